What follows belongs to an exercise in optimizing a design on an open flow for small area; a production flow would make more cautious choices. At most, simulation tests tie the RTL to the original design; equivalence was not proved. The runs stand in the order in which they began. Some may have run side by side, so a run need not build on the results above it, and the first need not be the original design. Not every run is shown, and edits may drop behaviour that the tests do not exercise. For run 8, only the layout was checked, not whether the RTL still works. Power figures rest on the tool's default switching activity, not on a simulated workload.

<file path="run.sh">
#!/bin/bash
# synth_recipe.tcl (not shown) runs the flow's synth.tcl, then flattens the netlist and writes it again
# the make line also repeats each setting of config.mk as NAME=value (left out here)
make -C /OpenROAD-flow-scripts/flow DESIGN_CONFIG=/design/flow/config.mk WORK_HOME=/design/flow/orfs CLKGATE_MAP_FILE= SYNTH_SCRIPT=/design/flow/synth_recipe.tcl finish
</file>
<file path="design.v">
module shift(
	input clk,
	input rst,
	input WireIn,
	output ANDShift
	);
	reg Out;
	reg [9:0] ShiftReg;
	always@ (posedge clk) begin
		if (rst) begin
			ShiftReg = 10'b0;
			Out <= 0;
		end
		else begin
			ShiftReg = ShiftReg << 1;  
			ShiftReg[0] = WireIn;  
			if(ShiftReg == 10'b11_1111_1111) Out <= 1;  
			else Out <= 0;
		end
	end
	assign ANDShift = Out;
endmodule
module move_forward(
	input clk,
	input rst,
	input go,
	input [11:0] steps,
	input [3:0] old_state,
	input boundary,
	output [3:0] state,
	output reg done
	);
	reg [3:0] mystate;
	assign state = mystate;
	reg [23:0] counter;
	reg [11:0] mysteps;
	always@(posedge clk) begin
		if (rst) begin
			done <= 0;
			counter <= 0;
			mysteps <= 0;
			mystate <= 4'b1100;
		end
		else if (go && boundary) done <= 1;
		else if (go && !done) begin
			if (mysteps	< steps) begin
				counter <= counter+1;
				if (counter == 24'b0000_0000_0000_0000_0111_1111) begin
					mysteps <= mysteps+1;
					case (mystate)
						4'b1100: mystate <= 4'b0110;
						4'b0110: mystate <= 4'b0011;
						4'b0011: mystate <= 4'b1001;
						4'b1001: mystate <= 4'b1100;
					endcase
					counter <= 0;
				end
			end
			else done <= 1;
		end
		else if (!go) begin
			done <= 0;
			mysteps <= 0;
			mystate <= old_state;
		end
	end
endmodule
module move_backward(
	input clk,
	input rst,
	input go,
	input [11:0] steps,
	input [3:0] old_state,
	input boundary,
	output [3:0] state,
	output reg done
	);
	reg [3:0] mystate;
	assign state = mystate;
	reg [23:0] counter;
	reg [11:0] mysteps;
	always@(posedge clk) begin
		if (rst) begin
			done <= 0;
			counter <= 0;
			mysteps <= 0;
			mystate <= 4'b1100;
		end
		else if (go && boundary) done <= 1;
		else if (go && !done) begin
			if (mysteps	< steps) begin
				counter <= counter+1;
				if (counter == 24'b0000_0000_0000_0000_0111_1111) begin
					mysteps <= mysteps+1;
					case (mystate)
						4'b1100: mystate <= 4'b1001;
						4'b1001: mystate <= 4'b0011;
						4'b0011: mystate <= 4'b0110;
						4'b0110: mystate <= 4'b1100;
					endcase
					counter <= 0;					
				end
			end
			else done <= 1;
		end
		else if (!go) begin
			done <= 0;
			mysteps <= 0;
			mystate <= old_state;
		end
	end
endmodule
module motor_control(
	input clk,
	input rst,
	input go,
	input direction,
	input [11:0] steps,
	input boundary1,
	input boundary2,
	output reg [3:0] state,
	output reg done
	);
	reg [3:0] mystate;
	wire [3:0] state_forward;
	wire [3:0] state_backward;
	reg go_forward;
	reg go_backward;
	wire done_forward;
	wire done_backward;	
	always@(posedge clk) begin
		if (rst) begin
			done <= 0;
			state <= 0;
			mystate <= 4'b1100;
			go_forward <= 0;
			go_backward <= 0;
		end
		else begin
		if (!direction) done <= done_forward;
		else if (direction) done <= done_backward;
		if (go) begin
			state <= mystate;
			if (!direction) begin
				go_forward <= 1;
				mystate <= state_forward;
			end
			else if (direction) begin
				go_backward <= 1;
				mystate <= state_backward;
			end
		end
		else begin
			go_forward <= 0;
			go_backward <= 0;
			state <= 0;
		end
		end
	end
	move_forward mf(
		.clk(clk),
		.rst(rst),
		.go(go_forward),
		.steps(steps),
		.old_state(mystate),
		.boundary(boundary1),
		.state(state_forward),
		.done(done_forward)
		);
	move_backward mb(
		.clk(clk),
		.rst(rst),
		.go(go_backward),
		.steps(steps),
		.old_state(mystate),
		.boundary(boundary2),
		.state(state_backward),
		.done(done_backward)
		);
endmodule
module motor_main(
	input clk,
	input rst,
	input [7:0] direction,
	input scan_offset_move,
	input scan_move,
	input horizontal_offset,
	input boundary_main_1,
	input boundary_main_2,
	input boundary_magnet_1,
	input boundary_magnet_2,
	input reset,
	output [3:0] motor_main_state,
	output [3:0] motor_magnet_state,
	output reg movement_done,
	output reg reset_done,
	output reg offset_done
	);	
	wire wire_N = direction[0];
	wire wire_NE = direction[1];
	wire wire_E = direction[2];
	wire wire_SE = direction[3];
	wire wire_S = direction[4];
	wire wire_SW = direction[5];
	wire wire_W = direction[6];
	wire wire_NW = direction[7];
	wire [3:0] state_main;
	wire [3:0] state_magnet;
	reg go_main;
	reg go_magnet;
	reg [11:0] steps_main;
	reg [11:0] steps_magnet;
	reg dir_main;
	reg dir_magnet;
	reg resetting;
	reg offsetting;
	wire done_main;
	wire done_magnet;
	assign motor_main_state = state_main;
	assign motor_magnet_state = state_magnet;
	always@(posedge clk) begin
		if (rst) begin
			movement_done <= 0;
			reset_done <= 0;
			offset_done <= 0;
			go_main <= 0;
			go_magnet <= 0;
			steps_main <= 0;
			steps_magnet <= 0;
			dir_main <= 0;
			dir_magnet <= 0;
			resetting <= 0;
			offsetting <= 0;
		end
		else begin
		if (resetting) reset_done <= (done_main && done_magnet);
		else if (offsetting) offset_done <= done_magnet;
		else if (go_main && go_magnet) movement_done <= (done_main && done_magnet);
		else if (go_main) movement_done <= done_main;
		else if (go_magnet) movement_done <= done_magnet;
		if (!go_main && !go_magnet) begin
			movement_done <= 0;
			reset_done <= 0;
			offset_done <= 0;
		end
		if (movement_done || reset_done || offset_done) begin
			go_main <= 0;
			go_magnet <= 0;
			resetting <= 0;
			offsetting <= 0;
		end
		else if (reset) begin
			go_main <= 1;
			go_magnet <= 1;
			dir_main <= 0;
			dir_magnet <= 0;
			steps_main <= 12'b1111_1111_1111;
			steps_magnet <= 12'b1111_1111_1111;
			resetting <= 1;
		end
		else if (scan_offset_move) begin
			go_main <= 1;
			dir_main <= 1;
			steps_main <= 12'd220;
		end
		else if (scan_move) begin
			go_main <= 1;
			dir_main <= 1;
			steps_main <= 12'd188;
		end
		else if (horizontal_offset) begin
			go_magnet <= 1;
			dir_magnet <= 1;
			steps_magnet <= 12'd83;
			offsetting <= 1;
		end
		else if (wire_N) begin
			go_main <= 1;
			dir_main <= 0;
			steps_main <= 12'd188;
		end
		else if (wire_S) begin
			go_main <= 1;
			dir_main <= 1;
			steps_main <= 12'd188;
		end
		else if (wire_W) begin
			go_magnet <= 1;
			dir_magnet <= 0;
			steps_magnet <= 12'd188;
		end
		else if (wire_E) begin
			go_magnet <= 1;
			dir_magnet <= 1;
			steps_magnet <= 12'd188;
		end
		else if (wire_NW) begin
			go_main <= 1;
			go_magnet <= 1;
			dir_main <= 0;
			dir_magnet <= 0;
			steps_main <= 12'd188;
			steps_magnet <= 12'd188;
		end
		else if (wire_SW) begin
			go_main <= 1;
			go_magnet <= 1;
			dir_main <= 1;
			dir_magnet <= 0;
			steps_main <= 12'd188;
			steps_magnet <= 12'd188;
		end
		else if (wire_SE) begin
			go_main <= 1;
			go_magnet <= 1;
			dir_main <= 1;
			dir_magnet <= 1;
			steps_main <= 12'd188;
			steps_magnet <= 12'd188;
		end
		else if (wire_NE) begin
			go_main <= 1;
			go_magnet <= 1;
			dir_main <= 0;
			dir_magnet <= 1;
			steps_main <= 12'd188;
			steps_magnet <= 12'd188;
		end
		end
	end
	motor_control mainMotor(
		.clk(clk),
		.rst(rst),
		.go(go_main),
		.direction(dir_main),
		.steps(steps_main),
		.boundary1(boundary_main_1),
		.boundary2(boundary_main_2),
		.state(state_main),
		.done(done_main)
	);
	motor_control magnetMotor(
		.clk(clk),
		.rst(rst),
		.go(go_magnet),
		.direction(dir_magnet),
		.steps(steps_magnet),
		.boundary1(boundary_magnet_1),
		.boundary2(boundary_magnet_2),
		.state(state_magnet),
		.done(done_magnet)
	);
endmodule
module sensor_scan(
	input clk,
	input rst,
	input start_scan,
	input [9:0] scan_data,
	input scan_move_done,
	input TxD_busy,
	output reg sending_scan_left,
	output reg sending_scan_right,
	output reg [4:0] pieces,
	output reg scan_offset_move,
	output reg scan_move
	);
	reg scanning;
	reg done;
	reg [4:0] position;
	reg begun_move;
	reg sending_move;
	reg sent_left;
	reg sent_right;
	reg sent_move;
	always@(posedge clk) begin
		if (rst) begin
			scanning <= 0;
			done <= 0;
			position <= 0;
			begun_move <= 0;
			sending_move <= 0;
			sent_left <= 0;
			sent_right <= 0;
			sent_move <= 0;
			sending_scan_left <= 0;
			sending_scan_right <= 0;
			pieces <= 0;
			scan_offset_move <= 0;
			scan_move <= 0;
		end
		else begin
		if (scan_move) scan_move <= 0;
		if (scan_offset_move) scan_offset_move <= 0;
		if (begun_move) begin
			if (scan_move_done) begin
				begun_move <= 0;
				sending_move <= 1;
			end
		end
		else if (TxD_busy) begin
			if (sending_move) begin
				sending_move <= 0;
				sent_move <= 1;
				position <= position+1;
			end
			else if (sending_scan_left) begin
				sending_scan_left <= 0;
				sent_left <= 1;
			end
			else if (sending_scan_right) begin
				sending_scan_right <= 0;
				sent_right <= 1;
			end
		end
		else if (start_scan) begin
			scanning <= 1;
			position <= 5'd0;
		end
		else if (scanning) begin
			if (position == 0) begin
				scan_offset_move <= 1;
				begun_move <= 1;
			end
			else if (sent_move) begin
				sent_move <= 0;
				sending_scan_left <= 1;
				pieces[0] <= scan_data[0];
				pieces[1] <= scan_data[1];
				pieces[2] <= scan_data[2];
				pieces[3] <= scan_data[3];
				pieces[4] <= scan_data[4];
			end
			else if (sent_left) begin
				sent_left <= 0;
				sending_scan_right <= 1;
				pieces[0] <= scan_data[5];
				pieces[1] <= scan_data[6];
				pieces[2] <= scan_data[7];
				pieces[3] <= scan_data[8];
				pieces[4] <= scan_data[9];
			end
			else if (sent_right) begin
				sent_right <= 0;
				if (position == 5'd10) scanning <= 0;
				else begin
					scan_move <= 1;
					begun_move <= 1;
				end
			end
		end
		end
	end
endmodule
module magnet_control(
	input clk,
	input rst,
	input magnet_on,
	input magnet_off,
	output magnet_state
	);
	reg magnet;
	assign magnet_state = magnet;
	always@(posedge clk) begin
		if (rst) magnet <= 1;
		else if (magnet_on) magnet <= 0;
		else if (magnet_off) magnet <= 1;
	end
endmodule
module display_interface(
	input clk,
	input rst,
	input black_to_play,
	input white_to_play,
	input draw_offer,
	input black_wins,
	input white_wins,
	input draw_game,
	input normal_wait,
	input player_must_jump,
	input more_jumps_available,
	input unrecoverable_error,
	input did_not_move,
	input new_game,
	input user_turn_done,
	output [10:0] display
	);
	reg black_play;
	reg white_play;
	reg draw_offered;
	reg black_win;
	reg white_win;
	reg draw;
	reg normal;
	reg must_jump;
	reg more_jumps;
	reg error;
	reg no_move;
	assign display[0] = black_play;
	assign display[1] = white_play;
	assign display[2] = black_win;
	assign display[3] = white_win;
	assign display[4] = draw;
	assign display[5] = normal;
	assign display[6] = must_jump;
	assign display[7] = more_jumps;
	assign display[8] = error;
	assign display[9] = draw_offered;
	assign display[10] = no_move;
	always@(posedge clk) begin
		if (rst) begin
			black_play <= 0;
			white_play <= 0;
			draw_offered <= 0;
			black_win <= 0;
			white_win <= 0;
			draw <= 0;
			normal <= 0;
			must_jump <= 0;
			more_jumps <= 0;
			error <= 0;
			no_move <= 0;
		end
		else begin
		if (black_to_play) begin
			black_play <= 1;
			white_play <= 0;
		end
		if (white_to_play) begin
			black_play <= 0;
			white_play <= 1;
		end
		if (draw_offer) draw_offered <= 1;
		if (new_game) begin
			black_win <= 0;
			white_win <= 0;
			draw <= 0;
			draw_offered <= 0;
		end
		else begin
			if (black_wins) black_win <= 1;
			else if (white_wins) white_win <= 1;
			else if (draw_game) draw <= 1;
		end
		if (user_turn_done) begin
			normal <= 0;
			must_jump <= 0;
			more_jumps <= 0;
			error <= 0;
			no_move <= 0;
			draw_offered <= 0;
		end
		else begin
			if (normal_wait) normal <= 1;
			if (player_must_jump) must_jump <= 1;
			if (more_jumps_available) more_jumps <= 1;
			if (unrecoverable_error) error <= 1;
			if (did_not_move) no_move <= 1;
		end
		end
	end
endmodule
module encoding(
	input clk,
	input rst,
	input user_turn_done,
	input movement_done,
	input reset_done,
	input offset_done,
	input [7:0] input_stream,
	input sending_scan_left,
	input sending_scan_right,
	input resign,
	input draw,
	input [4:0] pieces,
	input new_game,
	input [2:0] black_setting,
	input [2:0] white_setting,
	output reg [7:0] dataStream,
	output reg data_start
	);
	always@(posedge clk) begin
		if (rst) begin
			data_start <= 0;
			dataStream <= 0;
		end
		else begin
		if (user_turn_done) begin
			data_start <= 1;
			dataStream <= 8'b00000000;
		end
		else if (draw) begin
			data_start <= 1;
			dataStream <= 8'b00010000;
		end
		else if (resign) begin
			data_start <= 1;
			dataStream <= 8'b00100000;
		end
		else if (reset_done) begin
			data_start <= 1;
			dataStream <= 8'b01111111;
		end
		else if (offset_done) begin
			data_start <= 1;
			dataStream <= 8'b01111001;
		end
		else if (movement_done) begin
			data_start <= 1;
			dataStream[7:6] <= 2'b01;
			dataStream[5:3] <= input_stream[5:3];
			dataStream[2:0] <= 3'b000;
		end
		else if (sending_scan_left) begin
			data_start <= 1;
			dataStream[7:5] <= 3'b101;		 
			dataStream[4:0] <= pieces;
		end
		else if (sending_scan_right) begin
			data_start <= 1;
			dataStream[7:5] <= 3'b100;		 
			dataStream[4:0] <= pieces;
		end
		else if (new_game) begin
			data_start <= 1;
			dataStream[7:6] <= 2'b11;
			dataStream[5:3] <= black_setting;
			dataStream[2:0] <= white_setting;
		end
		else data_start <= 0;
		end
	end
endmodule
module decoding(
	input clk,
	input rst,
	input data_incoming,
	input [7:0] dataStream,
	input new_game,
	input user_turn_done,
	output reg [7:0] direction,
	output reg want_scan,
	output reg magnet_on,
	output reg magnet_off,
	output reg reset,
	output reg black_to_play,
	output reg white_to_play,
	output reg draw_offer,
	output reg black_wins,
	output reg white_wins,
	output reg draw,
	output reg normal_wait,
	output reg player_must_jump,
	output reg more_jumps_available,
	output reg unrecoverable_error,
	output reg did_not_move,
	output reg horizontal_offset
	);
	reg old_state;
	reg data_start;
	always@(posedge clk) begin
		if (rst) begin
			direction <= 0;
			want_scan <= 0;
			magnet_on <= 0;
			magnet_off <= 0;
			reset <= 0;
			black_to_play <= 0;
			white_to_play <= 0;
			draw_offer <= 0;
			black_wins <= 0;
			white_wins <= 0;
			draw <= 0;
			normal_wait <= 0;
			player_must_jump <= 0;
			more_jumps_available <= 0;
			unrecoverable_error <= 0;
			did_not_move <= 0;
			horizontal_offset <= 0;
			old_state <= 0;
			data_start <= 0;
		end
		else begin
		if ((data_incoming != old_state) && data_incoming) begin
			old_state <= 1;
			data_start <= 1;
		end
		else if ((data_incoming != old_state) && (!data_incoming)) old_state <= 0;
		else data_start <= 0;
		if (data_start) begin
			if (dataStream[7:6] == 2'b00) begin
				if (dataStream[2:0] == 3'b000) begin
					case (dataStream[5:3])
						3'd0: direction <= 8'b00000001;  
						3'd1: direction <= 8'b00000010;  
						3'd2: direction <= 8'b00000100;  
						3'd3: direction <= 8'b00001000;  
						3'd4: direction <= 8'b00010000;  
						3'd5: direction <= 8'b00100000;  
						3'd6: direction <= 8'b01000000;  
						3'd7: direction <= 8'b10000000;  
					endcase
				end
				else if (dataStream[5:0] == 6'b111111) reset <= 1;
				else if (dataStream[5:0] == 6'b111001) horizontal_offset <= 1;
			end
			else if (dataStream[7:6] == 2'b01) begin
				if (dataStream[5]) magnet_on <= 1;
				else if (!dataStream[5]) magnet_off <= 1;
			end
			else if (dataStream[7:6] == 2'b10) begin
				if (dataStream[5:0] == 6'b111111) want_scan <= 1;
				else if (dataStream[5:2] == 4'b1000) begin
					if (dataStream[1:0] == 2'b01) black_to_play <= 1;
					else if (dataStream[1:0] == 2'b10) white_to_play <= 1;
				end
				else if (dataStream[5:2] == 4'b1010) draw_offer <= 1;
				else if (dataStream[5:2] == 4'b0000) begin
					if (dataStream[1:0] == 2'b01) black_wins <= 1;
					else if (dataStream[1:0] == 2'b10) white_wins <= 1;
					else if (dataStream[1:0] == 2'b11) draw <= 1;
				end
			end
			else if (dataStream[7:6] == 2'b11) begin
				if (dataStream[5:0] == 6'b000000) normal_wait <= 1;
				else if (dataStream[5:0] == 6'b000001) player_must_jump <= 1;
				else if (dataStream[5:0] == 6'b000010) more_jumps_available <= 1;
				else if (dataStream[5:0] == 6'b111111) unrecoverable_error <= 1;
				else if (dataStream[5:0] == 6'b000011) did_not_move <= 1;
			end
		end
		else begin
			direction <= 0;
			want_scan <= 0;
			magnet_on <= 0;
			magnet_off <= 0;
			reset <= 0;
			horizontal_offset <= 0;
			black_wins <= 0;
			white_wins <= 0;
			draw <= 0;
			white_to_play <= 0;
			black_to_play <= 0;
			draw_offer <= 0;
			normal_wait <= 0;
			player_must_jump <= 0;
			more_jumps_available <= 0;
			unrecoverable_error <= 0;
			did_not_move <= 0;
		end
		end
	end
endmodule
module async_receiver(clk, rst, RxD, RxD_data_ready, RxD_data, RxD_endofpacket, RxD_idle);
input clk, rst, RxD;
output RxD_data_ready;   
output [7:0] RxD_data;
parameter ClkFrequency = 50000000;  
parameter Baud = 115200;
output RxD_endofpacket;   
output RxD_idle;   
parameter Baud8 = Baud*8;
parameter Baud8GeneratorAccWidth = 16;
wire [Baud8GeneratorAccWidth:0] Baud8GeneratorInc = ((Baud8<<(Baud8GeneratorAccWidth-7))+(ClkFrequency>>8))/(ClkFrequency>>7);
reg [Baud8GeneratorAccWidth:0] Baud8GeneratorAcc;
always @(posedge clk) if (rst) Baud8GeneratorAcc <= 0; else Baud8GeneratorAcc <= Baud8GeneratorAcc[Baud8GeneratorAccWidth-1:0] + Baud8GeneratorInc;
wire Baud8Tick = Baud8GeneratorAcc[Baud8GeneratorAccWidth];
reg [1:0] RxD_sync_inv;
always @(posedge clk) if (rst) RxD_sync_inv <= 2'b00; else if(Baud8Tick) RxD_sync_inv <= {RxD_sync_inv[0], ~RxD};
reg [1:0] RxD_cnt_inv;
reg RxD_bit_inv;
always @(posedge clk)
if (rst)
begin
	RxD_cnt_inv <= 2'b00;
	RxD_bit_inv <= 1'b0;
end
else
if(Baud8Tick)
begin
	if( RxD_sync_inv[1] && RxD_cnt_inv!=2'b11) RxD_cnt_inv <= RxD_cnt_inv + 2'h1;
	else 
	if(~RxD_sync_inv[1] && RxD_cnt_inv!=2'b00) RxD_cnt_inv <= RxD_cnt_inv - 2'h1;
	if(RxD_cnt_inv==2'b00) RxD_bit_inv <= 1'b0;
	else
	if(RxD_cnt_inv==2'b11) RxD_bit_inv <= 1'b1;
end
reg [3:0] state;
reg [3:0] bit_spacing;
wire next_bit = (bit_spacing==4'd10);
always @(posedge clk)
if(rst || state==0)
	bit_spacing <= 4'b0000;
else
if(Baud8Tick)
	bit_spacing <= {bit_spacing[2:0] + 4'b0001} | {bit_spacing[3], 3'b000};
always @(posedge clk)
if (rst) state <= 4'b0000;
else
if(Baud8Tick)
case(state)
	4'b0000: if(RxD_bit_inv) state <= 4'b1000;   
	4'b1000: if(next_bit) state <= 4'b1001;   
	4'b1001: if(next_bit) state <= 4'b1010;   
	4'b1010: if(next_bit) state <= 4'b1011;   
	4'b1011: if(next_bit) state <= 4'b1100;   
	4'b1100: if(next_bit) state <= 4'b1101;   
	4'b1101: if(next_bit) state <= 4'b1110;   
	4'b1110: if(next_bit) state <= 4'b1111;   
	4'b1111: if(next_bit) state <= 4'b0001;   
	4'b0001: if(next_bit) state <= 4'b0000;   
	default: state <= 4'b0000;
endcase
reg [7:0] RxD_data;
always @(posedge clk)
if (rst) RxD_data <= 8'h00;
else
if(Baud8Tick && next_bit && state[3]) RxD_data <= {~RxD_bit_inv, RxD_data[7:1]};
reg RxD_data_ready, RxD_data_error;
always @(posedge clk)
if (rst)
begin
	RxD_data_ready <= 1'b0;
	RxD_data_error <= 1'b0;
end
else
begin
	RxD_data_ready <= (Baud8Tick && next_bit && state==4'b0001 && ~RxD_bit_inv);   
	RxD_data_error <= (Baud8Tick && next_bit && state==4'b0001 &&  RxD_bit_inv);   
end
reg [4:0] gap_count;
always @(posedge clk) if (rst || state!=0) gap_count<=5'h00; else if(Baud8Tick & ~gap_count[4]) gap_count <= gap_count + 5'h01;
assign RxD_idle = gap_count[4];
reg RxD_endofpacket; always @(posedge clk) if (rst) RxD_endofpacket <= 1'b0; else RxD_endofpacket <= Baud8Tick & (gap_count==5'h0F);
endmodule
module async_transmitter(clk, rst, TxD_start, TxD_data, TxD, TxD_busy);
input clk, rst, TxD_start;
input [7:0] TxD_data;
output TxD, TxD_busy;
parameter ClkFrequency = 50000000;	 
parameter Baud = 115200;
parameter RegisterInputData = 1;	 
parameter BaudGeneratorAccWidth = 16;
reg [BaudGeneratorAccWidth:0] BaudGeneratorAcc;
wire [BaudGeneratorAccWidth:0] BaudGeneratorInc = ((Baud<<(BaudGeneratorAccWidth-4))+(ClkFrequency>>5))/(ClkFrequency>>4);
wire BaudTick = BaudGeneratorAcc[BaudGeneratorAccWidth];
wire TxD_busy;
always @(posedge clk) if (rst) BaudGeneratorAcc <= 0; else if(TxD_busy) BaudGeneratorAcc <= BaudGeneratorAcc[BaudGeneratorAccWidth-1:0] + BaudGeneratorInc;
reg [3:0] state;
wire TxD_ready = (state==0);
assign TxD_busy = ~TxD_ready;
reg [7:0] TxD_dataReg;
always @(posedge clk) if (rst) TxD_dataReg <= 8'h00; else if(TxD_ready & TxD_start) TxD_dataReg <= TxD_data;
wire [7:0] TxD_dataD = RegisterInputData ? TxD_dataReg : TxD_data;
always @(posedge clk)
if (rst) state <= 4'b0000;
else
case(state)
	4'b0000: if(TxD_start) state <= 4'b0001;
	4'b0001: if(BaudTick) state <= 4'b0100;
	4'b0100: if(BaudTick) state <= 4'b1000;   
	4'b1000: if(BaudTick) state <= 4'b1001;   
	4'b1001: if(BaudTick) state <= 4'b1010;   
	4'b1010: if(BaudTick) state <= 4'b1011;   
	4'b1011: if(BaudTick) state <= 4'b1100;   
	4'b1100: if(BaudTick) state <= 4'b1101;   
	4'b1101: if(BaudTick) state <= 4'b1110;   
	4'b1110: if(BaudTick) state <= 4'b1111;   
	4'b1111: if(BaudTick) state <= 4'b0010;   
	4'b0010: if(BaudTick) state <= 4'b0011;   
	4'b0011: if(BaudTick) state <= 4'b0000;   
	default: if(BaudTick) state <= 4'b0000;
endcase
reg muxbit;
always @( * )
case(state[2:0])
	3'd0: muxbit <= TxD_dataD[0];
	3'd1: muxbit <= TxD_dataD[1];
	3'd2: muxbit <= TxD_dataD[2];
	3'd3: muxbit <= TxD_dataD[3];
	3'd4: muxbit <= TxD_dataD[4];
	3'd5: muxbit <= TxD_dataD[5];
	3'd6: muxbit <= TxD_dataD[6];
	3'd7: muxbit <= TxD_dataD[7];
endcase
reg TxD;
always @(posedge clk) if (rst) TxD <= 1'b1; else TxD <= (state<4) | (state[3] & muxbit);   
endmodule
module Main(
	input CLOCK_50,
	input rst,
	input [3:0] KEY,
	input [5:0] SW,
	input [9:0] SENSOR_N,
	input [3:0] BOUNDARY_N,
	input UART_RXD,
	output UART_TXD,
	output [3:0] MOTOR_MAIN,
	output [3:0] MOTOR_MAGNET,
	output MAGNET_N,
	output [10:0] DISPLAY
	);
	wire [35:0] GPIO_0;
	assign GPIO_0[6'd26] = SENSOR_N[0];
	assign GPIO_0[6'd27] = SENSOR_N[1];
	assign GPIO_0[6'd29] = SENSOR_N[2];
	assign GPIO_0[6'd31] = SENSOR_N[3];
	assign GPIO_0[6'd33] = SENSOR_N[4];
	assign GPIO_0[6'd35] = SENSOR_N[5];
	assign GPIO_0[6'd34] = SENSOR_N[6];
	assign GPIO_0[6'd32] = SENSOR_N[7];
	assign GPIO_0[6'd30] = SENSOR_N[8];
	assign GPIO_0[6'd28] = SENSOR_N[9];
	assign GPIO_0[4'd2] = BOUNDARY_N[0];
	assign GPIO_0[4'd4] = BOUNDARY_N[1];
	assign GPIO_0[4'd6] = BOUNDARY_N[2];
	assign GPIO_0[4'd8] = BOUNDARY_N[3];
	wire scan_offset_move, scan_move, horizontal_offset, reset;
	wire movement_done, reset_done, offset_done;
	wire want_scan, TxD_busy, TxD_start, RxD_data_ready;
	wire sending_scan_left, sending_scan_right;
	wire magnet_on, magnet_off;
	wire black_to_play, white_to_play, draw_offer, black_wins, white_wins;
	wire draw_game, normal_wait, player_must_jump, more_jumps_available;
	wire unrecoverable_error, did_not_move;
	wire RxD_endofpacket, RxD_idle;
	reg [3:0] posKEY;
	reg [3:0] edgeKEY;
	wire [7:0] input_stream;
	wire [7:0] output_stream;
	wire [7:0] direction;
	wire [4:0] pieces;
	wire [9:0] sensorData;
		wire boundary_S;
	wire boundary_N;
	wire boundary_E;
	wire boundary_W;
always @ (posedge CLOCK_50) begin
	if (rst) begin
		posKEY <= 4'b0000;
		edgeKEY <= 4'b0000;
	end
	else begin
	if(!KEY[0] & !edgeKEY[0]) begin
		posKEY[0] <= 1;
		edgeKEY[0] <= 1;
	end
	else if (KEY[0]) edgeKEY[0] <= 0;
	else posKEY[0] <= 0;
	if(!KEY[1] & !edgeKEY[1]) begin
		posKEY[1] <= 1;
		edgeKEY[1] <= 1;
	end
	else if (KEY[1]) edgeKEY[1] <= 0;
	else posKEY[1] <= 0;
	if(!KEY[2] & !edgeKEY[2]) begin
		posKEY[2] <= 1;
		edgeKEY[2] <= 1;
	end
	else if (KEY[2]) edgeKEY[2] <= 0;
	else posKEY[2] <= 0;
	if(!KEY[3] & !edgeKEY[3]) begin
		posKEY[3] <= 1;
		edgeKEY[3] <= 1;
	end
	else if (KEY[3]) edgeKEY[3] <= 0;
	else posKEY[3] <= 0;
	end
end
shift Bound_N(
	.clk(CLOCK_50),
	.rst(rst),
	.WireIn(!GPIO_0[4'd2]),
	.ANDShift(boundary_N)
	);
shift Bound_S(
	.clk(CLOCK_50),
	.rst(rst),
	.WireIn(!GPIO_0[4'd4]),
	.ANDShift(boundary_S)
	);
shift Bound_W(
	.clk(CLOCK_50),
	.rst(rst),
	.WireIn(!GPIO_0[4'd6]),
	.ANDShift(boundary_W)
	);
shift Bound_E(
	.clk(CLOCK_50),
	.rst(rst),
	.WireIn(!GPIO_0[4'd8]),
	.ANDShift(boundary_E)
	);
shift Sensor1(
	.clk(CLOCK_50),
	.rst(rst),
	.WireIn(!GPIO_0[6'd26]),
	.ANDShift(sensorData[0])
	);
shift Sensor2(
	.clk(CLOCK_50),
	.rst(rst),
	.WireIn(!GPIO_0[6'd27]),
	.ANDShift(sensorData[1])
	);
shift Sensor3(
	.clk(CLOCK_50),
	.rst(rst),
	.WireIn(!GPIO_0[6'd29]),
	.ANDShift(sensorData[2])
	);
shift Sensor4(
	.clk(CLOCK_50),
	.rst(rst),
	.WireIn(!GPIO_0[6'd31]),
	.ANDShift(sensorData[3])
	);
shift Sensor5(
	.clk(CLOCK_50),
	.rst(rst),
	.WireIn(!GPIO_0[6'd33]),
	.ANDShift(sensorData[4])
	);
shift Sensor6(
	.clk(CLOCK_50),
	.rst(rst),
	.WireIn(!GPIO_0[6'd35]),
	.ANDShift(sensorData[5])
	);
shift Sensor7(
	.clk(CLOCK_50),
	.rst(rst),
	.WireIn(!GPIO_0[6'd34]),
	.ANDShift(sensorData[6])
	);
shift Sensor8(
	.clk(CLOCK_50),
	.rst(rst),
	.WireIn(!GPIO_0[6'd32]),
	.ANDShift(sensorData[7])
	);
shift Sensor9(
	.clk(CLOCK_50),
	.rst(rst),
	.WireIn(!GPIO_0[6'd30]),
	.ANDShift(sensorData[8])
	);
shift Sensor10(
	.clk(CLOCK_50),
	.rst(rst),
	.WireIn(!GPIO_0[6'd28]),
	.ANDShift(sensorData[9])
	);
motor_main m(
	.clk(CLOCK_50),
	.rst(rst),
	.direction(direction),
	.scan_offset_move(scan_offset_move),
	.scan_move(scan_move),
	.horizontal_offset(horizontal_offset),
	.boundary_main_1(boundary_S),
	.boundary_main_2(boundary_N),
	.boundary_magnet_1(boundary_E),
	.boundary_magnet_2(boundary_W),
	.reset(reset),
	.motor_main_state(MOTOR_MAIN),
	.motor_magnet_state(MOTOR_MAGNET),
	.movement_done(movement_done),
	.reset_done(reset_done),
	.offset_done(offset_done)
	);
sensor_scan s(
	.clk(CLOCK_50),
	.rst(rst),
	.start_scan(want_scan),
	.scan_data(sensorData),
	.scan_move_done(movement_done),
	.TxD_busy(TxD_busy),
	.sending_scan_left(sending_scan_left),
	.sending_scan_right(sending_scan_right),
	.pieces(pieces),
	.scan_offset_move(scan_offset_move),
	.scan_move(scan_move)
	);
magnet_control ma(
	.clk(CLOCK_50),
	.rst(rst),
	.magnet_on(magnet_on),
	.magnet_off(magnet_off),
	.magnet_state(MAGNET_N)
	);
display_interface di(
	.clk(CLOCK_50),
	.rst(rst),
	.black_to_play(black_to_play),
	.white_to_play(white_to_play),
	.draw_offer(draw_offer),
	.black_wins(black_wins),
	.white_wins(white_wins),
	.draw_game(draw_game),
	.normal_wait(normal_wait),
	.player_must_jump(player_must_jump),
	.more_jumps_available(more_jumps_available),
	.unrecoverable_error(unrecoverable_error),
	.did_not_move(did_not_move),
	.new_game(posKEY[1]),
	.user_turn_done(posKEY[0]),
	.display(DISPLAY)
	);
encoding e(
	.clk(CLOCK_50),
	.rst(rst),
	.user_turn_done(posKEY[0]),
	.movement_done(movement_done),
	.reset_done(reset_done),
	.offset_done(offset_done),
	.input_stream(input_stream),
	.sending_scan_left(sending_scan_left),
	.sending_scan_right(sending_scan_right),
	.resign(posKEY[2]),
	.draw(posKEY[3]),
	.pieces(pieces),
	.new_game(posKEY[1]),
	.black_setting(SW[5:3]),
	.white_setting(SW[2:0]),
	.dataStream(output_stream),
	.data_start(TxD_start)
	);
decoding d(
	.clk(CLOCK_50),
	.rst(rst),
	.data_incoming(RxD_data_ready),
	.dataStream(input_stream),
	.new_game(1'b0),
	.user_turn_done(1'b0),
	.direction(direction),
	.want_scan(want_scan),
	.magnet_on(magnet_on),
	.magnet_off(magnet_off),
	.reset(reset),
	.black_to_play(black_to_play),
	.white_to_play(white_to_play),
	.draw_offer(draw_offer),
	.black_wins(black_wins),
	.white_wins(white_wins),
	.draw(draw_game),
	.normal_wait(normal_wait),
	.player_must_jump(player_must_jump),
	.more_jumps_available(more_jumps_available),
	.unrecoverable_error(unrecoverable_error),
	.did_not_move(did_not_move),
	.horizontal_offset(horizontal_offset)
	);
async_receiver r(
	.clk(CLOCK_50),
	.rst(rst),
	.RxD(UART_RXD),
	.RxD_data_ready(RxD_data_ready),
	.RxD_data(input_stream),
	.RxD_endofpacket(RxD_endofpacket),
	.RxD_idle(RxD_idle)
	);
async_transmitter t(
	.clk(CLOCK_50),
	.rst(rst),
	.TxD_start(TxD_start),
	.TxD_data(output_stream),
	.TxD(UART_TXD),
	.TxD_busy(TxD_busy)
	);
endmodule
</file>
<file path="constraint.sdc">
create_clock -name core_clock -period 20.0 [get_ports {CLOCK_50}]
set_input_delay 4.0000 -clock core_clock [delete_from_list [all_inputs] [get_ports {CLOCK_50}]]
set_output_delay 4.0000 -clock core_clock [all_outputs]
set_load 0.01 [all_outputs]
</file>
<file path="config.mk">
export PLATFORM = sky130hd
export DESIGN_NAME = Main
export DESIGN_NICKNAME = Main
export VERILOG_FILES = /design/flow/design.v
export SDC_FILE = /design/flow/constraint.sdc
export NUM_CORES = 4
export LEC_CHECK = 0
export CAP_MARGIN = 20
export CORE_MARGIN = 2
export CORE_UTILIZATION = 40
export SLEW_MARGIN = 20
</file>
==> summary.txt, run 1 <==
Comb power frac=2.8%; Worst Setup Start Kind=primary input; crit path kind=primary input to flop; Hold WC Path Type=flop to flop; CTS H-Tree Depth=2; worst hold slack=438 ps; Reg power frac=49.1%; Pleak=8.08 nW; gp weighted congestion=0.811; DRC Markers=0; RSZ-0062 raised after global routing=false; total power=0.00202 W; I/O Buffers=47; Pwr Density=84.6 mW/mm²; Initial DRC Count=1,351; core footprint=0.0524 mm²; Pre-antenna DRT Iters=6; crit path DAT=6140 ps; final net count=2,479; slowest stage cell on the critical path=o21ai_1; Routed WL=47.9 mm; syn_nets=2,498; cell family contributing the most delay on the critical path=buffers and inverters; Switching Power=0.000441 W; Hold Buf Count CTS=0; Root Buffer=clkbuf_16; remaining global-route overflow=0; vias in the first global route=16,000; MaxCap Viol Count=0; Cells after Synth=2,404; crit path capture type=flop; fin crit share=28.4%; WL/cell=15.4 µm; Net Sw Frac=21.9%; Max stage delay on crit path=490 ps; die footprint=0.0547 mm²; first-pass GRT wire length=80.3 mm; P&R area growth vs syn=12.6%; critical path required time=20,470 ps; gr usage total=17.4%; wl on met1=23.7 mm; Critical Path Fanout Max=87; EDFF count, synth=0; Final setup viols=0; initial antenna violation count=0; Diodes inserted=0; CTS tree=yes; top sig layer=met4; largest net degree at the start of global routing=195; Synth warnings=13; CTS Buffer Depth=3; post-route ant nets=0; critical path, cell by cell=buf_8, clkinv_1, buf_4, o21ai_1, buf_4, nor2_1; Mapped Area=0.0211 mm²; Worst-Margin Slew=942 ps; Clock Latency Late Sink=590 ps; drt via density=5.53; worst vdd ir=0.0706 mV; Final HPWL DP=31.9 mm; post-synthesis sequential area ratio=45.8%; Clk network pwr share=48.1%; synth unique cells=79; Pint=0.00157 W; I/O pin count=48; Fin. Hold Viols=0; chip height=234 µm; row count=84; Tmin final=5680 ps; setup skew after layout=15.6 ps; max-slew violations=0; placed cell areas=0.0221 mm²; routed wl met2=21.6 mm; Synth Flop Type=dfxtp_1; total clock sinks=484; Die Wd=234 µm; CP most frequent cell=buf_4; status=finished clean; share of layout cells above drive strength 1=5.28%; Slew HR=36.9%; routed wl met3=1.75 mm; total CTS buffers=53; setup bufs post-CTS=0; CP Buf/Inv Count=4; setup TNS=0 ps; starting density of the core=40.3%; Async S/R FF share, synth=0%; via count=17,200; post-route design area=0.0238 mm²; FMAX=176 MHz; Clock Pin Slew Worst Setup and Hold Paths=60 ps; #FFs+latches synth=484; Mean Syn Cell Area=8.79 µm²; Post-CTS Resized=0
-- power groups by stage --
stage / Combinational, W / Clock (W) / Sequential, W
6_report: 0.0000565 / 0.000969 / 0.000989
4_1_cts: 0.0000570 / 0.000998 / 0.000989
5_1_grt: 0.0000636 / 0.00104 / 0.000991
3_3_place_gp: 0.0000551 / 0 / 0.00101
3_5_place_dp: 0.0000565 / 0 / 0.00101
2_1_floorplan: 0.0000422 / 0 / 0.00101
-- synthesized netlist by cell type, types with 33 or more instances --
cell type / n / area, µm²
a211oi_1: 40 / 300
a21oi_1: 178 / 891
and3_1: 33 / 206
clkbuf_1: 107 / 402
dfxtp_1: 484 / 9690
ha_1: 67 / 838
inv_1: 75 / 282
mux2i_1: 41 / 410
nand2_1: 149 / 559
nand3_1: 100 / 500
nand4_1: 61 / 382
nor2_1: 252 / 946
nor2b_1: 122 / 763
nor3_1: 86 / 430
nor4_1: 47 / 294
o21ai_0: 81 / 405
o31ai_1: 41 / 308
or3_1: 50 / 313
xnor2_1: 34 / 298
-- sequential cells by signal, indices dropped and copies added (netlist names), 14 cells and up --
signal	flops
m.magnetMotor.mb.counter	24
m.magnetMotor.mf.counter	24
r.Baud8GeneratorAcc	14
m.mainMotor.mb.counter	24
m.mainMotor.mf.counter	24
t.BaudGeneratorAcc	17
-- stage by stage --
step | setup slack, ps | utilization (%) | cells
after floorplan | 14760 | - | 2404
after global placement | 13850 | 42.1 | 3018
after detailed placement | 13740 | 42.1 | 3018
after CTS | 14360 | 45.4 | 3112
after global routing | 14080 | 45.4 | 3112
final | 14320 | 45.4 | 3112
-- cell type report --
type | instances | area, µm²
Fill cell | 4992 | 28600
Multi-Input combinational cell | 1710 | 10600
Sequential cell | 484 | 9690
Clock buffer | 78 | 1590
Tap cell | 688 | 861
Timing Repair Buffer | 61 | 593
Inverter | 75 | 282
Clock inverter | 16 | 155
-- worst paths after layout --
check	startpoint	end	slack, ps	depth (start not counted)
max	rst	m.mainMotor.mf.counter[21]	14320	6
min reg2reg	Sensor10.ShiftReg[1]	Sensor10.Out	440	2
min	Sensor10.ShiftReg[1]	Sensor10.Out	440	2
max reg2reg	m.steps_main[7]	m.mainMotor.mf.counter[21]	16320	9
-- worst min-delay path, delay by kind of cell, from the launching register on --
kind,cells,cell delay [ps]
AND/OR/NAND/NOR,2,110
flip-flops,1,300
-- per-layer routing --
metal | up-vias | track usage (%)
li1 | 8690 | -
met1 | 8145 | 24.5
met2 | 303 | 27.9
met3 | 65 | 2.47
met4 | 0 | 4.77
met5 | - | 0
-- placed cells by master (no fill, tap or decap), drive strengths merged, types with 12 or more instances in the layout --
master / netlist / layout
o21ai: 87 / 87
xor2: 31 / 31
o2111ai: 15 / 15
or4: 34 / 34
nand3: 100 / 100
xnor2: 34 / 34
clkbuf: 107 / 78
dfxtp: 484 / 484
nor2b: 122 / 122
mux2i: 41 / 41
o21a: 18 / 18
and4: 16 / 16
a21oi: 178 / 178
clkdlybuf4s50: 0 / 46
nor2: 252 / 252
o31ai: 42 / 42
a31oi: 18 / 18
nand2b: 15 / 15
o311ai: 12 / 12
nand2: 149 / 149
nor4: 49 / 49
o41ai: 12 / 12
buf: 28 / 15
a211oi: 41 / 41
and3: 33 / 33
nor3: 86 / 86
or3: 50 / 50
nand4: 61 / 61
ha: 67 / 67
inv: 75 / 75
o211ai: 21 / 21
-- kinds of logic after synthesis --
family / synth area share [%]
and+or+nand+nor: 24.8
buffers and inverters: 3.95
AOI/OAI and AO/OA: 16.5
xor gates and xnor gates: 2.69
DFF: 45.8
muxes: 2.26
adders and majority gates: 3.97
==> run 2, diff against run 1 <==
==> design.v (replaced) <==
module filt(
	input clk,
	input rst,
	input in_n,
	output out
	);
	reg [3:0] c;
	assign out = c[3] & c[1];
	always @(posedge clk)
		if (rst | in_n) c <= 4'd0;
		else if (!out) c <= c + 4'd1;
endmodule
module mv #(parameter FWD = 1, parameter [11:0] OFF = 12'd220) (
	input clk,
	input rst,
	input go,
	input [1:0] sc,
	input [1:0] old_ph,
	input boundary,
	output reg [1:0] ph,
	output reg done
	);
	reg [6:0] counter;
	reg [11:0] mysteps;
	wire lt = (sc == 2'd3) ? (mysteps != 12'hfff) :
	          (sc == 2'd1) ? (mysteps < 12'd188) :
	          (sc == 2'd2) ? (mysteps < OFF) : 1'b0;
	always @(posedge clk) begin
		if (rst) begin
			done <= 0;
			counter <= 0;
			mysteps <= 0;
			ph <= 0;
		end
		else if (go && boundary) done <= 1;
		else if (go && !done) begin
			if (lt) begin
				counter <= counter + 7'd1;
				if (&counter) begin
					mysteps <= mysteps + 12'd1;
					ph <= FWD ? {ph[0], ~ph[1]} : {~ph[0], ph[1]};
				end
			end
			else done <= 1;
		end
		else if (!go) begin
			done <= 0;
			mysteps <= 0;
			ph <= old_ph;
		end
	end
endmodule
module mc #(parameter [11:0] OFF = 12'd220) (
	input clk,
	input rst,
	input go,
	input dir,
	input [1:0] sc,
	input b1,
	input b2,
	output [3:0] state,
	output reg done
	);
	reg [1:0] myph;
	reg [1:0] oph;
	reg en;
	reg gf, gb;
	wire [1:0] phf, phb;
	wire df, db;
	assign state = en ? {~oph[0], ~oph[1], oph[0], oph[1]} : 4'b0000;
	always @(posedge clk) begin
		if (rst) begin
			done <= 0;
			en <= 0;
			oph <= 0;
			myph <= 0;
			gf <= 0;
			gb <= 0;
		end
		else begin
			done <= dir ? db : df;
			if (go) begin
				en <= 1;
				oph <= myph;
				if (!dir) begin
					gf <= 1;
					myph <= phf;
				end
				else begin
					gb <= 1;
					myph <= phb;
				end
			end
			else begin
				gf <= 0;
				gb <= 0;
				en <= 0;
			end
		end
	end
	mv #(.FWD(1), .OFF(OFF)) f(.clk(clk), .rst(rst), .go(gf), .sc(sc), .old_ph(myph),
		.boundary(b1), .ph(phf), .done(df));
	mv #(.FWD(0), .OFF(OFF)) b(.clk(clk), .rst(rst), .go(gb), .sc(sc), .old_ph(myph),
		.boundary(b2), .ph(phb), .done(db));
endmodule
module Main(
	input CLOCK_50,
	input rst,
	input [3:0] KEY,
	input [5:0] SW,
	input [9:0] SENSOR_N,
	input [3:0] BOUNDARY_N,
	input UART_RXD,
	output UART_TXD,
	output [3:0] MOTOR_MAIN,
	output [3:0] MOTOR_MAGNET,
	output MAGNET_N,
	output [10:0] DISPLAY
	);
	wire clk = CLOCK_50;
	reg [3:0] posKEY;
	reg [3:0] edgeKEY;
	integer i;
	always @(posedge clk) begin
		if (rst) begin
			posKEY <= 4'b0000;
			edgeKEY <= 4'b0000;
		end
		else begin
			for (i = 0; i < 4; i = i + 1) begin
				if (!KEY[i] & !edgeKEY[i]) begin
					posKEY[i] <= 1;
					edgeKEY[i] <= 1;
				end
				else if (KEY[i]) edgeKEY[i] <= 0;
				else posKEY[i] <= 0;
			end
		end
	end
	wire [9:0] sensorData;
	wire [3:0] bnd;  
	genvar g;
	generate
		for (g = 0; g < 10; g = g + 1) begin : sf
			filt u(.clk(clk), .rst(rst), .in_n(SENSOR_N[g]), .out(sensorData[g]));
		end
		for (g = 0; g < 4; g = g + 1) begin : bf
			filt u(.clk(clk), .rst(rst), .in_n(BOUNDARY_N[g]), .out(bnd[g]));
		end
	endgenerate
	reg [12:0] racc;
	reg rtick;
	always @(posedge clk)
		if (rst) {rtick, racc} <= 14'd0;
		else {rtick, racc} <= {1'b0, racc} + 14'd151;
	reg [1:0] RxD_sync_inv;
	reg [1:0] RxD_cnt_inv;
	reg RxD_bit_inv;
	always @(posedge clk)
		if (rst) RxD_sync_inv <= 2'b00;
		else if (rtick) RxD_sync_inv <= {RxD_sync_inv[0], ~UART_RXD};
	always @(posedge clk)
		if (rst) begin
			RxD_cnt_inv <= 2'b00;
			RxD_bit_inv <= 1'b0;
		end
		else if (rtick) begin
			if (RxD_sync_inv[1] && RxD_cnt_inv != 2'b11) RxD_cnt_inv <= RxD_cnt_inv + 2'h1;
			else if (~RxD_sync_inv[1] && RxD_cnt_inv != 2'b00) RxD_cnt_inv <= RxD_cnt_inv - 2'h1;
			if (RxD_cnt_inv == 2'b00) RxD_bit_inv <= 1'b0;
			else if (RxD_cnt_inv == 2'b11) RxD_bit_inv <= 1'b1;
		end
	reg [3:0] rstate;
	reg [3:0] bit_spacing;
	wire next_bit = (bit_spacing == 4'd10);
	always @(posedge clk)
		if (rst || rstate == 0) bit_spacing <= 4'b0000;
		else if (rtick) bit_spacing <= {bit_spacing[2:0] + 4'b0001} | {bit_spacing[3], 3'b000};
	always @(posedge clk)
		if (rst) rstate <= 4'b0000;
		else if (rtick)
			case (rstate)
				4'b0000: if (RxD_bit_inv) rstate <= 4'b1000;
				4'b1000: if (next_bit) rstate <= 4'b1001;
				4'b1001: if (next_bit) rstate <= 4'b1010;
				4'b1010: if (next_bit) rstate <= 4'b1011;
				4'b1011: if (next_bit) rstate <= 4'b1100;
				4'b1100: if (next_bit) rstate <= 4'b1101;
				4'b1101: if (next_bit) rstate <= 4'b1110;
				4'b1110: if (next_bit) rstate <= 4'b1111;
				4'b1111: if (next_bit) rstate <= 4'b0001;
				4'b0001: if (next_bit) rstate <= 4'b0000;
				default: rstate <= 4'b0000;
			endcase
	reg [7:0] rdata;
	always @(posedge clk)
		if (rst) rdata <= 8'h00;
		else if (rtick && next_bit && rstate[3]) rdata <= {~RxD_bit_inv, rdata[7:1]};
	reg rrdy, rd1, rd2, rd3;
	always @(posedge clk)
		if (rst) {rrdy, rd1, rd2, rd3} <= 4'b0;
		else begin
			rrdy <= rtick && next_bit && rstate == 4'b0001 && ~RxD_bit_inv;
			rd1 <= rrdy;
			rd2 <= rd1;
			rd3 <= rd2;
		end
	wire cv = rd2 | rd3;
	wire [1:0] top = rdata[7:6];
	wire [5:0] lo = rdata[5:0];
	wire c00 = cv & (top == 2'b00);
	wire c10 = cv & (top == 2'b10);
	wire c11 = cv & (top == 2'b11);
	wire mv_cmd = c00 & (lo[2:0] == 3'b000);
	wire [7:0] direction = mv_cmd ? (8'd1 << lo[5:3]) : 8'd0;
	wire cmd_reset = c00 & (lo == 6'b111111);
	wire cmd_hoff = c00 & (lo == 6'b111001);
	wire magnet_on = cv & (top == 2'b01) & lo[5];
	wire magnet_off = cv & (top == 2'b01) & ~lo[5];
	wire want_scan = c10 & (lo == 6'b111111);
	wire black_to_play = c10 & (lo == 6'b100001);
	wire white_to_play = c10 & (lo == 6'b100010);
	wire draw_offer = c10 & (lo[5:2] == 4'b1010);
	wire black_wins = c10 & (lo == 6'b000001);
	wire white_wins = c10 & (lo == 6'b000010);
	wire draw_game = c10 & (lo == 6'b000011);
	wire normal_wait = c11 & (lo == 6'b000000);
	wire player_must_jump = c11 & (lo == 6'b000001);
	wire more_jumps_available = c11 & (lo == 6'b000010);
	wire unrecoverable_error = c11 & (lo == 6'b111111);
	wire did_not_move = c11 & (lo == 6'b000011);
	reg magnet;
	assign MAGNET_N = magnet;
	always @(posedge clk)
		if (rst) magnet <= 1;
		else if (magnet_on) magnet <= 0;
		else if (magnet_off) magnet <= 1;
	reg black_play, white_play, draw_offered, black_win, white_win, draw;
	reg normal, must_jump, more_jumps, error, no_move;
	assign DISPLAY = {no_move, draw_offered, error, more_jumps, must_jump, normal,
	                  draw, white_win, black_win, white_play, black_play};
	always @(posedge clk) begin
		if (rst) begin
			black_play <= 0;
			white_play <= 0;
			draw_offered <= 0;
			black_win <= 0;
			white_win <= 0;
			draw <= 0;
			normal <= 0;
			must_jump <= 0;
			more_jumps <= 0;
			error <= 0;
			no_move <= 0;
		end
		else begin
			if (black_to_play) begin
				black_play <= 1;
				white_play <= 0;
			end
			if (white_to_play) begin
				black_play <= 0;
				white_play <= 1;
			end
			if (draw_offer) draw_offered <= 1;
			if (posKEY[1]) begin
				black_win <= 0;
				white_win <= 0;
				draw <= 0;
				draw_offered <= 0;
			end
			else begin
				if (black_wins) black_win <= 1;
				else if (white_wins) white_win <= 1;
				else if (draw_game) draw <= 1;
			end
			if (posKEY[0]) begin
				normal <= 0;
				must_jump <= 0;
				more_jumps <= 0;
				error <= 0;
				no_move <= 0;
				draw_offered <= 0;
			end
			else begin
				if (normal_wait) normal <= 1;
				if (player_must_jump) must_jump <= 1;
				if (more_jumps_available) more_jumps <= 1;
				if (unrecoverable_error) error <= 1;
				if (did_not_move) no_move <= 1;
			end
		end
	end
	wire scan_offset_move, scan_move;
	reg movement_done, reset_done, offset_done;
	reg go_main, go_magnet;
	reg [1:0] steps_main, steps_magnet;  
	reg dir_main, dir_magnet;
	reg resetting, offsetting;
	wire done_main, done_magnet;
	always @(posedge clk) begin
		if (rst) begin
			movement_done <= 0;
			reset_done <= 0;
			offset_done <= 0;
			go_main <= 0;
			go_magnet <= 0;
			steps_main <= 0;
			steps_magnet <= 0;
			dir_main <= 0;
			dir_magnet <= 0;
			resetting <= 0;
			offsetting <= 0;
		end
		else begin
			if (resetting) reset_done <= (done_main && done_magnet);
			else if (offsetting) offset_done <= done_magnet;
			else if (go_main && go_magnet) movement_done <= (done_main && done_magnet);
			else if (go_main) movement_done <= done_main;
			else if (go_magnet) movement_done <= done_magnet;
			if (!go_main && !go_magnet) begin
				movement_done <= 0;
				reset_done <= 0;
				offset_done <= 0;
			end
			if (movement_done || reset_done || offset_done) begin
				go_main <= 0;
				go_magnet <= 0;
				resetting <= 0;
				offsetting <= 0;
			end
			else if (cmd_reset) begin
				go_main <= 1;
				go_magnet <= 1;
				dir_main <= 0;
				dir_magnet <= 0;
				steps_main <= 2'd3;
				steps_magnet <= 2'd3;
				resetting <= 1;
			end
			else if (scan_offset_move) begin
				go_main <= 1;
				dir_main <= 1;
				steps_main <= 2'd2;
			end
			else if (scan_move) begin
				go_main <= 1;
				dir_main <= 1;
				steps_main <= 2'd1;
			end
			else if (cmd_hoff) begin
				go_magnet <= 1;
				dir_magnet <= 1;
				steps_magnet <= 2'd2;
				offsetting <= 1;
			end
			else if (direction[0]) begin  
				go_main <= 1;
				dir_main <= 0;
				steps_main <= 2'd1;
			end
			else if (direction[4]) begin  
				go_main <= 1;
				dir_main <= 1;
				steps_main <= 2'd1;
			end
			else if (direction[6]) begin  
				go_magnet <= 1;
				dir_magnet <= 0;
				steps_magnet <= 2'd1;
			end
			else if (direction[2]) begin  
				go_magnet <= 1;
				dir_magnet <= 1;
				steps_magnet <= 2'd1;
			end
			else if (direction[7]) begin  
				go_main <= 1;
				go_magnet <= 1;
				dir_main <= 0;
				dir_magnet <= 0;
				steps_main <= 2'd1;
				steps_magnet <= 2'd1;
			end
			else if (direction[5]) begin  
				go_main <= 1;
				go_magnet <= 1;
				dir_main <= 1;
				dir_magnet <= 0;
				steps_main <= 2'd1;
				steps_magnet <= 2'd1;
			end
			else if (direction[3]) begin  
				go_main <= 1;
				go_magnet <= 1;
				dir_main <= 1;
				dir_magnet <= 1;
				steps_main <= 2'd1;
				steps_magnet <= 2'd1;
			end
			else if (direction[1]) begin  
				go_main <= 1;
				go_magnet <= 1;
				dir_main <= 0;
				dir_magnet <= 1;
				steps_main <= 2'd1;
				steps_magnet <= 2'd1;
			end
		end
	end
	mc #(.OFF(12'd220)) mainMotor(.clk(clk), .rst(rst), .go(go_main), .dir(dir_main),
		.sc(steps_main), .b1(bnd[1]), .b2(bnd[0]), .state(MOTOR_MAIN), .done(done_main));
	mc #(.OFF(12'd83)) magnetMotor(.clk(clk), .rst(rst), .go(go_magnet), .dir(dir_magnet),
		.sc(steps_magnet), .b1(bnd[3]), .b2(bnd[2]), .state(MOTOR_MAGNET), .done(done_magnet));
	reg scanning;
	reg [4:0] position;
	reg begun_move, sending_move;
	reg sent_left, sent_right, sent_move;
	reg sending_scan_left, sending_scan_right;
	reg [4:0] pieces;
	reg scan_offset_move_r, scan_move_r;
	assign scan_offset_move = scan_offset_move_r;
	assign scan_move = scan_move_r;
	wire TxD_busy;
	always @(posedge clk) begin
		if (rst) begin
			scanning <= 0;
			position <= 0;
			begun_move <= 0;
			sending_move <= 0;
			sent_left <= 0;
			sent_right <= 0;
			sent_move <= 0;
			sending_scan_left <= 0;
			sending_scan_right <= 0;
			pieces <= 0;
			scan_offset_move_r <= 0;
			scan_move_r <= 0;
		end
		else begin
			if (scan_move_r) scan_move_r <= 0;
			if (scan_offset_move_r) scan_offset_move_r <= 0;
			if (begun_move) begin
				if (movement_done) begin
					begun_move <= 0;
					sending_move <= 1;
				end
			end
			else if (TxD_busy) begin
				if (sending_move) begin
					sending_move <= 0;
					sent_move <= 1;
					position <= position + 5'd1;
				end
				else if (sending_scan_left) begin
					sending_scan_left <= 0;
					sent_left <= 1;
				end
				else if (sending_scan_right) begin
					sending_scan_right <= 0;
					sent_right <= 1;
				end
			end
			else if (want_scan) begin
				scanning <= 1;
				position <= 5'd0;
			end
			else if (scanning) begin
				if (position == 0) begin
					scan_offset_move_r <= 1;
					begun_move <= 1;
				end
				else if (sent_move) begin
					sent_move <= 0;
					sending_scan_left <= 1;
					pieces <= sensorData[4:0];
				end
				else if (sent_left) begin
					sent_left <= 0;
					sending_scan_right <= 1;
					pieces <= sensorData[9:5];
				end
				else if (sent_right) begin
					sent_right <= 0;
					if (position == 5'd10) scanning <= 0;
					else begin
						scan_move_r <= 1;
						begun_move <= 1;
					end
				end
			end
		end
	end
	reg [7:0] dataStream;
	reg data_start;
	always @(posedge clk) begin
		if (rst) begin
			data_start <= 0;
			dataStream <= 0;
		end
		else begin
			if (posKEY[0]) begin
				data_start <= 1;
				dataStream <= 8'b00000000;
			end
			else if (posKEY[3]) begin
				data_start <= 1;
				dataStream <= 8'b00010000;
			end
			else if (posKEY[2]) begin
				data_start <= 1;
				dataStream <= 8'b00100000;
			end
			else if (reset_done) begin
				data_start <= 1;
				dataStream <= 8'b01111111;
			end
			else if (offset_done) begin
				data_start <= 1;
				dataStream <= 8'b01111001;
			end
			else if (movement_done) begin
				data_start <= 1;
				dataStream <= {2'b01, rdata[5:3], 3'b000};
			end
			else if (sending_scan_left) begin
				data_start <= 1;
				dataStream <= {3'b101, pieces};
			end
			else if (sending_scan_right) begin
				data_start <= 1;
				dataStream <= {3'b100, pieces};
			end
			else if (posKEY[1]) begin
				data_start <= 1;
				dataStream <= {2'b11, SW[5:3], SW[2:0]};
			end
			else data_start <= 0;
		end
	end
	reg [15:0] tacc;
	reg ttick;
	reg [3:0] tstate;
	wire TxD_ready = (tstate == 0);
	assign TxD_busy = ~TxD_ready;
	always @(posedge clk)
		if (rst) {ttick, tacc} <= 17'd0;
		else if (TxD_busy) {ttick, tacc} <= {1'b0, tacc} + 17'd151;
	reg [7:0] TxD_dataReg;
	always @(posedge clk)
		if (rst) TxD_dataReg <= 8'h00;
		else if (TxD_ready & data_start) TxD_dataReg <= dataStream;
	always @(posedge clk)
		if (rst) tstate <= 4'b0000;
		else
			case (tstate)
				4'b0000: if (data_start) tstate <= 4'b0001;
				4'b0001: if (ttick) tstate <= 4'b0100;
				4'b0100: if (ttick) tstate <= 4'b1000;
				4'b1000: if (ttick) tstate <= 4'b1001;
				4'b1001: if (ttick) tstate <= 4'b1010;
				4'b1010: if (ttick) tstate <= 4'b1011;
				4'b1011: if (ttick) tstate <= 4'b1100;
				4'b1100: if (ttick) tstate <= 4'b1101;
				4'b1101: if (ttick) tstate <= 4'b1110;
				4'b1110: if (ttick) tstate <= 4'b1111;
				4'b1111: if (ttick) tstate <= 4'b0010;
				4'b0010: if (ttick) tstate <= 4'b0011;
				4'b0011: if (ttick) tstate <= 4'b0000;
				default: if (ttick) tstate <= 4'b0000;
			endcase
	wire muxbit = TxD_dataReg[tstate[2:0]];
	reg TxD;
	assign UART_TXD = TxD;
	always @(posedge clk)
		if (rst) TxD <= 1'b1;
		else TxD <= (tstate < 4) | (tstate[3] & muxbit);
endmodule
==> summary.txt, run 2 <==
Initial DRC Count=562; drt via density=5.36; remaining global-route overflow=0; setup skew after layout=12.1 ps; vias in the first global route=9,661; FILL cells=3,057; Pwr Density=85.4 mW/mm²; starting density of the core=40.8%; max-slew violations=0; total CTS buffers=34; FMAX=171 MHz; setup bufs post-CTS=0; setup TNS=0 ps; total clock sinks=291; I/O Buffers=47; most common cell after layout, fill and taps aside=dfxtp_1; Pleak=5.17 nW; first-pass GRT wire length=46.0 mm; Post-CTS Resized=0; Post-Place Setup Slack=13,540 ps; Fin. Hold Viols=0; Root Buffer=clkbuf_16; Async S/R FF share, synth=0%; Mean Syn Cell Area=8.57 µm²; Cells after DPL=1,881; top-count cell post-synth=dfxtp_1; worst vdd ir=0.0628 mV; Synth warnings=8; WL/cell=13.9 µm; Cells after Synth=1,511; Final setup viols=0; placed cell areas=0.0136 mm²; Final HPWL DP=18.0 mm; post-synthesis sequential area ratio=45.0%; gr usage total=16.0%; FF+latch area=0.00583 mm²; DRC Markers=0; EDFF count, synth=0; core footprint=0.0317 mm²; multi-input logic area=0.00662 mm²; gp weighted congestion=0.832; area share of the largest cell type after synthesis=45.0%; CTS Buffer Depth=3; Clock Pin Slew Worst Setup and Hold Paths=60 ps; crit path kind=primary input to flop; Hold Buf Count CTS=0; die footprint=0.0338 mm²; most frequent cells in the layout=291 x dfxtp_1, 197 x nor2_1, 121 x nand2_1; Largest register FFs=40; CTS tree=yes; I/O pin count=48; Worst Setup Start Kind=primary input; syn_nets=1,569; Biggest register=sf.u.c; Slew HR=29.9%; chip height=184 µm; Pre-antenna DRT Iters=5; P&R area growth vs syn=13.4%; row count=65; crit path DAT=6250 ps; final net count=1,573; largest net degree at the start of global routing=135; CTS H-Tree Depth=2; status=finished clean; #FFs+latches synth=291; largest area contributor in the netlist=dfxtp_1; share of layout cells above drive strength 1=5.27%; post-route ant nets=0; Worst-Margin Slew=1050 ps; Die Wd=184 µm; via count=10,400; critical path required time=20,390 ps; Tmin final=5860 ps; MaxCap Viol Count=0; Post-Layout Cell Count=1,938; top post-synthesis cells by count=291 x dfxtp_1, 197 x nor2_1, 121 x nand2_1, 117 x a21oi_1, 84 x nor3_1; Mapped Area=0.0130 mm²; Routed WL=26.9 mm; Diodes inserted=0; Synth Flop Type=dfxtp_1; Synth area leaders=dfxtp_1 45%, nor2_1 5.7%, a21oi_1 4.5%, nand2_1 3.5%, nor3_1 3.2%; fin crit share=29.3%; synth unique cells=80; worst setup margin=14,140 ps; initial antenna violation count=0; crit path capture type=flop; Hold WC Path Type=flop to flop; post-route design area=0.0147 mm²; Critical Path Fanout Max=134; RSZ-0062 raised after global routing=false; Clock Latency Late Sink=500 ps
[run 2: changes by cell type in the layout (fill, tap and decap cells not counted), sizes merged, moves of 32 or more]
cell and delta:
nor2b -101, nand3 -40, a21oi -61, o31ai -36, ha -36, nor2 -53
dfxtp -193, o21ai -36, inv -32, nand4 -38
[run 2: logic make-up after synthesis]
kind of cell	share of synthesized area [%]
AOI/OAI and AO/OA	13.7
xor gates and xnor gates	5.48
adders and majority gates	2.99
buffers and inverters	4.05
DFF	45.0
muxes	4.05
and+or+nand+nor	24.7
[run 2: power by group]
part	switching [W]	internal (W)
Combinational	0.0000278	0.0000210
Sequential	0.0000117	0.000591
Clock	0.000230	0.000373
Total	0.000269	0.000985
[run 2: cell type report]
| cell class | count | share of cell area, % |
|---|---|---|
| Clock buffer | 51 | 6.87 |
| Clock inverter | 6 | 0.571 |
| Inverter | 42 | 1.07 |
| Multi-Input combinational cell | 1096 | 45.0 |
| Sequential cell | 291 | 39.7 |
| Tap cell | 402 | 3.42 |
| Timing Repair Buffer | 50 | 3.36 |
[run 2: layer usage]
layer	track usage [%]	up-vias	share of wire [%]
met3	2.63	44	3.5
met2	25.7	159	45
met5	0	-	0
li1	-	5374	-
met4	4.99	0	2.0
met1	21.9	4817	49
[run 2: through the flow]
| stage | util (%) | power [W] | hold slack, ps |
|---|---|---|---|
| 3_5_place_dp | 42.9 | 0.000664 | 432 |
| 3_3_place_gp | 42.9 | 0.000663 | 423 |
| 4_1_cts | 46.3 | 0.00128 | 444 |
| 2_1_floorplan | - | 0.000648 | 414 |
| 6_report | 46.3 | 0.00125 | 444 |
| 5_1_grt | 46.3 | 0.00131 | 463 |
[run 2: path summary, 6_finish.rpt]
path                                           endpoint              startpoint  slack (ps)  cells after the start
worst min register to register                      rd2                     rd1         440                      1
worst max register to register  mainMotor.b.mysteps[10]  mainMotor.b.mysteps[8]       17000                      6
worst max-delay path             mainMotor.f.mysteps[6]                     rst       14140                      5
worst min-delay path                                rd2                     rd1         440                      1
[run 2: critical path, cell delays in order]
cell     delay, ps
buf_6          610
inv_1          710
nand2_1        500
nor2_1          80
a31o_2         250
==> run 3, diff against run 2 <==
--- a/config.mk
+++ b/config.mk
@@ -9,3 +9,4 @@
 export CORE_MARGIN = 2
 export CORE_UTILIZATION = 40
+export CTS_BUF_LIST = sky130_fd_sc_hd__clkbuf_4
 export SLEW_MARGIN = 20
==> summary.txt, run 3 <==
Routed WL=27.3 mm; drt via density=5.27; Cells after Synth=1,511; Final setup viols=0; FMAX=175 MHz; placed cell areas=0.0136 mm²; FF+latch area=0.00583 mm²; crit path kind=flop to output port; Post-Layout Cell Count=2,030; top post-synthesis cells by count=291 x dfxtp_1, 197 x nor2_1, 121 x nand2_1, 117 x a21oi_1, 84 x nor3_1; Largest register FFs=40; worst vdd ir=0.0483 mV; largest area contributor in the netlist=dfxtp_1; setup TNS=0 ps; area share of the largest cell type after synthesis=45.0%; Fin. Hold Viols=0; Mean Syn Cell Area=8.57 µm²; EDFF count, synth=0; post-synthesis sequential area ratio=45.0%; Final HPWL DP=18.0 mm; critical path, cell by cell=and2_1, clkdlybuf4s50_1; Pre-antenna DRT Iters=5; Pleak=5.29 nW; Worst Setup Start Kind=flop; Synth warnings=8; fin crit share=28.6%; critical path required time=16,000 ps; Mapped Area=0.0130 mm²; Clock Pin Slew Worst Setup and Hold Paths=60 ps; Worst setup startpoint=mainMotor.oph[1]; Tmin final=5730 ps; multi-input logic area=0.00662 mm²; CTS tree=yes; most frequent cells in the layout=291 x dfxtp_1, 197 x nor2_1, 121 x nand2_1, 121 x clkbuf_4, 117 x a21oi_1; post-route ant nets=0; #FFs+latches synth=291; synth unique cells=80; Pwr Density=83.3 mW/mm²; initial antenna violation count=1; total CTS buffers=81; I/O Buffers=47; via count=10,700; CTS Buffer Depth=3; Critical R2R Launch=mainMotor.b.mysteps[8]; most common cell after layout, fill and taps aside=dfxtp_1; Synth Flop Type=dfxtp_1; top-count cell post-synth=dfxtp_1; row count=65; status=finished clean; Hold WC Path Type=flop to flop; crit path capture type=output port; DRC Markers=0; FILL cells=3,125; setup skew after layout=44.6 ps; Async S/R FF share, synth=0%; final core utilization=46.4%; max-slew violations=0; Cells after DPL=1,881; gp weighted congestion=0.832; Critical Path Fanout Max=3; share of layout cells above drive strength 1=10.1%; Clock Latency Late Sink=680 ps; P&R area growth vs syn=13.6%; Hold Buf Count CTS=0; Slew HR=26.5%; final net count=1,620; largest net degree at the start of global routing=135; MaxCap Viol Count=0; Root Buffer=clkbuf_4; core footprint=0.0317 mm²; vias in the first global route=10,000; die footprint=0.0338 mm²; Max stage delay on crit path=530 ps; gr usage total=16.3%; Die Wd=184 µm; Biggest register=sf.u.c; Initial DRC Count=641; chip height=184 µm; syn_nets=1,569; total clock sinks=291; slowest stage cell on the critical path=clkdlybuf4s50_1; remaining global-route overflow=0; min-delay src=dataStream[1]; first-pass GRT wire length=46.6 mm; CTS H-Tree Depth=3; Worst-Margin Slew=1100 ps; starting density of the core=40.8%; Post-CTS Resized=0; RSZ-0062 raised after global routing=false; post-route design area=0.0147 mm²; I/O pin count=48; crit path DAT=1730 ps; WL/cell=13.5 µm; Synth area leaders=dfxtp_1 45%, nor2_1 5.7%, a21oi_1 4.5%, nand2_1 3.5%, nor3_1 3.2%; setup bufs post-CTS=0
==> run 3: cell counts after synthesis <==
No cell type changed its count.
==> run 3: path summary, 6_finish.rpt <==
check / endpoint / slack, ps / cells after the start
setup reg to reg: mainMotor.b.mysteps[10] / 17000 / 6
setup / recovery: MOTOR_MAIN[0] / 14270 / 2
hold / removal: TxD_dataReg[1] / 440 / 2
hold reg to reg: TxD_dataReg[1] / 440 / 2
==> run 3: metrics by stage <==
step                      hold slack (ps)  worst slack (ps)  power [W]
after floorplan                       414             14990   0.000648
after global placement                423             13570   0.000663
after detailed placement              432             13540   0.000664
after CTS                             420             14190    0.00125
after global routing                  465             14110    0.00129
final                                 439             14270    0.00123
==> run 3: layout make-up <==
type / count / area share, %
diodes: 1 / 0.0170
clock buffers: 121 / 6.17
well taps: 402 / 3.42
repair buffers: 50 / 3.36
flip-flops and latches: 291 / 39.6
clock inverters: 27 / 1.43
inverters: 42 / 1.07
multi-input cells: 1096 / 45.0
==> run 3: cell families (layout without fill, tap and decap cells) <==
kind of cell	after synthesis	count (layout)	synth area share [%]
AND/OR/NAND/NOR	645	645	24.7
flip-flops	291	291	45.0
AO/OA/AOI/OAI	290	290	13.7
buffers and inverters	124	240	4.05
XOR/XNOR	81	81	5.48
multiplexers	49	49	4.05
adder cells (fa/ha/maj)	31	31	2.99
other	0	1	0
==> run 3: power breakdown <==
part           switching [W]  internal, W   total, W
combinational      0.0000279    0.0000210  0.0000490
sequential         0.0000116     0.000591   0.000602
clock               0.000246     0.000329   0.000575
total               0.000286     0.000940    0.00123
==> run 3: metal layers <==
| metal | wire (µm) | GRT usage, % |
|---|---|---|
| met1 | 13300 | 21.6 |
| met5 | 0 | 0 |
| met4 | 674 | 6.53 |
| met3 | 1120 | 3.63 |
| met2 | 12300 | 25.7 |
==> run 3: critical path, delay by kind of cell, from the launching register on <==
family / cells / cell delay (ps)
buf+inv: 1 / 530
simple gates: 1 / 140
flops: 1 / 390
==> run 4, diff against run 3 <==
--- a/config.mk
+++ b/config.mk
@@ -9,4 +9,5 @@
 export CORE_MARGIN = 2
 export CORE_UTILIZATION = 40
-export CTS_BUF_LIST = sky130_fd_sc_hd__clkbuf_4
+export CTS_BUF_LIST = sky130_fd_sc_hd__clkbuf_2
+export CTS_CLUSTER_SIZE = 30
 export SLEW_MARGIN = 20
==> summary.txt, run 4 <==
status=finished clean; Cells after Synth=1,511; gr usage total=16.3%; row count=65; Worst Setup Start Kind=flop; first-pass GRT wire length=46.7 mm; remaining global-route overflow=0; EDFF count, synth=0; r2r setup slk=16,980 ps; Critical R2R Launch=mainMotor.b.mysteps[8]; P&R area growth vs syn=10.3%; Tmin final=5900 ps; post-route design area=0.0143 mm²; critical path required time=16,000 ps; top post-synthesis cells by count=291 x dfxtp_1, 197 x nor2_1, 121 x nand2_1, 117 x a21oi_1, 84 x nor3_1; I/O pin count=48; Largest register FFs=40; mux share of post-synthesis cell area=4.05%; total clock sinks=291; Post-CTS Resized=0; Synth area leaders=dfxtp_1 45%, nor2_1 5.7%, a21oi_1 4.5%, nand2_1 3.5%, nor3_1 3.2%; crit path DAT=1900 ps; worst vdd ir=0.0388 mV; FMAX=170 MHz; largest area contributor in the netlist=dfxtp_1; RR Endpoint=mainMotor.b.mysteps[10]; R2R cell count=6; via count=10,700; most common cell after layout, fill and taps aside=dfxtp_1; setup skew after layout=95.0 ps; Pre-antenna DRT Iters=5; die footprint=0.0338 mm²; Worst-Margin Slew=1060 ps; slowest stage cell on the critical path=clkdlybuf4s50_1; Post-Synth Adder-Cell Area=2.99%; largest net degree at the start of global routing=135; Pleak=5.17 nW; max-slew violations=0; syn_nets=1,569; MaxCap Viol Count=0; Mapped Area=0.0130 mm²; Post-Place Setup Slack=13,540 ps; final core utilization=45.1%; #FFs+latches synth=291; Routed WL=27.4 mm; setup TNS=0 ps; CTS H-Tree Depth=3; critical path, cell by cell=and2_1, clkdlybuf4s50_1; WHS Path Cells=2; chip height=184 µm; cell family contributing the most delay on the critical path=buffers and inverters; Simple-Gate Fraction of Synth Area=24.7%; initial antenna violation count=1; area share of the largest cell type after synthesis=45.0%; placed cell areas=0.0136 mm²; share of layout cells above drive strength 1=9.59%; RSZ-0062 raised after global routing=false; Biggest register=sf.u.c; final net count=1,618; Hold EP=TxD_dataReg[1]; Initial DRC Count=571; DRC Markers=0; Die Wd=184 µm; worst setup margin=14,100 ps; setup bufs post-CTS=0; XOR/XNOR share of the synthesized area=5.48%; Async S/R FF share, synth=0%; worst hold slack=414 ps; Clock Latency Late Sink=840 ps; Slew HR=29.6%; Fin. Hold Viols=0; CTS Buffer Depth=3; Max stage delay on crit path=530 ps; post-synthesis sequential area ratio=45.0%; Synth Area in Compound Gates=13.7%; CP Buf/Inv Count=1; vias in the first global route=10,100; post-route ant nets=0; Root Buffer=clkbuf_2; Pwr Density=74.0 mW/mm²; core footprint=0.0317 mm²; largest family of logic cells by synthesized area=simple AND/OR/NAND/NOR gates; Synth warnings=8; gp weighted congestion=0.832; most frequent cells in the layout=291 x dfxtp_1, 197 x nor2_1, 121 x nand2_1; synth unique cells=80; CTS tree=yes; Final HPWL DP=18.0 mm; Synth Flop Type=dfxtp_1; top-count cell post-synth=dfxtp_1; Mean Syn Cell Area=8.57 µm²; WL/cell=13.6 µm; starting density of the core=40.8%; fin crit share=29.5%; I/O Buffers=47; min-delay src=dataStream[1]; Hold WC Path Type=flop to flop; total CTS buffers=79; Clock Pin Slew Worst Setup and Hold Paths=100 ps; Final setup viols=0; Critical Path Fanout Max=3; drt via density=5.28; crit path kind=flop to output port; Hold Buf Count CTS=0; crit path capture type=output port
-- run 4: stage by stage --
| step | cells | power [W] |
|---|---|---|
| 2_1_floorplan | 1511 | 0.000648 |
| 3_3_place_gp | 1881 | 0.000663 |
| 3_5_place_dp | 1881 | 0.000664 |
| 4_1_cts | 2019 | 0.00108 |
| 5_1_grt | 2020 | 0.00112 |
| 6_report | 2020 | 0.00106 |
-- run 4: layer usage --
layer / vias to the layer above / wire (µm) / global-route usage, % / share of wire, %
li1: 5517 / - / - / -
met1: 4921 / 13300 / 21.6 / 49
met2: 173 / 12500 / 25.9 / 45
met3: 59 / 1010 / 3.31 / 3.7
met4: 0 / 665 / 6.94 / 2.4
met5: - / 0 / 0 / 0
-- run 4: logic make-up after synthesis --
logic type      count (synthesis)
simple gates                  645
flops                         291
xor+xnor                       81
buf+inv                       124
compound gates                290
fa+ha+maj                      31
mux                            49
-- run 4: layout make-up --
type	instances	area, µm²
clock buffers	115	576
inverters	42	158
repair buffers	50	494
flip-flops and latches	291	5830
well taps	402	503
clock inverters	23	115
multi-input cells	1096	6620
fillers	3153	17400
diodes	1	2.50
-- run 4: worst max-delay path by stage --
| stage | startpoint | slack, ps | to | cells past startpoint |
|---|---|---|---|---|
| 6_report | mainMotor.oph[1] | 14100 | MOTOR_MAIN[0] | 2 |
| 5_1_grt | magnetMotor.en | 13950 | MOTOR_MAGNET[3] | 2 |
| 2_1_floorplan | rst | 14990 | dataStream[7] | 4 |
| 3_5_place_dp | rst | 13540 | mainMotor.f.mysteps[11] | 5 |
| 4_1_cts | mainMotor.en | 13980 | MOTOR_MAIN[3] | 2 |
| 3_3_place_gp | rst | 13570 | magnetMotor.f.mysteps[9] | 4 |
-- run 4: worst register-to-register path: stages, from the launching register on --
cell	delay, ps
dfxtp_1	390
nor4_1	310
o211ai_1	130
o22ai_1	640
nand3_1	680
or4b_1	650
a21oi_1	150
-- run 4: report_power, final --
group	leakage (nW)	switching [W]	internal, W
Combinational	2.28	0.0000278	0.0000210
Clock	0.536	0.000241	0.000166
Sequential	2.35	0.0000118	0.000590
==> run 5, diff against run 4 <==
--- a/design.v
+++ b/design.v
@@ -5,9 +5,11 @@
 	output out
 	);
-	reg [3:0] c;
-	assign out = c[3] & c[1];
+	reg [3:0] q;
+	wire [3:0] c = q ^ 4'b0011;
+	wire x = c[3] | c[2] | ~(c[1] | c[0]);
+	assign out = c[3] & c[2] & c[1];
 	always @(posedge clk)
-		if (rst | in_n) c <= 4'd0;
-		else if (!out) c <= c + 4'd1;
+		if (rst | in_n) q <= 4'b0011;
+		else q <= {c[2:0], x} ^ 4'b0011;
 endmodule
 module mv #(parameter FWD = 1, parameter [11:0] OFF = 12'd220) (
@@ -26,27 +28,24 @@
 	          (sc == 2'd1) ? (mysteps < 12'd188) :
 	          (sc == 2'd2) ? (mysteps < OFF) : 1'b0;
+	wire step = go && !boundary && !done && lt;
 	always @(posedge clk) begin
 		if (rst) begin
 			done <= 0;
 			counter <= 0;
-			mysteps <= 0;
-			ph <= 0;
 		end
-		else if (go && boundary) done <= 1;
-		else if (go && !done) begin
-			if (lt) begin
-				counter <= counter + 7'd1;
-				if (&counter) begin
-					mysteps <= mysteps + 12'd1;
-					ph <= FWD ? {ph[0], ~ph[1]} : {~ph[0], ph[1]};
-				end
-			end
-			else done <= 1;
+		else begin
+			done <= go && (boundary || done || !lt);
+			if (step) counter <= counter + 7'd1;
 		end
-		else if (!go) begin
-			done <= 0;
+	end
+	always @(posedge clk) begin
+		if (!go) begin
 			mysteps <= 0;
 			ph <= old_ph;
 		end
+		else if (step && &counter) begin
+			mysteps <= mysteps + 12'd1;
+			ph <= FWD ? {ph[0], ~ph[1]} : {~ph[0], ph[1]};
+		end
 	end
 endmodule
@@ -64,6 +63,6 @@
 	reg [1:0] myph;
 	reg [1:0] oph;
-	reg en;
 	reg gf, gb;
+	wire en = gf | gb;  
 	wire [1:0] phf, phb;
 	wire df, db;
@@ -72,6 +71,4 @@
 		if (rst) begin
 			done <= 0;
-			en <= 0;
-			oph <= 0;
 			myph <= 0;
 			gf <= 0;
@@ -81,6 +78,4 @@
 			done <= dir ? db : df;
 			if (go) begin
-				en <= 1;
-				oph <= myph;
 				if (!dir) begin
 					gf <= 1;
@@ -95,8 +90,8 @@
 				gf <= 0;
 				gb <= 0;
-				en <= 0;
 			end
 		end
 	end
+	always @(posedge clk) if (go) oph <= myph;
 	mv #(.FWD(1), .OFF(OFF)) f(.clk(clk), .rst(rst), .go(gf), .sc(sc), .old_ph(myph),
 		.boundary(b1), .ph(phf), .done(df));
@@ -174,6 +169,9 @@
 	reg [3:0] bit_spacing;
 	wire next_bit = (bit_spacing == 4'd10);
+	wire frame_end = rtick && next_bit && rstate == 4'b0001;
 	always @(posedge clk)
-		if (rst || rstate == 0) bit_spacing <= 4'b0000;
+		if (rst) bit_spacing <= 4'b0000;
+		else if (rstate == 0) bit_spacing <= (bit_spacing[3] && bit_spacing[2:0] != 3'd6 && bit_spacing[2:0] != 3'd7) ? bit_spacing + 4'd1 : 4'd0;
+		else if (frame_end) bit_spacing <= RxD_bit_inv ? 4'd0 : 4'd11;
 		else if (rtick) bit_spacing <= {bit_spacing[2:0] + 4'b0001} | {bit_spacing[3], 3'b000};
 	always @(posedge clk)
@@ -195,16 +193,6 @@
 	reg [7:0] rdata;
 	always @(posedge clk)
-		if (rst) rdata <= 8'h00;
-		else if (rtick && next_bit && rstate[3]) rdata <= {~RxD_bit_inv, rdata[7:1]};
-	reg rrdy, rd1, rd2, rd3;
-	always @(posedge clk)
-		if (rst) {rrdy, rd1, rd2, rd3} <= 4'b0;
-		else begin
-			rrdy <= rtick && next_bit && rstate == 4'b0001 && ~RxD_bit_inv;
-			rd1 <= rrdy;
-			rd2 <= rd1;
-			rd3 <= rd2;
-		end
-	wire cv = rd2 | rd3;
+		if (rtick && next_bit && rstate[3]) rdata <= {~RxD_bit_inv, rdata[7:1]};
+	wire cv = (rstate == 0) && (bit_spacing == 4'd13 || bit_spacing == 4'd14);
 	wire [1:0] top = rdata[7:6];
 	wire [5:0] lo = rdata[5:0];
@@ -306,6 +294,4 @@
 			go_main <= 0;
 			go_magnet <= 0;
-			steps_main <= 0;
-			steps_magnet <= 0;
 			dir_main <= 0;
 			dir_magnet <= 0;
@@ -335,6 +321,4 @@
 				dir_main <= 0;
 				dir_magnet <= 0;
-				steps_main <= 2'd3;
-				steps_magnet <= 2'd3;
 				resetting <= 1;
 			end
@@ -342,15 +326,12 @@
 				go_main <= 1;
 				dir_main <= 1;
-				steps_main <= 2'd2;
 			end
 			else if (scan_move) begin
 				go_main <= 1;
 				dir_main <= 1;
-				steps_main <= 2'd1;
 			end
 			else if (cmd_hoff) begin
 				go_magnet <= 1;
 				dir_magnet <= 1;
-				steps_magnet <= 2'd2;
 				offsetting <= 1;
 			end
@@ -358,20 +339,16 @@
 				go_main <= 1;
 				dir_main <= 0;
-				steps_main <= 2'd1;
 			end
 			else if (direction[4]) begin  
 				go_main <= 1;
 				dir_main <= 1;
-				steps_main <= 2'd1;
 			end
 			else if (direction[6]) begin  
 				go_magnet <= 1;
 				dir_magnet <= 0;
-				steps_magnet <= 2'd1;
 			end
 			else if (direction[2]) begin  
 				go_magnet <= 1;
 				dir_magnet <= 1;
-				steps_magnet <= 2'd1;
 			end
 			else if (direction[7]) begin  
@@ -380,6 +357,4 @@
 				dir_main <= 0;
 				dir_magnet <= 0;
-				steps_main <= 2'd1;
-				steps_magnet <= 2'd1;
 			end
 			else if (direction[5]) begin  
@@ -388,6 +363,4 @@
 				dir_main <= 1;
 				dir_magnet <= 0;
-				steps_main <= 2'd1;
-				steps_magnet <= 2'd1;
 			end
 			else if (direction[3]) begin  
@@ -396,6 +369,4 @@
 				dir_main <= 1;
 				dir_magnet <= 1;
-				steps_main <= 2'd1;
-				steps_magnet <= 2'd1;
 			end
 			else if (direction[1]) begin  
@@ -404,4 +375,19 @@
 				dir_main <= 0;
 				dir_magnet <= 1;
+			end
+		end
+	end
+	always @(posedge clk) begin
+		if (!(movement_done || reset_done || offset_done)) begin
+			if (cmd_reset) begin
+				steps_main <= 2'd3;
+				steps_magnet <= 2'd3;
+			end
+			else if (scan_offset_move) steps_main <= 2'd2;
+			else if (scan_move) steps_main <= 2'd1;
+			else if (cmd_hoff) steps_magnet <= 2'd2;
+			else if (direction[0] | direction[4]) steps_main <= 2'd1;
+			else if (direction[6] | direction[2]) steps_magnet <= 2'd1;
+			else if (direction[7] | direction[5] | direction[3] | direction[1]) begin
 				steps_main <= 2'd1;
 				steps_magnet <= 2'd1;
@@ -426,5 +412,4 @@
 		if (rst) begin
 			scanning <= 0;
-			position <= 0;
 			begun_move <= 0;
 			sending_move <= 0;
@@ -434,5 +419,4 @@
 			sending_scan_left <= 0;
 			sending_scan_right <= 0;
-			pieces <= 0;
 			scan_offset_move_r <= 0;
 			scan_move_r <= 0;
@@ -451,5 +435,4 @@
 					sending_move <= 0;
 					sent_move <= 1;
-					position <= position + 5'd1;
 				end
 				else if (sending_scan_left) begin
@@ -464,5 +447,4 @@
 			else if (want_scan) begin
 				scanning <= 1;
-				position <= 5'd0;
 			end
 			else if (scanning) begin
@@ -474,10 +456,8 @@
 					sent_move <= 0;
 					sending_scan_left <= 1;
-					pieces <= sensorData[4:0];
 				end
 				else if (sent_left) begin
 					sent_left <= 0;
 					sending_scan_right <= 1;
-					pieces <= sensorData[9:5];
 				end
 				else if (sent_right) begin
@@ -492,51 +472,32 @@
 		end
 	end
-	reg [7:0] dataStream;
-	reg data_start;
 	always @(posedge clk) begin
-		if (rst) begin
-			data_start <= 0;
-			dataStream <= 0;
-		end
-		else begin
-			if (posKEY[0]) begin
-				data_start <= 1;
-				dataStream <= 8'b00000000;
-			end
-			else if (posKEY[3]) begin
-				data_start <= 1;
-				dataStream <= 8'b00010000;
-			end
-			else if (posKEY[2]) begin
-				data_start <= 1;
-				dataStream <= 8'b00100000;
-			end
-			else if (reset_done) begin
-				data_start <= 1;
-				dataStream <= 8'b01111111;
-			end
-			else if (offset_done) begin
-				data_start <= 1;
-				dataStream <= 8'b01111001;
-			end
-			else if (movement_done) begin
-				data_start <= 1;
-				dataStream <= {2'b01, rdata[5:3], 3'b000};
-			end
-			else if (sending_scan_left) begin
-				data_start <= 1;
-				dataStream <= {3'b101, pieces};
-			end
-			else if (sending_scan_right) begin
-				data_start <= 1;
-				dataStream <= {3'b100, pieces};
-			end
-			else if (posKEY[1]) begin
-				data_start <= 1;
-				dataStream <= {2'b11, SW[5:3], SW[2:0]};
-			end
-			else data_start <= 0;
+		if (begun_move) ;
+		else if (TxD_busy) begin
+			if (sending_move) position <= position + 5'd1;
+		end
+		else if (want_scan) position <= 5'd0;
+		else if (scanning && position != 0) begin
+			if (sent_move) pieces <= sensorData[4:0];
+			else if (sent_left) pieces <= sensorData[9:5];
 		end
 	end
+	reg [7:0] dataStream;
+	reg data_start;
+	wire ev = posKEY[0] | posKEY[3] | posKEY[2] | reset_done | offset_done |
+	          movement_done | sending_scan_left | sending_scan_right | posKEY[1];
+	always @(posedge clk)
+		if (rst) data_start <= 0;
+		else data_start <= ev;
+	always @(posedge clk)
+		if (posKEY[0]) dataStream <= 8'b00000000;
+		else if (posKEY[3]) dataStream <= 8'b00010000;
+		else if (posKEY[2]) dataStream <= 8'b00100000;
+		else if (reset_done) dataStream <= 8'b01111111;
+		else if (offset_done) dataStream <= 8'b01111001;
+		else if (movement_done) dataStream <= {2'b01, rdata[5:3], 3'b000};
+		else if (sending_scan_left) dataStream <= {3'b101, pieces};
+		else if (sending_scan_right) dataStream <= {3'b100, pieces};
+		else dataStream <= {2'b11, SW[5:3], SW[2:0]};
 	reg [15:0] tacc;
 	reg ttick;
@@ -549,6 +510,5 @@
 	reg [7:0] TxD_dataReg;
 	always @(posedge clk)
-		if (rst) TxD_dataReg <= 8'h00;
-		else if (TxD_ready & data_start) TxD_dataReg <= dataStream;
+		if (TxD_ready & data_start) TxD_dataReg <= dataStream;
 	always @(posedge clk)
 		if (rst) tstate <= 4'b0000;
==> flow/run.sh (new file) <==
#!/bin/bash
# Own layout flow: the standard synthesis, then the combinational logic is
# re-mapped by ABC with an area-oriented script (flip-flops are kept as they are,
# same cells and names), then the standard layout from floorplan on, with
# port buffers of the smallest buffer and a clock tree of small buffers without
# dummy loads.
set -euo pipefail
HERE=$(pwd)
R=$HERE/orfs/results/${FLOW_PLATFORM}/Main/base
LIB=$FLOW_HOME/platforms/${FLOW_PLATFORM}/lib/sky130_fd_sc_hd__tt_025C_1v80.lib
YOSYS=$FLOW_HOME/../tools/install/yosys/bin/yosys
export BUFFER_PORTS_ARGS="-buffer_cell sky130_fd_sc_hd__buf_1"
export CTS_ARGS="$(cat $HERE/flow/cts_args.txt)"

bash standard.sh synth > standard_synth.log 2>&1
cp $R/1_2_yosys.v $HERE/std_1_2_yosys.v

cat > $HERE/remap.ys <<EOY
read_liberty -ignore_miss_func $LIB
read_verilog $HERE/std_1_2_yosys.v
hierarchy -top ${FLOW_TOP}
setattr -mod -set keep_hierarchy 1 sky130_fd_sc_hd__*df* sky130_fd_sc_hd__*dl* sky130_fd_sc_hd__conb_1
flatten
rename -hide w:_*_.*
select ${FLOW_TOP}
opt_clean
abc -liberty $LIB -dont_use sky130_fd_sc_hd__probe_p_8 -dont_use sky130_fd_sc_hd__probec_p_8 -dont_use sky130_fd_sc_hd__lpflow_bleeder_1 -dont_use sky130_fd_sc_hd__lpflow_clkbufkapwr_1 -dont_use sky130_fd_sc_hd__lpflow_clkbufkapwr_16 -dont_use sky130_fd_sc_hd__lpflow_clkbufkapwr_2 -dont_use sky130_fd_sc_hd__lpflow_clkbufkapwr_4 -dont_use sky130_fd_sc_hd__lpflow_clkbufkapwr_8 -dont_use sky130_fd_sc_hd__lpflow_clkinvkapwr_1 -dont_use sky130_fd_sc_hd__lpflow_clkinvkapwr_16 -dont_use sky130_fd_sc_hd__lpflow_clkinvkapwr_2 -dont_use sky130_fd_sc_hd__lpflow_clkinvkapwr_4 -dont_use sky130_fd_sc_hd__lpflow_clkinvkapwr_8 -dont_use sky130_fd_sc_hd__lpflow_decapkapwr_12 -dont_use sky130_fd_sc_hd__lpflow_decapkapwr_3 -dont_use sky130_fd_sc_hd__lpflow_decapkapwr_4 -dont_use sky130_fd_sc_hd__lpflow_decapkapwr_6 -dont_use sky130_fd_sc_hd__lpflow_decapkapwr_8 -dont_use sky130_fd_sc_hd__lpflow_inputiso0n_1 -dont_use sky130_fd_sc_hd__lpflow_inputiso0p_1 -dont_use sky130_fd_sc_hd__lpflow_inputiso1n_1 -dont_use sky130_fd_sc_hd__lpflow_inputiso1p_1 -dont_use sky130_fd_sc_hd__lpflow_inputisolatch_1 -dont_use sky130_fd_sc_hd__lpflow_isobufsrc_1 -dont_use sky130_fd_sc_hd__lpflow_isobufsrc_16 -dont_use sky130_fd_sc_hd__lpflow_isobufsrc_2 -dont_use sky130_fd_sc_hd__lpflow_isobufsrc_4 -dont_use sky130_fd_sc_hd__lpflow_isobufsrc_8 -dont_use sky130_fd_sc_hd__lpflow_isobufsrckapwr_16 -dont_use sky130_fd_sc_hd__lpflow_lsbuf_lh_hl_isowell_tap_1 -dont_use sky130_fd_sc_hd__lpflow_lsbuf_lh_hl_isowell_tap_2 -dont_use sky130_fd_sc_hd__lpflow_lsbuf_lh_hl_isowell_tap_4 -dont_use sky130_fd_sc_hd__lpflow_lsbuf_lh_isowell_4 -dont_use sky130_fd_sc_hd__lpflow_lsbuf_lh_isowell_tap_1 -dont_use sky130_fd_sc_hd__lpflow_lsbuf_lh_isowell_tap_2 -dont_use sky130_fd_sc_hd__lpflow_lsbuf_lh_isowell_tap_4  -script +$(cat $HERE/flow/abc_script.txt)
opt_clean
hilomap -singleton -hicell sky130_fd_sc_hd__conb_1 HI -locell sky130_fd_sc_hd__conb_1 LO
insbuf -buf sky130_fd_sc_hd__buf_4 A X
opt_clean -purge
rename -enumerate -pattern rm_%_
stat -liberty $LIB
write_verilog -noattr -nohex -nodec -selected $HERE/remap_1_2_yosys.v
EOY
$YOSYS -s $HERE/remap.ys > remap.log 2>&1
cp $HERE/remap_1_2_yosys.v $R/1_2_yosys.v
rm -f $R/1_synth.odb $R/1_synth.sdc
bash standard.sh > standard.log 2>&1
==> flow/abc_script.txt (new file) <==
strash;&get,-n;&fraig,-x;&put;scorr;dc2;strash;&get,-n;&dch,-f;&nf,-R,1000;&put
==> flow/cts_args.txt (new file) <==
-sink_clustering_enable -repair_clock_nets -dont_use_dummy_load -buf_list sky130_fd_sc_hd__clkbuf_4 -sink_clustering_size 8 -sink_clustering_max_diameter 40
==> standard.sh (new file) <==
#!/bin/bash
# synth_recipe.tcl (not shown) runs the flow's synth.tcl, then flattens the netlist and writes it again
# the make line also repeats each setting of config.mk as NAME=value (left out here)
make -C /OpenROAD-flow-scripts/flow DESIGN_CONFIG=/design/flow/config.mk WORK_HOME=/design/flow/orfs CLKGATE_MAP_FILE= SYNTH_SCRIPT=/design/flow/synth_recipe.tcl "${@:-finish}"
--- a/config.mk
+++ b/config.mk
@@ -8,6 +8,4 @@
 export CAP_MARGIN = 20
 export CORE_MARGIN = 2
-export CORE_UTILIZATION = 40
-export CTS_BUF_LIST = sky130_fd_sc_hd__clkbuf_2
-export CTS_CLUSTER_SIZE = 30
+export CORE_UTILIZATION = 65
 export SLEW_MARGIN = 20
removed: run.sh
==> summary.txt, run 5 <==
crit path kind=flop to output port; Pleak=4.13 nW; CTS Buffer Depth=3; total power=0.000901 W; share of layout cells above drive strength 1=4.13%; FMAX=170 MHz; via count=8,283; total clock sinks=285; die footprint=0.0175 mm²; I/O pin count=48; first-pass GRT wire length=34.5 mm; syn_nets=1,154; FF+latch area=0.00613 mm²; worst vdd ir=0.0501 mV; MaxCap Viol Count=0; row count=46; r2r setup slk=16,090 ps; Tmin final=5890 ps; crit path DAT=1890 ps; Cells after DPL=1,384; R2R cell count=15; multi-input logic area=0.00444 mm²; Clock Latency Late Sink=620 ps; initial antenna violation count=1; remaining global-route overflow=0; WL/cell=14.1 µm; setup bufs post-CTS=0; Initial DRC Count=550; gp weighted congestion=0.817; starting density of the core=67.0%; Die Wd=132 µm; Biggest register=sf.u.q; Pwr Density=78.7 mW/mm²; gr usage total=23.2%; most common cell after layout, fill and taps aside=dfxtp_1; FILL cells=1,298; DRC Markers=0; setup skew after layout=33.0 ps; drt via density=5.80; RSZ-0062 raised after global routing=false; vias in the first global route=7,729; Worst-Margin Slew=883 ps; setup TNS=0 ps; chip height=132 µm; Slew HR=40.6%; Mapped Area=0.0107 mm²; Post-Layout Cell Count=1,428; final net count=1,240; worst hold slack=418 ps; P&R area growth vs syn=6.88%; CTS tree=yes; max-slew violations=0; Clock Pin Slew Worst Setup and Hold Paths=80 ps; final core utilization=71.6%; Final setup viols=0; post-route ant nets=0; CTS H-Tree Depth=2; Mean Syn Cell Area=9.51 µm²; Routed WL=20.1 mm; most frequent cells in the layout=243 x dfxtp_1, 149 x nor2_1, 106 x a21oi_1; I/O Buffers=47; Largest register FFs=40; Synth warnings=8; Pre-antenna DRT Iters=6; Worst Setup Start Kind=flop; crit path capture type=output port; Hold Buf Count CTS=0; Hold WC Path Type=flop to flop; status=finished clean; Final HPWL DP=13.7 mm; total CTS buffers=43; Root Buffer=clkbuf_4; critical path required time=16,000 ps; core footprint=0.0160 mm²; Cells after Synth=1,127; Post-CTS Resized=0; largest net degree at the start of global routing=85; WHS Path Cells=0; fin crit share=29.4%; Fin. Hold Viols=0; Critical Path Fanout Max=22
[run 5: metal layers]
layer / wire length [µm] / global-route usage, % / vias to the layer above
met4: 472 / 8.24 / 0
met2: 9130 / 38.7 / 147
met5: 0 / 0 / -
li1: - / - / 4309
met3: 691 / 4.25 / 38
met1: 9820 / 30.4 / 3789
[run 5: critical path: stages, from the launching register on]
cell and delay (ps):
dfxtp_1 770, nor2_1 190, nor2b_1 150, buf_1 150
[run 5: metrics by stage]
stage / area [µm²] / setup WS, ps
final: 11500 / 14110
after global routing: 11500 / 13900
after CTS: 11500 / 14050
after detailed placement: 11100 / 13820
after global placement: 11100 / 13880
after floorplan: 10700 / 15040
[run 5: report_power, final]
group / internal [W] / switching, W / total [W] / leakage (nW)
Clock: 0.0000990 / 0.000174 / 0.000273 / 0.198
Combinational: 0.0000114 / 0.0000184 / 0.0000298 / 1.54
Sequential: 0.000591 / 0.00000673 / 0.000598 / 2.40
[run 5: path summary, 6_finish.rpt]
path | from | end
max | magnetMotor.gb | MOTOR_MAGNET[0]
min | dataStream[6] | TxD_dataReg[6]
max reg2reg | magnetMotor.f.mysteps[0] | magnetMotor.f.mysteps[10]
min reg2reg | dataStream[6] | TxD_dataReg[6]
[run 5: final cells by class]
cell class	count	share of cell area, %
flip-flops and latches	285	53.5
multi-input cells	811	38.8
clock buffers	43	2.82
well taps	216	2.36
repair buffers	52	1.90
inverters	20	0.655
diodes	1	0.0218
==> run 6, diff against run 5 <==
==> flow/cts_args.txt (replaced) <==
-sink_clustering_enable -repair_clock_nets -dont_use_dummy_load -buf_list sky130_fd_sc_hd__clkbuf_4 -sink_clustering_size 10 -sink_clustering_max_diameter 50
==> summary.txt, run 6 <==
r2r setup slk=16,050 ps; CTS Buffer Depth=3; Fin. Hold Viols=0; Synth warnings=8; die footprint=0.0175 mm²; P&R area growth vs syn=6.32%; GR met2 Demand/Resource=38.5%; remaining global-route overflow=0; status=finished clean; crit path DAT=1880 ps; CTS tree=yes; share of layout cells above drive strength 1=3.49%; via count=8,275; core footprint=0.0160 mm²; Routed WL=20.1 mm; Clock Latency Late Sink=620 ps; RR Endpoint=magnetMotor.f.mysteps[10]; Cells after Synth=1,127; crit path capture type=output port; Biggest register=sf.u.q; CTS H-Tree Depth=2; setup bufs post-CTS=0; starting density of the core=67.0%; Final setup viols=0; total clock sinks=285; CP Buf/Inv Count=1; MaxCap Viol Count=0; Hold Buf Count CTS=0; multi-input logic area=0.00444 mm²; vias in the first global route=7,634; worst vdd ir=0.0565 mV; min-delay src=dataStream[4]; total CTS buffers=35; largest net degree at the start of global routing=85; Mean Syn Cell Area=9.51 µm²; Mapped Area=0.0107 mm²; Pre-antenna DRT Iters=5; slowest stage cell on the critical path=dfxtp_1; Slew HR=40.4%; Critical Path Fanout Max=22; post-route ant nets=0; WHS Path Cells=0; GRT Max-Usage Layer=met2; R2R cell count=15; Post-CTS Resized=0; drt via density=5.83; chip height=132 µm; FILL cells=1,303; Cells after DPL=1,384; Pleak=4.10 nW; gr usage total=23.2%; Initial DRC Count=438; WP depth=3; placed cell areas=0.0111 mm²; Hold EP=TxD_dataReg[4]; FF+latch area=0.00613 mm²; syn_nets=1,154; Max stage delay on crit path=770 ps; initial antenna violation count=1; I/O pin count=48; WL/cell=14.2 µm; Worst setup startpoint=magnetMotor.gb; critical path required time=16,000 ps; crit path kind=flop to output port; Final HPWL DP=13.7 mm; post-route design area=0.0114 mm²; first-pass GRT wire length=34.5 mm; gp weighted congestion=0.817; Die Wd=132 µm; Worst-Margin Slew=887 ps; row count=46; most common cell after layout, fill and taps aside=dfxtp_1; FMAX=170 MHz; Tmin final=5880 ps; Root Buffer=clkbuf_4; GR Util met3=3.87%; Post-Layout Cell Count=1,420; I/O Buffers=47; Pwr Density=77.2 mW/mm²; DRC Markers=0; RSZ-0062 raised after global routing=false; global-route track usage on met1=30.9%; setup TNS=0 ps; most frequent cells in the layout=243 x dfxtp_1, 149 x nor2_1, 106 x a21oi_1; Critical R2R Launch=magnetMotor.f.mysteps[0]; setup skew after layout=42.1 ps; final net count=1,232; fin crit share=29.4%; Clock Pin Slew Worst Setup and Hold Paths=110 ps; cell family contributing the most delay on the critical path=flip-flops; Largest register FFs=40; max-slew violations=0; critical path, cell by cell=nor2_1, nor2b_1, buf_1; Hold WC Path Type=flop to flop; Worst Setup Start Kind=flop
==> run 6: worst max path at each step <==
stage | endpoint | slack, ps
6_report | MOTOR_MAGNET[0] | 14120
5_1_grt | MOTOR_MAGNET[2] | 13920
4_1_cts | MOTOR_MAGNET[0] | 14060
3_5_place_dp | offset_done | 13820
3_3_place_gp | offset_done | 13880
2_1_floorplan | MOTOR_MAGNET[0] | 15040
==> run 6: layout make-up <==
| class | count | share of cell area, % |
|---|---|---|
| sequential | 285 | 53.8 |
| multi-input combinational | 811 | 39.0 |
| tap | 216 | 2.37 |
| clock buffer | 35 | 2.31 |
| timing repair buffer | 52 | 1.91 |
| inverter | 20 | 0.659 |
| antenna | 1 | 0.0220 |
==> run 6: per-layer routing <==
layer,up-vias,wire (µm)
met3,34,672
met1,3823,9950
met2,127,9020
met5,-,0
met4,0,473
li1,4291,-
==> run 6: stage by stage <==
step                hold WS [ps]  setup WS [ps]  utilization, %  total power [W]
finish                       398          14120            71.2         0.000879
global route                 423          13920            71.2         0.000917
floorplan                    386          15040               -         0.000627
global placement             387          13880            69.6         0.000640
detailed placement           389          13820            69.6         0.000641
CTS                          403          14060            71.2         0.000890
==> run 6: power breakdown <==
| group | switching [W] | total (W) | internal (W) |
|---|---|---|---|
| logic | 0.0000185 | 0.0000298 | 0.0000114 |
| clock network | 0.000170 | 0.000252 | 0.0000813 |
| registers | 0.00000670 | 0.000598 | 0.000591 |
==> run 7, diff against run 6 <==
--- a/design.v
+++ b/design.v
@@ -30,13 +30,8 @@
 	wire step = go && !boundary && !done && lt;
 	always @(posedge clk) begin
-		if (rst) begin
-			done <= 0;
-			counter <= 0;
-		end
-		else begin
-			done <= go && (boundary || done || !lt);
-			if (step) counter <= counter + 7'd1;
-		end
+		if (rst) counter <= 0;
+		else if (step) counter <= counter + 7'd1;
 	end
+	always @(posedge clk) done <= go && (boundary || done || !lt);
 	always @(posedge clk) begin
 		if (!go) begin
@@ -70,5 +65,4 @@
 	always @(posedge clk) begin
 		if (rst) begin
-			done <= 0;
 			myph <= 0;
 			gf <= 0;
@@ -76,5 +70,4 @@
 		end
 		else begin
-			done <= dir ? db : df;
 			if (go) begin
 				if (!dir) begin
@@ -93,4 +86,5 @@
 		end
 	end
+	always @(posedge clk) done <= dir ? db : df;
 	always @(posedge clk) if (go) oph <= myph;
 	mv #(.FWD(1), .OFF(OFF)) f(.clk(clk), .rst(rst), .go(gf), .sc(sc), .old_ph(myph),
@@ -400,5 +394,5 @@
 		.sc(steps_magnet), .b1(bnd[3]), .b2(bnd[2]), .state(MOTOR_MAGNET), .done(done_magnet));
 	reg scanning;
-	reg [4:0] position;
+	reg [3:0] position;  
 	reg begun_move, sending_move;
 	reg sent_left, sent_right, sent_move;
@@ -463,5 +457,5 @@
 				else if (sent_right) begin
 					sent_right <= 0;
-					if (position == 5'd10) scanning <= 0;
+					if (position == 4'd10) scanning <= 0;
 					else begin
 						scan_move_r <= 1;
@@ -475,7 +469,7 @@
 		if (begun_move) ;
 		else if (TxD_busy) begin
-			if (sending_move) position <= position + 5'd1;
+			if (sending_move) position <= position + 4'd1;
 		end
-		else if (want_scan) position <= 5'd0;
+		else if (want_scan) position <= 4'd0;
 		else if (scanning && position != 0) begin
 			if (sent_move) pieces <= sensorData[4:0];
@@ -483,5 +477,4 @@
 		end
 	end
-	reg [7:0] dataStream;
 	reg data_start;
 	wire ev = posKEY[0] | posKEY[3] | posKEY[2] | reset_done | offset_done |
@@ -490,14 +483,15 @@
 		if (rst) data_start <= 0;
 		else data_start <= ev;
-	always @(posedge clk)
-		if (posKEY[0]) dataStream <= 8'b00000000;
-		else if (posKEY[3]) dataStream <= 8'b00010000;
-		else if (posKEY[2]) dataStream <= 8'b00100000;
-		else if (reset_done) dataStream <= 8'b01111111;
-		else if (offset_done) dataStream <= 8'b01111001;
-		else if (movement_done) dataStream <= {2'b01, rdata[5:3], 3'b000};
-		else if (sending_scan_left) dataStream <= {3'b101, pieces};
-		else if (sending_scan_right) dataStream <= {3'b100, pieces};
-		else dataStream <= {2'b11, SW[5:3], SW[2:0]};
+	reg [7:0] dataStream;
+	always @*
+		if (posKEY[0]) dataStream = 8'b00000000;
+		else if (posKEY[3]) dataStream = 8'b00010000;
+		else if (posKEY[2]) dataStream = 8'b00100000;
+		else if (reset_done) dataStream = 8'b01111111;
+		else if (offset_done) dataStream = 8'b01111001;
+		else if (movement_done) dataStream = {2'b01, rdata[5:3], 3'b000};
+		else if (sending_scan_left) dataStream = {3'b101, pieces};
+		else if (sending_scan_right) dataStream = {3'b100, pieces};
+		else dataStream = {2'b11, SW[5:3], SW[2:0]};
 	reg [15:0] tacc;
 	reg ttick;
@@ -508,7 +502,9 @@
 		if (rst) {ttick, tacc} <= 17'd0;
 		else if (TxD_busy) {ttick, tacc} <= {1'b0, tacc} + 17'd151;
+	wire tnext0 = (TxD_ready & ~data_start) |
+	              (ttick & (tstate == 4'b0011 | (tstate[3:2] == 2'b01 & tstate[1:0] != 2'b00)));
 	reg [7:0] TxD_dataReg;
 	always @(posedge clk)
-		if (TxD_ready & data_start) TxD_dataReg <= dataStream;
+		if (tnext0 & ev) TxD_dataReg <= dataStream;
 	always @(posedge clk)
 		if (rst) tstate <= 4'b0000;
==> flow/abc_script.txt (replaced) <==
strash;&get,-n;&fraig,-x;&put;dc2;dc2;dc2;strash;&get,-n;&dch,-f;&nf,-R,1000;&put
==> summary.txt, run 7 <==
status=finished clean; Final setup viols=0; Hold Buf Count CTS=0; gr usage total=23.2%; setup TNS=0 ps; crit path kind=flop to output port; DRC Markers=0; setup bufs post-CTS=0; P&R area growth vs syn=6.26%; crit path capture type=output port; Pleak=3.88 nW; largest net degree at the start of global routing=102; Root Buffer=clkbuf_4; final net count=1,204; core footprint=0.0158 mm²; die footprint=0.0171 mm²; drt via density=5.81; Mapped Area=0.0105 mm²; FMAX=170 MHz; Tmin final=5870 ps; fin crit share=29.4%; Mean Syn Cell Area=9.48 µm²; most common cell after layout, fill and taps aside=dfxtp_1; share of layout cells above drive strength 1=3.40%; Post-Place Setup Slack=14,030 ps; critical path required time=16,000 ps; first-pass GRT wire length=32.6 mm; Routed WL=19.6 mm; Initial DRC Count=451; Final HPWL DP=13.3 mm; via count=8,091; Clock Latency Late Sink=600 ps; post-route ant nets=0; most frequent cells in the layout=235 x dfxtp_1, 155 x nor2_1, 108 x a21oi_1; CTS H-Tree Depth=2; initial antenna violation count=1; Largest register FFs=40; CTS tree=yes; Die Wd=131 µm; vias in the first global route=7,185; total clock sinks=276; worst setup margin=14,130 ps; remaining global-route overflow=0; Fin. Hold Viols=0; Slew HR=33.5%; Worst-Margin Slew=989 ps; CTS Buffer Depth=3; total CTS buffers=34; chip height=131 µm; final core utilization=70.2%; I/O pin count=48; Cells after Synth=1,102; Post-CTS Resized=0; Clock Pin Slew Worst Setup and Hold Paths=100 ps; I/O Buffers=47; Biggest register=sf.u.q; worst vdd ir=0.0655 mV; Pre-antenna DRT Iters=4; MaxCap Viol Count=0; Synth warnings=8; Pwr Density=76.9 mW/mm²; max-slew violations=0; crit path DAT=1870 ps; RSZ-0062 raised after global routing=false; gp weighted congestion=0.801; Hold WC Path Type=flop to flop; setup skew after layout=52.8 ps; Cells after DPL=1,357; Critical Path Fanout Max=21; Post-Layout Cell Count=1,392; WL/cell=14.1 µm; starting density of the core=66.0%; row count=46; Worst Setup Start Kind=flop; syn_nets=1,129
run 7: worst max-delay path, cell delays in order, from the launching register on:
cell     delay, ps
dfxtp_1        800
nor2_1         190
nor2b_1        150
buf_1          160
run 7: stage by stage:
stage	hold WS, ps	total power [W]	instance area (µm²)
2_1_floorplan	410	0.000610	10500
3_5_place_dp	424	0.000624	10800
6_report	447	0.000854	11100
4_1_cts	450	0.000865	11100
3_3_place_gp	415	0.000622	10800
5_1_grt	459	0.000893	11100
run 7: worst paths after layout:
check                  startpoint  cells past startpoint  slack (ps)                   endpoint
setup / recovery   magnetMotor.gb                      3       14130            MOTOR_MAGNET[1]
setup reg to reg  steps_magnet[1]                     18       16120  magnetMotor.f.mysteps[10]
hold reg to reg      sf[9].u.q[0]                      1         450               sf[9].u.q[1]
hold / removal       sf[9].u.q[0]                      1         450               sf[9].u.q[1]
run 7: area by class of cell:
class / instances / area (µm²)
antenna: 1 / 2.50
sequential: 276 / 5940
inverter: 19 / 71.3
fill: 1282 / 4720
tap: 216 / 270
multi-input combinational: 796 / 4370
clock buffer: 34 / 255
timing repair buffer: 50 / 203
run 7: routing by layer:
layer	track usage (%)	vias up	part of all wire (%)
met3	4.23	44	4.0
met2	36.8	140	45
li1	-	4174	-
met1	32.0	3733	49
met5	0	-	0
met4	8.95	0	2.6
run 7: power breakdown:
group / switching (W) / internal (W)
clock network: 0.000164 / 0.0000790
logic: 0.0000190 / 0.0000126
registers: 0.00000698 / 0.000572
==> run 8, diff against run 7 <==
--- a/design.v
+++ b/design.v
@@ -160,33 +160,18 @@
 			else if (RxD_cnt_inv == 2'b11) RxD_bit_inv <= 1'b1;
 		end
-	reg [3:0] rstate;
-	reg [3:0] bit_spacing;
-	wire next_bit = (bit_spacing == 4'd10);
-	wire frame_end = rtick && next_bit && rstate == 4'b0001;
+	reg [6:0] rt;
+	wire in_frame = (rt <= 7'd74);
+	wire sample = rtick && in_frame && (rt[2:0] == 3'd2) && (rt[6:3] != 4'd0);
 	always @(posedge clk)
-		if (rst) bit_spacing <= 4'b0000;
-		else if (rstate == 0) bit_spacing <= (bit_spacing[3] && bit_spacing[2:0] != 3'd6 && bit_spacing[2:0] != 3'd7) ? bit_spacing + 4'd1 : 4'd0;
-		else if (frame_end) bit_spacing <= RxD_bit_inv ? 4'd0 : 4'd11;
-		else if (rtick) bit_spacing <= {bit_spacing[2:0] + 4'b0001} | {bit_spacing[3], 3'b000};
-	always @(posedge clk)
-		if (rst) rstate <= 4'b0000;
-		else if (rtick)
-			case (rstate)
-				4'b0000: if (RxD_bit_inv) rstate <= 4'b1000;
-				4'b1000: if (next_bit) rstate <= 4'b1001;
-				4'b1001: if (next_bit) rstate <= 4'b1010;
-				4'b1010: if (next_bit) rstate <= 4'b1011;
-				4'b1011: if (next_bit) rstate <= 4'b1100;
-				4'b1100: if (next_bit) rstate <= 4'b1101;
-				4'b1101: if (next_bit) rstate <= 4'b1110;
-				4'b1110: if (next_bit) rstate <= 4'b1111;
-				4'b1111: if (next_bit) rstate <= 4'b0001;
-				4'b0001: if (next_bit) rstate <= 4'b0000;
-				default: rstate <= 4'b0000;
-			endcase
+		if (rst) rt <= 7'd79;
+		else if (rt == 7'd79) begin
+			if (rtick && RxD_bit_inv) rt <= 7'd0;
+		end
+		else if (rt >= 7'd75) rt <= rt + 7'd1;
+		else if (rtick) rt <= (rt == 7'd74 && RxD_bit_inv) ? 7'd79 : rt + 7'd1;
 	reg [7:0] rdata;
 	always @(posedge clk)
-		if (rtick && next_bit && rstate[3]) rdata <= {~RxD_bit_inv, rdata[7:1]};
-	wire cv = (rstate == 0) && (bit_spacing == 4'd13 || bit_spacing == 4'd14);
+		if (sample && rt != 7'd74) rdata <= {~RxD_bit_inv, rdata[7:1]};
+	wire cv = (rt == 7'd77) || (rt == 7'd78);
 	wire [1:0] top = rdata[7:6];
 	wire [5:0] lo = rdata[5:0];
==> summary.txt, run 8 <==
Pleak=3.89 nW; Hold WC Path Type=flop to flop; via count=7,956; Cells after Synth=1,070; Mapped Area=0.0103 mm²; final core utilization=69.7%; core footprint=0.0157 mm²; Worst setup startpoint=magnetMotor.gb; Biggest register=sf.u.q; Max stage delay on crit path=770 ps; Root Buffer=clkbuf_4; most frequent cells in the layout=234 x dfxtp_1, 148 x nor2_1, 118 x a21oi_1; crit path capture type=output port; FMAX=168 MHz; starting density of the core=65.7%; Pre-antenna DRT Iters=5; Final setup viols=0; Worst-Margin Slew=934 ps; RSZ-0062 raised after global routing=false; RR Endpoint=magnetMotor.b.mysteps[10]; Slew HR=37.7%; I/O Buffers=47; r2r setup slk=16,150 ps; Hold Buf Count CTS=0; Largest register FFs=40; Critical R2R Launch=magnetMotor.b.mysteps[0]; post-route ant nets=0; Critical Path Fanout Max=21; Synth warnings=8; worst hold slack=433 ps; gp weighted congestion=0.836; Clock Latency Late Sink=720 ps; Final HPWL DP=13.1 mm; final net count=1,168; Post-CTS Resized=0; CTS Buffer Depth=3; critical path, cell by cell=nor2_1, nor2b_1, buf_1; R2R cell count=15; Die Wd=130 µm; crit path kind=flop to output port; gr usage total=23.2%; slowest stage cell on the critical path=dfxtp_1; max-slew violations=0; FILL cells=1,293; initial antenna violation count=1; largest net degree at the start of global routing=99; die footprint=0.0169 mm²; vias in the first global route=7,214; Initial DRC Count=539; chip height=130 µm; critical path required time=16,000 ps; setup skew after layout=66.5 ps; MaxCap Viol Count=0; P&R area growth vs syn=6.04%; Tmin final=5960 ps; Critical Path Sink=MOTOR_MAGNET[0]; CTS tree=yes; CTS H-Tree Depth=1; syn_nets=1,097; total CTS buffers=31; status=finished clean; I/O pin count=48; Routed WL=19.3 mm; setup bufs post-CTS=0; WL/cell=14.2 µm; Mean Syn Cell Area=9.65 µm²; DRC Markers=0; worst vdd ir=0.0535 mV; total clock sinks=275; Worst Setup Start Kind=flop; share of layout cells above drive strength 1=3.16%; remaining global-route overflow=0; drt via density=5.87; fin crit share=29.8%; most common cell after layout, fill and taps aside=dfxtp_1; first-pass GRT wire length=32.7 mm; setup TNS=0 ps; total power=0.000899 W; row count=46; Pwr Density=82.1 mW/mm²; Fin. Hold Viols=0; Clock Pin Slew Worst Setup and Hold Paths=100 ps; crit path DAT=1960 ps
run 8: area by class of cell:
type / instances / area, µm² / share of cell area [%]
Sequential cell: 275 / 5920 / 54.0
Timing Repair Buffer: 49 / 195 / 1.78
Tap cell: 216 / 270 / 2.47
Inverter: 18 / 67.6 / 0.617
Clock buffer: 31 / 233 / 2.12
Antenna cell: 1 / 2.50 / 0.0228
Multi-Input combinational cell: 766 / 4270 / 39.0
run 8: how the worst min path moves through the flow:
stage / startpoint / to / cells past startpoint
after floorplan: sf[0].u.q[1] / sf[0].u.q[2] / 1
after global placement: bf[0].u.q[0] / bf[0].u.q[1] / 1
after detailed placement: sf[1].u.q[0] / sf[1].u.q[1] / 1
after CTS: racc[12] / rtick / 2
after global routing: racc[12] / rtick / 2
final: racc[12] / rtick / 2
run 8: metrics by stage:
stage,setup slack (ps),area [µm²],std cells
floorplan,15060,10300,1070
global placement,13910,10700,1324
detailed placement,13890,10700,1324
CTS,14000,11000,1355
global route,13790,11000,1356
finish,14040,11000,1356
run 8: worst max-delay path, delay by kind of cell, from the launching register on:
kind,cells,cell delay [ps]
buffers and inverters,1,160
flip-flops,1,770
AND/OR/NAND/NOR,2,370
run 8: power breakdown:
group	switching (W)	leakage (nW)	internal, W
logic	0.0000413	1.44	0.0000302
clock network	0.000163	0.143	0.0000708
registers	0.0000155	2.31	0.000578
total	0.000220	3.89	0.000679
run 8: per-layer routing:
layer	vias up	share of wire, %	global-route usage [%]
met5	-	0	0
met4	0	2.0	5.69
met3	37	5.8	4.88
met2	173	45	37.6
met1	3669	47	32.2
li1	4077	-	-
==> run 9, diff against run 8 <==
--- a/design.v
+++ b/design.v
@@ -384,7 +384,9 @@
 	reg sending_scan_left, sending_scan_right;
 	reg [4:0] pieces;
-	reg scan_offset_move_r, scan_move_r;
-	assign scan_offset_move = scan_offset_move_r;
-	assign scan_move = scan_move_r;
+	reg begun_d;
+	always @(posedge clk) begun_d <= begun_move;
+	wire begun_first = begun_move & ~begun_d;
+	assign scan_offset_move = begun_first & (position == 4'd0);
+	assign scan_move = begun_first & (position != 4'd0);
 	wire TxD_busy;
 	always @(posedge clk) begin
@@ -398,10 +400,6 @@
 			sending_scan_left <= 0;
 			sending_scan_right <= 0;
-			scan_offset_move_r <= 0;
-			scan_move_r <= 0;
 		end
 		else begin
-			if (scan_move_r) scan_move_r <= 0;
-			if (scan_offset_move_r) scan_offset_move_r <= 0;
 			if (begun_move) begin
 				if (movement_done) begin
@@ -429,5 +427,4 @@
 			else if (scanning) begin
 				if (position == 0) begin
-					scan_offset_move_r <= 1;
 					begun_move <= 1;
 				end
@@ -444,5 +441,4 @@
 					if (position == 4'd10) scanning <= 0;
 					else begin
-						scan_move_r <= 1;
 						begun_move <= 1;
 					end
@@ -482,33 +478,19 @@
 	reg ttick;
 	reg [3:0] tstate;
-	wire TxD_ready = (tstate == 0);
+	wire TxD_ready = (tstate == 4'd5);
 	assign TxD_busy = ~TxD_ready;
 	always @(posedge clk)
 		if (rst) {ttick, tacc} <= 17'd0;
 		else if (TxD_busy) {ttick, tacc} <= {1'b0, tacc} + 17'd151;
-	wire tnext0 = (TxD_ready & ~data_start) |
-	              (ttick & (tstate == 4'b0011 | (tstate[3:2] == 2'b01 & tstate[1:0] != 2'b00)));
+	wire tnext0 = (TxD_ready & ~data_start) | (ttick & tstate == 4'd1);
 	reg [7:0] TxD_dataReg;
 	always @(posedge clk)
 		if (tnext0 & ev) TxD_dataReg <= dataStream;
 	always @(posedge clk)
-		if (rst) tstate <= 4'b0000;
-		else
-			case (tstate)
-				4'b0000: if (data_start) tstate <= 4'b0001;
-				4'b0001: if (ttick) tstate <= 4'b0100;
-				4'b0100: if (ttick) tstate <= 4'b1000;
-				4'b1000: if (ttick) tstate <= 4'b1001;
-				4'b1001: if (ttick) tstate <= 4'b1010;
-				4'b1010: if (ttick) tstate <= 4'b1011;
-				4'b1011: if (ttick) tstate <= 4'b1100;
-				4'b1100: if (ttick) tstate <= 4'b1101;
-				4'b1101: if (ttick) tstate <= 4'b1110;
-				4'b1110: if (ttick) tstate <= 4'b1111;
-				4'b1111: if (ttick) tstate <= 4'b0010;
-				4'b0010: if (ttick) tstate <= 4'b0011;
-				4'b0011: if (ttick) tstate <= 4'b0000;
-				default: if (ttick) tstate <= 4'b0000;
-			endcase
+		if (rst) tstate <= 4'd5;
+		else if (TxD_ready) begin
+			if (data_start) tstate <= 4'd6;
+		end
+		else if (ttick) tstate <= (tstate == 4'd1) ? 4'd5 : tstate + 4'd1;
 	wire muxbit = TxD_dataReg[tstate[2:0]];
 	reg TxD;
@@ -516,4 +498,4 @@
 	always @(posedge clk)
 		if (rst) TxD <= 1'b1;
-		else TxD <= (tstate < 4) | (tstate[3] & muxbit);
+		else TxD <= tstate[3] ? muxbit : (tstate != 4'd7);
 endmodule
==> summary.txt, run 9 <==
status=finished clean; worst setup margin=14,070 ps; I/O pin count=48; Clock Latency Late Sink=690 ps; worst hold slack=442 ps; total clock sinks=274; worst vdd ir=0.0785 mV; CTS H-Tree Depth=1; total CTS buffers=31; Hold WC Path Type=flop to flop; Cells after Synth=1,085; post-route ant nets=0; total power=0.000905 W; initial antenna violation count=1; Critical Path Fanout Max=21; P&R area growth vs syn=5.88%; starting density of the core=67.1%; largest net degree at the start of global routing=94; Slew HR=40.0%; Pleak=3.82 nW; fin crit share=29.7%; Mean Syn Cell Area=9.47 µm²; CTS tree=yes; WL/cell=13.7 µm; Hold Buf Count CTS=0; via count=7,874; I/O Buffers=47; row count=45; Cells after DPL=1,333; core footprint=0.0153 mm²; final net count=1,182; Initial DRC Count=436; R2R cell count=17; Biggest register=sf.u.q; crit path capture type=output port; Synth warnings=8; share of layout cells above drive strength 1=2.95%; Pre-antenna DRT Iters=5; Clock Pin Slew Worst Setup and Hold Paths=100 ps; most common cell after layout, fill and taps aside=dfxtp_1; most frequent cells in the layout=233 x dfxtp_1, 164 x nor2_1, 94 x a21oi_1; Post-Place Setup Slack=13,810 ps; Final setup viols=0; Final HPWL DP=12.6 mm; Root Buffer=clkbuf_4; MaxCap Viol Count=0; RSZ-0062 raised after global routing=false; Mapped Area=0.0103 mm²; Die Wd=130 µm; setup skew after layout=54.3 ps; Worst-Margin Slew=891 ps; gp weighted congestion=0.784; crit path kind=flop to output port; Largest register FFs=40; FMAX=169 MHz; remaining global-route overflow=0; DRC Markers=0; vias in the first global route=6,962; WHS Path Cells=1; die footprint=0.0168 mm²; setup bufs post-CTS=0; CTS Buffer Depth=3; Post-Layout Cell Count=1,365; crit path DAT=1930 ps; chip height=130 µm; Post-CTS Resized=0; first-pass GRT wire length=31.6 mm; Routed WL=18.6 mm; setup TNS=0 ps; FILL cells=1,249; Pwr Density=83.2 mW/mm²; gr usage total=22.3%; drt via density=5.77; Fin. Hold Viols=0; max-slew violations=0; syn_nets=1,112; critical path required time=16,000 ps; Worst Setup Start Kind=flop; Tmin final=5930 ps
==> run 9: path summary, 6_finish.rpt <==
path / startpoint / to / slack, ps
max reg2reg: magnetMotor.b.mysteps[0] / magnetMotor.b.mysteps[10] / 15920
min reg2reg: bf[1].u.q[1] / bf[1].u.q[2] / 440
max: magnetMotor.gb / MOTOR_MAGNET[0] / 14070
min: bf[1].u.q[1] / bf[1].u.q[2] / 440
==> run 9: report_power, final <==
| group | internal (W) | leakage (nW) | switching (W) |
|---|---|---|---|
| Combinational | 0.0000322 | 1.37 | 0.0000481 |
| Sequential | 0.000578 | 2.30 | 0.0000168 |
| Clock | 0.0000710 | 0.143 | 0.000160 |
| Total | 0.000681 | 3.82 | 0.000224 |
==> run 9: stage by stage <==
| stage | utilization [%] | area, µm² |
|---|---|---|
| 2_1_floorplan | - | 10300 |
| 3_3_place_gp | 69.5 | 10600 |
| 3_5_place_dp | 69.5 | 10600 |
| 4_1_cts | 71.0 | 10900 |
| 5_1_grt | 71.0 | 10900 |
| 6_report | 71.0 | 10900 |
==> run 9: cell type report <==
class | instances | area [µm²] | share of cell area, %
clock buffers | 31 | 233 | 2.14
repair buffers | 48 | 188 | 1.73
multi-input cells | 778 | 4210 | 38.7
diodes | 1 | 2.50 | 0.0230
inverters | 22 | 82.6 | 0.759
flip-flops and latches | 274 | 5900 | 54.2
well taps | 211 | 264 | 2.43
==> run 9: layer usage <==
| layer | share of wire, % | track usage [%] | up-vias |
|---|---|---|---|
| met5 | 0 | 0 | - |
| met4 | 1.5 | 5.19 | 0 |
| met3 | 4.2 | 4.59 | 26 |
| met2 | 44 | 35.1 | 122 |
| met1 | 50 | 32.0 | 3644 |
| li1 | - | - | 4082 |
==> run 9: worst max-delay path, cell delays in order (launching register included) <==
cell and delay (ps):
dfxtp_1 800, nor2_1 190, nor2b_1 150, buf_1 150
==> run 10, diff against run 9 <==
==> flow/cts_args.txt (replaced) <==
-sink_clustering_enable -repair_clock_nets -dont_use_dummy_load -buf_list sky130_fd_sc_hd__clkbuf_8 -sink_clustering_size 16 -sink_clustering_max_diameter 50
==> summary.txt, run 10 <==
remaining global-route overflow=0; total clock sinks=274; most common cell after layout, fill and taps aside=dfxtp_1; worst vdd ir=0.0714 mV; Fin. Hold Viols=0; Routed WL=18.6 mm; final net count=1,173; R2R cell count=17; Pre-antenna DRT Iters=5; CTS tree=yes; max-slew violations=0; FILL cells=1,224; Pleak=3.83 nW; crit path DAT=1810 ps; Diodes inserted=0; Pwr Density=85.3 mW/mm²; DRC Markers=0; MaxCap Viol Count=0; crit path kind=flop to output port; Final setup viols=0; vias in the first global route=6,940; crit path capture type=output port; I/O Buffers=47; initial antenna violation count=0; share of layout cells above drive strength 1=2.19%; Hold Buf Count CTS=0; Cells after DPL=1,333; setup TNS=0 ps; die footprint=0.0168 mm²; FMAX=172 MHz; Critical Path Sink=MOTOR_MAGNET[0]; Post-Place Setup Slack=13,810 ps; status=finished clean; RSZ-0062 raised after global routing=false; Largest register FFs=40; worst setup margin=14,190 ps; CTS Buffer Depth=3; Worst setup startpoint=magnetMotor.gb; Initial DRC Count=447; Critical Path Fanout Max=21; Slew HR=39.1%; RR Endpoint=magnetMotor.b.mysteps[10]; most frequent cells in the layout=233 x dfxtp_1, 164 x nor2_1, 94 x a21oi_1; Critical R2R Launch=magnetMotor.b.mysteps[0]; I/O pin count=48; critical path required time=16,000 ps; Synth warnings=8; Clock Pin Slew Worst Setup and Hold Paths=100 ps; Final HPWL DP=12.6 mm; core footprint=0.0153 mm²; total CTS buffers=22; via count=7,844; Tmin final=5810 ps; post-route ant nets=0; setup skew after layout=35.1 ps; fin crit share=29.1%; Die Wd=130 µm; Mapped Area=0.0103 mm²; Root Buffer=clkbuf_8; P&R area growth vs syn=6.54%; drt via density=5.79; setup bufs post-CTS=0; starting density of the core=67.1%; largest net degree at the start of global routing=94; Hold WC Path Type=flop to flop; r2r setup slk=15,890 ps; Biggest register=sf.u.q; Clock Latency Late Sink=530 ps; gr usage total=22.3%; Worst Setup Start Kind=flop; row count=45; chip height=130 µm; Worst-Margin Slew=905 ps; CTS H-Tree Depth=1; Cells after Synth=1,085; Mean Syn Cell Area=9.47 µm²; final core utilization=71.4%; first-pass GRT wire length=31.5 mm; Post-CTS Resized=0; WL/cell=13.7 µm; syn_nets=1,112; Post-Layout Cell Count=1,355; gp weighted congestion=0.784
-- run 10: stage by stage --
stage	instance area, µm²	hold WS [ps]	power, W
3_3_place_gp	10600	415	0.000685
4_1_cts	10900	414	0.000943
2_1_floorplan	10300	406	0.000663
6_report	10900	417	0.000933
5_1_grt	10900	448	0.000976
3_5_place_dp	10600	421	0.000687
-- run 10: layer usage --
metal  part of all wire, %  wire length [µm]  vias to the layer above  track usage [%]
met3                   4.5               834                       28             4.10
met4                   1.7               316                        0             5.38
met2                    45              8300                      124             35.6
met1                    49              9170                     3625             31.7
li1                      -                 -                     4067                -
met5                     0                 0                        -                0
-- run 10: how the worst min path moves through the flow --
stage | start | endpoint | slack [ps] | depth (start not counted)
after floorplan | sf[0].u.q[1] | sf[0].u.q[2] | 410 | 1
after global placement | sf[9].u.q[0] | sf[9].u.q[1] | 410 | 1
after detailed placement | sf[0].u.q[1] | sf[0].u.q[2] | 420 | 1
after CTS | racc[12] | rtick | 410 | 2
after global routing | racc[12] | rtick | 450 | 2
final | racc[12] | rtick | 420 | 2
-- run 10: worst max-delay path: stages (launching register included) --
cell     delay (ps)
dfxtp_1         800
nor2_1          190
nor2b_1         150
buf_1           150
-- run 10: where the power goes --
part | switching, W | total [W] | internal, W
Sequential | 0.0000167 | 0.000594 | 0.000578
Clock | 0.000160 | 0.000259 | 0.0000989
Combinational | 0.0000478 | 0.0000800 | 0.0000322
-- run 10: area by class of cell --
cell class	count	area (µm²)	area share [%]
well taps	211	264	2.41
flip-flops and latches	274	5900	53.9
repair buffers	48	188	1.72
clock buffers	22	303	2.77
inverters	22	82.6	0.755
multi-input cells	778	4210	38.5
==> run 11, diff against run 10 <==
==> flow/cts_args.txt (replaced) <==
-sink_clustering_enable -repair_clock_nets -dont_use_dummy_load -buf_list sky130_fd_sc_hd__clkbuf_2 -sink_clustering_size 6 -sink_clustering_max_diameter 40
==> summary.txt, run 11 <==
Post-CTS Resized=0; status=finished clean; syn_nets=1,112; Final setup viols=0; Clock Pin Slew Worst Setup and Hold Paths=110 ps; worst vdd ir=0.0649 mV; RSZ-0062 raised after global routing=false; final core utilization=71.2%; Largest register FFs=40; Comb power frac=8.8%; Die Wd=130 µm; post-route ant nets=0; Initial DRC Count=435; I/O pin count=48; Net Sw Frac=26.1%; Pre-antenna DRT Iters=4; Worst-Margin Slew=904 ps; setup bufs post-CTS=0; Hold Buf Count CTS=0; setup TNS=0 ps; MaxCap Viol Count=0; Pwr Density=83.9 mW/mm²; starting density of the core=67.1%; critical path required time=16,000 ps; most common cell after layout, fill and taps aside=dfxtp_1; CTS H-Tree Depth=2; Routed WL=19.0 mm; die footprint=0.0168 mm²; remaining global-route overflow=0; setup skew after layout=73.6 ps; Reg power frac=65.0%; chip height=130 µm; via count=8,014; Post-Place Setup Slack=13,810 ps; drt via density=5.79; Mean Syn Cell Area=9.47 µm²; Worst Setup Start Kind=flop; largest net degree at the start of global routing=94; crit path kind=flop to output port; Tmin final=6050 ps; row count=45; fin crit share=30.3%; total clock sinks=274; P&R area growth vs syn=6.10%; CTS tree=yes; DRC Markers=0; core footprint=0.0153 mm²; I/O Buffers=47; Max stage delay on crit path=800 ps; WL/cell=13.7 µm; worst setup margin=13,950 ps; Clock Latency Late Sink=780 ps; first-pass GRT wire length=32.1 mm; gp weighted congestion=0.784; Fin. Hold Viols=0; Mapped Area=0.0103 mm²; Pint=0.000676 W; crit path capture type=output port; Final HPWL DP=12.6 mm; Clk network pwr share=26.1%; slowest stage cell on the critical path=dfxtp_1; Biggest register=sf.u.q; critical path, cell by cell=nor2_1, nor2b_1, buf_1; Synth warnings=8; crit path DAT=2050 ps; Cells after Synth=1,085; share of layout cells above drive strength 1=4.60%; gr usage total=22.9%; Root Buffer=clkbuf_2; total CTS buffers=51; FMAX=165 MHz; max-slew violations=0; most frequent cells in the layout=233 x dfxtp_1, 164 x nor2_1, 94 x a21oi_1; vias in the first global route=7,170; Slew HR=39.7%; final net count=1,202; Hold WC Path Type=flop to flop; Pleak=3.89 nW; CTS Buffer Depth=3; initial antenna violation count=1; Switching Power=0.000238 W; Critical Path Fanout Max=21
run 11: power groups by stage:
| stage | Combinational (W) | Sequential [W] | Clock, W |
|---|---|---|---|
| final | 0.0000808 | 0.000594 | 0.000239 |
| after detailed placement | 0.0000798 | 0.000607 | 0 |
| after CTS | 0.0000806 | 0.000594 | 0.000249 |
| after global placement | 0.0000785 | 0.000606 | 0 |
| after floorplan | 0.0000601 | 0.000603 | 0 |
| after global routing | 0.0000927 | 0.000598 | 0.000274 |
run 11: final timing paths:
check                                 from                   endpoint  slack (ps)  depth (start not counted)
setup / recovery            magnetMotor.gb            MOTOR_MAGNET[0]       13950                          3
hold / removal                sf[1].u.q[0]               sf[1].u.q[1]         440                          1
hold reg to reg               sf[1].u.q[0]               sf[1].u.q[1]         440                          1
setup reg to reg  magnetMotor.b.mysteps[0]  magnetMotor.b.mysteps[10]       15960                         17
run 11: per-layer routing:
metal / GRT usage [%] / up-vias / part of all wire, %
met5: 0 / - / 0
met4: 8.35 / 0 / 1.5
met3: 5.45 / 28 / 4.8
met2: 35.7 / 147 / 45
met1: 31.4 / 3708 / 49
li1: - / 4131 / -
run 11: per-stage QoR:
stage / power (W) / hold WS [ps] / area (µm²) / instances
2_1_floorplan: 0.000663 / 406 / 10300 / 1085
3_3_place_gp: 0.000685 / 415 / 10600 / 1333
3_5_place_dp: 0.000687 / 421 / 10600 / 1333
4_1_cts: 0.000924 / 442 / 10900 / 1384
5_1_grt: 0.000965 / 448 / 10900 / 1385
6_report: 0.000914 / 443 / 10900 / 1385
run 11: critical path: cells and delay by family (launching register included):
family                 cells  cell delay (ps)
DFF                        1              800
and+or+nand+nor            2              340
buffers and inverters      1              150
run 11: cell type report:
class	instances	area, µm²
clock buffers	51	255
flip-flops and latches	274	5900
diodes	1	2.50
fillers	1253	4420
multi-input cells	778	4210
well taps	211	264
repair buffers	48	188
inverters	22	82.6
==> run 12, diff against run 11 <==
--- a/design.v
+++ b/design.v
@@ -26,6 +26,5 @@
 	reg [11:0] mysteps;
 	wire lt = (sc == 2'd3) ? (mysteps != 12'hfff) :
-	          (sc == 2'd1) ? (mysteps < 12'd188) :
-	          (sc == 2'd2) ? (mysteps < OFF) : 1'b0;
+	          sc[1] ? (mysteps < OFF) : (mysteps < 12'd188);
 	wire step = go && !boundary && !done && lt;
 	always @(posedge clk) begin
@@ -273,6 +272,4 @@
 			go_main <= 0;
 			go_magnet <= 0;
-			dir_main <= 0;
-			dir_magnet <= 0;
 			resetting <= 0;
 			offsetting <= 0;
@@ -298,60 +295,43 @@
 				go_main <= 1;
 				go_magnet <= 1;
-				dir_main <= 0;
-				dir_magnet <= 0;
 				resetting <= 1;
 			end
 			else if (scan_offset_move) begin
 				go_main <= 1;
-				dir_main <= 1;
 			end
 			else if (scan_move) begin
 				go_main <= 1;
-				dir_main <= 1;
 			end
 			else if (cmd_hoff) begin
 				go_magnet <= 1;
-				dir_magnet <= 1;
 				offsetting <= 1;
 			end
 			else if (direction[0]) begin  
 				go_main <= 1;
-				dir_main <= 0;
 			end
 			else if (direction[4]) begin  
 				go_main <= 1;
-				dir_main <= 1;
 			end
 			else if (direction[6]) begin  
 				go_magnet <= 1;
-				dir_magnet <= 0;
 			end
 			else if (direction[2]) begin  
 				go_magnet <= 1;
-				dir_magnet <= 1;
 			end
 			else if (direction[7]) begin  
 				go_main <= 1;
 				go_magnet <= 1;
-				dir_main <= 0;
-				dir_magnet <= 0;
 			end
 			else if (direction[5]) begin  
 				go_main <= 1;
 				go_magnet <= 1;
-				dir_main <= 1;
-				dir_magnet <= 0;
 			end
 			else if (direction[3]) begin  
 				go_main <= 1;
 				go_magnet <= 1;
-				dir_main <= 1;
-				dir_magnet <= 1;
 			end
 			else if (direction[1]) begin  
 				go_main <= 1;
 				go_magnet <= 1;
-				dir_main <= 0;
-				dir_magnet <= 1;
 			end
 		end
@@ -362,13 +342,32 @@
 				steps_main <= 2'd3;
 				steps_magnet <= 2'd3;
+				dir_main <= 0;
+				dir_magnet <= 0;
+			end
+			else if (scan_offset_move) begin
+				steps_main <= 2'd2;
+				dir_main <= 1;
+			end
+			else if (scan_move) begin
+				steps_main <= 2'd1;
+				dir_main <= 1;
+			end
+			else if (cmd_hoff) begin
+				steps_magnet <= 2'd2;
+				dir_magnet <= 1;
+			end
+			else if (direction[0] | direction[4]) begin
+				steps_main <= 2'd1;
+				dir_main <= direction[4];
+			end
+			else if (direction[6] | direction[2]) begin
+				steps_magnet <= 2'd1;
+				dir_magnet <= direction[2];
 			end
-			else if (scan_offset_move) steps_main <= 2'd2;
-			else if (scan_move) steps_main <= 2'd1;
-			else if (cmd_hoff) steps_magnet <= 2'd2;
-			else if (direction[0] | direction[4]) steps_main <= 2'd1;
-			else if (direction[6] | direction[2]) steps_magnet <= 2'd1;
 			else if (direction[7] | direction[5] | direction[3] | direction[1]) begin
 				steps_main <= 2'd1;
 				steps_magnet <= 2'd1;
+				dir_main <= direction[5] | direction[3];
+				dir_magnet <= direction[3] | direction[1];
 			end
 		end
==> flow/run.sh (replaced) <==
#!/bin/bash
# Own layout flow: the standard synthesis, then the combinational logic is
# re-mapped by ABC with an area-oriented script (flip-flops are kept as they are,
# same cells and names), then the standard layout from floorplan on, with
# port buffers of the smallest buffer and a clock tree of small buffers without
# dummy loads.
set -euo pipefail
HERE=$(pwd)
R=$HERE/orfs/results/${FLOW_PLATFORM}/Main/base
LIB=$FLOW_HOME/platforms/${FLOW_PLATFORM}/lib/sky130_fd_sc_hd__tt_025C_1v80.lib
YOSYS=$FLOW_HOME/../tools/install/yosys/bin/yosys
export BUFFER_PORTS_ARGS="-buffer_cell sky130_fd_sc_hd__buf_1"
export CTS_ARGS="$(cat $HERE/flow/cts_args.txt)"

bash standard.sh synth > standard_synth.log 2>&1
cp $R/1_2_yosys.v $HERE/std_1_2_yosys.v

# Re-map with each ABC script in abc_scripts.txt (one per line), in parallel,
# and keep the smallest result.
remap() {
  local n=$1 script=$2
cat > $HERE/remap_$n.ys <<EOY
read_liberty -ignore_miss_func $LIB
read_verilog $HERE/std_1_2_yosys.v
hierarchy -top ${FLOW_TOP}
setattr -mod -set keep_hierarchy 1 sky130_fd_sc_hd__*df* sky130_fd_sc_hd__*dl* sky130_fd_sc_hd__conb_1
flatten
rename -hide w:_*_.*
select ${FLOW_TOP}
opt_clean
abc -liberty $LIB -dont_use sky130_fd_sc_hd__probe_p_8 -dont_use sky130_fd_sc_hd__probec_p_8 -dont_use sky130_fd_sc_hd__lpflow_bleeder_1 -dont_use sky130_fd_sc_hd__lpflow_clkbufkapwr_1 -dont_use sky130_fd_sc_hd__lpflow_clkbufkapwr_16 -dont_use sky130_fd_sc_hd__lpflow_clkbufkapwr_2 -dont_use sky130_fd_sc_hd__lpflow_clkbufkapwr_4 -dont_use sky130_fd_sc_hd__lpflow_clkbufkapwr_8 -dont_use sky130_fd_sc_hd__lpflow_clkinvkapwr_1 -dont_use sky130_fd_sc_hd__lpflow_clkinvkapwr_16 -dont_use sky130_fd_sc_hd__lpflow_clkinvkapwr_2 -dont_use sky130_fd_sc_hd__lpflow_clkinvkapwr_4 -dont_use sky130_fd_sc_hd__lpflow_clkinvkapwr_8 -dont_use sky130_fd_sc_hd__lpflow_decapkapwr_12 -dont_use sky130_fd_sc_hd__lpflow_decapkapwr_3 -dont_use sky130_fd_sc_hd__lpflow_decapkapwr_4 -dont_use sky130_fd_sc_hd__lpflow_decapkapwr_6 -dont_use sky130_fd_sc_hd__lpflow_decapkapwr_8 -dont_use sky130_fd_sc_hd__lpflow_inputiso0n_1 -dont_use sky130_fd_sc_hd__lpflow_inputiso0p_1 -dont_use sky130_fd_sc_hd__lpflow_inputiso1n_1 -dont_use sky130_fd_sc_hd__lpflow_inputiso1p_1 -dont_use sky130_fd_sc_hd__lpflow_inputisolatch_1 -dont_use sky130_fd_sc_hd__lpflow_isobufsrc_1 -dont_use sky130_fd_sc_hd__lpflow_isobufsrc_16 -dont_use sky130_fd_sc_hd__lpflow_isobufsrc_2 -dont_use sky130_fd_sc_hd__lpflow_isobufsrc_4 -dont_use sky130_fd_sc_hd__lpflow_isobufsrc_8 -dont_use sky130_fd_sc_hd__lpflow_isobufsrckapwr_16 -dont_use sky130_fd_sc_hd__lpflow_lsbuf_lh_hl_isowell_tap_1 -dont_use sky130_fd_sc_hd__lpflow_lsbuf_lh_hl_isowell_tap_2 -dont_use sky130_fd_sc_hd__lpflow_lsbuf_lh_hl_isowell_tap_4 -dont_use sky130_fd_sc_hd__lpflow_lsbuf_lh_isowell_4 -dont_use sky130_fd_sc_hd__lpflow_lsbuf_lh_isowell_tap_1 -dont_use sky130_fd_sc_hd__lpflow_lsbuf_lh_isowell_tap_2 -dont_use sky130_fd_sc_hd__lpflow_lsbuf_lh_isowell_tap_4  -script +$script
opt_clean
hilomap -singleton -hicell sky130_fd_sc_hd__conb_1 HI -locell sky130_fd_sc_hd__conb_1 LO
insbuf -buf sky130_fd_sc_hd__buf_4 A X
opt_clean -purge
rename -enumerate -pattern rm_%_
select -assert-none ${FLOW_TOP}/t:\$* ${FLOW_TOP}/t:\$scopeinfo %d
tee -o $HERE/remap_$n.stat stat -liberty $LIB
write_verilog -noattr -nohex -nodec -selected $HERE/remap_$n.v
EOY
  timeout 1200 $YOSYS -s $HERE/remap_$n.ys > $HERE/remap_$n.log 2>&1 || true
}
n=0
while IFS= read -r line; do
  [[ -z "$line" ]] && continue
  n=$((n+1))
  remap $n "$line" &
done < $HERE/flow/abc_scripts.txt
wait
best=""; bestarea=""
for f in $HERE/remap_*.stat; do
  a=$(grep -o "Chip area for module.*: [0-9.]*" $f | awk '{print $NF}')
  [[ -z "$a" ]] && continue
  v=${f%.stat}.v
  [[ -s $v ]] || continue
  if [[ -z "$best" ]] || awk -v x=$a -v y=$bestarea 'BEGIN{exit !(x<y)}'; then best=$v; bestarea=$a; fi
done
echo "picked $best ($bestarea)" > $HERE/remap_pick.txt
cp $best $HERE/remap_1_2_yosys.v
cp $HERE/remap_1_2_yosys.v $R/1_2_yosys.v
rm -f $R/1_synth.odb $R/1_synth.sdc
bash standard.sh > standard.log 2>&1
==> flow/abc_scripts.txt (new file) <==
strash;&get,-n;&fraig,-x;&put;dc2;dc2;dc2;strash;&get,-n;&dch,-f;&nf,-R,1000;&put
strash;&get,-n;&fraig,-x;&put;dc2;dc2;dc2;strash;&get,-n;&deepsyn,-T,40;&dch,-f;&nf,-R,1000;&put
strash;&get,-n;&fraig,-x;&put;dc2;dc2;dc2;strash;&get,-n;&deepsyn,-T,40,-S,7;&dch,-f;&nf,-R,1000;&put
strash;&get,-n;&fraig,-x;&put;dc2;dc2;dc2;strash;&get,-n;&deepsyn,-T,40,-S,42;&put;dc2;strash;&get,-n;&dch,-f;&nf,-R,1000;&put
==> flow/cts_args.txt (replaced) <==
-sink_clustering_enable -repair_clock_nets -dont_use_dummy_load -buf_list sky130_fd_sc_hd__clkbuf_4 -sink_clustering_size 10 -sink_clustering_max_diameter 50
removed: flow/abc_script.txt
==> summary.txt, run 12 <==
most common cell after layout, fill and taps aside=dfxtp_1; Critical R2R Launch=tstate[3]; row count=45; CTS tree=yes; chip height=129 µm; starting density of the core=66.8%; total clock sinks=274; Root Buffer=clkbuf_4; crit path capture type=output port; Final setup viols=0; Clock Latency Late Sink=690 ps; MaxCap Viol Count=0; Comb power frac=10.3%; Pleak=3.87 nW; Slew HR=34.6%; Pint=0.000691 W; Hold WC Path Type=flop to flop; Hold EP=sf[7].u.q[1]; vias in the first global route=7,003; Mean Syn Cell Area=9.61 µm²; drt via density=5.77; post-route design area=0.0108 mm²; Largest register FFs=40; Max stage delay on crit path=770 ps; Synth warnings=8; via count=7,746; setup bufs post-CTS=0; gp weighted congestion=0.792; status=finished clean; initial antenna violation count=2; FMAX=169 MHz; Worst Setup Start Kind=flop; core footprint=0.0153 mm²; max-slew violations=0; CTS Buffer Depth=3; CTS H-Tree Depth=1; die footprint=0.0167 mm²; placed cell areas=0.0106 mm²; total CTS buffers=31; setup skew after layout=56.9 ps; first-pass GRT wire length=31.3 mm; share of layout cells above drive strength 1=3.27%; critical path required time=16,000 ps; largest net degree at the start of global routing=95; critical path, cell by cell=nor2_1, nor2b_1, buf_1; WHS Path Cells=1; Critical Path Fanout Max=21; setup TNS=0 ps; Die Wd=129 µm; WL/cell=13.8 µm; min-delay src=sf[7].u.q[0]; Mapped Area=0.0102 mm²; I/O pin count=48; I/O Buffers=47; Clock Pin Slew Worst Setup and Hold Paths=110 ps; Reg power frac=64.7%; Switching Power=0.000233 W; crit path kind=flop to output port; Initial DRC Count=487; Tmin final=5930 ps; Biggest register=sf.u.q; P&R area growth vs syn=6.13%; fin crit share=29.7%; RR Endpoint=tacc[15]; r2r setup slk=16,110 ps; syn_nets=1,087; Pwr Density=85.5 mW/mm²; Pre-antenna DRT Iters=5; DRC Markers=0; crit path DAT=1930 ps; most frequent cells in the layout=231 x dfxtp_1, 145 x nor2_1, 94 x a21oi_1; final net count=1,159; remaining global-route overflow=0; gr usage total=22.3%; RSZ-0062 raised after global routing=false; Worst-Margin Slew=973 ps; Net Sw Frac=25.2%; Hold Buf Count CTS=0; Fin. Hold Viols=0; Final HPWL DP=12.8 mm; R2R cell count=17; post-route ant nets=0; worst vdd ir=0.0586 mV; Routed WL=18.6 mm; Post-CTS Resized=0; FILL cells=1,192; Clk network pwr share=24.9%; slowest stage cell on the critical path=dfxtp_1; Cells after Synth=1,060
## run 12: layout make-up
| type | count | area, µm² | area share [%] |
|---|---|---|---|
| sequential | 274 | 5920 | 54.7 |
| multi-input combinational | 755 | 4120 | 38.1 |
| tap | 211 | 264 | 2.44 |
| clock buffer | 31 | 233 | 2.15 |
| timing repair buffer | 50 | 203 | 1.87 |
| inverter | 20 | 75.1 | 0.694 |
| antenna | 1 | 2.50 | 0.0231 |
## run 12: worst max-delay path by stage
stage,start,end,depth (start not counted)
final,mainMotor.gb,MOTOR_MAIN[1],3
after global routing,magnetMotor.gb,MOTOR_MAGNET[0],3
after CTS,mainMotor.gb,MOTOR_MAIN[1],3
after detailed placement,rst,no_move,5
after global placement,rst,draw_offered,5
after floorplan,mainMotor.gb,MOTOR_MAIN[0],2
## run 12: metrics by stage
stage / utilization [%] / hold WS (ps) / cells / total power [W] / setup WS (ps)
after floorplan: - / 406 / 1060 / 0.000679 / 15050
after global placement: 69.3 / 416 / 1310 / 0.000702 / 13930
after detailed placement: 69.3 / 418 / 1310 / 0.000705 / 13910
after CTS: 70.8 / 447 / 1341 / 0.000933 / 14000
after global routing: 70.8 / 463 / 1342 / 0.000968 / 13900
final: 70.8 / 440 / 1342 / 0.000924 / 14070
## run 12: critical path: cells and delay by family (launching register included)
kind / cells / cell delay, ps
buf+inv: 1 / 160
flops: 1 / 770
simple gates: 2 / 360
## run 12: power groups by stage
stage / clock (W) / combinational [W] / sequential (W)
3_5_place_dp: 0 / 0.0000943 / 0.000610
3_3_place_gp: 0 / 0.0000921 / 0.000610
4_1_cts: 0.000240 / 0.0000949 / 0.000598
6_report: 0.000230 / 0.0000954 / 0.000598
2_1_floorplan: 0 / 0.0000726 / 0.000606
5_1_grt: 0.000260 / 0.000107 / 0.000601
## run 12: metal layers
layer  up-vias  GRT usage (%)  share of wire (%)
met5         -              0              0.070
met4         2           5.37                1.8
li1       3988              -                  -
met1      3589           29.8                 48
met3        34           4.75                4.5
met2       133           37.5                 46
==> run 13, diff against run 12 <==
==> flow/abc_scripts.txt (replaced) <==
strash;&get,-n;&fraig,-x;&put;dc2;dc2;dc2;strash;&get,-n;&dch,-f;&nf,-R,1000;&put
==> flow/cts_args.txt (replaced) <==
-sink_clustering_enable -repair_clock_nets -dont_use_dummy_load -buf_list sky130_fd_sc_hd__clkbuf_8 -sink_clustering_size 20 -sink_clustering_max_diameter 60
==> summary.txt, run 13 <==
CTS tree=yes; GR met2 Demand/Resource=37.1%; Mean Syn Cell Area=9.48 µm²; syn_nets=1,111; row count=45; Critical R2R Launch=magnetMotor.f.mysteps[9]; Worst-Margin Slew=1030 ps; critical path, cell by cell=nor2_1, nor2b_1, buf_1; Post-Layout Cell Count=1,351; Max stage delay on crit path=780 ps; core footprint=0.0153 mm²; setup bufs post-CTS=0; global-route track usage on met1=30.0%; CP Buf/Inv Count=1; post-route design area=0.0109 mm²; largest net degree at the start of global routing=114; Mapped Area=0.0103 mm²; Routed WL=18.4 mm; initial antenna violation count=0; multi-input logic area=0.00419 mm²; Fin. Hold Viols=0; r2r setup slk=15,320 ps; total power=0.000902 W; Tmin final=5810 ps; gp weighted congestion=0.782; most common cell after layout, fill and taps aside=dfxtp_1; Pwr Density=82.7 mW/mm²; fin crit share=29.0%; DRC Markers=0; Final setup viols=0; total clock sinks=274; starting density of the core=67.1%; crit path kind=flop to output port; Largest register FFs=40; CTS H-Tree Depth=1; cell family contributing the most delay on the critical path=flip-flops; crit path capture type=output port; GRT Max-Usage Layer=met2; setup skew after layout=51.1 ps; CTS Buffer Depth=3; crit path DAT=1810 ps; worst hold slack=444 ps; setup TNS=0 ps; MaxCap Viol Count=0; I/O pin count=48; Critical Path Fanout Max=21; Diodes inserted=0; Initial DRC Count=450; RR Endpoint=magnetMotor.f.mysteps[10]; Worst setup startpoint=mainMotor.gb; GR Util met3=3.73%; Root Buffer=clkbuf_8; final net count=1,169; Die Wd=130 µm; drt via density=5.73; Pleak=3.88 nW; Post-CTS Resized=0; slowest stage cell on the critical path=dfxtp_1; status=finished clean; Final HPWL DP=12.9 mm; max-slew violations=0; Worst Setup Start Kind=flop; P&R area growth vs syn=6.09%; WHS Path Cells=1; vias in the first global route=6,888; remaining global-route overflow=0; share of layout cells above drive strength 1=1.93%; Hold Buf Count CTS=0; R2R cell count=16; RSZ-0062 raised after global routing=false; FILL cells=1,273; Clock Latency Late Sink=520 ps; Slew HR=31.0%; Synth warnings=8; worst vdd ir=0.0666 mV; post-route ant nets=0; placed cell areas=0.0107 mm²; critical path required time=16,000 ps; WL/cell=13.7 µm; Hold WC Path Type=flop to flop; Clock Pin Slew Worst Setup and Hold Paths=110 ps; Cells after DPL=1,333; via count=7,738; WP depth=3; FF+latch area=0.00592 mm²; gr usage total=22.0%; first-pass GRT wire length=31.0 mm; die footprint=0.0168 mm²; chip height=130 µm; Cells after Synth=1,084; most frequent cells in the layout=231 x dfxtp_1, 155 x nor2_1, 108 x a21oi_1; Biggest register=sf.u.q; FMAX=172 MHz; Critical Path Sink=MOTOR_MAIN[1]; Pre-antenna DRT Iters=5; total CTS buffers=18; I/O Buffers=47
==> run 13: cell count changes in the layout (fill, tap and decap cells not counted), moves of 6 or more <==
cell | before | now
clkbuf_4 | 32 | 1
nor2_1 | 145 | 155
o21ai_0 | 45 | 57
nand2b_1 | 15 | 8
nor3_1 | 84 | 78
a211oi_1 | 18 | 25
clkbuf_8 | 0 | 18
nand4_1 | 7 | 16
a21oi_1 | 94 | 108
==> run 13: final cells by class <==
type | instances | area share, %
Clock buffer | 18 | 2.27
Multi-Input combinational cell | 776 | 38.5
Sequential cell | 274 | 54.3
Inverter | 23 | 0.792
Timing Repair Buffer | 49 | 1.79
Tap cell | 211 | 2.42
==> run 13: per-stage QoR <==
step           setup slack, ps  util [%]
6_report                 14190      71.2
5_1_grt                  14020      71.2
4_1_cts                  14170      71.2
3_5_place_dp             13850      69.6
3_3_place_gp             13870      69.6
2_1_floorplan            15040         -
==> run 13: routing by layer <==
layer,part of all wire [%],vias to the layer above
met2,46,136
met5,0,-
met1,48,3529
met3,4.2,28
met4,1.8,0
li1,-,4045
==> run 13: worst min path at each step <==
stage                              end    startpoint
after global placement    bf[1].u.q[1]  bf[1].u.q[0]
after global routing      sf[4].u.q[2]  sf[4].u.q[1]
after floorplan                begun_d    begun_move
final                     sf[4].u.q[2]  sf[4].u.q[1]
after detailed placement  sf[2].u.q[1]  sf[2].u.q[0]
after CTS                        rtick      racc[12]
==> run 13: report_power, final <==
part           internal, W  switching (W)  total [W]
clock network    0.0000817       0.000153   0.000235
registers         0.000577      0.0000153   0.000592
logic            0.0000302      0.0000439  0.0000741
==> run 14, diff against run 13 <==
--- a/design.v
+++ b/design.v
@@ -25,6 +25,5 @@
 	reg [6:0] counter;
 	reg [11:0] mysteps;
-	wire lt = (sc == 2'd3) ? (mysteps != 12'hfff) :
-	          sc[1] ? (mysteps < OFF) : (mysteps < 12'd188);
+	wire lt = sc[1] ? (mysteps < 12'd188) : sc[0] ? (mysteps < OFF) : (mysteps != 12'hfff);
 	wire step = go && !boundary && !done && lt;
 	always @(posedge clk) begin
@@ -48,5 +47,4 @@
 	input rst,
 	input go,
-	input dir,
 	input [1:0] sc,
 	input b1,
@@ -59,4 +57,5 @@
 	reg gf, gb;
 	wire en = gf | gb;  
+	wire dir = sc[0];
 	wire [1:0] phf, phb;
 	wire df, db;
@@ -261,6 +260,5 @@
 	reg movement_done, reset_done, offset_done;
 	reg go_main, go_magnet;
-	reg [1:0] steps_main, steps_magnet;  
-	reg dir_main, dir_magnet;
+	reg [1:0] steps_main, steps_magnet;
 	reg resetting, offsetting;
 	wire done_main, done_magnet;
@@ -340,40 +338,21 @@
 		if (!(movement_done || reset_done || offset_done)) begin
 			if (cmd_reset) begin
-				steps_main <= 2'd3;
-				steps_magnet <= 2'd3;
-				dir_main <= 0;
-				dir_magnet <= 0;
-			end
-			else if (scan_offset_move) begin
-				steps_main <= 2'd2;
-				dir_main <= 1;
-			end
-			else if (scan_move) begin
-				steps_main <= 2'd1;
-				dir_main <= 1;
-			end
-			else if (cmd_hoff) begin
-				steps_magnet <= 2'd2;
-				dir_magnet <= 1;
-			end
-			else if (direction[0] | direction[4]) begin
-				steps_main <= 2'd1;
-				dir_main <= direction[4];
-			end
-			else if (direction[6] | direction[2]) begin
-				steps_magnet <= 2'd1;
-				dir_magnet <= direction[2];
+				steps_main <= 2'b00;
+				steps_magnet <= 2'b00;
 			end
+			else if (scan_offset_move) steps_main <= 2'b01;
+			else if (scan_move) steps_main <= 2'b11;
+			else if (cmd_hoff) steps_magnet <= 2'b01;
+			else if (direction[0] | direction[4]) steps_main <= {1'b1, direction[4]};
+			else if (direction[6] | direction[2]) steps_magnet <= {1'b1, direction[2]};
 			else if (direction[7] | direction[5] | direction[3] | direction[1]) begin
-				steps_main <= 2'd1;
-				steps_magnet <= 2'd1;
-				dir_main <= direction[5] | direction[3];
-				dir_magnet <= direction[3] | direction[1];
+				steps_main <= {1'b1, direction[5] | direction[3]};
+				steps_magnet <= {1'b1, direction[3] | direction[1]};
 			end
 		end
 	end
-	mc #(.OFF(12'd220)) mainMotor(.clk(clk), .rst(rst), .go(go_main), .dir(dir_main),
+	mc #(.OFF(12'd220)) mainMotor(.clk(clk), .rst(rst), .go(go_main),
 		.sc(steps_main), .b1(bnd[1]), .b2(bnd[0]), .state(MOTOR_MAIN), .done(done_main));
-	mc #(.OFF(12'd83)) magnetMotor(.clk(clk), .rst(rst), .go(go_magnet), .dir(dir_magnet),
+	mc #(.OFF(12'd83)) magnetMotor(.clk(clk), .rst(rst), .go(go_magnet),
 		.sc(steps_magnet), .b1(bnd[3]), .b2(bnd[2]), .state(MOTOR_MAGNET), .done(done_magnet));
 	reg scanning;
==> flow/abc_scripts.txt (replaced) <==
strash;&get,-n;&fraig,-x;&put;dc2;dc2;dc2;strash;&get,-n;&dch,-f;&nf,-R,1000;&put
strash;&get,-n;&fraig,-x;&put;dc2;dc2;dc2;strash;&get,-n;&deepsyn,-T,40;&dch,-f;&nf,-R,1000;&put
strash;&get,-n;&fraig,-x;&put;dc2;dc2;dc2;strash;&get,-n;&deepsyn,-T,40,-S,3;&dch,-f;&nf,-R,1000;&put;strash;&get,-n;&deepsyn,-T,20,-S,5;&dch,-f;&nf,-R,1000;&put
strash;&get,-n;&fraig,-x;&put;dc2;dc2;dc2;strash;&get,-n;&deepsyn,-T,40,-S,42;&put;dc2;strash;&get,-n;&dch,-f;&nf,-R,1000;&put
==> flow/cts_args.txt (replaced) <==
-sink_clustering_enable -repair_clock_nets -dont_use_dummy_load -buf_list sky130_fd_sc_hd__clkbuf_4 -sink_clustering_size 10 -sink_clustering_max_diameter 50
==> summary.txt, run 14 <==
Root Buffer=clkbuf_4; FILL cells=1,245; row count=45; crit path capture type=output port; gp weighted congestion=0.814; Hold Buf Count CTS=0; Final setup viols=0; Pwr Density=82.8 mW/mm²; fin crit share=29.5%; chip height=129 µm; Pre-antenna DRT Iters=5; post-route design area=0.0107 mm²; Post-Layout Cell Count=1,315; WL/cell=13.8 µm; CTS H-Tree Depth=1; Die Wd=129 µm; status=finished clean; I/O pin count=48; multi-input logic area=0.00413 mm²; gr usage total=22.1%; Pleak=3.96 nW; Clock Pin Slew Worst Setup and Hold Paths=110 ps; most frequent cells in the layout=231 x dfxtp_1, 138 x nor2_1, 103 x a21oi_1; starting density of the core=66.7%; total CTS buffers=31; FF+latch area=0.00586 mm²; placed cell areas=0.0105 mm²; RR Endpoint=magnetMotor.b.mysteps[10]; syn_nets=1,084; Clock Latency Late Sink=650 ps; CTS Buffer Depth=3; die footprint=0.0166 mm²; most common cell after layout, fill and taps aside=dfxtp_1; Initial DRC Count=526; post-route ant nets=0; P&R area growth vs syn=5.80%; final net count=1,155; Largest register FFs=40; core footprint=0.0152 mm²; setup bufs post-CTS=0; Cells after Synth=1,057; I/O Buffers=47; critical path required time=16,000 ps; Worst-Margin Slew=924 ps; drt via density=5.86; Synth warnings=8; Critical R2R Launch=magnetMotor.b.mysteps[0]; Tmin final=5900 ps; r2r setup slk=16,060 ps; Hold WC Path Type=flop to flop; crit path DAT=1900 ps; Post-CTS Resized=0; Mapped Area=0.0101 mm²; first-pass GRT wire length=30.9 mm; Cells after DPL=1,283; largest net degree at the start of global routing=100; CTS tree=yes; DRC Markers=0; total clock sinks=272; setup skew after layout=29.2 ps; crit path kind=flop to output port; Worst setup startpoint=magnetMotor.gb; MaxCap Viol Count=0; FMAX=169 MHz; vias in the first global route=6,860; RSZ-0062 raised after global routing=false; Final HPWL DP=12.3 mm; remaining global-route overflow=0; Fin. Hold Viols=0; R2R cell count=15; Worst Setup Start Kind=flop; Critical Path Sink=MOTOR_MAGNET[0]; Slew HR=38.4%; via count=7,704; share of layout cells above drive strength 1=3.11%; Biggest register=sf.u.q; max-slew violations=0; Routed WL=18.1 mm; worst vdd ir=0.0564 mV; setup TNS=0 ps; initial antenna violation count=1; Mean Syn Cell Area=9.59 µm²; Critical Path Fanout Max=21
## run 14: final cells by class
cell class | instances | area share (%)
flip-flops and latches | 272 | 54.6
multi-input cells | 754 | 38.5
well taps | 188 | 2.19
clock buffers | 31 | 2.17
repair buffers | 49 | 1.82
inverters | 20 | 0.700
diodes | 1 | 0.0233
## run 14: layer usage
layer	track usage (%)	wire length [µm]
met4	5.43	259
met3	4.66	811
met2	35.5	8180
met5	0	0
met1	30.8	8900
## run 14: worst min-delay path by stage
stage / from / end / slack, ps / cells past startpoint
6_report: sf[9].u.q[1] / sf[9].u.q[2] / 430 / 1
3_3_place_gp: sf[0].u.q[0] / sf[0].u.q[1] / 410 / 1
2_1_floorplan: sf[0].u.q[1] / sf[0].u.q[2] / 410 / 1
3_5_place_dp: sf[2].u.q[0] / sf[2].u.q[1] / 420 / 1
4_1_cts: sf[2].u.q[0] / sf[2].u.q[1] / 440 / 1
5_1_grt: sf[2].u.q[0] / sf[2].u.q[1] / 450 / 1
## run 14: where the power goes
group	total (W)	switching (W)	internal, W	leakage (nW)
clock network	0.000226	0.000155	0.0000710	0.143
registers	0.000590	0.0000152	0.000575	2.26
logic	0.0000714	0.0000430	0.0000285	1.55
## run 14: worst max-delay path, cell delays in order (launching register included)
cell     delay, ps
dfxtp_1        780
nor2_1         190
nor2b_1        140
buf_1          150
## run 14: through the flow
stage,util (%),setup slack [ps],hold slack (ps),total power (W)
after CTS,70.5,14040,444,0.000900
after global routing,70.5,13880,455,0.000934
after detailed placement,68.9,13920,420,0.000674
after global placement,68.9,13910,415,0.000671
final,70.5,14100,435,0.000888
after floorplan,-,15080,406,0.000650
==> run 15, diff against run 14 <==
--- a/flow/run.sh
+++ b/flow/run.sh
@@ -46,4 +46,5 @@
   n=$((n+1))
   remap $n "$line" &
+  if (( n % ${NUM_CORES:-4} == 0 )); then wait; fi
 done < $HERE/flow/abc_scripts.txt
 wait
==> flow/abc_scripts.txt (replaced) <==
strash;&get,-n;&fraig,-x;&put;dc2;dc2;dc2;strash;&get,-n;&dch,-f;&nf,-R,1000;&put
strash;&get,-n;&fraig,-x;&put;dc2;dc2;dc2;strash;&get,-n;&deepsyn,-T,40,-S,42;&put;dc2;strash;&get,-n;&dch,-f;&nf,-R,1000,-F,10,-A,4;&put
strash;&get,-n;&fraig,-x;&put;dc2;dc2;dc2;strash;&get,-n;&deepsyn,-T,40,-S,7;&put;dc2;strash;&get,-n;&dch,-f;&nf,-R,1000,-F,10,-A,4;&put
strash;&get,-n;&fraig,-x;&put;dc2;dc2;dc2;strash;&get,-n;&deepsyn,-T,40,-S,3;&put;dc2;strash;&get,-n;&dch,-f;&nf,-R,1000,-F,10,-A,4;&put
strash;&get,-n;&fraig,-x;&put;dc2;dc2;dc2;strash;&get,-n;&deepsyn,-T,40,-S,11;&put;dc2;strash;&get,-n;&dch,-f;&nf,-R,1000;&put
strash;&get,-n;&fraig,-x;&put;dc2;dc2;dc2;strash;&get,-n;&deepsyn,-T,40,-S,42;&put;dc2;strash;&get,-n;&dch,-f;&nf,-R,1000;&put
strash;&get,-n;&fraig,-x;&put;dc2;dc2;dc2;strash;&get,-n;&deepsyn,-T,40;&dch,-f;&nf,-R,1000;&put
strash;&get,-n;&fraig,-x;&put;dc2;dc2;dc2;strash;&get,-n;&deepsyn,-T,40,-S,5;&put;dc2;strash;&get,-n;&dch,-f;&nf,-R,1000,-F,10,-A,4;&put
==> summary.txt, run 15 <==
chip height=128 µm; fin crit share=29.7%; Fin. Hold Viols=0; remaining global-route overflow=0; CTS tree=yes; slowest stage cell on the critical path=dfxtp_1; via count=7,680; Initial DRC Count=404; FILL cells=1,202; total CTS buffers=31; share of layout cells above drive strength 1=3.23%; Hold WC Path Type=flop to flop; setup TNS=0 ps; Post-CTS Resized=0; I/O pin count=48; crit path kind=flop to output port; Slew HR=43.4%; GR Util met3=4.26%; drt via density=5.89; Final HPWL DP=12.9 mm; most frequent cells in the layout=231 x dfxtp_1, 136 x nor2_1, 115 x a21oi_1; critical path, cell by cell=nor2_1, nor2b_1, buf_1; Routed WL=18.9 mm; GRT Max-Usage Layer=met2; Hold Buf Count CTS=0; Clock Pin Slew Worst Setup and Hold Paths=110 ps; multi-input logic area=0.00404 mm²; CP Buf/Inv Count=1; Clock Latency Late Sink=660 ps; status=finished clean; worst setup margin=14,060 ps; die footprint=0.0165 mm²; gr usage total=22.8%; Max stage delay on crit path=760 ps; Pre-antenna DRT Iters=4; final net count=1,143; DRC Markers=0; Die Wd=128 µm; Tmin final=5940 ps; crit path capture type=output port; Worst-Margin Slew=828 ps; row count=45; post-route design area=0.0106 mm²; Cells after Synth=1,044; setup skew after layout=54.2 ps; GR met2 Demand/Resource=38.7%; Synth warnings=8; Mapped Area=0.0100 mm²; setup bufs post-CTS=0; cell family contributing the most delay on the critical path=flip-flops; Post-Layout Cell Count=1,303; Critical Path Fanout Max=21; FF+latch area=0.00586 mm²; most common cell after layout, fill and taps aside=dfxtp_1; initial antenna violation count=1; core footprint=0.0151 mm²; largest net degree at the start of global routing=75; CTS Buffer Depth=3; total clock sinks=272; vias in the first global route=7,148; RSZ-0062 raised after global routing=false; global-route track usage on met1=30.2%; I/O Buffers=47; max-slew violations=0; worst hold slack=439 ps; Cells after DPL=1,271; Final setup viols=0; Root Buffer=clkbuf_4; Post-Place Setup Slack=14,070 ps; gp weighted congestion=0.767; FMAX=168 MHz; first-pass GRT wire length=31.4 mm; Pwr Density=82.2 mW/mm²; post-route ant nets=0; CTS H-Tree Depth=1; Biggest register=sf.u.q; worst vdd ir=0.0754 mV; syn_nets=1,071; Largest register FFs=40; MaxCap Viol Count=0; starting density of the core=66.3%; Mean Syn Cell Area=9.62 µm²; placed cell areas=0.0104 mm²; Pleak=3.90 nW; WL/cell=14.5 µm; crit path DAT=1940 ps; critical path required time=16,000 ps; P&R area growth vs syn=5.93%; Worst Setup Start Kind=flop
-- run 15: cell count changes in the layout (fill, tap and decap cells not counted), sizes merged, moves of 5 or more --
| cell | previous run | this run |
|---|---|---|
| a21oi | 103 | 115 |
| and3 | 46 | 40 |
| nor3 | 95 | 72 |
| o21a | 15 | 3 |
| o21ai | 61 | 83 |
| o21bai | 7 | 0 |
| xnor2 | 2 | 7 |
-- run 15: metal layers --
layer  vias up  wire length, µm
li1       3968                -
met1      3566             9160
met2       117             8700
met3        29              700
met4         0              365
met5         -                0
-- run 15: area by class of cell --
class	instances	area share, %
flip-flops and latches	272	55.0
multi-input cells	743	38.0
well taps	188	2.21
clock buffers	31	2.19
repair buffers	50	1.91
inverters	18	0.635
diodes	1	0.0235
-- run 15: worst reg2reg max path, stage by stage (launching register included) --
cell      delay [ps]
dfxtp_1          370
a211oi_1         240
nor2b_1           60
o21ai_0          160
o22ai_1          100
nor3_1           230
and3_1           270
and3_1           260
and3_1           250
and3_1           280
and3_1           260
and3_1           250
and3_1           210
and2_0           250
and3_1           240
and2_0           220
a21oi_1           60
a21oi_1          140
-- run 15: power breakdown --
part	switching (W)	internal (W)	total [W]
clock	0.000160	0.0000710	0.000231
combinational	0.0000368	0.0000234	0.0000601
sequential	0.0000126	0.000571	0.000584
-- run 15: stage by stage --
step / util, % / power [W]
after floorplan: - / 0.000635
after global placement: 68.7 / 0.000652
after detailed placement: 68.7 / 0.000656
after CTS: 70.2 / 0.000885
after global routing: 70.2 / 0.000917
final: 70.2 / 0.000875
-- run 15: path summary, 6_finish.rpt --
path                            depth (start not counted)                      from  slack (ps)                        end
worst max-delay path                                    3            magnetMotor.gb       14060            MOTOR_MAGNET[0]
worst min-delay path                                    1              bf[2].u.q[0]         440               bf[2].u.q[1]
worst max register to register                         17  magnetMotor.b.mysteps[0]       16060  magnetMotor.b.mysteps[10]
worst min register to register                          1              bf[2].u.q[0]         440               bf[2].u.q[1]
==> run 16, diff against run 15 <==
--- a/config.mk
+++ b/config.mk
@@ -8,4 +8,4 @@
 export CAP_MARGIN = 20
 export CORE_MARGIN = 2
-export CORE_UTILIZATION = 65
+export CORE_UTILIZATION = 80
 export SLEW_MARGIN = 20
==> summary.txt, run 16 <==
setup bufs post-CTS=0; top sig layer=met4; Pre-antenna DRT Iters=6; starting density of the core=82.7%; min-delay src=sf[9].u.q[0]; most common cell after layout, fill and taps aside=dfxtp_1; Biggest register=sf.u.q; P&R area growth vs syn=5.50%; crit path kind=flop to output port; drt via density=6.29; R2R cell count=18; critical path required time=16,000 ps; largest net degree at the start of global routing=68; Tmin final=6000 ps; Root Buffer=clkbuf_4; Hold Buf Count CTS=0; Mean Syn Cell Area=9.55 µm²; Worst Setup Start Kind=flop; WHS Path Cells=1; wl on met1=9.02 mm; placed cell areas=0.0104 mm²; Largest register FFs=40; worst vdd ir=0.0842 mV; most frequent cells in the layout=231 x dfxtp_1, 138 x nor2_1, 107 x a21oi_1; Die Wd=116 µm; first-pass GRT wire length=34.0 mm; CTS H-Tree Depth=1; via count=8,109; Slew HR=32.3%; RR Endpoint=tacc[15]; crit path capture type=output port; final net count=1,150; FILL cells=694; CTS Buffer Depth=3; CP Buf/Inv Count=1; gr usage total=31.0%; chip height=116 µm; crit path DAT=2000 ps; Routed WL=20.7 mm; Cells after Synth=1,053; WL/cell=16.1 µm; share of layout cells above drive strength 1=3.12%; Clock Latency Late Sink=650 ps; setup skew after layout=45.5 ps; setup TNS=0 ps; Hold EP=sf[9].u.q[1]; critical path, cell by cell=nor2_1, nor2_1, buf_1; cell family contributing the most delay on the critical path=flip-flops; total CTS buffers=31; post-route design area=0.0106 mm²; Mapped Area=0.0101 mm²; initial antenna violation count=0; I/O pin count=48; Worst-Margin Slew=1010 ps; row count=40; Critical Path Fanout Max=20; slowest stage cell on the critical path=dfxtp_1; total clock sinks=272; CTS tree=yes; CP most frequent cell=nor2_1; syn_nets=1,080; Pleak=3.88 nW; max-slew violations=0; RSZ-0062 raised after global routing=false; remaining global-route overflow=0; post-route ant nets=0; I/O Buffers=47; Pwr Density=82.2 mW/mm²; routed wl met3=984 µm; r2r setup slk=15,720 ps; status=finished clean; routed wl met2=10.3 mm; fin crit share=30.0%; Fin. Hold Viols=0; FMAX=167 MHz; Clock Pin Slew Worst Setup and Hold Paths=110 ps; Critical R2R Launch=tstate[0]; Initial DRC Count=714; gp weighted congestion=0.846; DRC Markers=0; Hold WC Path Type=flop to flop; Final HPWL DP=14.1 mm; MaxCap Viol Count=0; Final setup viols=0; Diodes inserted=0; vias in the first global route=7,637; Synth warnings=8; die footprint=0.0135 mm²; Max stage delay on crit path=800 ps; core footprint=0.0122 mm²; Post-CTS Resized=0
run 16: cell count changes in the layout (fill, tap and decap cells not counted), moves of 5 or more:
cell / previous run / this run
and4_1: 5 / 0
nand3_1: 26 / 34
nand2_1: 46 / 54
a21oi_1: 115 / 107
run 16: per-stage QoR:
| step | power (W) | hold WS [ps] | setup WS [ps] | std cells | utilization (%) |
|---|---|---|---|---|---|
| floorplan | 0.000632 | 406 | 14930 | 1053 | - |
| global placement | 0.000647 | 413 | 13620 | 1258 | 85.3 |
| detailed placement | 0.000652 | 422 | 13610 | 1258 | 85.3 |
| CTS | 0.000875 | 405 | 13970 | 1289 | 87.2 |
| global route | 0.000903 | 438 | 13830 | 1289 | 87.3 |
| finish | 0.000873 | 402 | 14000 | 1289 | 87.3 |
run 16: worst max path at each step:
stage / startpoint / end / slack, ps / cells past startpoint
3_3_place_gp: rst / tstate[3] / 13620 / 6
3_5_place_dp: rst / tstate[3] / 13610 / 6
2_1_floorplan: rst / tstate[2] / 14930 / 4
6_report: magnetMotor.gb / MOTOR_MAGNET[3] / 14000 / 3
4_1_cts: magnetMotor.gb / MOTOR_MAGNET[1] / 13970 / 3
5_1_grt: magnetMotor.gb / MOTOR_MAGNET[1] / 13830 / 3
run 16: per-layer routing:
layer,up-vias,track usage (%)
met5,-,0
met4,0,9.60
met3,51,4.62
met2,273,55.0
met1,3811,39.6
li1,3974,-
run 16: area by class of cell:
class                   instances  area, µm²  share of cell area, %
clock buffers                  31        233                   2.19
inverters                      21       78.8                  0.743
multi-input cells             749       4050                   38.1
repair buffers                 48        188                   1.77
well taps                     168        210                   1.98
flip-flops and latches        272       5860                   55.2
run 16: where the power goes:
part           leakage, nW  internal (W)  switching (W)
Combinational         1.43     0.0000219      0.0000359
Sequential            2.31      0.000572      0.0000118
Clock                0.143     0.0000710       0.000160
Total                 3.88      0.000665       0.000208
==> run 17, diff against run 16 <==
--- a/config.mk
+++ b/config.mk
@@ -8,4 +8,4 @@
 export CAP_MARGIN = 20
 export CORE_MARGIN = 2
-export CORE_UTILIZATION = 80
+export CORE_UTILIZATION = 90
 export SLEW_MARGIN = 20
==> summary.txt, run 17 <==
Synth warnings=8; stage reached=global placement without I/O (3_1_place_gp_skip_io); starting density of the core=92.4%; Mapped Area=0.0101 mm²; chip height=110 µm; Die Wd=110 µm; Cells after Synth=1,053; Err=[ERROR GPL-0301] Utilization 103.773 % exceeds 100%.; row count=38; status=stopped before the end; Mean Syn Cell Area=9.55 µm²; syn_nets=1,080
==> run 18, diff against run 17 <==
--- a/design.v
+++ b/design.v
@@ -1,5 +1,4 @@
 module filt(
 	input clk,
-	input rst,
 	input in_n,
 	output out
@@ -10,5 +9,5 @@
 	assign out = c[3] & c[2] & c[1];
 	always @(posedge clk)
-		if (rst | in_n) q <= 4'b0011;
+		if (in_n) q <= 4'b0011;
 		else q <= {c[2:0], x} ^ 4'b0011;
 endmodule
@@ -130,8 +129,8 @@
 	generate
 		for (g = 0; g < 10; g = g + 1) begin : sf
-			filt u(.clk(clk), .rst(rst), .in_n(SENSOR_N[g]), .out(sensorData[g]));
+			filt u(.clk(clk), .in_n(SENSOR_N[g]), .out(sensorData[g]));
 		end
 		for (g = 0; g < 4; g = g + 1) begin : bf
-			filt u(.clk(clk), .rst(rst), .in_n(BOUNDARY_N[g]), .out(bnd[g]));
+			filt u(.clk(clk), .in_n(BOUNDARY_N[g]), .out(bnd[g]));
 		end
 	endgenerate
--- a/config.mk
+++ b/config.mk
@@ -8,4 +8,4 @@
 export CAP_MARGIN = 20
 export CORE_MARGIN = 2
-export CORE_UTILIZATION = 90
+export CORE_UTILIZATION = 65
 export SLEW_MARGIN = 20
==> summary.txt, run 18 <==
status=finished clean; critical path required time=16,000 ps; DRC Markers=0; RSZ-0062 raised after global routing=false; crit path DAT=1960 ps; Tmin final=5960 ps; WL/cell=13.4 µm; Post-Place Setup Slack=14,120 ps; gr usage total=21.5%; Synth warnings=8; Slew HR=26.2%; Clock Pin Slew Worst Setup and Hold Paths=110 ps; share of layout cells above drive strength 1=3.15%; setup TNS=0 ps; Pre-antenna DRT Iters=5; largest net degree at the start of global routing=60; remaining global-route overflow=0; min-delay src=sf[1].u.q[1]; Worst-Margin Slew=1100 ps; syn_nets=1,069; setup skew after layout=32.6 ps; final net count=1,139; FMAX=168 MHz; initial antenna violation count=1; r2r setup slk=16,150 ps; chip height=128 µm; Final HPWL DP=11.9 mm; Pleak=3.87 nW; R2R cell count=16; Critical R2R Launch=tstate[0]; first-pass GRT wire length=29.8 mm; Clock Latency Late Sink=670 ps; I/O Buffers=47; total CTS buffers=31; CTS H-Tree Depth=1; fin crit share=29.8%; I/O pin count=48; Pwr Density=84.3 mW/mm²; max-slew violations=0; Initial DRC Count=357; worst setup margin=14,040 ps; setup bufs post-CTS=0; Mapped Area=0.0100 mm²; Post-CTS Resized=0; MaxCap Viol Count=0; gp weighted congestion=0.781; Fin. Hold Viols=0; most common cell after layout, fill and taps aside=dfxtp_1; total clock sinks=272; CTS tree=yes; crit path kind=flop to output port; Mean Syn Cell Area=9.59 µm²; worst vdd ir=0.0602 mV; Worst Setup Start Kind=flop; post-route ant nets=0; Critical Path Fanout Max=20; via count=7,441; Final setup viols=0; WHS Path Cells=1; crit path capture type=output port; CTS Buffer Depth=3; most frequent cells in the layout=231 x dfxtp_1, 162 x nor2_1, 102 x a21oi_1; RR Endpoint=tacc[15]; row count=45; Hold EP=sf[1].u.q[2]; core footprint=0.0151 mm²; Biggest register=sf.u.q; die footprint=0.0164 mm²; Routed WL=17.4 mm; vias in the first global route=6,814; worst hold slack=429 ps; Die Wd=128 µm; drt via density=5.73; Hold WC Path Type=flop to flop; starting density of the core=66.3%; Largest register FFs=40; Cells after Synth=1,042; P&R area growth vs syn=5.81%; Hold Buf Count CTS=0; Root Buffer=clkbuf_4
run 18: worst max path at each step:
stage	from	cells past startpoint	to	slack, ps
2_1_floorplan	mainMotor.gb	2	MOTOR_MAIN[0]	15070
6_report	mainMotor.gb	3	MOTOR_MAIN[1]	14040
3_3_place_gp	rst	6	magnetMotor.myph[0]	14130
3_5_place_dp	rst	6	mainMotor.myph[0]	14120
4_1_cts	mainMotor.gb	3	MOTOR_MAIN[0]	13980
5_1_grt	mainMotor.gb	3	MOTOR_MAIN[1]	13860
run 18: layout make-up:
cell class	instances	area [µm²]
fill	1259	4510
inverter	20	75.1
tap	188	235
multi-input combinational	739	3990
antenna	1	2.50
timing repair buffer	48	188
clock buffer	31	233
sequential	272	5860
run 18: critical path: stages, from the launching register on:
cell,delay (ps)
dfxtp_1,780
nor2_1,200
nor2b_1,150
buf_1,160
run 18: layer usage:
layer / routed length (µm) / GRT usage, % / vias to the layer above
li1: - / - / 3873
met1: 8660 / 28.5 / 3406
met2: 7710 / 36.4 / 126
met3: 626 / 3.96 / 36
met4: 374 / 6.01 / 0
met5: 0 / 0 / -
run 18: report_power, final:
part | switching [W] | internal, W
combinational | 0.0000398 | 0.0000288
clock | 0.000158 | 0.0000710
sequential | 0.0000160 | 0.000578
total | 0.000214 | 0.000677
run 18: metrics by stage:
step | total power (W) | area (µm²) | utilization (%) | cells
floorplan | 0.000654 | 10000 | - | 1042
global placement | 0.000673 | 10300 | 68.5 | 1267
detailed placement | 0.000675 | 10300 | 68.5 | 1267
CTS | 0.000902 | 10600 | 70.0 | 1298
global route | 0.000939 | 10600 | 70.1 | 1299
finish | 0.000892 | 10600 | 70.1 | 1299

-- static timing again, ports no longer ideal --
Ports are ideal in the flow. The routed layouts listed here were re-timed in OpenROAD.
Step 1 assumes that a clkbuf_16 drives the clock port and a buf_2 every other input.
Step 2 moves the port delays by t, midway between the first and last clock arrival at a register: inputs arrive t later, outputs are due t later. That takes back most of the time a late clock gives input paths.
a / b / c = no drivers / after step 1 / after step 2; a / b = the first two.
run	shift t [ns]	setup WS [ns]	worst setup path at the end	latest minus earliest clock arrival (ns)	worst data-port slew with drivers (ns)
run 1	0.643	14.323 / 14.332 / 13.688	input to register	0.019 / 0.019	0.05
run 2	0.548	14.135 / 14.144 / 13.597	input to register	0.016 / 0.017	0.05
run 3	0.698	14.270 / 14.225 / 13.588	input to register	0.050 / 0.051	0.05
run 4	0.833	14.103 / 14.063 / 13.592	input to register	0.104 / 0.104	0.05
run 5	0.639	14.112 / 14.074 / 13.845	input to register	0.047 / 0.047	0.04
run 6	0.640	14.118 / 14.080 / 13.856	input to register	0.044 / 0.044	0.04
run 7	0.619	14.126 / 14.085 / 14.063	input to register	0.053 / 0.053	0.07
run 8	0.726	14.037 / 13.997 / 13.883	input to register	0.069 / 0.069	0.04
run 9	0.697	14.068 / 14.031 / 13.805	input to register	0.054 / 0.055	0.05
run 10	0.550	14.188 / 14.150 / 13.808	input to register	0.036 / 0.035	0.05
run 11	0.782	13.948 / 13.909 / 13.835	input to register	0.074 / 0.073	0.05
run 12	0.696	14.068 / 14.028 / 13.959	input to register	0.062 / 0.061	0.06
run 13	0.535	14.194 / 14.159 / 13.883	input to register	0.052 / 0.052	0.04
run 14	0.679	14.095 / 14.057 / 13.937	input to register	0.044 / 0.045	0.05
run 15	0.676	14.060 / 14.023 / 14.098	input to register	0.058 / 0.058	0.04
run 16	0.676	14.005 / 13.968 / 13.572	input to register	0.072 / 0.072	0.04
run 18	0.696	14.043 / 14.005 / 14.143	input to register	0.032 / 0.033	0.04
After both steps setup and hold are still met in every run listed. For run 3, which loses most, drivers alone change the setup slack by -0.045 ns; drivers and shift together by -0.682 ns.
